Source: an optimization exercise on an open RTL-to-GDS flow (aim: small area). Production flows keep margins and buffers that such runs may drop. At most, simulation tests tie the RTL to the original design; equivalence was not proved. The runs stand in the order in which they began. Some may have run side by side, so a run need not build on the results above it, and the first need not be the original design. Not every run is shown, and edits may drop behaviour that the tests do not exercise. For runs 4, 8, 9, 26, 28, 29, 34 and 35, only the layout was checked, not whether the RTL still works. No driver is modelled on the clock port, so clocking that relies on it looks cheaper here than on a real chip. Power figures rest on the tool's default switching activity, not on a simulated workload.

## flow/run.sh

```bash
#!/bin/bash
# synth_recipe.tcl (not shown) runs the flow's synth.tcl, then flattens the netlist and writes it again
# the make line also repeats each setting of config.mk as NAME=value (left out here)
make -C /OpenROAD-flow-scripts/flow DESIGN_CONFIG=/design/flow/config.mk WORK_HOME=/design/flow/orfs CLKGATE_MAP_FILE= SYNTH_SCRIPT=/design/flow/synth_recipe.tcl finish
```

## flow/config.mk

```make
export PLATFORM = sky130hd
export DESIGN_NAME = atm_code
export DESIGN_NICKNAME = atm_code
export VERILOG_FILES = /design/flow/design.v
export SDC_FILE = /design/flow/constraint.sdc
export NUM_CORES = 4
export LEC_CHECK = 0
export CAP_MARGIN = 20
export CORE_MARGIN = 2
export CORE_UTILIZATION = 40
export SLEW_MARGIN = 20
```

## flow/constraint.sdc

```tcl
create_clock -name core_clock -period 5.0 [get_ports {clk}]
set_input_delay 1.0000 -clock core_clock [delete_from_list [all_inputs] [get_ports {clk}]]
set_output_delay 1.0000 -clock core_clock [all_outputs]
set_load 0.01 [all_outputs]
```

## flow/design.v

```verilog
`timescale 1ns / 1ps
 module atm_code(input clk, input rst, input BTN3, BTN2, BTN1,input [3:0] SW,  
                     output reg [7:0] LED, output reg [6:0] digit4, digit3, digit2, digit1); 
	 reg [3:0] password;
    reg [15:0] balance;	
	 reg [3:0] current_state; 
	 reg [3:0] next_state;	
	 reg [31:0] counter; 
	 parameter [3:0] IDLE= 4'b0000;
	 parameter [3:0] PASS_ENT_3= 4'b0001;
	 parameter [3:0] PASS_ENT_2= 4'b0010;
	 parameter [3:0] PASS_ENT_1= 4'b0011;
	 parameter [3:0] LOCK = 4'b0100;
    parameter [3:0] ATM_MENU= 4'b0101;
	 parameter [3:0] MONEY= 4'b0110;
	 parameter [3:0] WARNING= 4'b0111;
	 parameter [3:0] PASS_CHG_3= 4'b1000;
	 parameter [3:0] PASS_CHG_2= 4'b1001;
	 parameter [3:0] PASS_CHG_1= 4'b1010;
	 parameter [3:0] PASS_NEW= 4'b1011;
	 always@ (posedge clk or posedge rst)
	 begin
		if(rst==1)
		begin
			current_state<=IDLE;
		end
		else
			current_state<=next_state; 
	 end
	always @ (*)
	begin
				case(current_state)
					IDLE:
					begin
						if(BTN3==1) next_state=PASS_ENT_3;
						else next_state=IDLE;
					end
					PASS_ENT_3:
					begin
						if (BTN3==1) 
						begin
							if(password==SW) next_state=ATM_MENU;	
							else next_state=PASS_ENT_2;
						end
						else if (BTN1==1) next_state=IDLE;
						else next_state=PASS_ENT_3;
					end
					PASS_ENT_2:
					begin
						if (BTN1==1) next_state=IDLE; 
						else if (BTN1==0 && BTN3==1)
						begin
							if (SW==password) next_state=ATM_MENU;
							else next_state=PASS_ENT_1;
						end
						else next_state=PASS_ENT_2;
					end
					PASS_ENT_1:
					begin
						if(BTN1==1) next_state=IDLE;  
						else if (BTN3==1)
						begin
							if (password==SW) next_state=ATM_MENU;
							else next_state=LOCK;	
						end
						else next_state=PASS_ENT_1;
					end
					LOCK:
					begin
						if(counter==32'd100) next_state=IDLE;
						else next_state=LOCK;
					end
					ATM_MENU:
					begin
						if(BTN1==1) next_state=IDLE;
						else if (BTN3==1) next_state=MONEY;
						else if (BTN2==1) next_state=PASS_CHG_3;
						else next_state=ATM_MENU;
					end
					MONEY:
					begin
						if (BTN1==1) next_state=ATM_MENU;
						else if(BTN2==1)
						begin	
							if (balance>SW) next_state=MONEY;		
							else next_state=WARNING;				
						end
						else if (BTN3==1) next_state=MONEY;
						else next_state=MONEY;
					end
					WARNING:
					begin
						if(counter==32'd50) next_state=MONEY;
						else next_state=WARNING;
					end
					PASS_CHG_3:
					begin
						if (BTN1==1) next_state=ATM_MENU;
						else if (BTN3==1)
						begin
							if (password==SW) next_state=PASS_NEW;
							else next_state=PASS_CHG_2;						
						end
						else next_state=PASS_CHG_3;
					end
					PASS_CHG_2:
					begin
						if(BTN1==1) next_state=ATM_MENU;
						else if(BTN3==1)
						begin
							if(password==SW) next_state=PASS_NEW;
							else next_state=PASS_CHG_1;
						end
						else next_state=PASS_CHG_2;
					end
					PASS_CHG_1:
					begin
						if (BTN1==1) next_state=ATM_MENU;
						else if (BTN3==1)
						begin
							if (password==SW) next_state=PASS_NEW;
							else next_state=LOCK;
						end	
						else next_state=PASS_CHG_1;						
					end
					PASS_NEW:
					begin
						if (BTN3==1) next_state=ATM_MENU;
						else next_state=PASS_NEW;
					end
					default: next_state=IDLE;
				endcase
	end
	always @ (posedge clk or posedge rst)
	begin
				if (rst) counter<=0;
				else
				begin
					case (current_state)
						LOCK:
						begin
							if(counter==32'd100) counter<=32'd0;
							else counter<=counter+1;
						end
						WARNING:
						begin
							if(counter==32'd50) counter<=32'd0;
							else counter<=counter+1;
						end
					endcase
				end
	end 	
	always @ (posedge clk or posedge rst)
	begin
			if(rst==1) 
			begin 
				balance<=16'b0000000000000000;  
				password<=4'b0000; 
				LED<=8'b10101010;
			end
			else
			begin
				case(current_state)
					IDLE: 
					begin
						LED <= 8'b00000001; 
						digit4<=7'b0110001;  
						digit3<=7'b0001000;  
						digit2<=7'b1111010;  
						digit1<=7'b1000010;  
					end
					PASS_ENT_3:
					begin
						LED <= 8'b10000000; 
						digit4<=7'b0011000;  
						digit3<=7'b0110000;  
						digit2<=7'b1111110;  
						digit1<=7'b0000110;  
					end
					PASS_ENT_2: 
					begin
						LED <= 8'b11000000;
						digit4<=7'b0011000;  
						digit3<=7'b0110000;  
						digit2<=7'b1111110;  
						digit1<=7'b0010010;  
					end
					PASS_ENT_1: 
					begin
						LED <= 8'b11100000;
						digit4<=7'b0011000;  
						digit3<=7'b0110000;  
						digit2<=7'b1111110;  
						digit1<=7'b1001111;  
					end
					LOCK:
					begin
						LED <= 8'b11111111; 
						digit4<=7'b0111000;  
						digit3<=7'b0001000;  
						digit2<=7'b1111001;  
						digit1<=7'b1110001;  
					end
					ATM_MENU: 
					begin
						LED <= 8'b00010000; 
						digit4<=7'b0000001;  
						digit3<=7'b0011000;  
						digit2<=7'b0110000;  
						digit1<=7'b1101010;  
					end
					MONEY: 
					begin
						if (BTN3==1) balance<=balance+SW; 
						else if (BTN2==1) 
						begin
							if(balance> SW) balance<=balance-SW;  
							else if (balance==SW) balance<=balance-SW;
							else balance<=balance;
						end
						LED <= 8'b00001000; 
						if (balance[15:12]==4'b0000) digit4<=7'b0000001;  
						else if (balance[15:12]==4'b0001) digit4<=7'b1001111;  
						else if (balance[15:12]==4'b0010) digit4<=7'b0010010;  
						else if (balance[15:12]==4'b0011) digit4<=7'b0000110;  
						else if (balance[15:12]==4'b0100) digit4<=7'b1001100;  
						else if (balance[15:12]==4'b0101) digit4<=7'b0100100;  
						else if (balance[15:12]==4'b0110) digit4<=7'b0100000;  
						else if (balance[15:12]==4'b0111) digit4<=7'b0001101;  
						else if (balance[15:12]==4'b1000) digit4<=7'b0000000;  
						else if (balance[15:12]==4'b1001) digit4<=7'b0000100;  
						else if (balance[15:12]==4'b1010) digit4<=7'b0001000;  
						else if (balance[15:12]==4'b1011) digit4<=7'b1100000;  
						else if (balance[15:12]==4'b1100) digit4<=7'b0110001;  
						else if (balance[15:12]==4'b1101) digit4<=7'b1000010;  
						else if (balance[15:12]==4'b1110) digit4<=7'b0110000;  
						else if (balance[15:12]==4'b1111) digit4<=7'b0111000;  
						if (balance[11:8]==4'b0000) digit3<=7'b0000001;  
						else if (balance[11:8]==4'b0001) digit3<=7'b1001111;  
						else if (balance[11:8]==4'b0010) digit3<=7'b0010010;  
						else if (balance[11:8]==4'b0011) digit3<=7'b0000110;  
						else if (balance[11:8]==4'b0100) digit3<=7'b1001100;  
						else if (balance[11:8]==4'b0101) digit3<=7'b0100100;  
						else if (balance[11:8]==4'b0110) digit3<=7'b0100000;  
						else if (balance[11:8]==4'b0111) digit3<=7'b0001101;  
						else if (balance[11:8]==4'b1000) digit3<=7'b0000000;  
						else if (balance[11:8]==4'b1001) digit3<=7'b0000100;  
						else if (balance[11:8]==4'b1010) digit3<=7'b0001000;  
						else if (balance[11:8]==4'b1011) digit3<=7'b1100000;  
						else if (balance[11:8]==4'b1100) digit3<=7'b0110001;  
						else if (balance[11:8]==4'b1101) digit3<=7'b1000010;  
						else if (balance[11:8]==4'b1110) digit3<=7'b0110000;  
						else if (balance[11:8]==4'b1111) digit3<=7'b0111000;  
						if (balance[7:4]==4'b0000) digit2<=7'b0000001;  
						else if (balance[7:4]==4'b0001) digit2<=7'b1001111;  
						else if (balance[7:4]==4'b0010) digit2<=7'b0010010;  
						else if (balance[7:4]==4'b0011) digit2<=7'b0000110;  
						else if (balance[7:4]==4'b0100) digit2<=7'b1001100;  
						else if (balance[7:4]==4'b0101) digit2<=7'b0100100;  
						else if (balance[7:4]==4'b0110) digit2<=7'b0100000;  
						else if (balance[7:4]==4'b0111) digit2<=7'b0001101;  
						else if (balance[7:4]==4'b1000) digit2<=7'b0000000;  
						else if (balance[7:4]==4'b1001) digit2<=7'b0000100;  
						else if (balance[7:4]==4'b1010) digit2<=7'b0001000;  
						else if (balance[7:4]==4'b1011) digit2<=7'b1100000;  
						else if (balance[7:4]==4'b1100) digit2<=7'b0110001;  
						else if (balance[7:4]==4'b1101) digit2<=7'b1000010;  
						else if (balance[7:4]==4'b1110) digit2<=7'b0110000;  
						else if (balance[7:4]==4'b1111) digit2<=7'b0111000;  
						if (balance[3:0]==4'b0000) digit1<=7'b0000001;  
						else if (balance[3:0]==4'b0001) digit1<=7'b1001111;  
						else if (balance[3:0]==4'b0010) digit1<=7'b0010010;  
						else if (balance[3:0]==4'b0011) digit1<=7'b0000110;  
						else if (balance[3:0]==4'b0100) digit1<=7'b1001100;  
						else if (balance[3:0]==4'b0101) digit1<=7'b0100100;  
						else if (balance[3:0]==4'b0110) digit1<=7'b0100000;  
						else if (balance[3:0]==4'b0111) digit1<=7'b0001101;  
						else if (balance[3:0]==4'b1000) digit1<=7'b0000000;  
						else if (balance[3:0]==4'b1001) digit1<=7'b0000100;  
						else if (balance[3:0]==4'b1010) digit1<=7'b0001000;  
						else if (balance[3:0]==4'b1011) digit1<=7'b1100000;  
						else if (balance[3:0]==4'b1100) digit1<=7'b0110001;  
						else if (balance[3:0]==4'b1101) digit1<=7'b1000010;  
						else if (balance[3:0]==4'b1110) digit1<=7'b0110000;  
						else if (balance[3:0]==4'b1111) digit1<=7'b0111000;  
					end
					WARNING:
					begin
						LED <= 8'b11111111; 
						digit4<=7'b1111110;  
						digit3<=7'b1101010;  
						digit2<=7'b0001000;  
						digit1<=7'b1111110;  
					end
					PASS_CHG_3:
					begin
						LED <= 8'b00000100;
						digit4<=7'b0011000;  
						digit3<=7'b0110001;  
						digit2<=7'b1111110;  
						digit1<=7'b0000110;  
					end
					PASS_CHG_2:
					begin
						LED <= 8'b00000110; 
						digit4<=7'b0011000;  
						digit3<=7'b0110001;  
						digit2<=7'b1111110;  
						digit1<=7'b0010010;  
					end
					PASS_CHG_1: 
					begin
						LED <= 8'b00000111; 
						digit4<=7'b0011000;  
						digit3<=7'b0110001;  
						digit2<=7'b1111110;  
						digit1<=7'b1001111;  
					end
					PASS_NEW: 
					begin
					if(BTN3==1)password<=SW;
					LED <= 8'b00000010; 
					digit4<=7'b0011000;  
					digit3<=7'b0001000;  
					digit2<=7'b0100100;  
					digit1<=7'b0100100;  
					end				
				endcase
			end
	end
endmodule
```

==> impl_metrics.ini, run 1 <==
[global_route]
antenna_found_initial = 0
grt_pass1_vias = 4875
grt_max_degree = 44
grt.overflow.total = 0
grtUsageTotal_pct = 19.4
grt_pass1_wl_um = 25300

[hold_path]
hold_depth = 1
hold_path.startpoint = counter[25]
hold_end = counter[25]
hold_class = flip-flop to flip-flop

[drt]
drtPass1Iterations = 5
num_vias = 5156
wire_per_inst_um = 16.8
ant_nets = 0
wl_um = 15000
viasPerCell = 5.77
drtIter0Drc = 410
drcViolationCount = 0

[pwr]
vdd_drop_max_mv = 0.186
leakage_uw = 0.00265
power_density_mw_per_mm2 = 507

[synth]
netlist_top_cells_area = dfrtp_1 25%, edfxtp_1 14%, nand2_1 5.2%
post-synth-top-area-cell = dfrtp_1
syn_area_mm2 = 0.00594
synth-edff-count = 28
synth_common_cells = 82 x nand2_1, 77 x nor2_1, 60 x dfrtp_1
ys_ff_latch = 92
synthCells = 695
synthArstFlopShare_pct = 69.6
ys.flop_type = dfrtp_1
ys_warn_count = 1
synth_nets = 717
synth_most_common_cell = nand2_1
syn_avg_cell_area_um2 = 8.54
synth_top_cell_area_share_pct = 25.3
synth_cell_type_count = 65
yosysSeqAreaShare_pct = 41.2

[cts]
cts.clk_slew.worst_paths_ns = 0.06
cts.sinks = 92
cts_buffers = 9
postCtsSetupRepairBufs = 0
cts_tree = yes
cts-root-buf = clkbuf_16
clock_path_buffers = 2
cts_resized = 0
clk-insertion-delay-late_ns = 0.35
htree_levels = 3
cts.hold.buffers_added = 0

[worst_setup_path]
reg2reg_depth = 7
crit_required_ns = 5.27
end_kind = flip-flop
crit_chain = clkdlybuf4s50_1 > nand3_1 > a2111oi_0 > a2bb2oi_1 > nor3_2 > xor2_1
reg2reg_from = current_state[2]
crit_buf_inv = 1
slowest_delay_ns = 1.08
start_kind = input pin
worst-r2r-setup-slack_ns = 2.15
critPathSlowestCell = clkdlybuf4s50_1
path_class = input pin to flip-flop
path_depth = 6
arrival_ns = 3.46
cp_max_fo = 24
critPathTopFamily = buffers and inverters
r2r_end = counter[4]

[placement]
gp_congestion = 0.862
io_buffers = 44
place_ws_ns = 1.48
place_area_mm2 = 0.00641
dpl.hpwl_um = 10800

[final_layout]
area_delta_synth_final_pct = 13.3
multi_input_area_mm2 = 0.00317
final_nets = 726
drive_above_1_share_pct = 7.19
fillers = 1442
diodes = 0
fin_util_pct = 46.3
seqCellArea_mm2 = 0.00245
stdcell_area_mm2 = 0.00673

[die]
core-area_mm2 = 0.0145
start_util_pct = 40.8
ios = 45
rows = 44
fp.dieW_um = 126
die_area_mm2 = 0.0158
die_h_um = 126

[timing]
setup_tns_ns = 0
period_share_pct = 63.8
setup_ws_ns = 1.81
worst_pin_slew_ns = 0.955
timing.final.crit_period_ns = 3.19
fmax_ghz = 0.314
setup-violations-final = 0
hold_viol_final = 0
skew_ns = 0.00660
final_max_slew_viol_count = 0
slew_headroom_pct = 36.2
rsz0062_at_grt = no

[run]
cap_violations = 0

[status]
status = complete, no violations
## layer usage
layer	up-vias	track usage [%]	wire (µm)
li1	2476	-	-
met1	2503	29.3	7410
met2	155	29.0	6620
met3	22	3.31	763
met4	0	5.24	246
met5	-	0	0
## flip-flops by register name, indices dropped and copies added (netlist names)
register and cells:
password 4, counter 32, digit1 7, current_state 4, digit4 7, digit3 7, digit2 7, balance 16
LED 8
## cells in the final DEF (no fill, tap or decap), drive strengths merged, types with 3 or more instances in the layout
cell,n
clkdlybuf4s50,44
a21oi,50
xor2,20
o22ai,6
o21a,3
mux2,4
nor3,23
xnor2,30
nor2,82
a2111oi,3
ha,11
o21bai,4
nand3,27
o21ai,58
clkbuf,9
inv,25
nand4,12
a22oi,5
a211oi,7
a21o,3
or2,3
buf,5
nor2b,8
edfxtp,28
and3,9
a221oi,5
dfrtp,60
nand2,82
clkinv,3
dfstp,4
nand2b,12
nand3b,4
o211ai,7
a31oi,9
nor4,11
## per-stage QoR
| stage | instances | hold slack, ns | power (µW) |
|---|---|---|---|
| after floorplan | 695 | 0.443 | 2210 |
| after global placement | 877 | 0.484 | 2640 |
| after detailed placement | 877 | 0.487 | 2680 |
| after CTS | 893 | 0.488 | 3410 |
| after global routing | 893 | 0.521 | 3650 |
| final | 893 | 0.492 | 3410 |
## power by group
group / leakage (µW) / total (µW) / switching [µW] / internal [µW]
sequential: 0.00111 / 1230 / 248 / 986
clock: 0.000151 / 727 / 291 / 435
combinational: 0.00139 / 1450 / 864 / 588
## cell type report
cell class / instances / share of cell area [%]
Tap cell: 184 / 3.42
Clock inverter: 7 / 1.32
Multi-Input combinational cell: 528 / 47.1
Timing Repair Buffer: 49 / 7.10
Clock buffer: 9 / 3.35
Inverter: 24 / 1.34
Sequential cell: 92 / 36.4
## how the worst max path moves through the flow
stage / from / endpoint / slack, ns
floorplan: SW[0] / balance[5] / 2.30
global placement: SW[0] / balance[5] / 1.55
detailed placement: SW[3] / balance[8] / 1.48
CTS: SW[3] / balance[5] / 1.84
global route: BTN3 / balance[15] / 1.51
finish: BTN3 / balance[15] / 1.81
## cells by family after synthesis
logic type	after synthesis	share of synthesized area [%]
and+or+nand+nor	280	23.4
AOI/OAI and AO/OA	179	18.5
DFF	92	41.2
buffers and inverters	75	5.40
xor gates and xnor gates	50	7.38
adders and majority gates	13	2.99
muxes	6	1.10
==> run 2, diff against run 1 <==
==> flow/design.v (replaced) <==
module atm_code(input clk, input rst, input BTN3, BTN2, BTN1, input [3:0] SW,
                output reg [7:0] LED, output reg [6:0] digit4, digit3, digit2, digit1);
  localparam [3:0] IDLE = 4'd0;
  localparam [3:0] PE3 = 4'd1;
  localparam [3:0] PE2 = 4'd2;
  localparam [3:0] PE1 = 4'd3;
  localparam [3:0] LOCK = 4'd4;
  localparam [3:0] MENU = 4'd5;
  localparam [3:0] MONEY = 4'd6;
  localparam [3:0] WARN = 4'd7;
  localparam [3:0] PC3 = 4'd8;
  localparam [3:0] PC2 = 4'd9;
  localparam [3:0] PC1 = 4'd10;
  localparam [3:0] NEW = 4'd11;
  localparam [3:0] RSTC = 4'd12;
  reg [3:0] st, disp;
  reg [3:0] pin;
  reg [15:0] bal_d;   
  reg [4:0] pend;     
  reg [6:0] cnt;      
  reg [3:0] st_n;
  reg [4:0] pend_n;
  wire [15:0] addb = {{12{pend[4]}}, pend[3:0]};
  wire [16:0] c;
  assign c[0] = pend[4];
  genvar i;
  generate for (i = 0; i < 16; i = i + 1) begin : rca
    assign c[i+1] = (bal_d[i] & addb[i]) | (c[i] & (bal_d[i] ^ addb[i]));
  end endgenerate
  wire [15:0] bal = bal_d ^ addb ^ c[15:0];
  wire hi_nz = |bal[15:4];
  wire [4:0] g1, g0;
  assign g1[0] = 1'b1; assign g0[0] = 1'b0;
  generate for (i = 0; i < 4; i = i + 1) begin : cmp
    assign g1[i+1] = (bal[i] & ~SW[i]) | (g1[i] & (bal[i] | ~SW[i]));
    assign g0[i+1] = (bal[i] & ~SW[i]) | (g0[i] & (bal[i] | ~SW[i]));
  end endgenerate
  wire gt = hi_nz | g0[4];
  wire ge = hi_nz | g1[4];
  wire ok = (pin == SW);
  wire t100 = (cnt == 7'd22);
  wire t50 = (cnt == 7'd86);
  wire run = (st == LOCK) ? !t100 : (st == WARN) ? !t50 : 1'b0;
  wire [6:0] cnt_step = {cnt[5:0], ~(cnt[6] ^ cnt[5])};
  always @(*) begin
    pend_n = 5'd0;
    if (st == MONEY) begin
      if (BTN3) pend_n = {1'b0, SW};
      else if (BTN2 && ge) pend_n = {1'b1, ~SW};
    end
  end
  always @(*) begin
    st_n = st;
    case (st)
      IDLE: if (BTN3) st_n = PE3;
      PE3: if (BTN3) st_n = ok ? MENU : PE2; else if (BTN1) st_n = IDLE;
      PE2: if (BTN1) st_n = IDLE; else if (BTN3) st_n = ok ? MENU : PE1;
      PE1: if (BTN1) st_n = IDLE; else if (BTN3) st_n = ok ? MENU : LOCK;
      LOCK: if (t100) st_n = IDLE;
      MENU: if (BTN1) st_n = IDLE; else if (BTN3) st_n = MONEY; else if (BTN2) st_n = PC3;
      MONEY: if (BTN1) st_n = MENU; else if (BTN2 && !gt) st_n = WARN;
      WARN: if (t50) st_n = MONEY;
      PC3: if (BTN1) st_n = MENU; else if (BTN3) st_n = ok ? NEW : PC2;
      PC2: if (BTN1) st_n = MENU; else if (BTN3) st_n = ok ? NEW : PC1;
      PC1: if (BTN1) st_n = MENU; else if (BTN3) st_n = ok ? NEW : LOCK;
      NEW: if (BTN3) st_n = MENU;
      default: st_n = 4'bxxxx;
    endcase
  end
  always @(posedge clk or posedge rst) begin
    if (rst) begin
      st <= IDLE; disp <= RSTC; pin <= 4'd0; bal_d <= 16'd0; pend <= 5'd0;
    end else begin
      st <= st_n; disp <= st; bal_d <= bal; pend <= pend_n;
      if (st == NEW && BTN3) pin <= SW;
    end
  end
  always @(posedge clk) cnt <= run ? cnt_step : 7'd0;
  function [6:0] hex7(input [3:0] v);
    case (v)
      4'd0: hex7 = 7'b0000001;
      4'd1: hex7 = 7'b1001111;
      4'd2: hex7 = 7'b0010010;
      4'd3: hex7 = 7'b0000110;
      4'd4: hex7 = 7'b1001100;
      4'd5: hex7 = 7'b0100100;
      4'd6: hex7 = 7'b0100000;
      4'd7: hex7 = 7'b0001101;
      4'd8: hex7 = 7'b0000000;
      4'd9: hex7 = 7'b0000100;
      4'd10: hex7 = 7'b0001000;
      4'd11: hex7 = 7'b1100000;
      4'd12: hex7 = 7'b0110001;
      4'd13: hex7 = 7'b1000010;
      4'd14: hex7 = 7'b0110000;
      4'd15: hex7 = 7'b0111000;
    endcase
  endfunction
  always @(*) begin
    case (disp)
      IDLE: begin LED = 8'b00000001; digit4 = 7'b0110001; digit3 = 7'b0001000; digit2 = 7'b1111010; digit1 = 7'b1000010; end
      PE3: begin LED = 8'b10000000; digit4 = 7'b0011000; digit3 = 7'b0110000; digit2 = 7'b1111110; digit1 = 7'b0000110; end
      PE2: begin LED = 8'b11000000; digit4 = 7'b0011000; digit3 = 7'b0110000; digit2 = 7'b1111110; digit1 = 7'b0010010; end
      PE1: begin LED = 8'b11100000; digit4 = 7'b0011000; digit3 = 7'b0110000; digit2 = 7'b1111110; digit1 = 7'b1001111; end
      LOCK: begin LED = 8'b11111111; digit4 = 7'b0111000; digit3 = 7'b0001000; digit2 = 7'b1111001; digit1 = 7'b1110001; end
      MENU: begin LED = 8'b00010000; digit4 = 7'b0000001; digit3 = 7'b0011000; digit2 = 7'b0110000; digit1 = 7'b1101010; end
      MONEY: begin LED = 8'b00001000; digit4 = hex7(bal_d[15:12]); digit3 = hex7(bal_d[11:8]); digit2 = hex7(bal_d[7:4]); digit1 = hex7(bal_d[3:0]); end
      WARN: begin LED = 8'b11111111; digit4 = 7'b1111110; digit3 = 7'b1101010; digit2 = 7'b0001000; digit1 = 7'b1111110; end
      PC3: begin LED = 8'b00000100; digit4 = 7'b0011000; digit3 = 7'b0110001; digit2 = 7'b1111110; digit1 = 7'b0000110; end
      PC2: begin LED = 8'b00000110; digit4 = 7'b0011000; digit3 = 7'b0110001; digit2 = 7'b1111110; digit1 = 7'b0010010; end
      PC1: begin LED = 8'b00000111; digit4 = 7'b0011000; digit3 = 7'b0110001; digit2 = 7'b1111110; digit1 = 7'b1001111; end
      NEW: begin LED = 8'b00000010; digit4 = 7'b0011000; digit3 = 7'b0001000; digit2 = 7'b0100100; digit1 = 7'b0100100; end
      RSTC: begin LED = 8'b10101010; digit4 = 7'bx; digit3 = 7'bx; digit2 = 7'bx; digit1 = 7'bx; end
      default: begin LED = 8'bx; digit4 = 7'bx; digit3 = 7'bx; digit2 = 7'bx; digit1 = 7'bx; end
    endcase
  end
endmodule
==> run 2 against run 1 <==
  * Now fails the layout checks on negative setup slack
  * Combinational power grew 23%
  * Utilization grew 2.5 points
  * Count of clock-buffer cells in the layout shrank 3
  * Routed wire length shrank 45%
  * Fmax shrank 51%
  * Worst hold slack lost 0.048 ns
  * Sequential share of layout area shrank 14 points
  * Setup slack lost 3.3 ns
  * Synthesized cell count shrank 38%
  * Clock power shrank 64%
  * Register-to-register slack lost 3.7 ns
  * Critical path type is now flip-flop to flip-flop
  * Largest cell class unchanged
==> impl_metrics.ini, run 2 <==
[timing]
worst_pin_slew_ns = 0.786
rsz0062_at_grt = yes
setup-violations-final = 13
hold_viol_final = 0
fmax_ghz = 0.153
slew_headroom_pct = 47.6
holdWs_ns = 0.444
skew_ns = 0.00788
setup_ws_ns = -1.53
final_max_slew_viol_count = 0
period_share_pct = 131
timing.final.crit_period_ns = 6.53

[final_layout]
top_regs = bal_d x16, cnt x7, pend x5
area_delta_synth_final_pct = 20.1
mostFrequentLayoutCell = clkdlybuf4s50_1
top_register = bal_d
final_nets = 523
drive_above_1_share_pct = 16.5
largest_register_ffs = 16
final_cell_mix = 44 x clkdlybuf4s50_1, 33 x nor2_1, 32 x a21oi_1
instances_no_fill = 583
diodes = 0

[pwr]
netSwitchingFraction_pct = 45.5
leakage_uw = 0.00182
switchingPower_uw = 1240
power_density_mw_per_mm2 = 615
combinationalPowerShare_pct = 65.2
vdd_drop_max_mv = 0.264
seq_power_share_pct = 25.3
p_int_uw = 1490
clockPowerShare_pct = 9.5

[synth]
synth_adder_area_share_pct = 17.9
synth_cell_type_count = 73
ys_warn_count = 1
synth_common_cells = 33 x nor2_1, 32 x a21oi_1, 31 x dfrtp_1, 31 x nand2_1, 30 x inv_1
netlist_top_cells_area = dfrtp_1 21%, ha_1 9.5%, fa_1 8.1%
ys.flop_type = dfrtp_1
synth_top_family_by_area = compound AO/OA/AOI/OAI gates
synth_top_cell_area_share_pct = 21.0
synthArstFlopShare_pct = 82.5
syn_area_mm2 = 0.00370
synth_nets = 484
ys_ff_latch = 40
post-synth-top-area-cell = dfrtp_1
synth_most_common_cell = nor2_1
synth-xor-area-share_pct = 2.13
synthCells = 432
synth_compound_area_share_pct = 22.6
syn_avg_cell_area_um2 = 8.56
synth_simple_gate_area_share_pct = 17.6
synth-edff-count = 0
synthMuxAreaShare_pct = 5.82
yosysSeqAreaShare_pct = 26.2

[worst_setup_path]
path_class = flip-flop to flip-flop
reg2reg_from = pend[4]
start_kind = flip-flop
worstSetupStartpoint = pend[4]
cp_max_fo = 3
arrival_ns = 6.70
end_kind = flip-flop
crit_required_ns = 5.17

[cts]
cts_tree = yes
cts_buffers = 5
cts-root-buf = clkbuf_8
clock_path_buffers = 2
clk-insertion-delay-late_ns = 0.29
htree_levels = 2
cts.sinks = 40
cts.clk_slew.worst_paths_ns = 0.08
cts.hold.buffers_added = 0

[placement]
place_ws_ns = -1.56
gp_congestion = 0.836
dpl.hpwl_um = 6400
io_buffers = 44
placedCellCount = 574

[global_route]
grt_pass1_vias = 2923
grt.overflow.total = 0
grtUsageTotal_pct = 17.3
antenna_found_initial = 0
grt_max_degree = 34
grt_pass1_wl_um = 14400

[die]
start_util_pct = 40.6
die_area_mm2 = 0.0100
core-area_mm2 = 0.00911
rows = 35
fp.dieW_um = 100
ios = 45
die_h_um = 100

[status]
status = complete, but fails checks
violations = negative setup slack

[drt]
drtIter0Drc = 143
wl_um = 8310
num_vias = 3173
drtPass1Iterations = 4
wire_per_inst_um = 14.3
ant_nets = 0
drcViolationCount = 0
viasPerCell = 5.44

[hold_path]
hold_path.startpoint = cnt[1]
hold_class = flip-flop to flip-flop

[run]
cap_violations = 0
run 2: cell count changes in the layout (fill, tap and decap cells not counted), moves of 16 or more:
cell      before  now
nand3_1       26   10
a21oi_1       50   32
nand2_1       82   31
dfrtp_1       60   30
xor2_1        20    1
xnor2_1       30    6
edfxtp_1      28    0
nor2_1        77   33
o21ai_0       58   25
ha_1          11   28
run 2: repair_timing:
item / CTS / global route
pin swaps: 6 / 4
setup endpoints to repair: 13 / 13
setup buffers: 1 / 0
resized for setup: 9 / 2
run 2: critical path, stage by stage (launching register included):
cell and delay [ns]:
dfrtp_4 0.48, inv_2 0.06, fa_2 0.18, fa_2 0.19
inv_2 0.04, fa_2 0.32, inv_2 0.06, fa_2 0.18
inv_2 0.04, fa_2 0.34, fa_2 0.35, fa_2 0.34
fa_2 0.35, fa_2 0.34, fa_2 0.34, fa_2 0.34
fa_2 0.35, fa_2 0.34, fa_2 0.34, fa_2 0.43
nor3_2 0.12, o2111ai_1 0.14, nor2_2 0.13, a31o_1 0.21
nand2_2 0.10, mux2_4 0.30
run 2: final timing paths:
path	to	slack (ns)	cells past startpoint
worst min register to register	cnt[2]	0.44	1
max in group asynchronous	pend[4]	3.56	3
worst max-delay path	st[0]	-1.53	25
worst min-delay path	cnt[2]	0.44	1
worst max register to register	st[0]	-1.53	25
min in group asynchronous	bal_d[10]	1.10	3
run 2: area by class of cell:
type | instances | area [µm²]
Clock inverter | 2 | 35.0
Timing Repair Buffer | 62 | 583
Sequential cell | 40 | 972
Tap cell | 111 | 139
Fill cell | 876 | 4670
Multi-Input combinational cell | 325 | 2500
Inverter | 37 | 139
Clock buffer | 6 | 72.6
run 2: kinds of logic after synthesis:
family	after synthesis
multiplexers	16
buffers and inverters	67
AO/OA/AOI/OAI	129
AND/OR/NAND/NOR	127
flip-flops	40
adder cells (fa/ha/maj)	44
XOR/XNOR	9
run 2: metal layers:
layer  part of all wire [%]  track usage (%)  vias up
met4                   0.71             3.90        0
li1                       -                -     1607
met5                      0                0        -
met2                     47             27.8       77
met3                    3.7             1.81        6
met1                     49             25.2     1483
run 2: power by group through the flow:
stage,registers [µW],logic [µW],clock network (µW)
finish,691,1780,260
global route,727,1990,281
CTS,693,1780,265
detailed placement,698,1760,0
global placement,688,1740,0
floorplan,543,1290,0
run 2: stage by stage:
step | cell area [µm²] | TNS, ns | utilization, % | total power [µW]
after global routing | 4440 | -16.93 | 48.8 | 3000
final | 4440 | -14.07 | 48.8 | 2730
after floorplan | 3730 | -13.46 | - | 1840
after global placement | 4290 | -13.65 | 47.1 | 2430
after CTS | 4430 | -14.08 | 48.7 | 2740
after detailed placement | 4290 | -14.42 | 47.1 | 2460
==> run 3, diff against run 2 <==
==> flow/flow/run.sh (new file) <==
#!/bin/bash
set -e
bash standard.sh > standard.log 2>&1
==> flow/standard.sh (new file) <==
#!/bin/bash
# synth_recipe.tcl (not shown) runs the flow's synth.tcl, then flattens the netlist and writes it again
# the make line also repeats each setting of config.mk as NAME=value (left out here)
make -C /OpenROAD-flow-scripts/flow DESIGN_CONFIG=/design/flow/config.mk WORK_HOME=/design/flow/orfs CLKGATE_MAP_FILE= SYNTH_SCRIPT=/design/flow/synth_recipe.tcl "${@:-finish}"
removed: flow/run.sh
==> run 3 against run 2 <==
  * The layout still fails its checks (negative setup slack)
  * Via count stayed put
  * Fmax stayed put
  * Die area stayed put
  * First-iteration DRC count stayed put
  * Setup slack stayed put
  * Critical endpoint unchanged
  * Largest power group unchanged
==> impl_metrics.ini, run 3 <==
[synth]
synth_nets = 484
syn_avg_cell_area_um2 = 8.56
post-synth-top-area-cell = dfrtp_1
synth_common_cells = 33 x nor2_1, 32 x a21oi_1, 31 x dfrtp_1, 31 x nand2_1, 30 x inv_1
synth_top_cell_area_share_pct = 21.0
ys_ff_latch = 40
syn_area_mm2 = 0.00370
ys_warn_count = 1
yosysSeqAreaShare_pct = 26.2
netlist_top_cells_area = dfrtp_1 21%, ha_1 9.5%, fa_1 8.1%
synthArstFlopShare_pct = 82.5
synth_cell_type_count = 73
synth-edff-count = 0
synth_most_common_cell = nor2_1
synthCells = 432
ys.flop_type = dfrtp_1

[timing]
final_max_slew_viol_count = 0
skew_ns = 0.00788
period_share_pct = 131
setup-violations-final = 13
fmax_ghz = 0.153
slew_headroom_pct = 47.6
worst_pin_slew_ns = 0.786
hold_viol_final = 0
setup_ws_ns = -1.53
timing.final.crit_period_ns = 6.53
rsz0062_at_grt = yes

[cts]
clock_path_buffers = 2
cts.sinks = 40
htree_levels = 2
cts_tree = yes
cts_buffers = 5
clk-insertion-delay-late_ns = 0.29
cts.clk_slew.worst_paths_ns = 0.08
cts-root-buf = clkbuf_8

[drt]
wl_um = 8310
num_vias = 3173
drcViolationCount = 0
drtIter0Drc = 143
viasPerCell = 5.44
ant_nets = 0
wire_per_inst_um = 14.3
drtPass1Iterations = 4

[status]
violations = negative setup slack
status = complete, but fails checks

[worst_setup_path]
start_kind = flip-flop
cp_max_fo = 3
end_kind = flip-flop
crit_top_cell = fa_2
critPathTopFamily = adder cells
arrival_ns = 6.70
slowest_delay_ns = 0.48
critPathSlowestCell = dfrtp_4
crit_buf_inv = 4
path_class = flip-flop to flip-flop
crit_required_ns = 5.17

[global_route]
grt_max_degree = 34
grt_pass1_vias = 2923
antenna_found_initial = 0
met1_usage_pct = 25.2
met2_usage_pct = 27.8
grt_use_met3_pct = 1.81
busiest_layer = met2
grtUsageTotal_pct = 17.3
grt_pass1_wl_um = 14400
grt.overflow.total = 0

[die]
core-area_mm2 = 0.00911
die_area_mm2 = 0.0100
ios = 45
fp.dieW_um = 100
start_util_pct = 40.6
die_h_um = 100
rows = 35

[final_layout]
diodes = 0
largest_register_ffs = 16
top_regs = bal_d x16, cnt x7, pend x5
area_delta_synth_final_pct = 20.1
fin_util_pct = 48.8
final_cell_mix = 44 x clkdlybuf4s50_1, 33 x nor2_1, 32 x a21oi_1
mostFrequentLayoutCell = clkdlybuf4s50_1
drive_above_1_share_pct = 16.5
instances_no_fill = 583
top_register = bal_d
final_nets = 523

[pwr]
power_density_mw_per_mm2 = 615
vdd_drop_max_mv = 0.264
leakage_uw = 0.00182

[placement]
dpl.hpwl_um = 6400
gp_congestion = 0.836
place_ws_ns = -1.56
placedCellCount = 574
io_buffers = 44

[run]
cap_violations = 0

[hold_path]
hold_class = flip-flop to flip-flop
-- run 3: cell counts after synthesis --
Identical to the previous run, type by type.
-- run 3: path summary, 6_finish.rpt --
check | endpoint | slack (ns) | depth (start not counted) | start
worst max-delay path | st[0] | -1.53 | 25 | pend[4]
worst max register to register | st[0] | -1.53 | 25 | pend[4]
min in group asynchronous | bal_d[10] | 1.10 | 3 | rst
worst min register to register | cnt[2] | 0.44 | 1 | cnt[1]
worst min-delay path | cnt[2] | 0.44 | 1 | cnt[1]
max in group asynchronous | pend[4] | 3.56 | 3 | rst
-- run 3: layout make-up --
cell class                 instances  area, µm²
clock buffer                       6       72.6
inverter                          37        139
clock inverter                     2       35.0
sequential                        40        972
timing repair buffer              62        583
fill                             876       4670
multi-input combinational        325       2500
tap                              111        139
-- run 3: where the power goes --
| group | leakage (µW) | switching (µW) | internal (µW) |
|---|---|---|---|
| sequential | 0.000486 | 261 | 431 |
| combinational | 0.00128 | 872 | 910 |
| clock | 0.0000552 | 112 | 148 |
| total | 0.00182 | 1240 | 1490 |
-- run 3: timing repair --
item                       in CTS  in global routing
hold buffers                    0                  0
pin swaps                       6                  4
buffers inserted                1                  0
setup endpoints to repair      13                 13
resized for setup               9                  2
-- run 3: metal layers --
layer / wire length, µm / vias up / share of wire [%]
li1: - / 1607 / -
met4: 59 / 0 / 0.71
met5: 0 / - / 0
met2: 3910 / 77 / 47
met1: 4040 / 1483 / 49
met3: 306 / 6 / 3.7
-- run 3: worst reg2reg max path: stages, from the launching register on --
cell	delay, ns
dfrtp_4	0.48
inv_2	0.06
fa_2	0.18
fa_2	0.19
inv_2	0.04
fa_2	0.32
inv_2	0.06
fa_2	0.18
inv_2	0.04
fa_2	0.34
fa_2	0.35
fa_2	0.35
fa_2	0.35
fa_2	0.34
fa_2	0.35
fa_2	0.34
fa_2	0.35
fa_2	0.34
fa_2	0.35
fa_2	0.43
nor3_2	0.12
o2111ai_1	0.14
nor2_2	0.13
a31o_1	0.21
nand2_2	0.10
mux2_4	0.30
-- run 3: cell families after synthesis --
group,synth area share [%]
XOR/XNOR,2.13
buffers and inverters,7.78
AND/OR/NAND/NOR,17.6
multiplexers,5.82
adder cells (fa/ha/maj),17.9
flip-flops,26.2
AO/OA/AOI/OAI,22.6
-- run 3: through the flow --
stage	hold WS [ns]	total power, µW	setup TNS [ns]	instance area, µm²
finish	0.444	2730	-14.07	4440
global route	0.454	3000	-16.93	4440
CTS	0.451	2740	-14.08	4430
detailed placement	0.444	2460	-14.42	4290
global placement	0.426	2430	-13.65	4290
floorplan	0.374	1840	-13.46	3730
==> run 4, diff against run 3 <==
--- a/flow/design.v
+++ b/flow/design.v
@@ -20,14 +20,21 @@
   reg [6:0] cnt;      
   reg [3:0] st_n;
   reg [4:0] pend_n;
-  wire [15:0] addb = {{12{pend[4]}}, pend[3:0]};
-  wire [16:0] c;
-  assign c[0] = pend[4];
+  wire s = pend[4];
+  wire [4:0] c;
+  assign c[0] = s;
   genvar i;
-  generate for (i = 0; i < 16; i = i + 1) begin : rca
-    assign c[i+1] = (bal_d[i] & addb[i]) | (c[i] & (bal_d[i] ^ addb[i]));
+  generate for (i = 0; i < 4; i = i + 1) begin : rca
+    assign c[i+1] = (bal_d[i] & pend[i]) | (c[i] & (bal_d[i] ^ pend[i]));
   end endgenerate
-  wire [15:0] bal = bal_d ^ addb ^ c[15:0];
+  wire [15:0] bal;
+  assign bal[3:0] = bal_d[3:0] ^ pend[3:0] ^ c[3:0];
+  wire [16:4] k;
+  assign k[4] = c[4] ^ s;
+  generate for (i = 4; i < 16; i = i + 1) begin : incdec
+    assign k[i+1] = k[i] & (bal_d[i] ^ s);
+  end endgenerate
+  assign bal[15:4] = bal_d[15:4] ^ k[15:4];
   wire hi_nz = |bal[15:4];
   wire [4:0] g1, g0;
   assign g1[0] = 1'b1; assign g0[0] = 1'b0;
==> flow/run.sh (new file) <==
#!/bin/bash
# synth_recipe.tcl (not shown) runs the flow's synth.tcl, then flattens the netlist and writes it again
# the make line also repeats each setting of config.mk as NAME=value (left out here)
make -C /OpenROAD-flow-scripts/flow DESIGN_CONFIG=/design/flow/config.mk WORK_HOME=/design/flow/orfs CLKGATE_MAP_FILE= SYNTH_SCRIPT=/design/flow/synth_recipe.tcl finish
removed: flow/flow/run.sh
removed: flow/standard.sh
==> run 4 against run 3 <==
  * Now clean on timing, DRC and antenna
  * Sequential share of layout area down 0.091 points
  * Clock skew rose by 0.0064 ns
  * Via count is 9.2% higher
  * Register-to-register slack gained 2.2 ns
  * Worst hold slack worse by 0.014 ns
  * Critical path depth decreased by 12
  * Die area up 4.4%
  * Largest power group unchanged
  * Power decreased by 44%
  * Utilization down 1.1 points
  * Sequential cell count stayed put
==> impl_metrics.ini, run 4 <==
[pwr]
seq_power_share_pct = 32.3
p_int_uw = 877
leakage_uw = 0.00184
clockPowerShare_pct = 14.3
switchingPower_uw = 662
combinationalPowerShare_pct = 53.4
netSwitchingFraction_pct = 43.0
power_density_mw_per_mm2 = 347
vdd_drop_max_mv = 0.248

[synth]
synth_top_family_by_area = simple AND/OR/NAND/NOR gates
synth_compound_area_share_pct = 19.9
ys_warn_count = 1
synthArstFlopShare_pct = 82.5
netlist_top_cells_area = dfrtp_1 20%, ha_1 9.7%, a21oi_1 5.9%
syn_avg_cell_area_um2 = 7.88
synth_simple_gate_area_share_pct = 21.8
synth_top_cell_area_share_pct = 20.0
synth_most_common_cell = nor2_1
ys.flop_type = dfrtp_1
synth-xor-area-share_pct = 5.21
synth_nets = 534
post-synth-top-area-cell = dfrtp_1
synthMuxAreaShare_pct = 8.96
synth-edff-count = 0
ys_ff_latch = 40
synthCells = 491
yosysSeqAreaShare_pct = 25.0
synth_cell_type_count = 61
synth_common_cells = 57 x nor2_1, 46 x a21oi_1, 38 x nand2_1, 38 x o21ai_0, 34 x inv_1
syn_area_mm2 = 0.00387
synth_adder_area_share_pct = 12.0

[timing]
skew_ns = 0.0142
fmax_ghz = 0.231
worst_pin_slew_ns = 0.943
period_share_pct = 86.7
rsz0062_at_grt = no
hold_viol_final = 0
setup-violations-final = 0
slew_headroom_pct = 36.5
final_max_slew_viol_count = 0
timing.final.crit_period_ns = 4.34
setup_tns_ns = 0
setup_ws_ns = 0.664

[cts]
cts.sinks = 40
clk-insertion-delay-late_ns = 0.29
cts_resized = 0
cts.hold.buffers_added = 0
cts.clk_slew.worst_paths_ns = 0.08
clock_path_buffers = 2
cts_tree = yes
cts-root-buf = clkbuf_8
postCtsSetupRepairBufs = 0
cts_buffers = 5
htree_levels = 2

[worst_setup_path]
arrival_ns = 4.50
cp_max_fo = 11
crit_chain = inv_1 > fa_1 > fa_1 > inv_1 > fa_1 > fa_1 > and4b_1 > mux2i_1 > o21ai_0 > a222oi_1 > nand4_1 > a21boi_2 > mux2_1
crit_buf_inv = 2
critPathSlowestCell = mux2i_1
slowest_delay_ns = 0.59
critPathTopFamily = adder cells
crit_top_cell = fa_1
start_kind = flip-flop
path_class = flip-flop to flip-flop
end_kind = flip-flop
crit_required_ns = 5.17

[final_layout]
top_regs = bal_d x16, cnt x7, pend x5
diodes = 0
largest_register_ffs = 16
fillers = 945
final_nets = 554
area_delta_synth_final_pct = 14.8
drive_above_1_share_pct = 6.45
mostFrequentLayoutCell = nor2_1
stdcell_area_mm2 = 0.00444
final_cell_mix = 57 x nor2_1, 46 x a21oi_1, 44 x clkdlybuf4s50_1
top_register = bal_d

[global_route]
grt_pass1_wl_um = 15600
grt_max_degree = 34
grtUsageTotal_pct = 18.4
grt_pass1_vias = 3235
antenna_found_initial = 0
grt.overflow.total = 0

[drt]
drtIter0Drc = 175
drcViolationCount = 0
wl_met3_um = 233
met1_length_um = 4520
wl_met2_um = 4460
wire_per_inst_um = 14.6
num_vias = 3464
wl_um = 9340
drtPass1Iterations = 4
ant_nets = 0
viasPerCell = 5.40
highest_layer = met4

[placement]
dpl.hpwl_um = 7080
io_buffers = 44
place_area_mm2 = 0.00435
gp_congestion = 0.841
place_ws_ns = 0.650

[die]
fp.dieW_um = 102
rows = 35
die_area_mm2 = 0.0105
core-area_mm2 = 0.00933
ios = 45
die_h_um = 102
start_util_pct = 41.5

[run]
cap_violations = 0

[hold_path]
hold_class = flip-flop to flip-flop

[status]
status = complete, no violations
==> run 4: changes by cell type in the layout (fill, tap and decap cells not counted), sizes merged, moves of 6 or more <==
cell	before	now
xor2	1	9
nor2b	4	11
nor2	35	57
nand2	32	38
xnor2	8	14
mux2i	5	11
fa	15	4
buf	18	3
a21oi	32	46
==> run 4: area by class of cell <==
type / instances / area, µm² / share of cell area, %
clock buffers: 6 / 82.6 / 1.86
clock inverters: 2 / 10.0 / 0.225
inverters: 34 / 128 / 2.87
multi-input cells: 383 / 2630 / 59.2
flip-flops and latches: 40 / 968 / 21.8
well taps: 129 / 161 / 3.63
repair buffers: 47 / 463 / 10.4
==> run 4: cells by family after synthesis <==
logic type               Yosys count
XOR/XNOR                          23
adder cells (fa/ha/maj)           35
multiplexers                      28
AND/OR/NAND/NOR                  167
flip-flops                        40
buffers and inverters             68
AO/OA/AOI/OAI                    130
==> run 4: per-stage QoR <==
| stage | utilization [%] | power, µW | instances | hold WS (ns) |
|---|---|---|---|---|
| after floorplan | - | 1000 | 491 | 0.352 |
| after global placement | 46.6 | 1310 | 633 | 0.428 |
| after detailed placement | 46.6 | 1320 | 633 | 0.418 |
| after CTS | 47.6 | 1550 | 641 | 0.429 |
| after global routing | 47.6 | 1660 | 641 | 0.439 |
| final | 47.6 | 1540 | 641 | 0.431 |
==> run 4: power by group through the flow <==
stage,clock network (µW),logic [µW],registers [µW]
after global placement,0,813,498
after CTS,229,826,494
final,221,822,497
after detailed placement,0,820,501
after floorplan,0,609,395
after global routing,240,913,512
==> run 4: metal layers <==
metal / GRT usage (%) / up-vias
met1: 25.2 / 1643
met3: 2.19 / 11
met4: 4.41 / 0
met2: 30.9 / 58
li1: - / 1752
met5: 0 / -
==> run 4: final timing paths <==
kind / depth (start not counted) / end / start / slack [ns]
worst min register to register: 0 / disp[3] / st[3] / 0.43
min in group asynchronous: 3 / bal_d[0] / rst / 1.11
worst max-delay path: 13 / st[1] / bal_d[0] / 0.66
worst max register to register: 13 / st[1] / bal_d[0] / 0.66
worst min-delay path: 0 / disp[3] / st[3] / 0.43
max in group asynchronous: 3 / disp[3] / rst / 3.55
==> run 5, diff against run 4 <==
--- a/flow/design.v
+++ b/flow/design.v
@@ -35,7 +35,8 @@
     assign k[i+1] = k[i] & (bal_d[i] ^ s);
   end endgenerate
   assign bal[15:4] = bal_d[15:4] ^ k[15:4];
-  wire hi_nz = |bal[15:4];
+  wire inc = c[4] & ~s, dec = s & ~c[4];
+  wire hi_nz = ~((bal_d[15:4] == 12'd0 & ~inc & ~dec) | (bal_d[15:4] == 12'hfff & inc) | (bal_d[15:4] == 12'd1 & dec));
   wire [4:0] g1, g0;
   assign g1[0] = 1'b1; assign g0[0] = 1'b0;
   generate for (i = 0; i < 4; i = i + 1) begin : cmp
==> run 5 against run 4 <==
  * Count of clock-buffer cells in the layout decreased by 1
  * Utilization decreased by 0.71 points
  * First-iteration DRC count decreased by 16%
  * Final area decreased by 3.8%
  * Still clean on timing, DRC and antenna
  * Highest routed layer unchanged
  * Power increased by 38%
  * Die area decreased by 4.6%
==> impl_metrics.ini, run 5 <==
[synth]
syn_area_mm2 = 0.00368
synthArstFlopShare_pct = 82.5
synth_nets = 498
syn_avg_cell_area_um2 = 8.10
ys_ff_latch = 40
post-synth-top-area-cell = dfrtp_1
ys.flop_type = dfrtp_1
yosysSeqAreaShare_pct = 26.3
netlist_top_cells_area = dfrtp_1 21%, ha_1 10%, a21oi_1 5.2%
synth-edff-count = 0
synth_top_cell_area_share_pct = 21.1
ys_warn_count = 1
synth_cell_type_count = 59
synthCells = 455
synth_common_cells = 38 x a21oi_1, 36 x o21ai_0, 34 x nor2_1
synth_most_common_cell = a21oi_1

[drt]
viasPerCell = 5.48
ant_nets = 0
drtIter0Drc = 147
drtPass1Iterations = 4
num_vias = 3245
wire_per_inst_um = 15.4
drcViolationCount = 0
wl_um = 9100

[cts]
cts.sinks = 40
cts.hold.buffers_added = 0
postCtsSetupRepairBufs = 0
clock_path_buffers = 2
clk-insertion-delay-late_ns = 0.29
cts-root-buf = clkbuf_8
cts_tree = yes
cts_buffers = 5
htree_levels = 2
cts.clk_slew.worst_paths_ns = 0.08
cts_resized = 0

[worst_setup_path]
arrival_ns = 2.82
cp_max_fo = 20
worst-r2r-setup-slack_ns = 1.30
reg2reg_depth = 15
r2r_end = st[0]
start_kind = flip-flop
endpoint = digit3[6]
end_kind = output pin
path_class = flip-flop to output pin
worstSetupStartpoint = disp[2]
reg2reg_from = pend[4]
crit_required_ns = 4.00

[timing]
holdWs_ns = 0.452
period_share_pct = 76.4
rsz0062_at_grt = no
skew_ns = 0.0129
worst_pin_slew_ns = 0.824
hold_viol_final = 0
fmax_ghz = 0.262
setup_ws_ns = 1.18
final_max_slew_viol_count = 0
slew_headroom_pct = 45.1
timing.final.crit_period_ns = 3.82
setup_tns_ns = 0
setup-violations-final = 0

[final_layout]
drive_above_1_share_pct = 6.65
largest_register_ffs = 16
final_nets = 523
area_delta_synth_final_pct = 16.0
final_cell_mix = 44 x clkdlybuf4s50_1, 38 x a21oi_1, 36 x o21ai_0
mostFrequentLayoutCell = clkdlybuf4s50_1
diodes = 0
top_regs = bal_d x16, cnt x7, pend x5
top_register = bal_d
instances_no_fill = 592

[die]
start_util_pct = 40.5
die_h_um = 100
rows = 35
die_area_mm2 = 0.0100
core-area_mm2 = 0.00911
ios = 45
fp.dieW_um = 100

[pwr]
seq_power_share_pct = 27.1
clockPowerShare_pct = 12.4
p_int_uw = 1190
switchingPower_uw = 927
power_density_mw_per_mm2 = 496
combinationalPowerShare_pct = 60.5
netSwitchingFraction_pct = 43.7
vdd_drop_max_mv = 0.227
leakage_uw = 0.00176

[status]
status = complete, no violations

[global_route]
grt_pass1_vias = 3078
grt_max_degree = 29
grt.overflow.total = 0
grt_pass1_wl_um = 15500
antenna_found_initial = 0
grtUsageTotal_pct = 19.0

[run]
cap_violations = 0

[hold_path]
hold_class = flip-flop to flip-flop

[placement]
io_buffers = 44
dpl.hpwl_um = 6990
placedCellCount = 584
place_ws_ns = 1.32
gp_congestion = 0.862
==> run 5: cell count changes in the layout (fill, tap and decap cells not counted), sizes merged, moves of 5 or more <==
cell   delta
nand2     -6
mux2      -5
nand3     +7
nor2     -21
a21oi     -8
==> run 5: cells by family after synthesis <==
kind of cell    synth area share (%)
fa+ha+maj                       12.9
mux                             6.38
flops                           26.3
xor+xnor                        5.23
compound gates                  22.2
buf+inv                         6.55
simple gates                    20.4
==> run 5: metrics by stage <==
stage	utilization [%]	cell area [µm²]	power, µW
after floorplan	-	3680	1330
after global placement	45.7	4160	1850
after detailed placement	45.7	4160	1860
after CTS	46.9	4270	2130
after global routing	46.9	4270	2310
final	46.9	4270	2120
==> run 5: per-layer routing <==
metal / part of all wire (%) / global-route usage [%]
met5: 0 / 0
met4: 2.0 / 5.27
met3: 3.4 / 2.23
met2: 46 / 29.6
met1: 49 / 28.0
==> run 5: worst min path at each step <==
stage,from,endpoint,depth (start not counted)
floorplan,st[0],disp[0],0
global placement,cnt[1],cnt[2],1
detailed placement,cnt[1],cnt[2],1
CTS,cnt[1],cnt[2],1
global route,cnt[1],cnt[2],1
finish,cnt[1],cnt[2],1
==> run 5: cell type report <==
class	instances	area [µm²]
Clock buffer	5	68.8
Clock inverter	3	42.5
Fill cell	913	4840
Inverter	33	124
Multi-Input combinational cell	354	2470
Sequential cell	40	968
Tap cell	111	139
Timing Repair Buffer	46	455
==> run 5: worst max-delay path, stage by stage, from the launching register on <==
cell and delay (ns):
dfstp_2 0.74, inv_1 0.20, nor2_1 0.45, nand2_1 0.26, o31ai_1 0.30, clkdlybuf4s50_1 0.58
==> run 5: power groups by stage <==
| stage | logic, µW | clock network, µW | registers [µW] |
|---|---|---|---|
| 2_1_floorplan | 893 | 0 | 438 |
| 3_3_place_gp | 1280 | 0 | 574 |
| 3_5_place_dp | 1280 | 0 | 577 |
| 4_1_cts | 1290 | 268 | 571 |
| 5_1_grt | 1420 | 284 | 602 |
| 6_report | 1280 | 263 | 574 |
==> run 6, diff against run 5 <==
==> flow/flow/run.sh (new file) <==
#!/bin/bash
# Own layout flow: the standard synthesis, then the combinational logic between the
# standard synthesis's registers is re-mapped by ABC for area (registers, their names and
# cell types are kept as they are), then the standard layout from floorplan on, with
# the port buffers made of the smallest buffer cell.
set -euo pipefail
W=$(pwd)
R=$W/orfs/results/$FLOW_PLATFORM/atm_code/base
bash standard.sh synth > std_synth.log 2>&1
cp $R/1_2_yosys.v $W/synth_std.v
yosys -c flow/resyn.tcl > resyn.log 2>&1
openroad -no_init -exit flow/mkodb.tcl > mkodb.log 2>&1
bash standard.sh BUFFER_PORTS_ARGS="-buffer_cell sky130_fd_sc_hd__buf_1" finish > std_finish.log 2>&1
==> flow/flow/area.abc (new file) <==
strash
&get -n
&deepsyn -T 20
&put
dch -f
amap
topo
==> flow/flow/mkodb.tcl (new file) <==
# 1_synth.odb from the re-mapped netlist, as ORFS's synth_odb.tcl makes it from 1_2_yosys.v
set p $::env(FLOW_HOME)/platforms/sky130hd
set R orfs/results/$::env(FLOW_PLATFORM)/atm_code/base
read_lef $p/lef/sky130_fd_sc_hd.tlef
read_lef $p/lef/sky130_fd_sc_hd_merged.lef
read_liberty $p/lib/sky130_fd_sc_hd__tt_025C_1v80.lib
read_verilog resyn.v
link_design $::env(FLOW_TOP)
read_sdc $R/1_2_yosys.sdc
write_db $R/1_synth.odb
write_sdc -no_timestamp $R/1_synth.sdc
==> flow/flow/resyn.tcl (new file) <==
# Re-map the combinational logic of the standard synthesis netlist; registers stay.
set lib $::env(FLOW_HOME)/platforms/sky130hd/lib/sky130_fd_sc_hd__tt_025C_1v80.lib
set du {-dont_use *probe* -dont_use *lpflow* -dont_use *clkbuf* -dont_use *clkinv* -dont_use *dlygate* -dont_use *clkdly*}
yosys read_liberty -ignore_miss_func -ignore_miss_dir $lib
yosys read_verilog synth_std.v
yosys hierarchy -top $::env(FLOW_TOP)
yosys blackbox sky130_fd_sc_hd__df* sky130_fd_sc_hd__edf* sky130_fd_sc_hd__sdf* sky130_fd_sc_hd__dl*
yosys flatten
yosys opt -full
yosys read_liberty -lib -overwrite -ignore_miss_func -ignore_miss_dir $lib
yosys abc -liberty $lib {*}$du -script flow/area.abc
yosys setundef -zero
yosys splitnets
yosys opt_clean -purge
yosys hilomap -singleton -hicell sky130_fd_sc_hd__conb_1 HI -locell sky130_fd_sc_hd__conb_1 LO
yosys insbuf -buf sky130_fd_sc_hd__buf_4 A X
yosys check -assert -mapped
yosys stat -liberty $lib
yosys write_verilog -noattr -nohex -nodec resyn.v
==> flow/standard.sh (new file) <==
#!/bin/bash
# synth_recipe.tcl (not shown) runs the flow's synth.tcl, then flattens the netlist and writes it again
# the make line also repeats each setting of config.mk as NAME=value (left out here)
make -C /OpenROAD-flow-scripts/flow DESIGN_CONFIG=/design/flow/config.mk WORK_HOME=/design/flow/orfs CLKGATE_MAP_FILE= SYNTH_SCRIPT=/design/flow/synth_recipe.tcl "${@:-finish}"
removed: flow/run.sh
==> run 6 against run 5 <==
  * Still clean
  * Register-to-register slack worse by 0.64 ns
  * Synthesized cell count is 3.7% lower
  * Power is 9.4% higher
  * First-iteration DRC count is 27% higher
  * Critical path type is now flip-flop to flip-flop
  * Critical endpoint is now st[1]
  * Largest cell class unchanged
==> impl_metrics.ini, run 6 <==
[timing]
slew_headroom_pct = 49.2
setup_tns_ns = 0
setup-violations-final = 0
skew_ns = 0.00725
fmax_ghz = 0.231
worst_pin_slew_ns = 0.755
rsz0062_at_grt = no
hold_viol_final = 0
period_share_pct = 86.7
final_max_slew_viol_count = 0
timing.final.crit_period_ns = 4.34
setup_ws_ns = 0.664

[placement]
io_buffers = 44
placedCellCount = 548
place_ws_ns = 0.746
dpl.hpwl_um = 5890
gp_congestion = 0.914
place_area_mm2 = 0.00303

[synth]
ys_warn_count = 1
syn_area_mm2 = 0.00299
synth_nets = 447
syn_avg_cell_area_um2 = 6.82
synthCells = 438

[pwr]
vdd_drop_max_mv = 0.190
leakage_uw = 0.00135
power_density_mw_per_mm2 = 737
p_total_uw = 2320

[worst_setup_path]
crit_chain = nand2_1 > nand2_1 > o21ai_0 > a21oi_1 > nand2_1 > o21ai_0 > nand2_1 > o21ai_0 > and3_1 > o22ai_1 > inv_1 > o221ai_1 > inv_1 > o21ai_0 > or3_1 > nor2_1 > o21ai_0 > nor3_1 > o311ai_0 > nand3_1 > nand3_1 > a2111oi_0 > a21oi_1
slowest_delay_ns = 0.47
path_class = flip-flop to flip-flop
crit_top_cell = o21ai_0
cp_max_fo = 8
arrival_ns = 4.50
end_kind = flip-flop
start_kind = flip-flop
critPathSlowestCell = dfrtp_1
crit_required_ns = 5.16

[final_layout]
mostFrequentLayoutCell = nor2_1
fillers = 782
final_cell_mix = 90 x nor2_1, 60 x inv_1, 44 x o21ai_0, 44 x buf_1, 36 x nand2_1
drive_above_1_share_pct = 3.06
largest_register_ffs = 16
stdcell_area_mm2 = 0.00315
instances_no_fill = 556
final_nets = 465
top_register = bal_d
diodes = 0
top_regs = bal_d x16, cnt x7, pend x5
area_delta_synth_final_pct = 5.32

[global_route]
met2_usage_pct = 29.8
grt_pass1_vias = 2728
grt_use_met3_pct = 3.01
antenna_found_initial = 0
busiest_layer = met2
grt.overflow.total = 0
met1_usage_pct = 24.8
grtUsageTotal_pct = 18.2
grt_max_degree = 34
grt_pass1_wl_um = 12400

[die]
core-area_mm2 = 0.00725
fp.dieW_um = 90.4
die_area_mm2 = 0.00817
rows = 31
die_h_um = 90.4
ios = 45
start_util_pct = 41.2

[cts]
clock_path_buffers = 2
postCtsSetupRepairBufs = 0
cts_tree = yes
htree_levels = 2
clk-insertion-delay-late_ns = 0.29
cts_buffers = 5
cts_resized = 0
cts.clk_slew.worst_paths_ns = 0.08
cts.sinks = 40
cts-root-buf = clkbuf_8
cts.hold.buffers_added = 0

[run]
cap_violations = 0

[drt]
num_vias = 3015
wl_um = 7530
wire_per_inst_um = 13.5
drtPass1Iterations = 6
drtIter0Drc = 187
viasPerCell = 5.42
drcViolationCount = 0
ant_nets = 0

[status]
status = complete, no violations

[hold_path]
hold_class = flip-flop to flip-flop
run 6: layer usage:
metal  up-vias  wire length [µm]
li1       1508                 -
met1      1353              3420
met2       136              3420
met3        18               521
met4         0               170
met5         -                 0
run 6: layout make-up:
cell class / count / area (µm²) / area share, %
Clock buffer: 5 / 68.8 / 2.19
Multi-Input combinational cell: 302 / 1530 / 48.6
Clock inverter: 3 / 42.5 / 1.35
Tap cell: 99 / 124 / 3.94
Sequential cell: 40 / 968 / 30.8
Timing Repair Buffer: 47 / 188 / 5.97
Inverter: 60 / 225 / 7.16
run 6: worst paths after layout:
kind	start	endpoint	slack, ns	cells past startpoint
min in group asynchronous	rst	bal_d[12]	0.75	3
max in group asynchronous	rst	disp[2]	3.90	3
worst min register to register	cnt[4]	cnt[5]	0.44	2
worst min-delay path	cnt[4]	cnt[5]	0.44	2
worst max-delay path	bal_d[0]	st[1]	0.66	23
worst max register to register	bal_d[0]	st[1]	0.66	23
run 6: report_power, final:
| group | switching, µW | internal (µW) | total (µW) |
|---|---|---|---|
| clock | 113 | 148 | 261 |
| sequential | 184 | 448 | 632 |
| combinational | 942 | 485 | 1430 |
run 6: per-stage QoR:
step           util (%)  hold slack [ns]
5_1_grt            43.4            0.476
3_3_place_gp       41.7            0.435
3_5_place_dp       41.7            0.435
4_1_cts            43.3            0.446
2_1_floorplan         -            0.408
6_report           43.4            0.441
run 6: critical path, delay by kind of cell (launching register included):
kind	cells	cell delay, ns
AO/OA/AOI/OAI	11	1.87
buffers and inverters	2	0.23
flip-flops	1	0.47
AND/OR/NAND/NOR	10	1.63
==> run 7, diff against run 6 <==
--- a/flow/flow/run.sh
+++ b/flow/flow/run.sh
@@ -10,4 +10,4 @@
 cp $R/1_2_yosys.v $W/synth_std.v
 yosys -c flow/resyn.tcl > resyn.log 2>&1
 openroad -no_init -exit flow/mkodb.tcl > mkodb.log 2>&1
-bash standard.sh BUFFER_PORTS_ARGS="-buffer_cell sky130_fd_sc_hd__buf_1" finish > std_finish.log 2>&1
+bash standard.sh BUFFER_PORTS_ARGS="-buffer_cell sky130_fd_sc_hd__buf_1" CTS_ARGS="-buf_list sky130_fd_sc_hd__clkbuf_4 -root_buf sky130_fd_sc_hd__clkbuf_4 -sink_clustering_enable -sink_clustering_size 40 -sink_clustering_max_diameter 200 -dont_use_dummy_load -repair_clock_nets" finish > std_finish.log 2>&1
==> run 7 against run 6 <==
  * Critical endpoint unchanged
  * Critical path depth did not move
  * Critical path type unchanged
  * Cell count fell by 0.54%
  * Still clean on timing, DRC and antenna
  * Clock skew rose by 0.0024 ns
  * Sequential power barely moved
  * Non-clock buffer count did not move
  * Highest routed layer unchanged
  * Final area fell by 2.3%
==> impl_metrics.ini, run 7 <==
[worst_setup_path]
reg2reg_depth = 23
r2r_end = st[1]
start_kind = flip-flop
reg2reg_from = bal_d[0]
end_kind = flip-flop
slowest_delay_ns = 0.48
crit_chain = nand2_1 > nand2_1 > o21ai_0 > a21oi_1 > nand2_1 > o21ai_0 > nand2_1 > o21ai_0 > and3_1 > o22ai_1 > inv_1 > o221ai_1 > inv_1 > o21ai_0 > or3_1 > nor2_1 > o21ai_0 > nor3_1 > o311ai_0 > nand3_1 > nand3_1 > a2111oi_0 > a21oi_1
critPathSlowestCell = dfrtp_1
arrival_ns = 4.56
path_class = flip-flop to flip-flop
crit_top_cell = o21ai_0
worst-r2r-setup-slack_ns = 0.65
critPathTopFamily = compound AO/OA/AOI/OAI gates
crit_required_ns = 5.21
crit_buf_inv = 2
cp_max_fo = 8

[drt]
wire_per_inst_um = 13.6
drtPass1Iterations = 5
num_vias = 2985
ant_nets = 0
drcViolationCount = 0
viasPerCell = 5.40
drtIter0Drc = 174
wl_um = 7500

[global_route]
met1_usage_pct = 24.6
grt_max_degree = 34
grt_pass1_vias = 2737
grt_use_met3_pct = 3.01
met2_usage_pct = 30.5
antenna_found_initial = 0
grt_pass1_wl_um = 12400
busiest_layer = met2
grt.overflow.total = 0
grtUsageTotal_pct = 18.4

[final_layout]
area_delta_synth_final_pct = 2.85
diodes = 0
mostFrequentLayoutCell = nor2_1
drive_above_1_share_pct = 2.42
fillers = 791
seqCellArea_um2 = 968
largest_register_ffs = 16
instances_no_fill = 553
final_nets = 465
multi_input_area_mm2 = 0.00153
top_regs = bal_d x16, cnt x7, pend x5
final_cell_mix = 90 x nor2_1, 60 x inv_1, 44 x o21ai_0, 44 x buf_1, 36 x nand2_1
top_register = bal_d

[synth]
syn_avg_cell_area_um2 = 6.82
synth_nets = 447
synthCells = 438
syn_area_mm2 = 0.00299
ys_warn_count = 1

[cts]
postCtsSetupRepairBufs = 0
htree_levels = 2
cts_buffers = 5
cts.hold.buffers_added = 0
clock_path_buffers = 2
cts.clk_slew.worst_paths_ns = 0.11
cts-root-buf = clkbuf_4
cts.sinks = 40
clk-insertion-delay-late_ns = 0.33
cts_resized = 0
cts_tree = yes

[hold_path]
hold_path.startpoint = cnt[4]
hold_end = cnt[5]
hold_class = flip-flop to flip-flop
hold_depth = 2

[die]
core-area_mm2 = 0.00725
die_area_mm2 = 0.00817
start_util_pct = 41.2
ios = 45
fp.dieW_um = 90.4
die_h_um = 90.4
rows = 31

[timing]
slew_headroom_pct = 48.0
skew_ns = 0.00970
worst_pin_slew_ns = 0.772
hold_viol_final = 0
setup_tns_ns = 0
holdWs_ns = 0.447
final_max_slew_viol_count = 0
setup-violations-final = 0
fmax_ghz = 0.230
timing.final.crit_period_ns = 4.35
rsz0062_at_grt = no
period_share_pct = 87.0

[placement]
dpl.hpwl_um = 5890
io_buffers = 44
gp_congestion = 0.914
placedCellCount = 548

[run]
cap_violations = 0

[pwr]
power_density_mw_per_mm2 = 715
leakage_uw = 0.00132
vdd_drop_max_mv = 0.159
p_total_uw = 2200

[status]
status = complete, no violations
## run 7: through the flow
stage / area [µm²] / worst slack, ns / util (%)
global placement: 3030 / 1.00 / 41.7
global route: 3070 / 0.112 / 42.3
floorplan: 2990 / 1.28 / -
finish: 3070 / 0.649 / 42.3
detailed placement: 3030 / 0.746 / 41.7
CTS: 3070 / 0.672 / 42.3
## run 7: layout make-up
class                   count  share of cell area, %
clock buffers               5                   1.22
well taps                  99                   4.03
inverters                  60                   7.33
repair buffers             47                   6.11
flip-flops and latches     40                   31.5
multi-input cells         302                   49.8
## run 7: layer usage
layer / up-vias / part of all wire (%)
met1: 1338 / 45
met5: - / 0
met2: 121 / 46
li1: 1509 / -
met4: 0 / 2.3
met3: 17 / 6.3
## run 7: power by group
group,switching (µW),internal [µW]
clock network,94.1,47.1
registers,185,447
logic,939,485
total,1220,979
## run 7: worst max-delay path by stage
stage	start	endpoint	slack, ns	cells past startpoint
finish	bal_d[0]	st[1]	0.65	23
global route	bal_d[0]	st[1]	0.11	23
CTS	bal_d[0]	st[1]	0.67	23
detailed placement	bal_d[0]	st[1]	0.75	23
global placement	bal_d[0]	st[1]	1.00	23
floorplan	bal_d[0]	pend[0]	1.28	21
## run 7: tightest hold or removal path, delay by kind of cell (launching register included)
family / cells / cell delay (ns)
buffers and inverters: 1 / 0.06
flip-flops: 1 / 0.31
AND/OR/NAND/NOR: 1 / 0.04
==> run 8, diff against run 7 <==
--- a/flow/design.v
+++ b/flow/design.v
@@ -16,8 +16,9 @@
   reg [3:0] st, disp;
   reg [3:0] pin;
   reg [15:0] bal_d;   
-  reg [4:0] pend;     
-  reg [6:0] cnt;      
+  reg [6:0] x;
+  wire isMd = (disp == MONEY);   
+  wire [4:0] pend = isMd ? x[4:0] : 5'd0;
   reg [3:0] st_n;
   reg [4:0] pend_n;
   wire s = pend[4];
@@ -46,10 +47,10 @@
   wire gt = hi_nz | g0[4];
   wire ge = hi_nz | g1[4];
   wire ok = (pin == SW);
-  wire t100 = (cnt == 7'd22);
-  wire t50 = (cnt == 7'd86);
-  wire run = (st == LOCK) ? !t100 : (st == WARN) ? !t50 : 1'b0;
-  wire [6:0] cnt_step = {cnt[5:0], ~(cnt[6] ^ cnt[5])};
+  wire t100 = (x == 7'd22);
+  wire t50 = ~isMd & (x == 7'd43);
+  wire run = (st == LOCK) ? !t100 : (st == WARN) ? (!t50 & !isMd) : 1'b0;
+  wire [6:0] x_step = {x[5:0], ~(x[6] ^ x[5])};
   always @(*) begin
     pend_n = 5'd0;
     if (st == MONEY) begin
@@ -77,13 +78,13 @@
   end
   always @(posedge clk or posedge rst) begin
     if (rst) begin
-      st <= IDLE; disp <= RSTC; pin <= 4'd0; bal_d <= 16'd0; pend <= 5'd0;
+      st <= IDLE; disp <= RSTC; pin <= 4'd0; bal_d <= 16'd0;
     end else begin
-      st <= st_n; disp <= st; bal_d <= bal; pend <= pend_n;
+      st <= st_n; disp <= st; bal_d <= bal;
       if (st == NEW && BTN3) pin <= SW;
     end
   end
-  always @(posedge clk) cnt <= run ? cnt_step : 7'd0;
+  always @(posedge clk) x <= {2'b00, pend_n} | (run ? x_step : 7'd0);
   function [6:0] hex7(input [3:0] v);
     case (v)
       4'd0: hex7 = 7'b0000001;
==> flow/flow/run.sh (replaced) <==
#!/bin/bash
# Own layout flow: the standard synthesis, then the combinational logic between the
# standard synthesis's registers is re-mapped by ABC for area (registers, their names and
# cell types are kept as they are), then the standard layout from floorplan on, with
# the port buffers made of the smallest buffer cell and a clock tree of few, small buffers.
set -euo pipefail
W=$(pwd)
R=$W/orfs/results/$FLOW_PLATFORM/atm_code/base
bash standard.sh synth > std_synth.log 2>&1
cp $R/1_2_yosys.v $W/synth_std.v
yosys -c flow/resyn.tcl > resyn.log 2>&1
openroad -no_init -exit flow/mkodb.tcl > mkodb.log 2>&1
bash standard.sh BUFFER_PORTS_ARGS="-buffer_cell sky130_fd_sc_hd__buf_1" \
  CTS_ARGS="$(cat flow/cts_args.txt)" finish > std_finish.log 2>&1
==> flow/flow/cts_args.txt (new file) <==
-buf_list sky130_fd_sc_hd__clkbuf_16 -root_buf sky130_fd_sc_hd__clkbuf_16 -sink_clustering_enable -sink_clustering_size 50 -sink_clustering_max_diameter 500 -dont_use_dummy_load
==> run 8 against run 7 <==
  * Synthesized area is 0.54% lower
  * Routed wire length up 11%
  * Clock skew increased by 0.0058 ns
  * Setup slack better by 0.30 ns
  * Global-route usage is 2.4 points higher
  * Fmax up 7.3%
==> impl_metrics.ini, run 8 <==
[status]
status = complete, no violations

[drt]
drcViolationCount = 0
num_vias = 3187
wl_um = 8340
viasPerCell = 5.64
drtPass1Iterations = 6
drtIter0Drc = 352
wire_per_inst_um = 14.8
ant_nets = 0

[placement]
gp_congestion = 1.00
io_buffers = 44
dpl.hpwl_um = 6560
place_ws_ns = 0.951

[timing]
skew_ns = 0.0155
slew_headroom_pct = 51.9
timing.final.crit_period_ns = 4.05
rsz0062_at_grt = no
period_share_pct = 81.1
worst_pin_slew_ns = 0.716
setup_tns_ns = 0
fmax_ghz = 0.247
hold_viol_final = 0
setup_ws_ns = 0.946
setup-violations-final = 0
final_max_slew_viol_count = 0

[global_route]
grt.overflow.total = 0
grt_pass1_wl_um = 14000
antenna_found_initial = 0
grt_pass1_vias = 2884
grt_max_degree = 29
grtUsageTotal_pct = 20.8

[worst_setup_path]
arrival_ns = 4.20
endpoint = x[2]
end_kind = flip-flop
worst-r2r-setup-slack_ns = 0.95
cp_max_fo = 9
worstSetupStartpoint = disp[1]
crit_required_ns = 5.15
start_kind = flip-flop
path_class = flip-flop to flip-flop
reg2reg_depth = 15
r2r_end = x[2]
reg2reg_from = disp[1]

[cts]
clk-insertion-delay-late_ns = 0.28
cts_buffers = 5
htree_levels = 2
cts.sinks = 35
postCtsSetupRepairBufs = 0
cts.clk_slew.worst_paths_ns = 0.05
cts.hold.buffers_added = 0
cts_resized = 0
cts-root-buf = clkbuf_16
cts_tree = yes
clock_path_buffers = 2

[hold_path]
hold_depth = 0
hold_class = flip-flop to flip-flop

[final_layout]
area_delta_synth_final_pct = 5.10
largest_register_ffs = 16
mostFrequentLayoutCell = nor2_1
diodes = 0
fillers = 789
drive_above_1_share_pct = 1.72
final_cell_mix = 105 x nor2_1, 70 x inv_1, 44 x buf_1
top_register = bal_d
top_regs = bal_d x16, x x7
final_nets = 477

[pwr]
leakage_uw = 0.00129
power_density_mw_per_mm2 = 642
vdd_drop_max_mv = 0.235
p_total_uw = 2000

[die]
start_util_pct = 41.2
fp.dieW_um = 90.2
core-area_mm2 = 0.00721
rows = 31
ios = 45
die_area_mm2 = 0.00813
die_h_um = 90.2

[synth]
synthCells = 452
synth_nets = 461
syn_avg_cell_area_um2 = 6.57
syn_area_mm2 = 0.00297
ys_warn_count = 1

[run]
cap_violations = 0
-- run 8: routing by layer --
metal	vias up	GRT usage [%]	routed length [µm]
li1	1555	-	-
met1	1453	29.3	3910
met2	165	32.8	3690
met3	14	3.02	602
met4	0	6.67	140
met5	-	0	0
-- run 8: layout make-up --
cell class                 instances  area (µm²)  share of cell area, %
clock buffer                       5         125                   4.01
multi-input combinational        311        1590                   51.1
inverter                          70         263                   8.42
timing repair buffer              45         173                   5.53
tap                               99         124                   3.97
sequential                        35         843                   27.0
-- run 8: power breakdown --
part / total [µW] / internal, µW / switching (µW)
Combinational: 1220 / 413 / 806
Clock: 275 / 175 / 99.9
Sequential: 509 / 373 / 135
Total: 2000 / 961 / 1040
-- run 8: worst min path at each step --
stage / start / to
final: st[3] / disp[3]
after global routing: st[2] / disp[2]
after CTS: st[3] / disp[3]
after detailed placement: st[3] / disp[3]
after global placement: st[3] / disp[3]
after floorplan: st[1] / disp[1]
-- run 8: metrics by stage --
stage / std cells / hold WS (ns) / area [µm²] / util (%)
after detailed placement: 560 / 0.491 / 3000 / 41.5
final: 565 / 0.500 / 3120 / 43.3
after floorplan: 452 / 0.402 / 2970 / -
after global placement: 560 / 0.494 / 3000 / 41.5
after CTS: 565 / 0.499 / 3120 / 43.3
after global routing: 565 / 0.520 / 3120 / 43.3
-- run 8: worst max-delay path: stages (launching register included) --
cell       delay (ns)
dfrtp_1          0.51
inv_1            0.21
nor2_1           0.34
inv_1            0.14
nor2_1           0.45
o221ai_1         0.26
inv_1            0.12
o221ai_1         0.17
inv_1            0.11
o21ai_0          0.18
nor2_1           0.22
a21boi_0         0.12
a2111oi_0        0.48
inv_1            0.09
o2111ai_1        0.37
o221ai_1         0.15
==> run 9, diff against run 8 <==
==> flow/flow/cts_args.txt (replaced) <==
-buf_list sky130_fd_sc_hd__clkbuf_8 -root_buf sky130_fd_sc_hd__clkbuf_8 -dont_use_dummy_load
==> run 9 against run 8 <==
  * Global-route usage decreased by 0.33 points
  * Power decreased by 5.0%
  * Register-to-register slack about the same
  * Sequential power about the same
  * Critical path depth increased by 5
  * Fmax increased by 0.14%
  * Synthesized cell count unchanged
  * Clock skew increased by 0.0088 ns
  * Setup slack improved by 0.0056 ns
  * Via count decreased by 0.22%
  * Routed wire length decreased by 0.98%
  * Critical path type unchanged
  * Largest power group unchanged
==> impl_metrics.ini, run 9 <==
[status]
status = complete, no violations

[global_route]
grt_pass1_vias = 2871
grt_max_degree = 29
antenna_found_initial = 0
grt_pass1_wl_um = 13800
grt.overflow.total = 0
grtUsageTotal_pct = 20.4

[die]
ios = 45
core-area_mm2 = 0.00721
rows = 31
fp.dieW_um = 90.2
start_util_pct = 41.2
die_h_um = 90.2
die_area_mm2 = 0.00813

[final_layout]
largest_register_ffs = 16
diodes = 0
top_regs = bal_d x16, x x7
area_delta_synth_final_pct = 3.20
drive_above_1_share_pct = 1.72
mostFrequentLayoutCell = nor2_1
top_register = bal_d
final_nets = 477
final_cell_mix = 105 x nor2_1, 70 x inv_1, 44 x buf_1

[timing]
fmax_ghz = 0.247
setup_tns_ns = 0
setup_ws_ns = 0.951
period_share_pct = 81.0
worst_pin_slew_ns = 0.694
rsz0062_at_grt = no
final_max_slew_viol_count = 0
slew_headroom_pct = 53.3
setup-violations-final = 0
skew_ns = 0.0243
timing.final.crit_period_ns = 4.05
hold_viol_final = 0

[drt]
ant_nets = 0
drtIter0Drc = 308
drcViolationCount = 0
wire_per_inst_um = 14.6
wl_um = 8260
num_vias = 3180
drtPass1Iterations = 6
viasPerCell = 5.63

[synth]
synthCells = 452
ys_warn_count = 1
synth_nets = 461
syn_avg_cell_area_um2 = 6.57
syn_area_mm2 = 0.00297

[pwr]
leakage_uw = 0.00126
netSwitchingFraction_pct = 54.0
power_density_mw_per_mm2 = 620
p_int_uw = 875
vdd_drop_max_mv = 0.214
seq_power_share_pct = 26.7
combinationalPowerShare_pct = 63.9
clockPowerShare_pct = 9.4
switchingPower_uw = 1030

[worst_setup_path]
cp_max_fo = 8
path_class = flip-flop to flip-flop
arrival_ns = 4.21
start_kind = flip-flop
end_kind = flip-flop
crit_required_ns = 5.16

[cts]
cts_resized = 0
cts.sinks = 35
cts_tree = yes
clock_path_buffers = 2
cts-root-buf = clkbuf_8
cts.clk_slew.worst_paths_ns = 0.07
cts.hold.buffers_added = 0
cts_buffers = 5
htree_levels = 2
postCtsSetupRepairBufs = 0
clk-insertion-delay-late_ns = 0.29

[placement]
io_buffers = 44
dpl.hpwl_um = 6560
gp_congestion = 1.00
place_ws_ns = 0.951

[run]
cap_violations = 0

[hold_path]
hold_class = flip-flop to flip-flop
## run 9: power groups by stage
stage               combinational, µW  clock, µW  sequential, µW
floorplan                        1130          0             461
finish                           1220        179             508
CTS                              1200        184             504
global route                     1360        196             528
global placement                 1190          0             509
detailed placement               1190          0             510
## run 9: layout make-up
class	count	area, µm²
clock buffer	5	68.8
fill	788	4150
inverter	70	263
multi-input combinational	311	1590
sequential	35	843
tap	99	124
timing repair buffer	45	173
## run 9: worst paths after layout
path,startpoint,endpoint,slack (ns),cells past startpoint
max,x[4],x[2],0.95,20
min,st[2],disp[2],0.50,0
max reg2reg,x[4],x[2],0.95,20
min reg2reg,st[2],disp[2],0.50,0
max in group asynchronous,rst,disp[3],3.91,3
min in group asynchronous,rst,bal_d[14],0.75,3
## run 9: per-layer routing
metal	global-route usage, %	wire length [µm]
met2	32.1	3600
met3	3.27	666
met4	5.64	125
met1	29.2	3870
met5	0	0
## run 9: worst max-delay path, cell delays in order, from the launching register on
cell       delay (ns)
dfxtp_1          0.47
inv_1            0.18
o22ai_1          0.22
nor2_1           0.07
o21ai_0          0.19
nor2_1           0.08
a21oi_1          0.20
nor2b_1          0.20
o22ai_1          0.10
inv_1            0.09
o221ai_1         0.14
inv_1            0.12
o221ai_1         0.16
inv_1            0.10
o21ai_0          0.18
nor2_1           0.22
a21boi_0         0.13
a2111oi_0        0.45
inv_1            0.08
o2111ai_1        0.37
o221ai_1         0.15
## run 9: through the flow
| stage | instances | hold WS, ns | util (%) | area (µm²) | total power (µW) |
|---|---|---|---|---|---|
| 2_1_floorplan | 452 | 0.402 | - | 2970 | 1590 |
| 3_3_place_gp | 560 | 0.494 | 41.5 | 3000 | 1700 |
| 3_5_place_dp | 560 | 0.491 | 41.5 | 3000 | 1700 |
| 4_1_cts | 565 | 0.492 | 42.5 | 3070 | 1890 |
| 5_1_grt | 565 | 0.514 | 42.5 | 3070 | 2080 |
| 6_report | 565 | 0.495 | 42.5 | 3070 | 1900 |
==> run 10, diff against run 9 <==
--- a/flow/design.v
+++ b/flow/design.v
@@ -4,15 +4,15 @@
   localparam [3:0] PE3 = 4'd1;
   localparam [3:0] PE2 = 4'd2;
   localparam [3:0] PE1 = 4'd3;
-  localparam [3:0] LOCK = 4'd4;
+  localparam [3:0] LOCK = 4'd11;
   localparam [3:0] MENU = 4'd5;
-  localparam [3:0] MONEY = 4'd6;
-  localparam [3:0] WARN = 4'd7;
+  localparam [3:0] MONEY = 4'd15;
+  localparam [3:0] WARN = 4'd12;
   localparam [3:0] PC3 = 4'd8;
   localparam [3:0] PC2 = 4'd9;
   localparam [3:0] PC1 = 4'd10;
-  localparam [3:0] NEW = 4'd11;
-  localparam [3:0] RSTC = 4'd12;
+  localparam [3:0] NEW = 4'd4;
+  localparam [3:0] RSTC = 4'd7;
   reg [3:0] st, disp;
   reg [3:0] pin;
   reg [15:0] bal_d;   
==> flow/flow/cts_args.txt (replaced) <==
-buf_list sky130_fd_sc_hd__clkbuf_4 -root_buf sky130_fd_sc_hd__clkbuf_4 -sink_clustering_enable -dont_use_dummy_load
==> run 10 against run 9 <==
  * Still clean
  * Highest routed layer unchanged
  * Synthesized cell count decreased by 2.2%
  * Critical path type unchanged
  * Final area decreased by 0.61%
  * Synthesized area decreased by 1.9%
  * Setup slack got worse by 0.50 ns
  * Clock power decreased by 23%
  * Largest cell class unchanged
  * Utilization increased by 0.20 points
==> impl_metrics.ini, run 10 <==
[timing]
timing.final.crit_period_ns = 4.55
period_share_pct = 91.0
rsz0062_at_grt = no
fmax_ghz = 0.220
setup-violations-final = 0
hold_viol_final = 0
skew_ns = 0.0318
slew_headroom_pct = 46.5
final_max_slew_viol_count = 0
holdWs_ns = 0.451
worst_pin_slew_ns = 0.795

[global_route]
grtUsageTotal_pct = 19.6
grt.overflow.total = 0
grt_max_degree = 29
antenna_found_initial = 0
grt_pass1_vias = 2625
grt_pass1_wl_um = 12200

[worst_setup_path]
crit_chain = inv_1 > o22ai_1 > nor2_1 > o21ai_0 > nor2b_1 > o22ai_1 > nor2b_1 > o22ai_1 > a31oi_1 > nor4_2 > o22ai_1 > nor2_1 > inv_1 > nor2_1 > nand2_1 > a221oi_2 > a41oi_1 > a2111oi_2 > o211ai_1 > a41oi_1 > nand2_1 > o21ai_0 > a32oi_1
start_kind = flip-flop
crit_buf_inv = 2
end_kind = flip-flop
path_class = flip-flop to flip-flop
crit_top_cell = o22ai_1
critPathTopFamily = compound AO/OA/AOI/OAI gates
critPathSlowestCell = dfxtp_2
arrival_ns = 4.80
cp_max_fo = 7
crit_required_ns = 5.25
slowest_delay_ns = 0.42

[drt]
wire_per_inst_um = 14.0
ant_nets = 0
drtPass1Iterations = 5
wl_um = 7870
drtIter0Drc = 156
viasPerCell = 5.45
drcViolationCount = 0
num_vias = 3057

[cts]
cts.sinks = 35
clock_path_buffers = 2
htree_levels = 2
cts.hold.buffers_added = 0
cts_tree = yes
clk-insertion-delay-late_ns = 0.35
cts-root-buf = clkbuf_4
cts.clk_slew.worst_paths_ns = 0.12
cts_buffers = 5
postCtsSetupRepairBufs = 0

[final_layout]
top_register = bal_d
fin_util_pct = 42.7
diodes = 0
final_cell_mix = 89 x nor2_1, 66 x inv_1, 44 x buf_1
instances_no_fill = 561
largest_register_ffs = 16
area_delta_synth_final_pct = 4.60
mostFrequentLayoutCell = nor2_1
drive_above_1_share_pct = 4.55
top_regs = bal_d x16, x x7
final_nets = 473
stdcell_area_mm2 = 0.00305

[synth]
syn_area_mm2 = 0.00291
ys_warn_count = 1
synth_nets = 451
syn_avg_cell_area_um2 = 6.59
synthCells = 442

[run]
cap_violations = 0

[pwr]
netSwitchingFraction_pct = 50.5
clockPowerShare_pct = 10.1
vdd_drop_max_mv = 0.173
seq_power_share_pct = 31.2
p_int_uw = 675
leakage_uw = 0.00118
switchingPower_uw = 689
power_density_mw_per_mm2 = 448
combinationalPowerShare_pct = 58.7

[die]
rows = 31
ios = 45
start_util_pct = 40.8
core-area_mm2 = 0.00714
fp.dieW_um = 89.3
die_h_um = 89.3
die_area_mm2 = 0.00798

[status]
status = complete, no violations

[hold_path]
hold_class = flip-flop to flip-flop

[placement]
dpl.hpwl_um = 6160
place_area_mm2 = 0.00298
placedCellCount = 556
gp_congestion = 0.956
io_buffers = 44
[run 10: final timing paths]
| check | from | to | slack, ns | depth (start not counted) |
|---|---|---|---|---|
| max in group asynchronous | rst | bal_d[6] | 4.00 | 3 |
| min in group asynchronous | rst | st[2] | 0.67 | 3 |
| min reg2reg | st[1] | disp[1] | 0.45 | 0 |
| max reg2reg | x[4] | st[1] | 0.45 | 23 |
| max | x[4] | st[1] | 0.45 | 23 |
| min | st[1] | disp[1] | 0.45 | 0 |
[run 10: routing by layer]
metal	global-route usage (%)	wire, µm
met3	2.86	505
met2	30.2	3490
met4	7.87	199
met5	0	0
met1	27.7	3670
[run 10: per-stage QoR]
stage	total power, µW	TNS [ns]	setup slack, ns
after floorplan	1200	0	0.499
after global placement	1220	0	0.250
after detailed placement	1220	-0.0107	-0.0107
after CTS	1360	0	0.0653
after global routing	1500	0	0.0374
final	1360	0	0.449
[run 10: layout make-up]
type	count	area, µm²
Fill cell	791	4090
Inverter	67	251
Timing Repair Buffer	51	218
Clock buffer	5	37.5
Tap cell	99	124
Multi-Input combinational cell	304	1570
Sequential cell	35	846
[run 10: what timing repair did]
action,in CTS,in global routing
pin swaps,0,1
resized for setup,1,6
setup endpoints to repair,1,7
[run 10: worst register-to-register path: cells and delay by family (launching register included)]
kind / cells / cell delay [ns]
AOI/OAI and AO/OA: 13 / 2.58
and+or+nand+nor: 8 / 1.24
DFF: 1 / 0.42
buffers and inverters: 2 / 0.23
[run 10: power groups by stage]
| stage | Sequential, µW | Clock [µW] | Combinational [µW] |
|---|---|---|---|
| after detailed placement | 430 | 0 | 793 |
| final | 425 | 138 | 801 |
| after global routing | 437 | 152 | 908 |
| after floorplan | 400 | 0 | 796 |
| after CTS | 424 | 143 | 798 |
| after global placement | 430 | 0 | 794 |
==> run 11, diff against run 10 <==
--- a/flow/flow/run.sh
+++ b/flow/flow/run.sh
@@ -10,5 +10,5 @@
 cp $R/1_2_yosys.v $W/synth_std.v
 yosys -c flow/resyn.tcl > resyn.log 2>&1
 openroad -no_init -exit flow/mkodb.tcl > mkodb.log 2>&1
-bash standard.sh BUFFER_PORTS_ARGS="-buffer_cell sky130_fd_sc_hd__buf_1" \
+bash standard.sh $(cat flow/make_args.txt) BUFFER_PORTS_ARGS="-buffer_cell sky130_fd_sc_hd__buf_1" \
   CTS_ARGS="$(cat flow/cts_args.txt)" finish > std_finish.log 2>&1
==> flow/flow/cts_args.txt (replaced) <==
-buf_list sky130_fd_sc_hd__clkbuf_4 -root_buf sky130_fd_sc_hd__clkbuf_8 -sink_clustering_enable -sink_clustering_size 10 -dont_use_dummy_load
==> flow/flow/make_args.txt (new file) <==
GPL_TIMING_DRIVEN=0
==> run 11 against run 10 <==
  * Critical path depth grew 1
  * Synthesized area unchanged
  * Routed wire length rose by 1.3%
  * First-iteration DRC count increased by 56%
  * Count of clock-buffer cells in the layout stayed put
  * Non-clock buffer count up 35
  * Via count up 5.4%
  * Final area rose by 11%
  * Fmax fell by 0.18%
  * Critical endpoint unchanged
==> impl_metrics.ini, run 11 <==
[die]
ios = 45
fp.dieW_um = 89.3
die_h_um = 89.3
core-area_mm2 = 0.00714
die_area_mm2 = 0.00798
rows = 31
start_util_pct = 40.8

[global_route]
met2_usage_pct = 32.1
grtUsageTotal_pct = 20.2
met1_usage_pct = 27.9
grt_pass1_wl_um = 12600
busiest_layer = met2
grt_max_degree = 29
antenna_found_initial = 0
grt_pass1_vias = 2697
grt.overflow.total = 0
grt_use_met3_pct = 3.32

[run]
cap_violations = 0

[timing]
fmax_ghz = 0.219
hold_viol_final = 0
final_max_slew_viol_count = 0
slew_headroom_pct = 41.3
worst_pin_slew_ns = 0.873
setup-violations-final = 0
period_share_pct = 91.2
timing.final.crit_period_ns = 4.56
skew_ns = 0.0249

[cts]
cts.hold.buffers_added = 0
clock_path_buffers = 2
cts_tree = yes
cts.sinks = 35
htree_levels = 2
cts.clk_slew.worst_paths_ns = 0.08
clk-insertion-delay-late_ns = 0.29
cts-root-buf = clkbuf_8
cts_buffers = 5

[worst_setup_path]
r2r_end = st[1]
cp_max_fo = 7
reg2reg_from = bal_d[0]
endpoint = st[1]
arrival_ns = 4.73
worstSetupStartpoint = bal_d[0]
path_class = flip-flop to flip-flop
start_kind = flip-flop
worst-r2r-setup-slack_ns = 0.44
crit_required_ns = 5.17
end_kind = flip-flop
reg2reg_depth = 24

[synth]
synth_nets = 451
syn_avg_cell_area_um2 = 6.59
ys_warn_count = 1
syn_area_mm2 = 0.00291
synthCells = 442

[final_layout]
mostFrequentLayoutCell = nor2_1
area_delta_synth_final_pct = 16.1
diodes = 0
fin_util_pct = 47.4
top_regs = bal_d x16, x x7
instances_no_fill = 596
final_cell_mix = 86 x nor2_1, 63 x inv_1, 44 x buf_1
drive_above_1_share_pct = 12.9
top_register = bal_d
largest_register_ffs = 16
final_nets = 508

[hold_path]
hold_class = flip-flop to flip-flop

[drt]
num_vias = 3222
ant_nets = 0
wire_per_inst_um = 13.4
drtIter0Drc = 243
drtPass1Iterations = 5
viasPerCell = 5.41
wl_um = 7970
drcViolationCount = 0

[placement]
io_buffers = 44
dpl.hpwl_um = 6220
gp_congestion = 0.919
placedCellCount = 585

[status]
status = complete, no violations

[pwr]
leakage_uw = 0.00138
vdd_drop_max_mv = 0.161
power_density_mw_per_mm2 = 489
==> run 11: stage by stage <==
step,power [µW],TNS [ns],setup slack (ns),hold slack (ns),cell area [µm²]
after floorplan,1200,0,0.499,0.408,2910
after global placement,1460,-4.06,-0.836,0.430,3200
after detailed placement,1460,-3.98,-0.821,0.434,3200
after CTS,1650,0,0.0441,0.447,3300
after global routing,1800,-0.0142,-0.0142,0.475,3380
final,1650,0,0.441,0.450,3380
==> run 11: final cells by class <==
type | count | area, µm²
Clock buffer | 5 | 68.8
Buffer | 36 | 270
Tap cell | 99 | 124
Multi-Input combinational cell | 304 | 1600
Fill cell | 759 | 3760
Sequential cell | 35 | 848
Timing Repair Buffer | 50 | 210
Inverter | 67 | 259
==> run 11: timing repair <==
item / CTS / global route
endpoints found under the setup margin: 7 / 7
resized for setup: 7 / 11
setup buffers: 1 / 5
pin swaps: 0 / 3
==> run 11: worst min-delay path by stage <==
stage	slack, ns	depth (start not counted)	endpoint	startpoint
finish	0.45	0	disp[1]	st[1]
global route	0.48	0	disp[1]	st[1]
CTS	0.45	0	disp[1]	st[1]
detailed placement	0.43	0	disp[1]	st[1]
global placement	0.43	0	disp[1]	st[1]
floorplan	0.41	0	disp[1]	st[1]
==> run 11: worst max-delay path, stage by stage, from the launching register on <==
cell and delay [ns]:
dfrtp_1 0.45, inv_2 0.14, o22ai_1 0.11, nor2_1 0.14, o21ai_1 0.12, nor2b_2 0.19
o22ai_2 0.14, nor2b_1 0.20, o22ai_1 0.11, nor3_1 0.23, a31oi_1 0.13, nor4_2 0.29
o22ai_1 0.15, nor2_1 0.15, inv_1 0.08, nor2_2 0.15, nand2_2 0.11, a221oi_4 0.22
a41oi_1 0.11, a2111oi_2 0.43, o211ai_1 0.14, a41oi_1 0.22, nand2_1 0.13, o21ai_0 0.18
a32oi_1 0.12
==> run 11: where the power goes <==
part           switching [µW]  internal [µW]  leakage, µW
clock                    92.9           89.5    0.0000359
sequential               79.4            345     0.000421
combinational             566            482     0.000923
total                     738            917      0.00138
==> run 11: layer usage <==
metal  vias up  part of all wire, %  wire length [µm]
li1       1619                    -                 -
met1      1467                   47              3750
met2       128                   45              3630
met3         8                  6.2               498
met4         0                  1.2                96
met5         -                    0                 0
==> run 12, diff against run 11 <==
==> flow/flow/cts_args.txt (replaced) <==
-buf_list sky130_fd_sc_hd__clkbuf_4 -root_buf sky130_fd_sc_hd__clkbuf_4 -sink_clustering_enable -sink_clustering_max_diameter 40 -dont_use_dummy_load
==> run 12 against run 11 <==
  * Via count fell by 0.81%
  * Critical path depth did not move
  * Worst hold slack improved by 0.012 ns
  * Global-route usage barely moved
  * Clock power fell by 26%
  * Still clean
  * Power fell by 2.9%
  * Cell count did not move
  * Clock skew rose by 0.014 ns
  * Combinational power barely moved
  * Sequential power barely moved
  * Routed wire length fell by 0.20%
  * Synthesized area did not move
==> impl_metrics.ini, run 12 <==
[status]
status = complete, no violations

[global_route]
grtUsageTotal_pct = 20.1
antenna_found_initial = 0
grt_pass1_wl_um = 12600
grt_pass1_vias = 2702
grt_max_degree = 29
grt.overflow.total = 0

[worst_setup_path]
start_kind = flip-flop
path_class = flip-flop to flip-flop
crit_required_ns = 5.24
reg2reg_from = bal_d[0]
end_kind = flip-flop
cp_max_fo = 7
worstSetupStartpoint = bal_d[0]
arrival_ns = 4.78

[cts]
htree_levels = 2
cts.hold.buffers_added = 0
clock_path_buffers = 2
cts.clk_slew.worst_paths_ns = 0.12
clk-insertion-delay-late_ns = 0.35
cts_buffers = 5
cts-root-buf = clkbuf_4
cts_tree = yes
cts.sinks = 35

[final_layout]
area_delta_synth_final_pct = 15.0
final_nets = 508
top_regs = bal_d x16, x x7
fillers = 763
fin_util_pct = 46.9
drive_above_1_share_pct = 12.9
largest_register_ffs = 16
final_cell_mix = 86 x nor2_1, 63 x inv_1, 44 x buf_1
stdcell_area_mm2 = 0.00335
diodes = 0
mostFrequentLayoutCell = nor2_1
top_register = bal_d

[die]
die_h_um = 89.3
core-area_mm2 = 0.00714
ios = 45
rows = 31
fp.dieW_um = 89.3
start_util_pct = 40.8
die_area_mm2 = 0.00798

[drt]
wire_per_inst_um = 13.4
num_vias = 3196
viasPerCell = 5.36
ant_nets = 0
drcViolationCount = 0
drtIter0Drc = 208
wl_um = 7960
drtPass1Iterations = 5

[placement]
io_buffers = 44
gp_congestion = 0.919
dpl.hpwl_um = 6220
place_area_mm2 = 0.00320

[run]
cap_violations = 0

[hold_path]
hold_class = flip-flop to flip-flop
hold_path.startpoint = st[1]

[pwr]
leakage_uw = 0.00137
power_density_mw_per_mm2 = 480
p_total_uw = 1610
vdd_drop_max_mv = 0.193

[timing]
setup-violations-final = 0
worst_pin_slew_ns = 0.867
fmax_ghz = 0.220
rsz0062_at_grt = no
holdWs_ns = 0.463
slew_headroom_pct = 41.7
final_max_slew_viol_count = 0
hold_viol_final = 0
timing.final.crit_period_ns = 4.54
period_share_pct = 90.9
skew_ns = 0.0391

[synth]
synth_nets = 451
syn_area_mm2 = 0.00291
synthCells = 442
ys_warn_count = 1
syn_avg_cell_area_um2 = 6.59
## run 12: cell types whose count changed in the layout (fill, tap and decap cells not counted)
cell / delta
clkbuf_4: +5
clkbuf_8: -5
## run 12: what timing repair did
| item | in CTS | in global routing |
|---|---|---|
| resized for setup | 7 | 11 |
| pin swaps | 0 | 3 |
| endpoints found under the setup margin | 7 | 7 |
| buffers inserted | 1 | 5 |
## run 12: cell type report
type	count	area (µm²)	share of cell area, %
plain buffers	36	270	8.07
flip-flops and latches	35	848	25.3
multi-input cells	304	1600	47.8
clock buffers	5	37.5	1.12
well taps	99	124	3.70
inverters	67	259	7.73
repair buffers	50	210	6.28
## run 12: final timing paths
kind / to / slack [ns] / cells past startpoint
worst max-delay path: st[1] / 0.46 / 24
worst min-delay path: disp[1] / 0.46 / 0
worst max register to register: st[1] / 0.46 / 24
worst min register to register: disp[1] / 0.46 / 0
max in group asynchronous: bal_d[8] / 3.85 / 2
min in group asynchronous: bal_d[15] / 0.69 / 2
## run 12: power by group
group / total (µW) / internal [µW] / switching, µW
logic: 1050 / 482 / 566
registers: 425 / 345 / 80.3
clock network: 134 / 47.0 / 86.6
total: 1610 / 874 / 733
## run 12: worst max-delay path, cell delays in order, from the launching register on
cell	delay, ns
dfrtp_1	0.46
inv_2	0.14
o22ai_1	0.11
nor2_1	0.14
o21ai_1	0.12
nor2b_2	0.19
o22ai_2	0.14
nor2b_1	0.20
o22ai_1	0.10
nor3_1	0.23
a31oi_1	0.13
nor4_2	0.29
o22ai_1	0.15
nor2_1	0.15
inv_1	0.08
nor2_2	0.15
nand2_2	0.11
a221oi_4	0.22
a41oi_1	0.11
a2111oi_2	0.43
o211ai_1	0.14
a41oi_1	0.22
nand2_1	0.13
o21ai_0	0.18
a32oi_1	0.12
## run 12: metrics by stage
stage / worst slack (ns) / cells / setup TNS (ns)
after detailed placement: -0.821 / 585 / -3.98
after global placement: -0.836 / 585 / -4.06
after global routing: 0.000930 / 596 / 0
after floorplan: 0.499 / 442 / 0
final: 0.457 / 596 / 0
after CTS: 0.0491 / 591 / 0
## run 12: per-layer routing
layer	track usage [%]	part of all wire (%)	up-vias
met3	3.32	5.9	6
met2	32.1	46	126
met5	0	0	-
met1	27.8	47	1445
li1	-	-	1619
met4	6.65	1.1	0
==> run 13, diff against run 12 <==
==> flow/flow/cts_args.txt (replaced) <==
-buf_list sky130_fd_sc_hd__clkbuf_4 -root_buf sky130_fd_sc_hd__clkbuf_4 -sink_clustering_enable -sink_clustering_size 10 -dont_use_dummy_load
--- a/flow/flow/resyn.tcl
+++ b/flow/flow/resyn.tcl
@@ -6,11 +6,13 @@
 yosys hierarchy -top $::env(FLOW_TOP)
 yosys blackbox sky130_fd_sc_hd__df* sky130_fd_sc_hd__edf* sky130_fd_sc_hd__sdf* sky130_fd_sc_hd__dl*
 yosys flatten
+yosys rename -hide w:*.*
 yosys opt -full
 yosys read_liberty -lib -overwrite -ignore_miss_func -ignore_miss_dir $lib
 yosys abc -liberty $lib {*}$du -script flow/area.abc
 yosys setundef -zero
 yosys splitnets
+yosys rename -hide w:*.*
 yosys opt_clean -purge
 yosys hilomap -singleton -hicell sky130_fd_sc_hd__conb_1 HI -locell sky130_fd_sc_hd__conb_1 LO
 yosys insbuf -buf sky130_fd_sc_hd__buf_4 A X
==> run 13 against run 12 <==
  * Still clean
  * Non-clock buffer count shrank 33
  * Synthesized cell count shrank 8.1%
  * Sequential cell count is the same
  * Worst hold slack gained 0.0055 ns
  * Via count shrank 2.3%
  * Cell count shrank 9.2%
  * Sequential power shrank 1%
  * Fmax shrank 1.3%
  * Utilization grew 1.7 points
  * Critical path type unchanged
  * Critical endpoint unchanged
==> impl_metrics.ini, run 13 <==
[status]
status = complete, no violations

[cts]
cts.clk_slew.worst_paths_ns = 0.10
cts.sinks = 35
cts-root-buf = clkbuf_4
cts_tree = yes
clk-insertion-delay-late_ns = 0.34
cts.hold.buffers_added = 0
cts_buffers = 5
clock_path_buffers = 2
htree_levels = 2

[final_layout]
top_regs = bal_d x16, x x7
mostFrequentLayoutCell = nor2_1
final_nets = 475
largest_register_ffs = 16
final_cell_mix = 88 x nor2_1, 63 x inv_1, 44 x buf_1
stdcell_area_mm2 = 0.00311
fin_util_pct = 48.6
top_register = bal_d
diodes = 0
drive_above_1_share_pct = 7.33
area_delta_synth_final_pct = 17.5

[hold_path]
hold_class = flip-flop to flip-flop

[timing]
setup_tns_ns = 0
worst_pin_slew_ns = 0.831
hold_viol_final = 0
setup-violations-final = 0
period_share_pct = 92.0
slew_headroom_pct = 44.1
setup_ws_ns = 0.398
fmax_ghz = 0.217
final_max_slew_viol_count = 0
timing.final.crit_period_ns = 4.60
skew_ns = 0.0174

[drt]
drcViolationCount = 0
viasPerCell = 5.77
wire_per_inst_um = 14.6
drtPass1Iterations = 5
ant_nets = 0
drtIter0Drc = 235
num_vias = 3121
wl_um = 7890

[placement]
place_ws_ns = -1.20
place_area_mm2 = 0.00290
dpl.hpwl_um = 6060
gp_congestion = 0.886
io_buffers = 44

[global_route]
grt.overflow.total = 0
antenna_found_initial = 0
grtUsageTotal_pct = 21.3
grt_max_degree = 29
grt_pass1_wl_um = 12600
grt_pass1_vias = 2640

[synth]
synth_nets = 415
syn_avg_cell_area_um2 = 6.51
synthCells = 406
ys_warn_count = 1
syn_area_mm2 = 0.00264

[pwr]
vdd_drop_max_mv = 0.319
leakage_uw = 0.00121
p_total_uw = 1380
power_density_mw_per_mm2 = 443

[die]
fp.dieW_um = 85.3
rows = 29
die_h_um = 85.3
start_util_pct = 41.4
die_area_mm2 = 0.00727
ios = 45
core-area_mm2 = 0.00639

[run]
cap_violations = 0

[worst_setup_path]
end_kind = flip-flop
crit_required_ns = 5.23
path_class = flip-flop to flip-flop
worst-r2r-setup-slack_ns = 0.40
arrival_ns = 4.83
start_kind = flip-flop
cp_max_fo = 10
run 13: metal layers:
metal  global-route usage (%)  vias to the layer above  share of wire [%]
met4                     5.92                        0                1.4
met2                     34.1                      146                 45
met3                     3.50                       15                8.0
met1                     29.9                     1410                 45
li1                         -                     1550                  -
met5                        0                        -                  0
run 13: path summary, 6_finish.rpt:
kind / from / to / depth (start not counted)
setup / recovery: disp[0] / st[1] / 21
hold / removal: st[2] / disp[2] / 0
setup reg to reg: disp[0] / st[1] / 21
hold reg to reg: st[2] / disp[2] / 0
max in group asynchronous: rst / bal_d[6] / 2
min in group asynchronous: rst / pin[3] / 2
run 13: critical path, stage by stage (launching register included):
cell	delay [ns]
dfstp_2	0.59
nand2_1	0.14
nor2_1	0.28
inv_1	0.26
nor2_4	0.23
clkinvlp_4	0.14
nor3_2	0.17
a31oi_2	0.10
nor4_4	0.31
o22ai_2	0.13
nor2_1	0.14
inv_1	0.07
nor2_1	0.16
nand2_1	0.16
a221oi_4	0.24
a41oi_1	0.11
a2111oi_2	0.46
o211ai_1	0.15
a41oi_1	0.22
nand2_1	0.13
o21ai_0	0.17
a32oi_1	0.11
run 13: report_power, final:
group          internal, µW  switching [µW]  total (µW)
logic                   284             537         822
clock network          47.0            87.5         135
registers               345            75.1         420
total                   676             700        1380
run 13: per-stage QoR:
step,instances,hold slack (ns)
after floorplan,406,0.408
after global placement,527,0.437
after detailed placement,527,0.435
after CTS,533,0.467
after global routing,541,0.489
final,541,0.468
run 13: layout make-up:
cell class                      count  area [µm²]
Clock buffer                        5        37.5
Timing Repair Buffer               53         233
Tap cell                           77        96.3
Multi-Input combinational cell    304        1630
Fill cell                         661        3280
Inverter                           67         259
Sequential cell                    35         848
run 13: timing repair:
item | 4_1_cts | 5_1_grt
setup buffers | 1 | 8
gates resized for setup | 10 | 12
setup endpoints to repair | 7 | 7
pin swaps | 1 | 3
==> run 14, diff against run 13 <==
==> flow/flow/make_args.txt (replaced) <==
GPL_TIMING_DRIVEN=1
==> run 14 against run 13 <==
  * Routed wire length up 0.75%
  * Fmax up 1.7%
  * Die area unchanged
  * Clock power about the same
  * Via count unchanged
  * Clock skew up 0.00050 ns
  * First-iteration DRC count down 11%
  * Critical path type unchanged
==> impl_metrics.ini, run 14 <==
[cts]
cts.clk_slew.worst_paths_ns = 0.10
clk-insertion-delay-late_ns = 0.34
cts.hold.buffers_added = 0
cts_tree = yes
htree_levels = 2
cts-root-buf = clkbuf_4
clock_path_buffers = 2
cts.sinks = 35
cts_buffers = 5

[timing]
final_max_slew_viol_count = 0
setup_ws_ns = 0.474
skew_ns = 0.0179
slew_headroom_pct = 45.3
setup-violations-final = 0
holdWs_ns = 0.451
hold_viol_final = 0
setup_tns_ns = 0
period_share_pct = 90.5
fmax_ghz = 0.221
timing.final.crit_period_ns = 4.53
worst_pin_slew_ns = 0.812

[global_route]
grt_max_degree = 29
grt_pass1_wl_um = 13200
antenna_found_initial = 0
grt_pass1_vias = 2849
grt.overflow.total = 0
grtUsageTotal_pct = 22.1

[worst_setup_path]
start_kind = flip-flop
slowest_delay_ns = 0.42
crit_buf_inv = 2
path_class = flip-flop to flip-flop
arrival_ns = 4.73
end_kind = flip-flop
crit_required_ns = 5.21
critPathSlowestCell = a2111oi_2
crit_chain = inv_1 > o22ai_1 > nor2_1 > o21ai_1 > nor2b_2 > o22ai_2 > nor2b_1 > o22ai_1 > a31oi_1 > nor4_2 > o22ai_1 > nor2_1 > inv_1 > nor2_1 > nand2_1 > a221oi_2 > a41oi_1 > a2111oi_2 > o211ai_1 > a41oi_1 > nand2_1 > o21ai_0 > a32oi_1
cp_max_fo = 4
critPathTopFamily = compound AO/OA/AOI/OAI gates

[die]
die_h_um = 85.3
rows = 29
ios = 45
fp.dieW_um = 85.3
start_util_pct = 41.4
die_area_mm2 = 0.00727
core-area_mm2 = 0.00639

[final_layout]
top_regs = bal_d x16, x x7
multi_input_area_mm2 = 0.00158
stdcell_area_mm2 = 0.00304
seqCellArea_um2 = 846
largest_register_ffs = 16
final_cell_mix = 89 x nor2_1, 66 x inv_1, 44 x buf_1
area_delta_synth_final_pct = 14.9
top_register = bal_d
fillers = 683
diodes = 0
instances_no_fill = 540
final_nets = 474
drive_above_1_share_pct = 5.18
mostFrequentLayoutCell = nor2_1

[placement]
placedCellCount = 534
place_area_mm2 = 0.00296
gp_congestion = 1.00
place_ws_ns = 0.0372
dpl.hpwl_um = 6240
io_buffers = 44

[synth]
synthCells = 406
ys_warn_count = 1
syn_avg_cell_area_um2 = 6.51
syn_area_mm2 = 0.00264
synth_nets = 415

[drt]
wire_per_inst_um = 14.7
viasPerCell = 5.78
wl_um = 7950
num_vias = 3121
drcViolationCount = 0
drtIter0Drc = 210
ant_nets = 0
drtPass1Iterations = 5

[pwr]
power_density_mw_per_mm2 = 453
netSwitchingFraction_pct = 50.6
clockPowerShare_pct = 9.8
switchingPower_uw = 696
leakage_uw = 0.00120
vdd_drop_max_mv = 0.365
combinationalPowerShare_pct = 59.5
p_int_uw = 678
seq_power_share_pct = 30.7

[status]
status = complete, no violations

[run]
cap_violations = 0

[hold_path]
hold_class = flip-flop to flip-flop
-- run 14: worst paths after layout --
path                       startpoint  endpoint  slack, ns  cells past startpoint
setup / recovery                 x[0]     st[1]       0.47                     23
hold / removal                  st[1]   disp[1]       0.45                      0
setup reg to reg                 x[0]     st[1]       0.47                     23
hold reg to reg                 st[1]   disp[1]       0.45                      0
max in group asynchronous         rst   disp[2]       3.98                      3
min in group asynchronous         rst  bal_d[4]       0.69                      3
-- run 14: final cells by class --
type	count	share of cell area, %
flip-flops and latches	35	27.9
repair buffers	52	7.42
well taps	77	3.17
clock buffers	5	1.24
inverters	67	8.29
multi-input cells	304	52.0
-- run 14: worst register-to-register path: stages (launching register included) --
cell and delay, ns:
dfxtp_1 0.41, inv_1 0.10, o22ai_1 0.20, nor2_1 0.08, o21ai_1 0.24, nor2b_2 0.24, o22ai_2 0.09, nor2b_1 0.16
o22ai_1 0.18, a31oi_1 0.19, nor4_2 0.32, o22ai_1 0.15, nor2_1 0.15, inv_1 0.07, nor2_1 0.16, nand2_1 0.13
a221oi_2 0.24, a41oi_1 0.10, a2111oi_2 0.42, o211ai_1 0.14, a41oi_1 0.22, nand2_1 0.12, o21ai_0 0.17, a32oi_1 0.11
-- run 14: per-layer routing --
| metal | GRT usage [%] | part of all wire (%) | vias up |
|---|---|---|---|
| met2 | 36.4 | 47 | 116 |
| met5 | 0 | 0 | - |
| met1 | 30.4 | 47 | 1443 |
| met3 | 3.02 | 5.6 | 8 |
| li1 | - | - | 1554 |
| met4 | 6.49 | 1.1 | 0 |
-- run 14: repair_timing --
action,CTS,global route
pin swaps,0,1
endpoints found under the setup margin,1,7
resized for setup,1,9
buffers inserted,0,1
-- run 14: power by group through the flow --
stage,sequential [µW],clock (µW),combinational (µW)
final,422,135,818
after global routing,431,152,913
after CTS,418,141,801
after detailed placement,424,0,797
after global placement,424,0,796
after floorplan,400,0,555
-- run 14: stage by stage --
stage	util, %	power (µW)
2_1_floorplan	-	954
3_3_place_gp	46.3	1220
3_5_place_dp	46.3	1220
4_1_cts	46.9	1360
5_1_grt	47.5	1500
6_report	47.5	1370
==> run 15, diff against run 14 <==
==> flow/flow/run.sh (replaced) <==
#!/bin/bash
# Own layout flow: the standard synthesis, then the combinational logic between the
# standard synthesis's registers is re-mapped by ABC for area (registers, their names and
# cell types are kept as they are; three ABC runs with different seeds, the smallest is
# kept), then the standard layout from floorplan on, with the port buffers made of the
# smallest buffer cell and a clock tree of few, small buffers.
set -euo pipefail
W=$(pwd)
R=$W/orfs/results/$FLOW_PLATFORM/atm_code/base
bash standard.sh synth > std_synth.log 2>&1
cp $R/1_2_yosys.v $W/synth_std.v
for S in 1 2 3; do
  printf 'strash\n&get -n\n&deepsyn -T 30 -S %s\n&put\ndch -f\namap\ntopo\n' $S > area_$S.abc
  ABC_SCRIPT=$W/area_$S.abc RESYN_OUT=resyn_$S.v yosys -c flow/resyn.tcl > resyn_$S.log 2>&1 &
done
wait
best=$(for S in 1 2 3; do echo "$(grep 'Chip area' resyn_$S.log | tail -1 | awk '{print $NF}') $S"; done | sort -g | head -1 | awk '{print $2}')
echo "kept seed $best" > resyn_choice.txt
cp resyn_$best.v resyn.v
openroad -no_init -exit flow/mkodb.tcl > mkodb.log 2>&1
bash standard.sh $(cat flow/make_args.txt) BUFFER_PORTS_ARGS="-buffer_cell sky130_fd_sc_hd__buf_1" \
  CTS_ARGS="$(cat flow/cts_args.txt)" finish > std_finish.log 2>&1
==> flow/flow/cts_args.txt (replaced) <==
-buf_list sky130_fd_sc_hd__clkbuf_4 -root_buf sky130_fd_sc_hd__clkbuf_8 -sink_clustering_enable -dont_use_dummy_load
==> flow/flow/make_args.txt (replaced) <==
GPL_TIMING_DRIVEN=1 CORE_UTILIZATION=55 PLACE_DENSITY=0.75
--- a/flow/flow/resyn.tcl
+++ b/flow/flow/resyn.tcl
@@ -9,7 +9,7 @@
 yosys rename -hide w:*.*
 yosys opt -full
 yosys read_liberty -lib -overwrite -ignore_miss_func -ignore_miss_dir $lib
-yosys abc -liberty $lib {*}$du -script flow/area.abc
+yosys abc -liberty $lib {*}$du -script $::env(ABC_SCRIPT)
 yosys setundef -zero
 yosys splitnets
 yosys rename -hide w:*.*
@@ -18,4 +18,4 @@
 yosys insbuf -buf sky130_fd_sc_hd__buf_4 A X
 yosys check -assert -mapped
 yosys stat -liberty $lib
-yosys write_verilog -noattr -nohex -nodec resyn.v
+yosys write_verilog -noattr -nohex -nodec $::env(RESYN_OUT)
removed: flow/flow/area.abc
==> run 15 against run 14 <==
  * Cell count fell by 4.8%
  * Sequential power down about 10%
  * Clock skew grew 0.0021 ns
  * Synthesized area is 1.2% lower
  * Utilization grew 20 points
  * Largest power group unchanged
  * Highest routed layer unchanged
==> impl_metrics.ini, run 15 <==
[final_layout]
final_nets = 471
largest_register_ffs = 16
seqCellArea_um2 = 845
mostFrequentLayoutCell = nor2_1
top_regs = bal_d x16, x x7
fin_util_pct = 67.2
drive_above_1_share_pct = 10.2
instances_no_fill = 514
final_cell_mix = 82 x nor2_1, 63 x inv_1, 44 x buf_1
fillers = 416
top_register = bal_d
area_delta_synth_final_pct = 19.9
multi_input_area_mm2 = 0.00161
diodes = 0
stdcell_area_mm2 = 0.00313

[worst_setup_path]
arrival_ns = 4.95
start_kind = flip-flop
slowest_delay_ns = 0.55
reg2reg_from = disp[1]
end_kind = flip-flop
crit_required_ns = 5.16
r2r_end = st[1]
cp_max_fo = 4
critPathSlowestCell = dfstp_2
reg2reg_depth = 35
path_class = flip-flop to flip-flop
worst-r2r-setup-slack_ns = 0.21

[timing]
period_share_pct = 95.7
final_max_slew_viol_count = 0
worst_pin_slew_ns = 0.607
setup_tns_ns = 0
timing.final.crit_period_ns = 4.79
setup-violations-final = 0
hold_viol_final = 0
slew_headroom_pct = 59.2
holdWs_ns = 0.458
skew_ns = 0.0200
fmax_ghz = 0.209

[hold_path]
hold_end = disp[1]
hold_class = flip-flop to flip-flop
hold_depth = 0
hold_path.startpoint = st[1]

[pwr]
vdd_drop_max_mv = 0.259
leakage_uw = 0.00133
power_density_mw_per_mm2 = 381

[cts]
cts_tree = yes
cts-root-buf = clkbuf_8
htree_levels = 2
cts.clk_slew.worst_paths_ns = 0.06
clock_path_buffers = 2
cts_buffers = 5
cts.sinks = 35
clk-insertion-delay-late_ns = 0.30

[global_route]
grt_pass1_wl_um = 12400
grtUsageTotal_pct = 29.7
antenna_found_initial = 0
grt.overflow.total = 0
grt_pass1_vias = 2765
grt_max_degree = 29

[die]
ios = 45
rows = 25
die_area_mm2 = 0.00531
fp.dieW_um = 72.9
core-area_mm2 = 0.00466
die_h_um = 72.9
start_util_pct = 56.0

[placement]
gp_congestion = 0.995
io_buffers = 44
place_area_mm2 = 0.00291
placedCellCount = 500
dpl.hpwl_um = 5770

[drt]
viasPerCell = 6.13
wire_per_inst_um = 14.9
wl_um = 7660
drtIter0Drc = 351
drcViolationCount = 0
drtPass1Iterations = 5
num_vias = 3150
ant_nets = 0

[synth]
syn_area_mm2 = 0.00261
synthCells = 393
ys_warn_count = 1
synth_nets = 402
syn_avg_cell_area_um2 = 6.64

[run]
cap_violations = 0

[status]
status = complete, no violations
## run 15: changes by cell type in the layout (fill, tap and decap cells not counted), sizes merged, moves of 4 or more
| cell | change |
|---|---|
| nand2 | -11 |
| buf | +10 |
| nor3 | -8 |
| o22ai | +6 |
| o221ai | +5 |
| o31ai | -5 |
| nor4 | -4 |
| o21ai | -4 |
## run 15: power by group
| part | internal (µW) | leakage, µW | total (µW) | switching, µW |
|---|---|---|---|---|
| Clock | 89.9 | 0.0000359 | 190 | 100 |
| Sequential | 332 | 0.000422 | 380 | 47.9 |
| Combinational | 227 | 0.000873 | 623 | 396 |
## run 15: cell type report
class                   count  share of cell area, %
multi-input cells         293                   51.3
flip-flops and latches     35                   27.0
repair buffers             62                   9.59
inverters                  65                   7.79
clock buffers               5                   2.20
well taps                  54                   2.16
## run 15: routing by layer
metal	part of all wire (%)	GRT usage, %	routed length [µm]
met5	0	0	0
met4	2.5	13.2	188
met3	7.0	5.11	536
met2	49	49.9	3760
met1	41	37.2	3170
## run 15: worst max-delay path: cells and delay by family, from the launching register on
| kind | cells | cell delay [ns] |
|---|---|---|
| buf+inv | 8 | 0.77 |
| flops | 1 | 0.55 |
| simple gates | 13 | 1.73 |
| compound gates | 14 | 1.62 |
## run 15: worst max path at each step
stage,from,to,slack (ns),cells past startpoint
after floorplan,disp[0],st[1],0.05,34
after global placement,disp[0],st[1],0.08,34
after detailed placement,disp[0],st[1],-0.18,34
after CTS,disp[0],st[1],0.03,34
after global routing,x[4],st[1],-0.15,34
final,disp[1],st[1],0.21,35
## run 15: metrics by stage
step	setup WS [ns]	total power, µW
detailed placement	-0.179	978
global route	-0.146	1280
floorplan	0.0505	775
CTS	0.0324	1170
finish	0.213	1190
global placement	0.0811	970
## run 15: what timing repair did
action | in CTS | in global routing
endpoints found under the hold margin | 0 | 0
endpoints found under the setup margin | 7 | 8
setup buffers | 3 | 6
pin swaps | 2 | 9
gates cloned | 0 | 0
resized for setup | 4 | 22
hold buffers | 0 | 0
==> run 16, diff against run 15 <==
==> flow/flow/make_args.txt (replaced) <==
GPL_TIMING_DRIVEN=1
==> run 16 against run 15 <==
  * Combinational power hardly changed
  * Largest power group unchanged
  * Still clean
  * Utilization is 12 points lower
  * Fmax is 0.98% lower
  * Clock power hardly changed
  * Register-to-register slack worse by 0.05 ns
  * Count of clock-buffer cells in the layout stayed put
  * Cell count is 11% higher
==> impl_metrics.ini, run 16 <==
[global_route]
grt.overflow.total = 0
grt_pass1_wl_um = 14300
grt_max_degree = 29
antenna_found_initial = 0
grt_pass1_vias = 3115
grtUsageTotal_pct = 24.6

[hold_path]
hold_class = flip-flop to flip-flop

[timing]
slew_headroom_pct = 58.7
setup_tns_ns = 0
setup-violations-final = 0
worst_pin_slew_ns = 0.615
skew_ns = 0.0227
holdWs_ns = 0.462
fmax_ghz = 0.207
period_share_pct = 96.7
hold_viol_final = 0
final_max_slew_viol_count = 0
timing.final.crit_period_ns = 4.83

[pwr]
combinationalPowerShare_pct = 52.0
clockPowerShare_pct = 16.1
vdd_drop_max_mv = 0.256
p_int_uw = 641
seq_power_share_pct = 32.0
netSwitchingFraction_pct = 46.4
power_density_mw_per_mm2 = 342
leakage_uw = 0.00152
switchingPower_uw = 556

[cts]
clock_path_buffers = 2
cts.sinks = 35
cts.hold.buffers_added = 0
cts-root-buf = clkbuf_8
cts_buffers = 5
cts_tree = yes
clk-insertion-delay-late_ns = 0.30
cts.clk_slew.worst_paths_ns = 0.07
htree_levels = 2

[placement]
io_buffers = 44
placedCellCount = 524
gp_congestion = 0.890
dpl.hpwl_um = 6180

[drt]
viasPerCell = 5.68
ant_nets = 0
drtPass1Iterations = 5
drcViolationCount = 0
num_vias = 3237
wire_per_inst_um = 15.8
wl_um = 8980
drtIter0Drc = 250

[final_layout]
instances_no_fill = 570
top_register = bal_d
final_cell_mix = 78 x nor2_1, 62 x inv_1, 51 x buf_4
area_delta_synth_final_pct = 34.0
top_regs = bal_d x16, x x7
diodes = 0
seqCellArea_um2 = 850
mostFrequentLayoutCell = nor2_1
multi_input_area_mm2 = 0.00169
final_nets = 504
drive_above_1_share_pct = 19.7
fillers = 621
largest_register_ffs = 16

[die]
start_util_pct = 41.3
die_area_mm2 = 0.00719
die_h_um = 84.8
core-area_mm2 = 0.00631
ios = 45
rows = 29
fp.dieW_um = 84.8

[synth]
synthCells = 393
syn_area_mm2 = 0.00261
synth_nets = 402
syn_avg_cell_area_um2 = 6.64
ys_warn_count = 1

[worst_setup_path]
end_kind = flip-flop
slowest_delay_ns = 0.55
path_class = flip-flop to flip-flop
crit_top_cell = buf_4
crit_required_ns = 5.21
critPathSlowestCell = dfstp_2
cp_max_fo = 4
start_kind = flip-flop
arrival_ns = 5.05

[status]
status = complete, no violations

[run]
cap_violations = 0
run 16: path summary, 6_finish.rpt:
path / startpoint / to / slack (ns) / cells after the start
worst min-delay path: st[2] / disp[2] / 0.46 / 0
max in group asynchronous: rst / disp[1] / 3.91 / 3
worst max-delay path: disp[1] / bal_d[11] / 0.17 / 39
worst min register to register: st[2] / disp[2] / 0.46 / 0
min in group asynchronous: rst / bal_d[2] / 0.75 / 3
worst max register to register: disp[1] / bal_d[11] / 0.17 / 39
run 16: timing repair:
item	CTS	global route
endpoints found under the hold margin	0	0
gates resized for setup	4	50
setup buffers	33	8
endpoints found under the setup margin	7	11
pin swaps	4	15
run 16: power groups by stage:
stage / registers (µW) / clock network (µW) / logic (µW)
CTS: 380 / 195 / 605
global placement: 384 / 0 / 605
global route: 391 / 206 / 685
floorplan: 373 / 0 / 402
finish: 383 / 192 / 622
detailed placement: 386 / 0 / 602
run 16: layout make-up:
type                            instances  share of cell area, %
Timing Repair Buffer                   95                   15.7
Clock buffer                            5                   1.97
Sequential cell                        35                   24.3
Multi-Input combinational cell        293                   48.4
Inverter                               65                   6.97
Tap cell                               77                   2.75
run 16: through the flow:
step	util, %	cell area, µm²	worst slack (ns)	total power, µW
detailed placement	46.7	2950	-0.139	988
global route	55.4	3500	-0.118	1280
CTS	51.9	3280	0.0155	1180
finish	55.4	3500	0.166	1200
global placement	46.7	2950	0.0338	989
floorplan	-	2610	0.0505	775
run 16: layer usage:
layer / part of all wire [%] / vias to the layer above / GRT usage [%] / routed length [µm]
met1: 42 / 1489 / 30.4 / 3770
met3: 5.6 / 27 / 4.52 / 502
met4: 2.9 / 0 / 8.66 / 260
met5: 0 / - / 0 / 0
li1: - / 1597 / - / -
met2: 50 / 124 / 42.7 / 4450
run 16: critical path, delay by kind of cell, from the launching register on:
family | cells | cell delay, ns
flip-flops | 1 | 0.55
AND/OR/NAND/NOR | 10 | 1.07
AO/OA/AOI/OAI | 10 | 1.08
buffers and inverters | 19 | 2.09
==> run 17, diff against run 16 <==
--- a/flow/design.v
+++ b/flow/design.v
@@ -1,18 +1,19 @@
 module atm_code(input clk, input rst, input BTN3, BTN2, BTN1, input [3:0] SW,
                 output reg [7:0] LED, output reg [6:0] digit4, digit3, digit2, digit1);
   localparam [3:0] IDLE = 4'd0;
-  localparam [3:0] PE3 = 4'd1;
-  localparam [3:0] PE2 = 4'd2;
-  localparam [3:0] PE1 = 4'd3;
-  localparam [3:0] LOCK = 4'd11;
-  localparam [3:0] MENU = 4'd5;
-  localparam [3:0] MONEY = 4'd15;
-  localparam [3:0] WARN = 4'd12;
-  localparam [3:0] PC3 = 4'd8;
-  localparam [3:0] PC2 = 4'd9;
-  localparam [3:0] PC1 = 4'd10;
-  localparam [3:0] NEW = 4'd4;
-  localparam [3:0] RSTC = 4'd7;
+  localparam [3:0] PE3 = 4'd7;
+  localparam [3:0] PE2 = 4'd6;
+  localparam [3:0] PE1 = 4'd5;
+  localparam [3:0] LOCK = 4'd4;
+  localparam [3:0] MENU = 4'd1;
+  localparam [3:0] MONEY = 4'd2;
+  localparam [3:0] WARN = 4'd3;
+  localparam [3:0] PC3 = 4'd11;
+  localparam [3:0] PC2 = 4'd10;
+  localparam [3:0] PC1 = 4'd9;
+  localparam [3:0] NEW = 4'd12;
+  localparam [3:0] RSTC = 4'd13;
+  localparam [3:0] LOCKB = 4'd8;
   reg [3:0] st, disp;
   reg [3:0] pin;
   reg [15:0] bal_d;   
@@ -49,7 +50,8 @@
   wire ok = (pin == SW);
   wire t100 = (x == 7'd22);
   wire t50 = ~isMd & (x == 7'd43);
-  wire run = (st == LOCK) ? !t100 : (st == WARN) ? (!t50 & !isMd) : 1'b0;
+  wire inLOCK = (st == LOCK) | (st == LOCKB);   
+  wire run = inLOCK ? !t100 : (st == WARN) ? (!t50 & !isMd) : 1'b0;
   wire [6:0] x_step = {x[5:0], ~(x[6] ^ x[5])};
   always @(*) begin
     pend_n = 5'd0;
@@ -65,13 +67,13 @@
       PE3: if (BTN3) st_n = ok ? MENU : PE2; else if (BTN1) st_n = IDLE;
       PE2: if (BTN1) st_n = IDLE; else if (BTN3) st_n = ok ? MENU : PE1;
       PE1: if (BTN1) st_n = IDLE; else if (BTN3) st_n = ok ? MENU : LOCK;
-      LOCK: if (t100) st_n = IDLE;
+      LOCK, LOCKB: if (t100) st_n = IDLE;
       MENU: if (BTN1) st_n = IDLE; else if (BTN3) st_n = MONEY; else if (BTN2) st_n = PC3;
       MONEY: if (BTN1) st_n = MENU; else if (BTN2 && !gt) st_n = WARN;
       WARN: if (t50) st_n = MONEY;
       PC3: if (BTN1) st_n = MENU; else if (BTN3) st_n = ok ? NEW : PC2;
       PC2: if (BTN1) st_n = MENU; else if (BTN3) st_n = ok ? NEW : PC1;
-      PC1: if (BTN1) st_n = MENU; else if (BTN3) st_n = ok ? NEW : LOCK;
+      PC1: if (BTN1) st_n = MENU; else if (BTN3) st_n = ok ? NEW : LOCKB;
       NEW: if (BTN3) st_n = MENU;
       default: st_n = 4'bxxxx;
     endcase
@@ -120,6 +122,7 @@
       PC1: begin LED = 8'b00000111; digit4 = 7'b0011000; digit3 = 7'b0110001; digit2 = 7'b1111110; digit1 = 7'b1001111; end
       NEW: begin LED = 8'b00000010; digit4 = 7'b0011000; digit3 = 7'b0001000; digit2 = 7'b0100100; digit1 = 7'b0100100; end
       RSTC: begin LED = 8'b10101010; digit4 = 7'bx; digit3 = 7'bx; digit2 = 7'bx; digit1 = 7'bx; end
+      LOCKB: begin LED = 8'b11111111; digit4 = 7'b0111000; digit3 = 7'b0001000; digit2 = 7'b1111001; digit1 = 7'b1110001; end
       default: begin LED = 8'bx; digit4 = 7'bx; digit3 = 7'bx; digit2 = 7'bx; digit1 = 7'bx; end
     endcase
   end
==> flow/flow/run.sh (replaced) <==
#!/bin/bash
# Own layout flow: the standard synthesis, then the combinational logic between the
# standard synthesis's registers is re-mapped by ABC for area (registers, their names and
# cell types are kept as they are). ABC runs with four seeds; of the netlists whose
# pre-layout worst slack is at least 0.6 ns, the smallest is kept (if none, the one with
# the best slack). Then the standard layout from floorplan on, with the port buffers
# made of the smallest buffer cell and a clock tree of few, small buffers.
set -euo pipefail
W=$(pwd)
R=$W/orfs/results/$FLOW_PLATFORM/atm_code/base
bash standard.sh synth > std_synth.log 2>&1
cp $R/1_2_yosys.v $W/synth_std.v
for S in 1 2 3 4; do
  printf 'strash\n&get -n\n&deepsyn -T 30 -S %s\n&put\ndch -f\namap\ntopo\n' $S > area_$S.abc
  ( ABC_SCRIPT=$W/area_$S.abc RESYN_OUT=resyn_$S.v yosys -c flow/resyn.tcl > resyn_$S.log 2>&1
    NL=resyn_$S.v openroad -no_init -exit flow/sta.tcl > sta_$S.log 2>&1 ) &
done
wait
for S in 1 2 3 4; do
  echo "$S $(grep 'Chip area' resyn_$S.log | tail -1 | awk '{print $NF}') $(grep WNS_NS sta_$S.log | awk '{print $2}')"
done > candidates.txt
best=$(awk '$3 >= 0.6' candidates.txt | sort -k2 -g | head -1 | awk '{print $1}')
if [[ -z "$best" ]]; then best=$(sort -k3 -gr candidates.txt | head -1 | awk '{print $1}'); fi
echo "kept seed $best" > resyn_choice.txt
cp resyn_$best.v resyn.v
openroad -no_init -exit flow/mkodb.tcl > mkodb.log 2>&1
bash standard.sh $(cat flow/make_args.txt) BUFFER_PORTS_ARGS="-buffer_cell sky130_fd_sc_hd__buf_1" \
  CTS_ARGS="$(cat flow/cts_args.txt)" finish > std_finish.log 2>&1
==> flow/flow/cts_args.txt (replaced) <==
-buf_list sky130_fd_sc_hd__clkbuf_4 -sink_clustering_enable -dont_use_dummy_load
==> flow/flow/sta.tcl (new file) <==
# Pre-layout timing of a candidate netlist (no wires): prints its worst setup slack in ns.
set p $::env(FLOW_HOME)/platforms/sky130hd
read_lef $p/lef/sky130_fd_sc_hd.tlef
read_lef $p/lef/sky130_fd_sc_hd_merged.lef
read_liberty $p/lib/sky130_fd_sc_hd__tt_025C_1v80.lib
read_verilog $::env(NL)
link_design $::env(FLOW_TOP)
read_sdc $::env(FLOW_SDC)
puts "WNS_NS [expr {[sta::worst_slack_cmd max] * 1e9}]"
==> run 17 against run 16 <==
  * Final area down 17%
  * Clock skew grew 0.018 ns
  * Sequential share of layout area increased by 4.7 points
  * Clock power shrank 32%
  * Count of clock-buffer cells in the layout unchanged
  * Critical path type unchanged
==> impl_metrics.ini, run 17 <==
[cts]
cts.hold.buffers_added = 0
cts-root-buf = clkbuf_4
postCtsSetupRepairBufs = 0
cts_resized = 0
cts_tree = yes
cts.sinks = 35
htree_levels = 2
cts.clk_slew.worst_paths_ns = 0.12
clock_path_buffers = 2
cts_buffers = 5
clk-insertion-delay-late_ns = 0.34

[die]
fp.dieW_um = 84.8
ios = 45
die_area_mm2 = 0.00719
die_h_um = 84.8
start_util_pct = 41.3
core-area_mm2 = 0.00631
rows = 29

[placement]
io_buffers = 44
dpl.hpwl_um = 6470
place_ws_ns = 1.28
gp_congestion = 0.971

[final_layout]
area_delta_synth_final_pct = 11.7
diodes = 0
largest_register_ffs = 16
top_register = bal_d
mostFrequentLayoutCell = nor2_1
top_regs = bal_d x16, x x7
final_nets = 465
drive_above_1_share_pct = 1.98
final_cell_mix = 97 x nor2_1, 65 x inv_1, 46 x o21ai_0
fillers = 688

[synth]
syn_area_mm2 = 0.00261
syn_avg_cell_area_um2 = 6.46
synth_nets = 413
synthCells = 404
ys_warn_count = 1

[drt]
drtIter0Drc = 238
wl_um = 8010
ant_nets = 0
viasPerCell = 5.83
wire_per_inst_um = 15.1
drtPass1Iterations = 6
drcViolationCount = 0
num_vias = 3097

[global_route]
grt_pass1_wl_um = 13300
antenna_found_initial = 0
grt_pass1_vias = 2776
grt_max_degree = 29
grtUsageTotal_pct = 22.8
grt.overflow.total = 0

[worst_setup_path]
critPathSlowestCell = dfrtp_1
critPathTopFamily = compound AO/OA/AOI/OAI gates
cp_max_fo = 7
end_kind = flip-flop
start_kind = flip-flop
crit_top_cell = o21ai_0
crit_buf_inv = 5
arrival_ns = 4.01
slowest_delay_ns = 0.46
crit_required_ns = 5.22
crit_chain = inv_1 > o22ai_1 > nor2_1 > o21ai_0 > nand2_1 > o21ai_0 > nor2_1 > o21ai_0 > nand2_1 > inv_1 > o21ai_0 > inv_1 > o221ai_1 > inv_1 > o21ai_0 > nor2_1 > o21ai_0 > inv_1 > o21ai_0 > o2111ai_1 > o221ai_1
path_class = flip-flop to flip-flop

[timing]
rsz0062_at_grt = no
worst_pin_slew_ns = 0.582
hold_viol_final = 0
skew_ns = 0.0412
fmax_ghz = 0.264
setup-violations-final = 0
setup_ws_ns = 1.21
period_share_pct = 75.8
timing.final.crit_period_ns = 3.79
final_max_slew_viol_count = 0
slew_headroom_pct = 61.1
setup_tns_ns = 0

[pwr]
vdd_drop_max_mv = 0.286
power_density_mw_per_mm2 = 719
leakage_uw = 0.00122

[status]
status = complete, no violations

[run]
cap_violations = 0

[hold_path]
hold_class = flip-flop to flip-flop
## run 17: cell count changes in the layout (fill, tap and decap cells not counted), sizes merged, moves of 3 or more
cell	delta
and3	-3
o21ai	+9
a21boi	-3
nor2b	-4
nand3	-3
nor3	+6
nand2	+11
buf	-50
nor2	+9
o32ai	+3
a21oi	-3
## run 17: worst reg2reg max path, delay by kind of cell, from the launching register on
| family | cells | cell delay (ns) |
|---|---|---|
| AOI/OAI and AO/OA | 11 | 2.08 |
| buffers and inverters | 5 | 0.58 |
| and+or+nand+nor | 5 | 0.54 |
| DFF | 1 | 0.46 |
## run 17: final timing paths
kind                            cells past startpoint      from  slack, ns      end
worst max register to register                     21  bal_d[0]       1.21     x[3]
max in group asynchronous                           3       rst       3.96  disp[0]
worst min register to register                      0     st[3]       0.41  disp[3]
worst min-delay path                                0     st[3]       0.41  disp[3]
min in group asynchronous                           3       rst       0.68   pin[3]
worst max-delay path                               21  bal_d[0]       1.21     x[3]
## run 17: layout make-up
| class | instances | area [µm²] | area share [%] |
|---|---|---|---|
| Inverter | 65 | 244 | 8.37 |
| Multi-Input combinational cell | 304 | 1520 | 52.2 |
| Clock buffer | 5 | 37.5 | 1.29 |
| Timing Repair Buffer | 45 | 173 | 5.92 |
| Tap cell | 77 | 96.3 | 3.30 |
| Sequential cell | 35 | 845 | 29.0 |
## run 17: through the flow
stage | cell area (µm²) | hold slack (ns) | total power (µW) | util, % | std cells
after CTS | 2920 | 0.415 | 2090 | 46.2 | 531
after global placement | 2880 | 0.394 | 1950 | 45.6 | 526
after global routing | 2920 | 0.429 | 2290 | 46.2 | 531
after detailed placement | 2880 | 0.398 | 1950 | 45.6 | 526
after floorplan | 2610 | 0.375 | 1490 | - | 404
final | 2920 | 0.412 | 2100 | 46.2 | 531
## run 17: where the power goes
group | switching, µW | total (µW) | internal [µW]
clock | 84.4 | 131 | 47.0
combinational | 973 | 1430 | 458
sequential | 142 | 533 | 391
total | 1200 | 2100 | 896
## run 17: layer usage
metal  up-vias  track usage, %  routed length, µm
met2       129            38.3               3780
li1       1528               -                  -
met5         -               0                  0
met4         0            9.09                267
met3        20            3.24                502
met1      1420            29.7               3460
==> run 18, diff against run 17 <==
==> flow/flow/run.sh (replaced) <==
#!/bin/bash
# Own layout flow: the standard synthesis, then the combinational logic between the
# standard synthesis's registers is re-mapped by ABC for area (registers, their names and
# cell types are kept as they are). ABC runs with six seeds and two mappers; of the
# netlists whose pre-layout worst slack is at least 1.2 ns, the smallest is kept (if none,
# the one with the best slack). Then the standard layout from floorplan on, with the port buffers
# made of the smallest buffer cell and a clock tree of few, small buffers.
set -euo pipefail
W=$(pwd)
R=$W/orfs/results/$FLOW_PLATFORM/atm_code/base
bash standard.sh synth > std_synth.log 2>&1
cp $R/1_2_yosys.v $W/synth_std.v
# candidates: ABC seeds 1-6, each mapped with amap and with &nf; 4 at a time
cands=""
for S in 1 2 3 4 5 6; do
  printf 'strash\n&get -n\n&deepsyn -J 50 -T 120 -S %s\n&put\ndch -f\namap\ntopo\n' $S > area_a$S.abc
  printf 'strash\n&get -n\n&deepsyn -J 50 -T 120 -S %s\n&dch -f\n&nf -R 1000\n&put\ntopo\n' $S > area_n$S.abc
  cands="$cands a$S n$S"
done
run_cand() {
  ABC_SCRIPT=$W/area_$1.abc RESYN_OUT=resyn_$1.v yosys -c flow/resyn.tcl > resyn_$1.log 2>&1
  NL=resyn_$1.v openroad -no_init -exit flow/sta.tcl > sta_$1.log 2>&1
}
n=0
for C in $cands; do
  run_cand $C &
  n=$((n + 1))
  if (( n % ${NUM_CORES:-4} == 0 )); then wait; fi
done
wait
for C in $cands; do
  echo "$C $(grep 'Chip area' resyn_$C.log | tail -1 | awk '{print $NF}') $(grep WNS_NS sta_$C.log | awk '{print $2}')"
done > candidates.txt
best=$(awk 'NF == 3 && $3 >= 1.2' candidates.txt | sort -k2 -g | head -1 | awk '{print $1}')
if [[ -z "$best" ]]; then best=$(awk 'NF == 3' candidates.txt | sort -k3 -gr | head -1 | awk '{print $1}'); fi
echo "kept $best" > resyn_choice.txt
cp resyn_$best.v resyn.v
openroad -no_init -exit flow/mkodb.tcl > mkodb.log 2>&1
bash standard.sh $(cat flow/make_args.txt) BUFFER_PORTS_ARGS="-buffer_cell sky130_fd_sc_hd__buf_1" \
  CTS_ARGS="$(cat flow/cts_args.txt)" finish > std_finish.log 2>&1
==> flow/flow/cts_args.txt (replaced) <==
-buf_list sky130_fd_sc_hd__clkbuf_4 -sink_clustering_enable -sink_clustering_max_diameter 20 -dont_use_dummy_load
==> run 18 against run 17 <==
  * Global-route usage decreased by 0.24 points
  * Utilization increased by 0.12 points
  * Via count decreased by 0.23%
==> impl_metrics.ini, run 18 <==
[cts]
cts_resized = 0
cts-root-buf = clkbuf_4
cts.clk_slew.worst_paths_ns = 0.12
cts.sinks = 35
htree_levels = 2
cts_tree = yes
cts.hold.buffers_added = 0
clock_path_buffers = 2
cts_buffers = 5
clk-insertion-delay-late_ns = 0.34
postCtsSetupRepairBufs = 0

[pwr]
leakage_uw = 0.00127
clockPowerShare_pct = 6.5
combinationalPowerShare_pct = 67.6
p_int_uw = 917
switchingPower_uw = 1210
netSwitchingFraction_pct = 56.9
p_total_uw = 2130
power_density_mw_per_mm2 = 720
seq_power_share_pct = 25.9
vdd_drop_max_mv = 0.332

[timing]
period_share_pct = 84.7
holdWs_ns = 0.443
hold_viol_final = 0
rsz0062_at_grt = no
final_max_slew_viol_count = 0
setup_tns_ns = 0
timing.final.crit_period_ns = 4.23
fmax_ghz = 0.236
skew_ns = 0.0303
setup-violations-final = 0
slew_headroom_pct = 57.2
worst_pin_slew_ns = 0.626

[worst_setup_path]
r2r_end = x[4]
slowest_delay_ns = 0.43
endpoint = x[4]
reg2reg_from = x[4]
worst-r2r-setup-slack_ns = 0.77
critPathSlowestCell = dfxtp_1
worstSetupStartpoint = x[4]
crit_required_ns = 5.22
end_kind = flip-flop
crit_chain = inv_1 > o22ai_1 > nor2b_1 > o22ai_1 > nor2_1 > o21ai_0 > nor2_1 > o21ai_0 > nor2_1 > o221ai_1 > nor2_1 > inv_1 > nor2_1 > o221ai_1 > inv_1 > o21ai_0 > inv_1 > o221ai_1 > or2_0 > nor2_1 > o21ai_0 > o2111ai_1 > o21ai_0
reg2reg_depth = 23
cp_max_fo = 6
crit_top_cell = nor2_1
arrival_ns = 4.46
path_class = flip-flop to flip-flop
start_kind = flip-flop

[drt]
drtIter0Drc = 305
drtPass1Iterations = 5
wl_um = 8160
num_vias = 3090
viasPerCell = 5.75
ant_nets = 0
wire_per_inst_um = 15.2
drcViolationCount = 0

[final_layout]
drive_above_1_share_pct = 1.96
top_regs = bal_d x16, x x7
instances_no_fill = 537
area_delta_synth_final_pct = 11.6
mostFrequentLayoutCell = nor2_1
final_nets = 471
diodes = 0
largest_register_ffs = 16
final_cell_mix = 93 x nor2_1, 75 x inv_1, 47 x o21ai_0
top_register = bal_d
fillers = 692

[die]
start_util_pct = 41.5
die_area_mm2 = 0.00730
core-area_mm2 = 0.00639
fp.dieW_um = 85.4
ios = 45
rows = 29
die_h_um = 85.4

[global_route]
grtUsageTotal_pct = 22.6
grt_pass1_wl_um = 13100
antenna_found_initial = 0
grt_max_degree = 29
grt.overflow.total = 0
grt_pass1_vias = 2748

[hold_path]
hold_depth = 0
hold_class = flip-flop to flip-flop

[run]
cap_violations = 0

[placement]
gp_congestion = 0.953
io_buffers = 44
placedCellCount = 532
dpl.hpwl_um = 6470

[status]
status = complete, no violations

[synth]
ys_warn_count = 1
syn_area_mm2 = 0.00265
synth_nets = 419
syn_avg_cell_area_um2 = 6.47
synthCells = 410
-- run 18: cell types whose count changed in the layout (fill, tap and decap cells not counted), sizes merged, moves of 5 or more --
cell,change
nand2,-8
a31oi,+5
a211oi,+5
a21oi,-12
nor3,+6
inv,+10
o22a,+6
-- run 18: worst min path at each step --
stage	slack (ns)	to	startpoint
finish	0.44	disp[0]	st[0]
detailed placement	0.44	disp[0]	st[0]
global route	0.49	disp[0]	st[0]
floorplan	0.41	disp[0]	st[0]
global placement	0.44	disp[3]	st[3]
CTS	0.45	disp[0]	st[0]
-- run 18: per-stage QoR --
step                      instance area (µm²)  worst slack, ns  util [%]
final                                    2960            0.766      46.3
after CTS                                2960            0.806      46.3
after global routing                     2960            0.238      46.3
after floorplan                          2650             1.38         -
after global placement                   2920            0.937      45.7
after detailed placement                 2920            0.847      45.7
-- run 18: power groups by stage --
| stage | combinational [µW] | sequential [µW] | clock [µW] |
|---|---|---|---|
| after floorplan | 995 | 511 | 0 |
| after global placement | 1420 | 552 | 0 |
| after detailed placement | 1420 | 552 | 0 |
| after CTS | 1420 | 546 | 143 |
| after global routing | 1590 | 575 | 155 |
| final | 1440 | 552 | 138 |
-- run 18: cell type report --
| cell class | count | area [µm²] | area share, % |
|---|---|---|---|
| multi-input cells | 300 | 1530 | 51.6 |
| flip-flops and latches | 35 | 845 | 28.6 |
| inverters | 75 | 282 | 9.52 |
| repair buffers | 45 | 173 | 5.84 |
| well taps | 77 | 96.3 | 3.26 |
| clock buffers | 5 | 37.5 | 1.27 |
-- run 18: routing by layer --
| layer | GRT usage [%] | wire [µm] | share of wire, % |
|---|---|---|---|
| met4 | 6.93 | 169 | 2.1 |
| met5 | 0 | 0 | 0 |
| met1 | 28.7 | 3440 | 42 |
| met3 | 4.38 | 603 | 7.4 |
| met2 | 38.8 | 3940 | 48 |
-- run 18: critical path, delay by kind of cell, from the launching register on --
family	cells	cell delay, ns
flip-flops	1	0.43
AO/OA/AOI/OAI	11	1.86
AND/OR/NAND/NOR	8	1.35
buffers and inverters	4	0.48
==> run 19, diff against run 18 <==
==> flow/flow/cts_args.txt (replaced) <==
-buf_list {sky130_fd_sc_hd__clkbuf_4 sky130_fd_sc_hd__clkbuf_8} -sink_clustering_enable -dont_use_dummy_load
==> run 19 against run 18 <==
  * Non-clock buffer count unchanged
  * Largest power group unchanged
  * Critical path type unchanged
  * Still clean on timing, DRC and antenna
  * Final area increased by 1.1%
  * Sequential cell count unchanged
  * Sequential power about the same
  * First-iteration DRC count increased by 2.3%
  * Critical endpoint unchanged
==> impl_metrics.ini, run 19 <==
[status]
status = complete, no violations

[pwr]
switchingPower_uw = 1220
netSwitchingFraction_pct = 55.9
clockPowerShare_pct = 8.7
seq_power_share_pct = 25.4
leakage_uw = 0.00129
power_density_mw_per_mm2 = 729
p_int_uw = 961
vdd_drop_max_mv = 0.342
p_total_uw = 2180
combinationalPowerShare_pct = 66.0

[worst_setup_path]
arrival_ns = 4.41
crit_buf_inv = 4
path_class = flip-flop to flip-flop
cp_max_fo = 6
crit_required_ns = 5.16
critPathSlowestCell = dfxtp_1
slowest_delay_ns = 0.41
start_kind = flip-flop
end_kind = flip-flop
crit_top_cell = nor2_1
crit_chain = inv_1 > o22ai_1 > nor2b_1 > o22ai_1 > nor2_1 > o21ai_0 > nor2_1 > o21ai_0 > nor2_1 > o221ai_1 > nor2_1 > inv_1 > nor2_1 > o221ai_1 > inv_1 > o21ai_0 > inv_1 > o221ai_1 > or2_0 > nor2_1 > o21ai_0 > o2111ai_1 > o21ai_0
critPathTopFamily = compound AO/OA/AOI/OAI gates

[timing]
holdWs_ns = 0.455
slew_headroom_pct = 57.1
setup_ws_ns = 0.756
timing.final.crit_period_ns = 4.24
worst_pin_slew_ns = 0.627
final_max_slew_viol_count = 0
rsz0062_at_grt = no
hold_viol_final = 0
period_share_pct = 84.9
fmax_ghz = 0.236
skew_ns = 0.0174
setup-violations-final = 0
setup_tns_ns = 0

[cts]
cts_resized = 0
clock_path_buffers = 2
htree_levels = 2
cts-root-buf = clkbuf_8
cts_tree = yes
cts.hold.buffers_added = 0
cts_buffers = 5
clk-insertion-delay-late_ns = 0.29
postCtsSetupRepairBufs = 0
cts.clk_slew.worst_paths_ns = 0.08
cts.sinks = 35

[die]
fp.dieW_um = 85.4
rows = 29
core-area_mm2 = 0.00639
die_area_mm2 = 0.00730
die_h_um = 85.4
ios = 45
start_util_pct = 41.5

[global_route]
grt_max_degree = 29
grt_pass1_wl_um = 13100
antenna_found_initial = 0
grt.overflow.total = 0
grt_pass1_vias = 2750
grtUsageTotal_pct = 22.5

[drt]
drcViolationCount = 0
ant_nets = 0
drtPass1Iterations = 5
num_vias = 3084
wire_per_inst_um = 15.3
viasPerCell = 5.74
wl_um = 8200
drtIter0Drc = 312

[placement]
io_buffers = 44
place_ws_ns = 0.847
gp_congestion = 0.953
place_area_mm2 = 0.00292
dpl.hpwl_um = 6470

[hold_path]
hold_class = flip-flop to flip-flop

[final_layout]
mostFrequentLayoutCell = nor2_1
largest_register_ffs = 16
top_register = bal_d
drive_above_1_share_pct = 1.96
diodes = 0
final_nets = 471
final_cell_mix = 93 x nor2_1, 75 x inv_1, 47 x o21ai_0
stdcell_area_mm2 = 0.00299
top_regs = bal_d x16, x x7
area_delta_synth_final_pct = 12.7

[synth]
ys_warn_count = 1
syn_avg_cell_area_um2 = 6.47
synth_nets = 419
syn_area_mm2 = 0.00265
synthCells = 410

[run]
cap_violations = 0
==> run 19: cell types whose count changed in the layout (fill, tap and decap cells not counted) <==
cell	delta
clkbuf_4	-5
clkbuf_8	+5
==> run 19: area by class of cell <==
class / count / area [µm²]
Timing Repair Buffer: 45 / 173
Fill cell: 689 / 3400
Multi-Input combinational cell: 300 / 1530
Clock buffer: 5 / 68.8
Sequential cell: 35 / 845
Inverter: 75 / 282
Tap cell: 77 / 96.3
==> run 19: per-stage QoR <==
| step | util (%) | cells |
|---|---|---|
| after floorplan | - | 410 |
| after global placement | 45.7 | 532 |
| after detailed placement | 45.7 | 532 |
| after CTS | 46.8 | 537 |
| after global routing | 46.8 | 537 |
| final | 46.8 | 537 |
==> run 19: final timing paths <==
kind / start / endpoint / slack, ns / cells past startpoint
worst min-delay path: st[3] / disp[3] / 0.45 / 0
worst max register to register: x[4] / x[4] / 0.76 / 23
min in group asynchronous: rst / pin[0] / 0.75 / 3
worst min register to register: st[3] / disp[3] / 0.45 / 0
worst max-delay path: x[4] / x[4] / 0.76 / 23
max in group asynchronous: rst / disp[2] / 3.91 / 3
==> run 19: power groups by stage <==
stage	clock [µW]	sequential [µW]	combinational (µW)
2_1_floorplan	0	511	995
3_3_place_gp	0	552	1420
5_1_grt	202	576	1590
6_report	189	553	1440
4_1_cts	189	547	1420
3_5_place_dp	0	552	1420
==> run 19: layer usage <==
| metal | part of all wire, % | GRT usage (%) | vias up |
|---|---|---|---|
| met5 | 0 | 0 | - |
| met4 | 2.2 | 7.36 | 0 |
| met3 | 6.7 | 3.89 | 21 |
| met2 | 49 | 38.7 | 136 |
| met1 | 42 | 28.5 | 1407 |
| li1 | - | - | 1520 |
==> run 19: worst reg2reg max path: stages (launching register included) <==
cell and delay (ns):
dfxtp_1 0.41, inv_1 0.15, o22ai_1 0.25, nor2b_1 0.21, o22ai_1 0.10, nor2_1 0.13
o21ai_0 0.11, nor2_1 0.13, o21ai_0 0.10, nor2_1 0.14, o221ai_1 0.17, nor2_1 0.20
inv_1 0.08, nor2_1 0.18, o221ai_1 0.17, inv_1 0.11, o21ai_0 0.17, inv_1 0.14
o221ai_1 0.15, or2_0 0.25, nor2_1 0.13, o21ai_0 0.14, o2111ai_1 0.36, o21ai_0 0.14
==> run 20, diff against run 19 <==
--- a/flow/design.v
+++ b/flow/design.v
@@ -1,7 +1,7 @@
 module atm_code(input clk, input rst, input BTN3, BTN2, BTN1, input [3:0] SW,
                 output reg [7:0] LED, output reg [6:0] digit4, digit3, digit2, digit1);
-  localparam [3:0] IDLE = 4'd0;
-  localparam [3:0] PE3 = 4'd7;
+  localparam [3:0] IDLE = 4'd8;
+  localparam [3:0] PE3 = 4'd9;
   localparam [3:0] PE2 = 4'd6;
   localparam [3:0] PE1 = 4'd5;
   localparam [3:0] LOCK = 4'd4;
@@ -10,10 +10,10 @@
   localparam [3:0] WARN = 4'd3;
   localparam [3:0] PC3 = 4'd11;
   localparam [3:0] PC2 = 4'd10;
-  localparam [3:0] PC1 = 4'd9;
-  localparam [3:0] NEW = 4'd12;
+  localparam [3:0] PC1 = 4'd7;
+  localparam [3:0] NEW = 4'd0;
   localparam [3:0] RSTC = 4'd13;
-  localparam [3:0] LOCKB = 4'd8;
+  localparam [3:0] LOCKB = 4'd12;
   reg [3:0] st, disp;
   reg [3:0] pin;
   reg [15:0] bal_d;   
--- a/flow/flow/run.sh
+++ b/flow/flow/run.sh
@@ -4,7 +4,8 @@
 # cell types are kept as they are). ABC runs with six seeds and two mappers; of the
 # netlists whose pre-layout worst slack is at least 1.2 ns, the smallest is kept (if none,
 # the one with the best slack). Then the standard layout from floorplan on, with the port buffers
-# made of the smallest buffer cell and a clock tree of few, small buffers.
+# made of the smallest buffer cell and a clock tree of few, small
+# buffers (a clock buffer whose sinks see a slow clock slew after CTS is upsized).
 set -euo pipefail
 W=$(pwd)
 R=$W/orfs/results/$FLOW_PLATFORM/atm_code/base
@@ -36,5 +37,5 @@
 echo "kept $best" > resyn_choice.txt
 cp resyn_$best.v resyn.v
 openroad -no_init -exit flow/mkodb.tcl > mkodb.log 2>&1
-bash standard.sh $(cat flow/make_args.txt) BUFFER_PORTS_ARGS="-buffer_cell sky130_fd_sc_hd__buf_1" \
+bash standard.sh $(cat flow/make_args.txt) POST_CTS_TCL=$W/flow/fix_clk.tcl BUFFER_PORTS_ARGS="-buffer_cell sky130_fd_sc_hd__buf_1" \
   CTS_ARGS="$(cat flow/cts_args.txt)" finish > std_finish.log 2>&1
==> flow/flow/cts_args.txt (replaced) <==
-buf_list sky130_fd_sc_hd__clkbuf_4 -sink_clustering_enable -dont_use_dummy_load
==> flow/flow/fix_clk.tcl (new file) <==
estimate_parasitics -placement
set lim 85e-12
set changed 0
foreach inst [get_cells -filter "ref_name =~ sky130_fd_sc_hd__clkbuf_*"] {
  set out [get_pins -of_objects $inst -filter "direction == output"]
  set net [get_nets -of_objects $out]
  set worst 0
  foreach p [get_pins -of_objects $net -filter "direction == input"] {
    set s [sta::pin_slew $p max]
    if {$s > $worst} { set worst $s }
  }
  set ref [get_property $inst ref_name]
  puts "clock buffer [get_name $inst] $ref worst sink slew [format %.1f [expr {$worst * 1e12}]] ps"
  if {$worst > $lim && $ref eq "sky130_fd_sc_hd__clkbuf_4"} {
    replace_cell $inst sky130_fd_sc_hd__clkbuf_8
    incr changed
  }
}
puts "resized $changed clock buffers"
if {$changed > 0} {
  detailed_placement
  estimate_parasitics -placement
}
foreach inst [get_cells -filter "ref_name =~ sky130_fd_sc_hd__clkbuf_*"] {
  set out [get_pins -of_objects $inst -filter "direction == output"]
  set net [get_nets -of_objects $out]
  set worst 0
  foreach p [get_pins -of_objects $net -filter "direction == input"] {
    set s [sta::pin_slew $p max]
    if {$s > $worst} { set worst $s }
  }
  puts "after: [get_name $inst] [get_property $inst ref_name] [format %.1f [expr {$worst * 1e12}]] ps"
}
==> run 20 against run 19 <==
  * The run now fails in clock tree synthesis (4_1_cts)
  * Synthesized cell count fell by 15%
  * Synthesized area fell by 0.94%
==> impl_metrics.ini, run 20 <==
[status]
status = did not finish
failed_stage = clock tree synthesis (4_1_cts)
error = Error: cts.tcl, 90 invalid command name "sta::pin_slew"

[synth]
syn_avg_cell_area_um2 = 7.50
synth_nets = 359
synthCells = 350
syn_area_mm2 = 0.00263
ys_warn_count = 1

[placement]
gp_congestion = 0.874
io_buffers = 44
dpl.hpwl_um = 5560
placedCellCount = 471

[die]
die_h_um = 85.0
ios = 45
rows = 29
fp.dieW_um = 85.0
start_util_pct = 41.4
## run 20: metrics by stage
| stage | power, µW | hold slack (ns) | setup WS (ns) | instance area (µm²) |
|---|---|---|---|---|
| after floorplan | 1250 | 0.402 | 1.37 | 2630 |
| after global placement | 1600 | 0.432 | 0.990 | 2890 |
| after detailed placement | 1600 | 0.428 | 0.875 | 2890 |
## run 20: worst min-delay path by stage
stage	end	slack, ns	cells past startpoint
after floorplan	disp[3]	0.40	0
after global placement	disp[3]	0.43	0
after detailed placement	disp[3]	0.43	0
## run 20: power groups by stage
| stage | Clock (µW) | Combinational (µW) | Sequential [µW] |
|---|---|---|---|
| 3_3_place_gp | 0 | 1040 | 560 |
| 3_5_place_dp | 0 | 1040 | 560 |
| 2_1_floorplan | 0 | 743 | 507 |
==> run 21, diff against run 20 <==
==> flow/flow/fix_clk.tcl (replaced) <==
estimate_parasitics -placement
set lim 0.105
set changed 0
foreach inst [get_cells -filter "ref_name =~ sky130_fd_sc_hd__clkbuf_*"] {
  set out [get_pins -of_objects $inst -filter "direction == output"]
  set net [get_nets -of_objects $out]
  set worst 0
  foreach p [get_pins -of_objects $net -filter "direction == input"] {
    set s [get_property $p slew_max]
    if {$s > $worst} { set worst $s }
  }
  set ref [get_property $inst ref_name]
  puts "clock buffer [get_name $inst] $ref worst sink slew [format %.1f [expr {$worst * 1e3}]] ps"
  if {$worst > $lim && $ref eq "sky130_fd_sc_hd__clkbuf_4"} {
    replace_cell $inst sky130_fd_sc_hd__clkbuf_8
    incr changed
  }
}
puts "resized $changed clock buffers"
if {$changed > 0} {
  detailed_placement
  estimate_parasitics -placement
}
foreach inst [get_cells -filter "ref_name =~ sky130_fd_sc_hd__clkbuf_*"] {
  set out [get_pins -of_objects $inst -filter "direction == output"]
  set net [get_nets -of_objects $out]
  set worst 0
  foreach p [get_pins -of_objects $net -filter "direction == input"] {
    set s [get_property $p slew_max]
    if {$s > $worst} { set worst $s }
  }
  puts "after: [get_name $inst] [get_property $inst ref_name] [format %.1f [expr {$worst * 1e3}]] ps"
}
==> run 21 against run 20 <==
  * Now clean on timing, DRC and antenna
  * Synthesized area stayed put
  * Synthesized cell count stayed put
==> impl_metrics.ini, run 21 <==
[worst_setup_path]
start_kind = flip-flop
arrival_ns = 4.41
end_kind = flip-flop
slowest_delay_ns = 0.47
critPathSlowestCell = dfrtp_1
cp_max_fo = 8
path_class = flip-flop to flip-flop
crit_chain = maj3_1 > maj3_1 > maj3_1 > nand2_1 > nand2b_1 > o21ai_0 > and3_1 > a22o_1 > and2_0 > nand2_1 > nor2_1 > nand2_1 > nor2_1 > a31oi_1 > nor3_1 > o21ai_0 > o21ai_0 > nor2_1 > a21oi_1
crit_required_ns = 5.24

[drt]
drtIter0Drc = 259
wl_um = 7450
num_vias = 2747
viasPerCell = 5.77
ant_nets = 0
drcViolationCount = 0
drtPass1Iterations = 5
wire_per_inst_um = 15.6

[final_layout]
final_cell_mix = 55 x nor2_1, 44 x buf_1, 42 x nand2_1
fin_util_pct = 46.3
largest_register_ffs = 16
final_nets = 410
diodes = 0
area_delta_synth_final_pct = 11.9
mostFrequentLayoutCell = nor2_1
top_regs = bal_d x16, x x7
top_register = bal_d
drive_above_1_share_pct = 2.51

[synth]
syn_avg_cell_area_um2 = 7.50
synthCells = 350
ys_warn_count = 1
syn_area_mm2 = 0.00263
synth_nets = 359

[global_route]
grt_pass1_vias = 2424
grt_max_degree = 29
antenna_found_initial = 0
grt_pass1_wl_um = 12400
grtUsageTotal_pct = 21.2
grt.overflow.total = 0

[pwr]
power_density_mw_per_mm2 = 601
leakage_uw = 0.00116
vdd_drop_max_mv = 0.365

[cts]
cts.sinks = 35
cts.clk_slew.worst_paths_ns = 0.08
clk-insertion-delay-late_ns = 0.34
cts_tree = yes

[status]
status = complete, no violations

[die]
die_h_um = 85.0
fp.dieW_um = 85.0
core-area_mm2 = 0.00635
rows = 29
die_area_mm2 = 0.00723
ios = 45
start_util_pct = 41.4

[placement]
dpl.hpwl_um = 5560
gp_congestion = 0.874
io_buffers = 44

[timing]
period_share_pct = 83.4
timing.final.crit_period_ns = 4.17
worst_pin_slew_ns = 0.971
setup_tns_ns = 0
final_max_slew_viol_count = 0
skew_ns = 0.0322
hold_viol_final = 0
rsz0062_at_grt = no
fmax_ghz = 0.240
slew_headroom_pct = 35.0
setup-violations-final = 0

[hold_path]
hold_class = flip-flop to flip-flop

[run]
cap_violations = 0
==> run 21: worst max-delay path: cells and delay by family (launching register included) <==
| kind | cells | cell delay [ns] |
|---|---|---|
| DFF | 1 | 0.47 |
| adders and majority gates | 3 | 1.20 |
| and+or+nand+nor | 10 | 1.61 |
| AOI/OAI and AO/OA | 6 | 0.78 |
==> run 21: final timing paths <==
path | end | start | slack, ns | cells after the start
min in group asynchronous | bal_d[10] | rst | 0.71 | 2
worst min-delay path | disp[3] | st[3] | 0.44 | 0
max in group asynchronous | bal_d[3] | rst | 3.85 | 2
worst max register to register | st[0] | bal_d[0] | 0.83 | 19
worst max-delay path | st[0] | bal_d[0] | 0.83 | 19
worst min register to register | disp[3] | st[3] | 0.44 | 0
==> run 21: metrics by stage <==
step | std cells | hold WS, ns | power [µW] | setup slack (ns) | cell area, µm²
after global placement | 471 | 0.432 | 1600 | 0.990 | 2890
after floorplan | 350 | 0.402 | 1250 | 1.37 | 2630
after global routing | 476 | 0.453 | 1930 | 0.439 | 2940
after detailed placement | 471 | 0.428 | 1600 | 0.875 | 2890
final | 476 | 0.439 | 1760 | 0.831 | 2940
==> run 21: report_power, final <==
group | switching (µW) | total, µW | internal (µW)
Sequential | 180 | 557 | 377
Combinational | 656 | 1050 | 397
Clock | 90.6 | 155 | 64.0
Total | 927 | 1760 | 838
==> run 21: metal layers <==
metal  up-vias  GRT usage, %  share of wire, %
met3        16          3.89               6.0
met4         0          6.93               2.3
met2       108          33.5                47
li1       1362             -                 -
met5         -             0                 0
met1      1261          29.4                45
==> run 21: layout make-up <==
| type | count | area, µm² |
|---|---|---|
| fillers | 661 | 3410 |
| repair buffers | 44 | 165 |
| well taps | 77 | 96.3 |
| multi-input cells | 303 | 1740 |
| clock buffers | 5 | 50.0 |
| flip-flops and latches | 35 | 846 |
| inverters | 12 | 45.0 |
==> run 22, diff against run 21 <==
==> flow/flow/make_args.txt (replaced) <==
GPL_TIMING_DRIVEN=1 CORE_UTILIZATION=55
==> run 22 against run 21 <==
  * Still clean
  * Sequential power hardly changed
  * First-iteration DRC count is 23% higher
  * Global-route usage is 7.9 points higher
  * Sequential cell count stayed put
  * Register-to-register slack worse by 0.03 ns
  * Count of clock-buffer cells in the layout stayed put
  * Worst hold slack better by 0.0040 ns
  * Via count is 0.51% higher
  * Final area is 1.2% lower
  * Synthesized area stayed put
  * Largest cell class unchanged
==> impl_metrics.ini, run 22 <==
[status]
status = complete, no violations

[run]
cap_violations = 0

[worst_setup_path]
cp_max_fo = 8
start_kind = flip-flop
end_kind = flip-flop
reg2reg_depth = 19
arrival_ns = 4.44
r2r_end = st[0]
crit_required_ns = 5.24
reg2reg_from = bal_d[0]
worst-r2r-setup-slack_ns = 0.80
path_class = flip-flop to flip-flop

[drt]
ant_nets = 0
drtIter0Drc = 319
drtPass1Iterations = 5
wire_per_inst_um = 16.1
wl_um = 7310
drcViolationCount = 0
num_vias = 2761
viasPerCell = 6.09

[pwr]
leakage_uw = 0.00115
power_density_mw_per_mm2 = 605
vdd_drop_max_mv = 0.334

[hold_path]
hold_depth = 0
hold_class = flip-flop to flip-flop
hold_end = disp[3]
hold_path.startpoint = st[3]

[cts]
cts.clk_slew.worst_paths_ns = 0.09
cts.sinks = 35
cts_tree = yes
clk-insertion-delay-late_ns = 0.33

[timing]
timing.final.crit_period_ns = 4.20
setup_tns_ns = 0
hold_viol_final = 0
rsz0062_at_grt = no
fmax_ghz = 0.238
worst_pin_slew_ns = 0.979
slew_headroom_pct = 33.9
holdWs_ns = 0.443
final_max_slew_viol_count = 0
skew_ns = 0.0233
setup-violations-final = 0
period_share_pct = 84.0

[placement]
gp_congestion = 0.877
io_buffers = 44
dpl.hpwl_um = 5340

[global_route]
grt_max_degree = 29
grtUsageTotal_pct = 29.2
antenna_found_initial = 0
grt.overflow.total = 0
grt_pass1_wl_um = 12100
grt_pass1_vias = 2451

[synth]
ys_warn_count = 1
syn_area_mm2 = 0.00263
syn_avg_cell_area_um2 = 7.50
synth_nets = 359
synthCells = 350

[die]
core-area_mm2 = 0.00466
fp.dieW_um = 73.1
die_h_um = 73.1
die_area_mm2 = 0.00534
rows = 25
start_util_pct = 56.3
ios = 45

[final_layout]
largest_register_ffs = 16
final_nets = 410
fillers = 459
top_regs = bal_d x16, x x7
mostFrequentLayoutCell = nor2_1
final_cell_mix = 55 x nor2_1, 44 x buf_1, 42 x nand2_1
drive_above_1_share_pct = 2.51
area_delta_synth_final_pct = 10.5
diodes = 0
top_register = bal_d
## run 22: report_power, final
part	internal, µW	leakage (µW)	switching (µW)	total, µW
clock network	55.5	0.0000256	89.0	145
registers	376	0.000414	184	560
logic	397	0.000714	655	1050
## run 22: metal layers
metal  global-route usage, %  up-vias  routed length, µm  share of wire [%]
li1                        -     1364                  -                  -
met1                    41.7     1294               3340                 46
met2                    46.2       97               3490                 48
met3                    4.01        6                408                5.6
met4                    7.82        0                 67               0.92
met5                       0        -                  0                  0
## run 22: stage by stage
step	worst slack, ns	std cells	utilization, %	power, µW	area (µm²)
final	0.798	453	62.3	1760	2900
after global routing	0.273	453	62.3	1910	2900
after detailed placement	0.897	448	61.3	1600	2860
after global placement	1.07	448	61.3	1590	2860
after floorplan	1.37	350	-	1250	2630
## run 22: how the worst max path moves through the flow
stage	to	slack [ns]	cells after the start	startpoint
2_1_floorplan	st[0]	1.37	19	bal_d[0]
3_3_place_gp	st[0]	1.07	19	bal_d[0]
3_5_place_dp	x[1]	0.90	18	bal_d[0]
5_1_grt	st[0]	0.27	19	bal_d[0]
6_report	st[0]	0.80	19	bal_d[0]
## run 22: worst max-delay path: stages (launching register included)
cell      delay [ns]
dfrtp_1         0.47
maj3_1          0.41
maj3_1          0.41
maj3_1          0.40
nand2_1         0.10
nand2b_1        0.06
o21ai_0         0.09
and3_1          0.23
a22o_1          0.16
and2_0          0.18
nand2_1         0.10
nor2_1          0.18
nand2_1         0.11
nor2_1          0.29
a31oi_1         0.07
nor3_1          0.33
o21ai_0         0.15
o21ai_0         0.18
nor2_1          0.06
a21oi_1         0.13
## run 22: final cells by class
type / count / area (µm²) / share of cell area, %
tap: 54 / 67.6 / 2.33
inverter: 12 / 45.0 / 1.55
clock buffer: 5 / 43.8 / 1.51
timing repair buffer: 44 / 165 / 5.69
multi-input combinational: 303 / 1740 / 59.8
sequential: 35 / 846 / 29.1
==> run 23, diff against run 22 <==
==> flow/flow/run.sh (replaced) <==
#!/bin/bash
# Own layout flow: the standard synthesis, then the combinational logic between the
# standard synthesis's registers is re-mapped by ABC for area (registers, their names and
# cell types are kept as they are). ABC runs with several seeds and two mappers, in two
# rounds (the second starts from the first round's pick); of the netlists whose pre-layout
# worst slack is at least 1.2 ns, the smallest is kept (if none, the one with the best slack). Then the standard layout from floorplan on, with the port buffers
# made of the smallest buffer cell and a clock tree of few, small
# buffers (a clock buffer whose sinks see a slow clock slew after CTS is upsized).
set -euo pipefail
W=$(pwd)
R=$W/orfs/results/$FLOW_PLATFORM/atm_code/base
bash standard.sh synth > std_synth.log 2>&1
cp $R/1_2_yosys.v $W/synth_std.v
# candidates, round 1: ABC seeds 1-6 on the standard synthesis netlist, each mapped with amap
# and with &nf; round 2: seeds 7-12 on the best netlist of round 1. Four at a time.
run_cand() {  # run_cand NAME INPUT.v
  ABC_SCRIPT=$W/area_$1.abc SYNTH_IN=$2 RESYN_OUT=resyn_$1.v yosys -c flow/resyn.tcl > resyn_$1.log 2>&1
  NL=resyn_$1.v openroad -no_init -exit flow/sta.tcl > sta_$1.log 2>&1
}
run_all() {  # run_all INPUT.v NAMES...
  local in=$1 n=0; shift
  for C in "$@"; do
    run_cand $C $in &
    n=$((n + 1))
    if (( n % ${NUM_CORES:-4} == 0 )); then wait; fi
  done
  wait
}
pick() {  # pick NAMES... : the smallest netlist with pre-layout slack >= 1.2 ns, else the best slack
  for C in "$@"; do
    echo "$C $(grep 'Chip area' resyn_$C.log | tail -1 | awk '{print $NF}') $(grep WNS_NS sta_$C.log | awk '{print $2}')"
  done >> candidates.txt
  local b
  b=$(for C in "$@"; do grep "^$C " candidates.txt; done | awk 'NF == 3 && $3 >= 1.2' | sort -k2 -g | head -1 | awk '{print $1}')
  if [[ -z "$b" ]]; then b=$(for C in "$@"; do grep "^$C " candidates.txt; done | awk 'NF == 3' | sort -k3 -gr | head -1 | awk '{print $1}'); fi
  echo $b
}
: > candidates.txt
r1=""
for S in 1 2 3 4 5 6; do
  printf 'strash\n&get -n\n&deepsyn -J 50 -T 120 -S %s\n&put\ndch -f\namap\ntopo\n' $S > area_a$S.abc
  printf 'strash\n&get -n\n&deepsyn -J 50 -T 120 -S %s\n&dch -f\n&nf -R 1000\n&put\ntopo\n' $S > area_n$S.abc
  r1="$r1 a$S n$S"
done
run_all synth_std.v $r1
b1=$(pick $r1)
r2=""
for S in 7 8 9 10 11 12; do
  printf 'strash\n&get -n\n&deepsyn -J 50 -T 120 -S %s\n&put\ndch -f\namap\ntopo\n' $S > area_b$S.abc
  r2="$r2 b$S"
done
run_all resyn_$b1.v $r2
best=$(pick $b1 $r2)
echo "round 1 kept $b1; kept $best" > resyn_choice.txt
cp resyn_$best.v resyn.v
openroad -no_init -exit flow/mkodb.tcl > mkodb.log 2>&1
bash standard.sh $(cat flow/make_args.txt) POST_CTS_TCL=$W/flow/fix_clk.tcl BUFFER_PORTS_ARGS="-buffer_cell sky130_fd_sc_hd__buf_1" \
  CTS_ARGS="$(cat flow/cts_args.txt)" finish > std_finish.log 2>&1
==> flow/flow/make_args.txt (replaced) <==
GPL_TIMING_DRIVEN=1
--- a/flow/flow/resyn.tcl
+++ b/flow/flow/resyn.tcl
@@ -2,7 +2,7 @@
 set lib $::env(FLOW_HOME)/platforms/sky130hd/lib/sky130_fd_sc_hd__tt_025C_1v80.lib
 set du {-dont_use *probe* -dont_use *lpflow* -dont_use *clkbuf* -dont_use *clkinv* -dont_use *dlygate* -dont_use *clkdly*}
 yosys read_liberty -ignore_miss_func -ignore_miss_dir $lib
-yosys read_verilog synth_std.v
+yosys read_verilog $::env(SYNTH_IN)
 yosys hierarchy -top $::env(FLOW_TOP)
 yosys blackbox sky130_fd_sc_hd__df* sky130_fd_sc_hd__edf* sky130_fd_sc_hd__sdf* sky130_fd_sc_hd__dl*
 yosys flatten
==> run 23 against run 22 <==
  * Largest power group unchanged
  * Routed wire length is 12% higher
  * Die area is 33% higher
  * First-iteration DRC count is 24% lower
  * Count of clock-buffer cells in the layout stayed put
  * Sequential power is 8.2% lower
  * Via count is 9.4% higher
  * Setup slack worse by 0.20 ns
==> impl_metrics.ini, run 23 <==
[status]
status = complete, no violations

[drt]
wire_per_inst_um = 15.9
viasPerCell = 5.88
num_vias = 3021
ant_nets = 0
drtIter0Drc = 243
drcViolationCount = 0
wl_um = 8190
drtPass1Iterations = 5

[timing]
setup-violations-final = 0
period_share_pct = 88.1
hold_viol_final = 0
setup_ws_ns = 0.597
slew_headroom_pct = 55.1
final_max_slew_viol_count = 0
skew_ns = 0.0292
timing.final.crit_period_ns = 4.40
setup_tns_ns = 0
worst_pin_slew_ns = 0.667
fmax_ghz = 0.227
rsz0062_at_grt = no

[worst_setup_path]
crit_buf_inv = 3
path_depth = 21
worstSetupStartpoint = x[4]
crit_top_cell = o22ai_1
end_kind = flip-flop
crit_chain = inv_1 > o22ai_1 > nor2b_1 > o22ai_1 > nor2b_1 > o22ai_1 > nor2b_1 > o22ai_1 > nor4_2 > o22ai_1 > nor2_1 > inv_1 > nor2_1 > o221ai_1 > inv_1 > o21ai_0 > nor2_1 > o221ai_1 > o2111ai_1 > or3_1 > o221ai_1
slowest_delay_ns = 0.47
cp_max_fo = 8
critPathSlowestCell = dfxtp_1
r2r_end = x[2]
start_kind = flip-flop
worst-r2r-setup-slack_ns = 0.60
arrival_ns = 4.60
crit_required_ns = 5.20
reg2reg_from = x[4]
path_class = flip-flop to flip-flop
critPathTopFamily = compound AO/OA/AOI/OAI gates
reg2reg_depth = 21

[final_layout]
mostFrequentLayoutCell = nor2_1
final_nets = 448
fillers = 699
area_delta_synth_final_pct = 13.5
diodes = 0
seqCellArea_um2 = 846
drive_above_1_share_pct = 3.20
top_register = bal_d
top_regs = bal_d x16, x x7
final_cell_mix = 83 x nor2_1, 66 x inv_1, 44 x buf_1
fin_util_pct = 46.6
multi_input_area_mm2 = 0.00149
largest_register_ffs = 16

[global_route]
grtUsageTotal_pct = 23.0
grt.overflow.total = 0
grt_max_degree = 29
antenna_found_initial = 0
grt_pass1_vias = 2689
grt_pass1_wl_um = 13200

[pwr]
combinationalPowerShare_pct = 63.4
vdd_drop_max_mv = 0.363
clockPowerShare_pct = 8.8
seq_power_share_pct = 27.8
power_density_mw_per_mm2 = 631
p_int_uw = 840
leakage_uw = 0.00115
netSwitchingFraction_pct = 54.5
switchingPower_uw = 1010

[die]
rows = 29
die_area_mm2 = 0.00710
fp.dieW_um = 84.3
ios = 45
core-area_mm2 = 0.00628
start_util_pct = 41.1
die_h_um = 84.3

[synth]
syn_avg_cell_area_um2 = 6.71
ys_warn_count = 1
synth_nets = 393
syn_area_mm2 = 0.00258
synthCells = 384

[placement]
gp_congestion = 0.960
io_buffers = 44
dpl.hpwl_um = 6290
place_ws_ns = 0.559

[cts]
cts.clk_slew.worst_paths_ns = 0.10
cts.sinks = 35
clk-insertion-delay-late_ns = 0.36
cts_tree = yes

[hold_path]
hold_end = disp[3]
hold_depth = 0
hold_path.startpoint = st[3]
hold_class = flip-flop to flip-flop

[run]
cap_violations = 0
-- run 23: layer usage --
layer / vias to the layer above / track usage (%) / wire length, µm / share of wire, %
met5: - / 0 / 0 / 0
met4: 0 / 7.77 / 167 / 2.0
met3: 17 / 3.24 / 503 / 6.1
met2: 132 / 38.4 / 3820 / 47
met1: 1391 / 30.7 / 3700 / 45
li1: 1481 / - / - / -
-- run 23: through the flow --
stage	cells	power [µW]	instance area [µm²]	hold WS, ns
2_1_floorplan	384	1280	2580	0.386
3_3_place_gp	509	1660	2870	0.414
5_1_grt	514	1990	2930	0.424
6_report	514	1850	2930	0.407
3_5_place_dp	509	1660	2870	0.409
-- run 23: area by class of cell --
type | count | area share, %
timing repair buffer | 48 | 6.67
sequential | 35 | 28.9
multi-input combinational | 283 | 50.9
tap | 77 | 3.29
clock buffer | 5 | 1.71
inverter | 66 | 8.47
-- run 23: worst max path at each step --
stage	end
6_report	x[2]
5_1_grt	x[2]
3_5_place_dp	x[2]
3_3_place_gp	x[0]
2_1_floorplan	x[0]
-- run 23: worst reg2reg max path: cells and delay by family (launching register included) --
kind,cells,cell delay (ns)
AO/OA/AOI/OAI,10,1.75
buffers and inverters,3,0.31
flip-flops,1,0.47
AND/OR/NAND/NOR,8,1.74
-- run 23: power groups by stage --
stage | Sequential [µW] | Combinational, µW | Clock (µW)
2_1_floorplan | 474 | 801 | 0
3_3_place_gp | 515 | 1150 | 0
3_5_place_dp | 515 | 1150 | 0
5_1_grt | 529 | 1290 | 175
6_report | 514 | 1170 | 162
==> run 24, diff against run 23 <==
==> flow/flow/make_args.txt (replaced) <==
GPL_TIMING_DRIVEN=0
==> run 24 against run 23 <==
  * Sequential power is 2% higher
  * Still clean
  * Critical endpoint is now x[3]
  * Sequential share of layout area is 0.098 points higher
  * Highest routed layer unchanged
  * Via count is 0.79% lower
==> impl_metrics.ini, run 24 <==
[placement]
dpl.hpwl_um = 6070
io_buffers = 44
place_ws_ns = -0.176
gp_congestion = 0.927
place_area_mm2 = 0.00284
placedCellCount = 505

[worst_setup_path]
crit_required_ns = 5.17
crit_chain = inv_1 > o22ai_1 > nor2b_1 > o22ai_1 > nor2b_1 > o22ai_1 > nor2b_1 > o22ai_2 > nor4_2 > o22ai_1 > nor2_1 > inv_1 > nor2_1 > o221ai_1 > inv_1 > o21ai_0 > nor2_2 > o221ai_1 > o2111ai_1 > or3_1 > o221ai_1
cp_max_fo = 10
start_kind = flip-flop
path_class = flip-flop to flip-flop
crit_top_cell = o22ai_1
end_kind = flip-flop
slowest_delay_ns = 0.46
critPathSlowestCell = dfrtp_2
arrival_ns = 4.64

[final_layout]
largest_register_ffs = 16
seqCellArea_um2 = 848
stdcell_area_mm2 = 0.00292
mostFrequentLayoutCell = nor2_1
fillers = 679
diodes = 0
final_cell_mix = 80 x nor2_1, 64 x inv_1, 44 x buf_1
final_nets = 445
instances_no_fill = 511
fin_util_pct = 46.6
area_delta_synth_final_pct = 13.4
drive_above_1_share_pct = 4.38
top_register = bal_d
top_regs = bal_d x16, x x7
multi_input_area_mm2 = 0.00151

[cts]
cts.clk_slew.worst_paths_ns = 0.10
cts_tree = yes
cts.sinks = 35
clk-insertion-delay-late_ns = 0.33

[die]
die_area_mm2 = 0.00710
start_util_pct = 41.1
core-area_mm2 = 0.00628
fp.dieW_um = 84.3
ios = 45
rows = 29
die_h_um = 84.3

[drt]
drtIter0Drc = 238
num_vias = 2997
wire_per_inst_um = 15.5
ant_nets = 0
viasPerCell = 5.86
drcViolationCount = 0
wl_um = 7930
drtPass1Iterations = 5

[global_route]
grt_max_degree = 29
grt.overflow.total = 0
grt_pass1_wl_um = 13000
antenna_found_initial = 0
grt_pass1_vias = 2755
grtUsageTotal_pct = 22.2

[timing]
rsz0062_at_grt = no
hold_viol_final = 0
worst_pin_slew_ns = 0.711
final_max_slew_viol_count = 0
slew_headroom_pct = 52.2
period_share_pct = 89.2
skew_ns = 0.0277
timing.final.crit_period_ns = 4.46
setup_ws_ns = 0.540
fmax_ghz = 0.224
setup-violations-final = 0

[synth]
synthCells = 384
syn_avg_cell_area_um2 = 6.71
ys_warn_count = 1
synth_nets = 393
syn_area_mm2 = 0.00258

[pwr]
power_density_mw_per_mm2 = 626
p_total_uw = 1830
vdd_drop_max_mv = 0.310
leakage_uw = 0.00115

[run]
cap_violations = 0

[hold_path]
hold_class = flip-flop to flip-flop

[status]
status = complete, no violations
-- run 24: cell types whose count changed in the layout (fill, tap and decap cells not counted), sizes merged --
cell / change
buf: -3
-- run 24: where the power goes --
| part | internal (µW) | switching [µW] |
|---|---|---|
| sequential | 381 | 140 |
| clock | 64.1 | 91.6 |
| combinational | 390 | 763 |
-- run 24: layout make-up --
| type | count | area share (%) |
|---|---|---|
| clock buffers | 5 | 1.71 |
| well taps | 77 | 3.29 |
| multi-input cells | 283 | 51.6 |
| flip-flops and latches | 35 | 29.0 |
| inverters | 66 | 8.47 |
| repair buffers | 45 | 5.91 |
-- run 24: path summary, 6_finish.rpt --
check	from	slack, ns	cells past startpoint	to
max	bal_d[0]	0.54	21	x[3]
min	st[3]	0.42	0	disp[3]
max reg2reg	bal_d[0]	0.54	21	x[3]
min reg2reg	st[3]	0.42	0	disp[3]
max in group asynchronous	rst	3.82	2	bal_d[0]
min in group asynchronous	rst	0.71	2	st[0]
-- run 24: critical path: cells and delay by family, from the launching register on --
kind	cells	cell delay (ns)
compound gates	10	1.84
buf+inv	3	0.30
flops	1	0.46
simple gates	8	1.73
-- run 24: per-stage QoR --
stage | TNS [ns] | hold WS (ns)
2_1_floorplan | 0 | 0.386
3_3_place_gp | -0.773 | 0.404
3_5_place_dp | -0.869 | 0.402
5_1_grt | 0 | 0.426
6_report | 0 | 0.423
-- run 24: layer usage --
metal / GRT usage (%) / routed length [µm] / vias to the layer above
met5: 0 / 0 / -
met3: 3.83 / 452 / 14
li1: - / - / 1479
met1: 30.0 / 3630 / 1397
met4: 7.77 / 173 / 0
met2: 36.1 / 3670 / 107
==> run 25, diff against run 24 <==
--- a/flow/design.v
+++ b/flow/design.v
@@ -1,7 +1,7 @@
 module atm_code(input clk, input rst, input BTN3, BTN2, BTN1, input [3:0] SW,
                 output reg [7:0] LED, output reg [6:0] digit4, digit3, digit2, digit1);
-  localparam [3:0] IDLE = 4'd8;
-  localparam [3:0] PE3 = 4'd9;
+  localparam [3:0] IDLE = 4'd0;
+  localparam [3:0] PE3 = 4'd7;
   localparam [3:0] PE2 = 4'd6;
   localparam [3:0] PE1 = 4'd5;
   localparam [3:0] LOCK = 4'd4;
@@ -10,10 +10,10 @@
   localparam [3:0] WARN = 4'd3;
   localparam [3:0] PC3 = 4'd11;
   localparam [3:0] PC2 = 4'd10;
-  localparam [3:0] PC1 = 4'd7;
-  localparam [3:0] NEW = 4'd0;
+  localparam [3:0] PC1 = 4'd9;
+  localparam [3:0] NEW = 4'd12;
   localparam [3:0] RSTC = 4'd13;
-  localparam [3:0] LOCKB = 4'd12;
+  localparam [3:0] LOCKB = 4'd8;
   reg [3:0] st, disp;
   reg [3:0] pin;
   reg [15:0] bal_d;   
==> flow/flow/make_args.txt (replaced) <==
GPL_TIMING_DRIVEN=1
==> run 25 against run 24 <==
  * Synthesized area increased by 0.63%
  * Clock power about the same
  * Clock skew decreased by 0.0058 ns
  * Register-to-register slack improved by 0.13 ns
  * Count of clock-buffer cells in the layout unchanged
  * Synthesized cell count increased by 2.3%
  * Die area increased by 0.61%
  * First-iteration DRC count increased by 25%
  * Still clean on timing, DRC and antenna
  * Sequential power increased by 7.9%
  * Non-clock buffer count increased by 2
  * Power increased by 18%
  * Worst hold slack improved by 0.024 ns
  * Critical endpoint is now st[0]
  * Largest power group unchanged
==> impl_metrics.ini, run 25 <==
[synth]
syn_area_mm2 = 0.00259
syn_avg_cell_area_um2 = 6.60
ys_warn_count = 1
synth_nets = 402
synthCells = 393

[global_route]
grt_pass1_wl_um = 13100
antenna_found_initial = 0
grt_max_degree = 29
grt.overflow.total = 0
grtUsageTotal_pct = 22.6
grt_pass1_vias = 2673

[worst_setup_path]
crit_required_ns = 5.22
arrival_ns = 4.55
path_class = flip-flop to flip-flop
end_kind = flip-flop
cp_max_fo = 6
worst-r2r-setup-slack_ns = 0.67
start_kind = flip-flop

[timing]
slew_headroom_pct = 44.2
hold_viol_final = 0
holdWs_ns = 0.447
setup_ws_ns = 0.669
setup_tns_ns = 0
period_share_pct = 86.6
skew_ns = 0.0219
final_max_slew_viol_count = 0
worst_pin_slew_ns = 0.831
fmax_ghz = 0.231
timing.final.crit_period_ns = 4.33
setup-violations-final = 0
rsz0062_at_grt = no

[run]
cap_violations = 0

[die]
fp.dieW_um = 84.5
die_area_mm2 = 0.00714
core-area_mm2 = 0.00631
die_h_um = 84.5
ios = 45
rows = 29
start_util_pct = 41.1

[final_layout]
top_register = bal_d
drive_above_1_share_pct = 2.70
mostFrequentLayoutCell = nor2_1
area_delta_synth_final_pct = 13.1
diodes = 0
final_nets = 456
largest_register_ffs = 16
final_cell_mix = 83 x nor2_1, 58 x inv_1, 47 x o21ai_0
top_regs = bal_d x16, x x7

[cts]
clk-insertion-delay-late_ns = 0.34
cts.sinks = 35
cts_tree = yes
cts.clk_slew.worst_paths_ns = 0.07

[drt]
drtIter0Drc = 298
wire_per_inst_um = 14.7
drcViolationCount = 0
wl_um = 7690
num_vias = 2995
ant_nets = 0
viasPerCell = 5.74
drtPass1Iterations = 5

[placement]
place_ws_ns = 0.663
dpl.hpwl_um = 6180
gp_congestion = 0.979
io_buffers = 44

[pwr]
power_density_mw_per_mm2 = 735
leakage_uw = 0.00121
p_total_uw = 2160
vdd_drop_max_mv = 0.329

[hold_path]
hold_class = flip-flop to flip-flop

[status]
status = complete, no violations
==> run 25: critical path, cell delays in order, from the launching register on <==
cell and delay [ns]:
dfxtp_1 0.36, inv_1 0.15, nor2_1 0.09, o22ai_1 0.15, nor2_1 0.08, o21ai_1 0.23, nor2b_1 0.24, o22ai_2 0.10
nor2b_1 0.16, o22ai_1 0.15, nor2b_1 0.19, o221ai_1 0.18, nor2_1 0.17, inv_1 0.07, nor2_1 0.15, o221ai_1 0.17
inv_1 0.13, o21ai_0 0.16, inv_1 0.14, o221ai_1 0.15, or2_0 0.25, nor2_1 0.13, o21ai_0 0.16, nor3_1 0.18
nor3_1 0.07, o32ai_1 0.23
==> run 25: power breakdown <==
part | total (µW) | internal [µW] | leakage [µW] | switching [µW]
sequential | 563 | 404 | 0.000399 | 159
combinational | 1440 | 477 | 0.000782 | 962
clock | 154 | 63.9 | 0.0000282 | 90.2
==> run 25: cell type report <==
| type | instances | area, µm² |
|---|---|---|
| fill | 678 | 3380 |
| clock buffer | 5 | 50.0 |
| sequential | 35 | 845 |
| tap | 77 | 96.3 |
| inverter | 58 | 218 |
| timing repair buffer | 47 | 188 |
| multi-input combinational | 300 | 1540 |
==> run 25: final timing paths <==
check | cells after the start | endpoint | from
max | 25 | st[0] | x[4]
min | 0 | disp[3] | st[3]
max reg2reg | 25 | st[0] | x[4]
min reg2reg | 0 | disp[3] | st[3]
max in group asynchronous | 3 | disp[2] | rst
min in group asynchronous | 3 | bal_d[10] | rst
==> run 25: per-layer routing <==
layer / GRT usage, % / vias to the layer above / routed length, µm
met5: 0 / - / 0
met4: 8.95 / 0 / 195
met3: 4.92 / 19 / 533
met2: 31.8 / 111 / 3200
met1: 33.7 / 1363 / 3770
li1: - / 1502 / -
==> run 25: stage by stage <==
step / utilization, % / cells / instance area (µm²)
final: 46.5 / 522 / 2930
after global routing: 46.5 / 522 / 2930
after global placement: 45.5 / 516 / 2870
after detailed placement: 45.5 / 516 / 2870
after floorplan: - / 393 / 2590
==> run 26, diff against run 25 <==
--- a/flow/design.v
+++ b/flow/design.v
@@ -1,19 +1,19 @@
 module atm_code(input clk, input rst, input BTN3, BTN2, BTN1, input [3:0] SW,
                 output reg [7:0] LED, output reg [6:0] digit4, digit3, digit2, digit1);
-  localparam [3:0] IDLE = 4'd0;
-  localparam [3:0] PE3 = 4'd7;
-  localparam [3:0] PE2 = 4'd6;
-  localparam [3:0] PE1 = 4'd5;
-  localparam [3:0] LOCK = 4'd4;
-  localparam [3:0] MENU = 4'd1;
-  localparam [3:0] MONEY = 4'd2;
-  localparam [3:0] WARN = 4'd3;
-  localparam [3:0] PC3 = 4'd11;
-  localparam [3:0] PC2 = 4'd10;
-  localparam [3:0] PC1 = 4'd9;
-  localparam [3:0] NEW = 4'd12;
-  localparam [3:0] RSTC = 4'd13;
-  localparam [3:0] LOCKB = 4'd8;
+  localparam [3:0] IDLE = 4'd13;
+  localparam [3:0] PE3 = 4'd3;
+  localparam [3:0] PE2 = 4'd1;
+  localparam [3:0] PE1 = 4'd2;
+  localparam [3:0] LOCK = 4'd0;
+  localparam [3:0] MENU = 4'd15;
+  localparam [3:0] MONEY = 4'd14;
+  localparam [3:0] WARN = 4'd12;
+  localparam [3:0] PC3 = 4'd7;
+  localparam [3:0] PC2 = 4'd5;
+  localparam [3:0] PC1 = 4'd6;
+  localparam [3:0] NEW = 4'd10;
+  localparam [3:0] RSTC = 4'd8;
+  localparam [3:0] LOCKB = 4'd4;
   reg [3:0] st, disp;
   reg [3:0] pin;
   reg [15:0] bal_d;   
==> run 26 against run 25 <==
  * Still clean on timing, DRC and antenna
  * Critical path depth is 5 lower
  * Cell count fell by 1.5%
  * Utilization decreased by 0.36 points
  * Fmax down 1.6%
  * Setup slack got worse by 0.069 ns
==> impl_metrics.ini, run 26 <==
[status]
status = complete, no violations

[die]
die_h_um = 84.4
start_util_pct = 41.0
die_area_mm2 = 0.00713
fp.dieW_um = 84.4
rows = 29
ios = 45
core-area_mm2 = 0.00631

[global_route]
grtUsageTotal_pct = 22.6
grt_use_met3_pct = 3.44
grt_max_degree = 29
met1_usage_pct = 27.7
grt_pass1_wl_um = 13000
grt.overflow.total = 0
met2_usage_pct = 40.5
busiest_layer = met2
grt_pass1_vias = 2801
antenna_found_initial = 0

[cts]
clk-insertion-delay-late_ns = 0.34
cts.sinks = 35
cts_tree = yes
cts.clk_slew.worst_paths_ns = 0.09

[worst_setup_path]
r2r_end = st[1]
end_kind = flip-flop
reg2reg_depth = 20
crit_required_ns = 5.22
start_kind = flip-flop
reg2reg_from = disp[3]
arrival_ns = 4.62
cp_max_fo = 8
worst-r2r-setup-slack_ns = 0.60
path_class = flip-flop to flip-flop

[drt]
drtIter0Drc = 261
ant_nets = 0
wl_um = 8010
drtPass1Iterations = 6
num_vias = 2982
wire_per_inst_um = 15.6
drcViolationCount = 0
viasPerCell = 5.80

[final_layout]
diodes = 0
instances_no_fill = 514
final_nets = 448
mostFrequentLayoutCell = nor2_1
top_register = bal_d
final_cell_mix = 82 x nor2_1, 63 x inv_1, 44 x buf_1
area_delta_synth_final_pct = 12.6
top_regs = bal_d x16, x x7
drive_above_1_share_pct = 2.29
largest_register_ffs = 16

[pwr]
seq_power_share_pct = 30.0
switchingPower_uw = 829
p_total_uw = 1580
clockPowerShare_pct = 10.7
combinationalPowerShare_pct = 59.3
vdd_drop_max_mv = 0.263
leakage_uw = 0.00118
netSwitchingFraction_pct = 52.5
p_int_uw = 751
power_density_mw_per_mm2 = 543

[synth]
ys_warn_count = 1
synthCells = 387
syn_area_mm2 = 0.00259
synth_nets = 396
syn_avg_cell_area_um2 = 6.68

[timing]
rsz0062_at_grt = no
fmax_ghz = 0.227
hold_viol_final = 0
setup_tns_ns = 0
final_max_slew_viol_count = 0
worst_pin_slew_ns = 0.682
setup-violations-final = 0
slew_headroom_pct = 54.3
timing.final.crit_period_ns = 4.40
skew_ns = 0.0217
period_share_pct = 88.0

[run]
cap_violations = 0

[placement]
gp_congestion = 0.958
io_buffers = 44
dpl.hpwl_um = 6210
placedCellCount = 509

[hold_path]
hold_class = flip-flop to flip-flop
hold_end = disp[3]
hold_path.startpoint = st[3]
hold_depth = 0
==> run 26: how the worst max path moves through the flow <==
stage | slack [ns] | cells after the start | start | end
final | 0.60 | 20 | disp[3] | st[1]
after floorplan | 1.32 | 23 | x[4] | st[1]
after global routing | 0.08 | 23 | x[4] | st[1]
after global placement | 0.88 | 23 | x[4] | st[1]
after detailed placement | 0.68 | 23 | x[4] | st[1]
==> run 26: final cells by class <==
cell class                      count  area [µm²]
Tap cell                           77        96.3
Clock buffer                        5        56.3
Inverter                           63         236
Fill cell                         671        3400
Sequential cell                    35         846
Multi-Input combinational cell    289        1500
Timing Repair Buffer               45         173
==> run 26: worst max-delay path: stages (launching register included) <==
cell	delay, ns
dfstp_2	0.61
inv_1	0.12
nor2_1	0.19
inv_1	0.12
nor2_1	0.17
inv_1	0.13
nor2_1	0.38
o221ai_1	0.24
inv_1	0.11
o221ai_1	0.16
inv_1	0.11
o21ai_0	0.11
inv_1	0.09
nand2_1	0.08
a21oi_1	0.26
o21ai_0	0.18
inv_1	0.14
a41oi_1	0.06
a2111o_1	0.34
or4_1	0.49
o21a_1	0.18
==> run 26: power groups by stage <==
stage | combinational [µW] | sequential (µW) | clock [µW]
floorplan | 643 | 443 | 0
global placement | 922 | 474 | 0
detailed placement | 922 | 477 | 0
global route | 1040 | 488 | 187
finish | 937 | 473 | 170
==> run 26: per-layer routing <==
layer / vias up / part of all wire (%)
met5: - / 0
li1: 1478 / -
met4: 0 / 1.9
met2: 114 / 49
met1: 1375 / 43
met3: 15 / 5.6
==> run 26: per-stage QoR <==
stage                     utilization, %  worst slack (ns)  hold slack [ns]  area [µm²]
after floorplan                        -              1.32            0.391        2590
after global placement              45.2             0.876            0.417        2860
after detailed placement            45.2             0.677            0.415        2860
after global routing                46.1            0.0813            0.426        2910
final                               46.1             0.599            0.407        2910
==> run 27, diff against run 26 <==
--- a/flow/design.v
+++ b/flow/design.v
@@ -1,19 +1,19 @@
 module atm_code(input clk, input rst, input BTN3, BTN2, BTN1, input [3:0] SW,
                 output reg [7:0] LED, output reg [6:0] digit4, digit3, digit2, digit1);
-  localparam [3:0] IDLE = 4'd13;
-  localparam [3:0] PE3 = 4'd3;
-  localparam [3:0] PE2 = 4'd1;
-  localparam [3:0] PE1 = 4'd2;
-  localparam [3:0] LOCK = 4'd0;
-  localparam [3:0] MENU = 4'd15;
-  localparam [3:0] MONEY = 4'd14;
-  localparam [3:0] WARN = 4'd12;
-  localparam [3:0] PC3 = 4'd7;
-  localparam [3:0] PC2 = 4'd5;
-  localparam [3:0] PC1 = 4'd6;
-  localparam [3:0] NEW = 4'd10;
-  localparam [3:0] RSTC = 4'd8;
-  localparam [3:0] LOCKB = 4'd4;
+  localparam [3:0] IDLE = 4'd5;
+  localparam [3:0] PE3 = 4'd13;
+  localparam [3:0] PE2 = 4'd15;
+  localparam [3:0] PE1 = 4'd14;
+  localparam [3:0] LOCK = 4'd12;
+  localparam [3:0] MENU = 4'd7;
+  localparam [3:0] MONEY = 4'd4;
+  localparam [3:0] WARN = 4'd6;
+  localparam [3:0] PC3 = 4'd9;
+  localparam [3:0] PC2 = 4'd11;
+  localparam [3:0] PC1 = 4'd10;
+  localparam [3:0] NEW = 4'd2;
+  localparam [3:0] RSTC = 4'd0;
+  localparam [3:0] LOCKB = 4'd8;
   reg [3:0] st, disp;
   reg [3:0] pin;
   reg [15:0] bal_d;   
==> run 27 against run 26 <==
  * Cell count increased by 0.97%
  * Worst hold slack improved by 0.025 ns
  * Via count increased by 0.74%
  * Synthesized cell count increased by 1.3%
  * Sequential share of layout area about the same
  * Critical path depth decreased by 4
  * Count of clock-buffer cells in the layout unchanged
  * Fmax increased by 3.2%
  * Routed wire length increased by 3.0%
  * Register-to-register slack improved by 0.14 ns
  * Clock power decreased by 6%
  * Sequential cell count unchanged
  * Critical path type unchanged
==> impl_metrics.ini, run 27 <==
[hold_path]
hold_class = flip-flop to flip-flop
hold_depth = 0
hold_end = disp[2]
hold_path.startpoint = st[2]

[die]
ios = 45
rows = 29
die_area_mm2 = 0.00711
die_h_um = 84.4
fp.dieW_um = 84.4
core-area_mm2 = 0.00631
start_util_pct = 40.9

[global_route]
antenna_found_initial = 0
grt.overflow.total = 0
grtUsageTotal_pct = 23.3
grt_pass1_wl_um = 13500
grt_pass1_vias = 2803
grt_max_degree = 29

[worst_setup_path]
reg2reg_depth = 16
crit_chain = nor2_1 > nand2_1 > nor2_1 > inv_1 > a21oi_1 > o21ai_0 > nor2_1 > o21ai_0 > nor2_1 > o221ai_1 > inv_1 > o21ai_0 > nor2_1 > o21ai_0 > o2111ai_1 > o21ai_0
critPathTopFamily = simple AND/OR/NAND/NOR gates
reg2reg_from = disp[1]
cp_max_fo = 11
crit_required_ns = 5.19
arrival_ns = 4.46
r2r_end = x[4]
path_depth = 16
worst-r2r-setup-slack_ns = 0.73
crit_buf_inv = 2
critPathSlowestCell = dfrtp_1
start_kind = flip-flop
path_class = flip-flop to flip-flop
slowest_delay_ns = 0.51
end_kind = flip-flop

[final_layout]
instances_no_fill = 519
seqCellArea_um2 = 843
fillers = 706
diodes = 0
area_delta_synth_final_pct = 12.6
largest_register_ffs = 16
drive_above_1_share_pct = 2.04
mostFrequentLayoutCell = nor2_1
top_regs = bal_d x16, x x7
final_nets = 453
final_cell_mix = 99 x nor2_1, 56 x inv_1, 45 x o21ai_0
multi_input_area_mm2 = 0.00154
fin_util_pct = 46.1
top_register = bal_d

[timing]
setup_tns_ns = 0
slew_headroom_pct = 56.8
holdWs_ns = 0.432
fmax_ghz = 0.234
period_share_pct = 85.3
rsz0062_at_grt = no
timing.final.crit_period_ns = 4.27
setup-violations-final = 0
skew_ns = 0.0193
worst_pin_slew_ns = 0.646
hold_viol_final = 0
final_max_slew_viol_count = 0

[synth]
synth_nets = 401
syn_avg_cell_area_um2 = 6.59
ys_warn_count = 1
synthCells = 392
syn_area_mm2 = 0.00258

[pwr]
power_density_mw_per_mm2 = 756
leakage_uw = 0.00117
vdd_drop_max_mv = 0.276

[run]
cap_violations = 0

[drt]
drtIter0Drc = 294
ant_nets = 0
drtPass1Iterations = 5
num_vias = 3004
viasPerCell = 5.79
wire_per_inst_um = 15.9
wl_um = 8250
drcViolationCount = 0

[cts]
cts_tree = yes
clk-insertion-delay-late_ns = 0.33
cts.clk_slew.worst_paths_ns = 0.09
cts.sinks = 35

[placement]
gp_congestion = 0.959
dpl.hpwl_um = 6380
placedCellCount = 514
io_buffers = 44

[status]
status = complete, no violations
[run 27: metrics by stage]
stage / power, µW / instance area (µm²) / setup WS [ns]
5_1_grt: 2420 / 2910 / 0.146
3_3_place_gp: 2010 / 2850 / 1.00
3_5_place_dp: 2020 / 2850 / 0.841
6_report: 2200 / 2910 / 0.735
2_1_floorplan: 1550 / 2580 / 1.54
[run 27: worst max path at each step]
stage | slack, ns | to | start
2_1_floorplan | 1.54 | st[1] | x[4]
3_3_place_gp | 1.00 | x[4] | disp[1]
3_5_place_dp | 0.84 | x[4] | disp[1]
5_1_grt | 0.15 | x[3] | disp[1]
6_report | 0.73 | x[4] | disp[1]
[run 27: layer usage]
metal / global-route usage (%) / up-vias / share of wire (%)
met1: 31.4 / 1386 / 45
met5: 0 / - / 0
met4: 6.78 / 0 / 1.9
met2: 38.0 / 116 / 46
met3: 4.92 / 15 / 6.7
li1: - / 1487 / -
[run 27: report_power, final]
part / leakage, µW / total [µW] / internal [µW] / switching (µW)
combinational: 0.000731 / 1460 / 494 / 970
sequential: 0.000409 / 574 / 398 / 177
clock: 0.0000282 / 159 / 64.1 / 94.7
total: 0.00117 / 2200 / 956 / 1240
[run 27: final cells by class]
class	instances	share of cell area [%]
repair buffers	45	5.94
inverters	56	7.23
well taps	77	3.31
clock buffers	5	1.72
flip-flops and latches	35	29.0
multi-input cells	301	52.8
==> run 28, diff against run 27 <==
--- a/flow/design.v
+++ b/flow/design.v
@@ -1,19 +1,19 @@
 module atm_code(input clk, input rst, input BTN3, BTN2, BTN1, input [3:0] SW,
                 output reg [7:0] LED, output reg [6:0] digit4, digit3, digit2, digit1);
-  localparam [3:0] IDLE = 4'd5;
-  localparam [3:0] PE3 = 4'd13;
-  localparam [3:0] PE2 = 4'd15;
-  localparam [3:0] PE1 = 4'd14;
-  localparam [3:0] LOCK = 4'd12;
-  localparam [3:0] MENU = 4'd7;
-  localparam [3:0] MONEY = 4'd4;
-  localparam [3:0] WARN = 4'd6;
-  localparam [3:0] PC3 = 4'd9;
-  localparam [3:0] PC2 = 4'd11;
-  localparam [3:0] PC1 = 4'd10;
-  localparam [3:0] NEW = 4'd2;
-  localparam [3:0] RSTC = 4'd0;
-  localparam [3:0] LOCKB = 4'd8;
+  localparam [3:0] IDLE = 4'd11;
+  localparam [3:0] PE3 = 4'd1;
+  localparam [3:0] PE2 = 4'd0;
+  localparam [3:0] PE1 = 4'd2;
+  localparam [3:0] LOCK = 4'd3;
+  localparam [3:0] MENU = 4'd10;
+  localparam [3:0] MONEY = 4'd8;
+  localparam [3:0] WARN = 4'd9;
+  localparam [3:0] PC3 = 4'd5;
+  localparam [3:0] PC2 = 4'd4;
+  localparam [3:0] PC1 = 4'd6;
+  localparam [3:0] NEW = 4'd14;
+  localparam [3:0] RSTC = 4'd15;
+  localparam [3:0] LOCKB = 4'd7;
   reg [3:0] st, disp;
   reg [3:0] pin;
   reg [15:0] bal_d;   
==> run 28 against run 27 <==
  * Still clean on timing, DRC and antenna
  * Count of clock-buffer cells in the layout unchanged
  * Global-route usage shrank 0.42 points
  * Utilization is 0.059 points higher
  * Setup slack better by 0.49 ns
  * Synthesized area rose by 0.39%
  * Critical path type is now flip-flop to output pin
==> impl_metrics.ini, run 28 <==
[global_route]
grt_pass1_vias = 2695
grtUsageTotal_pct = 22.9
grt.overflow.total = 0
grt_max_degree = 29
antenna_found_initial = 0
grt_pass1_wl_um = 13200

[final_layout]
top_regs = bal_d x16, x x7
mostFrequentLayoutCell = nor2_1
final_nets = 447
instances_no_fill = 513
largest_register_ffs = 16
top_register = bal_d
drive_above_1_share_pct = 2.98
stdcell_area_mm2 = 0.00291
diodes = 0
final_cell_mix = 93 x nor2_1, 63 x inv_1, 44 x buf_1
area_delta_synth_final_pct = 12.3

[worst_setup_path]
critPathSlowestCell = dfstp_2
worst-r2r-setup-slack_ns = 1.28
arrival_ns = 2.77
endpoint = digit1[4]
crit_chain = inv_1 > nor2_1 > inv_1 > nor2_1 > inv_1 > o22ai_1 > nor2_1 > o32ai_1 > buf_1
crit_required_ns = 4.00
path_depth = 9
critPathTopFamily = buffers and inverters
worstSetupStartpoint = disp[3]
reg2reg_depth = 19
path_class = flip-flop to output pin
cp_max_fo = 13
r2r_end = x[2]
crit_buf_inv = 4
start_kind = flip-flop
reg2reg_from = bal_d[0]
slowest_delay_ns = 0.57
end_kind = output pin

[drt]
drtPass1Iterations = 5
wl_um = 8090
drcViolationCount = 0
wire_per_inst_um = 15.8
viasPerCell = 5.84
drtIter0Drc = 227
ant_nets = 0
num_vias = 2998

[timing]
worst_pin_slew_ns = 0.735
rsz0062_at_grt = no
hold_viol_final = 0
fmax_ghz = 0.265
final_max_slew_viol_count = 0
setup-violations-final = 0
period_share_pct = 75.4
skew_ns = 0.0279
setup_tns_ns = 0
timing.final.crit_period_ns = 3.77
slew_headroom_pct = 49.8

[die]
fp.dieW_um = 84.5
die_h_um = 84.5
ios = 45
core-area_mm2 = 0.00631
die_area_mm2 = 0.00714
start_util_pct = 41.1
rows = 29

[pwr]
netSwitchingFraction_pct = 56.1
switchingPower_uw = 1210
p_int_uw = 949
vdd_drop_max_mv = 0.392
clockPowerShare_pct = 7.3
seq_power_share_pct = 26.9
power_density_mw_per_mm2 = 743
combinationalPowerShare_pct = 65.8
leakage_uw = 0.00119

[placement]
dpl.hpwl_um = 6440
placedCellCount = 508
gp_congestion = 0.887
io_buffers = 44
place_area_mm2 = 0.00286

[cts]
clk-insertion-delay-late_ns = 0.33
cts.clk_slew.worst_paths_ns = 0.08
cts.sinks = 35
cts_tree = yes

[synth]
synth_nets = 395
syn_area_mm2 = 0.00259
synthCells = 386
syn_avg_cell_area_um2 = 6.72
ys_warn_count = 1

[hold_path]
hold_class = flip-flop to flip-flop
hold_depth = 0

[run]
cap_violations = 0

[status]
status = complete, no violations
==> run 28: cell count changes in the layout (fill, tap and decap cells not counted), sizes merged, moves of 4 or more <==
cell	previous run	this run
inv	56	63
o21ai	45	23
a31oi	5	11
a22oi	1	6
dfrtp	26	21
nor3	24	20
o22a	6	1
nand2	22	29
dfstp	2	7
nor2	99	93
a21oi	27	21
nor2b	5	1
==> run 28: per-stage QoR <==
| stage | total power [µW] | hold WS (ns) | util [%] | setup WS (ns) |
|---|---|---|---|---|
| 6_report | 2160 | 0.397 | 46.1 | 1.23 |
| 5_1_grt | 2360 | 0.403 | 46.1 | 0.848 |
| 3_5_place_dp | 1990 | 0.392 | 45.3 | 1.35 |
| 2_1_floorplan | 1530 | 0.379 | - | 1.77 |
| 3_3_place_gp | 1990 | 0.395 | 45.3 | 1.46 |
==> run 28: power by group through the flow <==
| stage | registers [µW] | logic [µW] | clock network, µW |
|---|---|---|---|
| 6_report | 581 | 1420 | 158 |
| 5_1_grt | 601 | 1580 | 176 |
| 3_5_place_dp | 579 | 1410 | 0 |
| 3_3_place_gp | 580 | 1410 | 0 |
| 2_1_floorplan | 523 | 1000 | 0 |
==> run 28: worst min path at each step <==
stage | start | slack, ns | end
3_5_place_dp | st[0] | 0.39 | disp[0]
2_1_floorplan | st[0] | 0.38 | disp[0]
6_report | st[0] | 0.40 | disp[0]
5_1_grt | st[0] | 0.40 | disp[0]
3_3_place_gp | st[0] | 0.40 | disp[0]
==> run 28: worst reg2reg max path, stage by stage, from the launching register on <==
cell       delay [ns]
dfrtp_1          0.41
inv_1            0.15
o22ai_1          0.24
a21oi_1          0.07
a21oi_1          0.17
inv_1            0.07
o21ai_0          0.06
o21ai_0          0.15
nor2_1           0.13
a21oi_1          0.06
or3_1            0.38
o22ai_1          0.20
inv_1            0.11
a21oi_1          0.18
inv_1            0.08
nor2_1           0.18
a21oi_1          0.09
a2111o_1         0.32
o2111ai_1        0.38
o221ai_1         0.16
==> run 28: layout make-up <==
type                       count  area (µm²)
fill                         713        3400
multi-input combinational    288        1510
sequential                    35         850
inverter                      63         236
timing repair buffer          45         173
tap                           77        96.3
clock buffer                   5        50.0
==> run 28: routing by layer <==
| metal | routed length, µm | vias up | part of all wire (%) | global-route usage [%] |
|---|---|---|---|---|
| met1 | 3670 | 1358 | 45 | 31.8 |
| met2 | 3580 | 135 | 44 | 35.1 |
| met3 | 604 | 21 | 7.5 | 4.72 |
| met5 | 0 | - | 0 | 0 |
| li1 | - | 1484 | - | - |
| met4 | 231 | 0 | 2.9 | 8.80 |
==> run 29, diff against run 28 <==
--- a/flow/design.v
+++ b/flow/design.v
@@ -1,20 +1,68 @@
 module atm_code(input clk, input rst, input BTN3, BTN2, BTN1, input [3:0] SW,
                 output reg [7:0] LED, output reg [6:0] digit4, digit3, digit2, digit1);
-  localparam [3:0] IDLE = 4'd11;
-  localparam [3:0] PE3 = 4'd1;
-  localparam [3:0] PE2 = 4'd0;
-  localparam [3:0] PE1 = 4'd2;
-  localparam [3:0] LOCK = 4'd3;
-  localparam [3:0] MENU = 4'd10;
-  localparam [3:0] MONEY = 4'd8;
+  localparam [3:0] IDLE = 4'd1;
+  localparam [3:0] PE3 = 4'd2;
+  localparam [3:0] PE2 = 4'd3;
+  localparam [3:0] PE1 = 4'd6;
+  localparam [3:0] LOCK = 4'd7;
+  localparam [3:0] MENU = 4'd0;
+  localparam [3:0] MONEY = 4'd11;
   localparam [3:0] WARN = 4'd9;
-  localparam [3:0] PC3 = 4'd5;
-  localparam [3:0] PC2 = 4'd4;
-  localparam [3:0] PC1 = 4'd6;
-  localparam [3:0] NEW = 4'd14;
-  localparam [3:0] RSTC = 4'd15;
-  localparam [3:0] LOCKB = 4'd7;
-  reg [3:0] st, disp;
+  localparam [3:0] PC3 = 4'd10;
+  localparam [3:0] PC2 = 4'd15;
+  localparam [3:0] PC1 = 4'd14;
+  localparam [3:0] NEW = 4'd5;
+  localparam [3:0] RSTC = 4'd4;
+  localparam [3:0] LOCKB = 4'd8;
+  reg [3:0] disp;       
+  reg [1:0] stl;        
+  reg [1:0] sth;        
+  wire [3:0] st = {sth, stl};
+  always @(*) begin
+    case ({disp, stl})
+      {IDLE, 2'd1}: sth = 2'd0;   
+      {IDLE, 2'd2}: sth = 2'd0;   
+      {PE3, 2'd2}: sth = 2'd0;   
+      {PE3, 2'd3}: sth = 2'd0;   
+      {PE3, 2'd0}: sth = 2'd0;   
+      {PE3, 2'd1}: sth = 2'd0;   
+      {PE2, 2'd3}: sth = 2'd0;   
+      {PE2, 2'd2}: sth = 2'd1;   
+      {PE2, 2'd0}: sth = 2'd0;   
+      {PE2, 2'd1}: sth = 2'd0;   
+      {PE1, 2'd2}: sth = 2'd1;   
+      {PE1, 2'd3}: sth = 2'd1;   
+      {PE1, 2'd0}: sth = 2'd0;   
+      {PE1, 2'd1}: sth = 2'd0;   
+      {LOCK, 2'd3}: sth = 2'd1;   
+      {LOCK, 2'd1}: sth = 2'd0;   
+      {MENU, 2'd0}: sth = 2'd0;   
+      {MENU, 2'd1}: sth = 2'd0;   
+      {MENU, 2'd3}: sth = 2'd2;   
+      {MENU, 2'd2}: sth = 2'd2;   
+      {MONEY, 2'd3}: sth = 2'd2;   
+      {MONEY, 2'd0}: sth = 2'd0;   
+      {MONEY, 2'd1}: sth = 2'd2;   
+      {WARN, 2'd1}: sth = 2'd2;   
+      {WARN, 2'd3}: sth = 2'd2;   
+      {PC3, 2'd2}: sth = 2'd2;   
+      {PC3, 2'd3}: sth = 2'd3;   
+      {PC3, 2'd1}: sth = 2'd1;   
+      {PC3, 2'd0}: sth = 2'd0;   
+      {PC2, 2'd3}: sth = 2'd3;   
+      {PC2, 2'd2}: sth = 2'd3;   
+      {PC2, 2'd1}: sth = 2'd1;   
+      {PC2, 2'd0}: sth = 2'd0;   
+      {PC1, 2'd2}: sth = 2'd3;   
+      {PC1, 2'd3}: sth = 2'd1;   
+      {PC1, 2'd1}: sth = 2'd1;   
+      {PC1, 2'd0}: sth = 2'd0;   
+      {NEW, 2'd1}: sth = 2'd1;   
+      {NEW, 2'd0}: sth = 2'd0;   
+      {RSTC, 2'd1}: sth = 2'd0;   
+      default: sth = 2'bxx;
+    endcase
+  end
   reg [3:0] pin;
   reg [15:0] bal_d;   
   reg [6:0] x;
@@ -73,16 +121,16 @@
       WARN: if (t50) st_n = MONEY;
       PC3: if (BTN1) st_n = MENU; else if (BTN3) st_n = ok ? NEW : PC2;
       PC2: if (BTN1) st_n = MENU; else if (BTN3) st_n = ok ? NEW : PC1;
-      PC1: if (BTN1) st_n = MENU; else if (BTN3) st_n = ok ? NEW : LOCKB;
+      PC1: if (BTN1) st_n = MENU; else if (BTN3) st_n = ok ? NEW : LOCK;
       NEW: if (BTN3) st_n = MENU;
       default: st_n = 4'bxxxx;
     endcase
   end
   always @(posedge clk or posedge rst) begin
     if (rst) begin
-      st <= IDLE; disp <= RSTC; pin <= 4'd0; bal_d <= 16'd0;
+      stl <= IDLE[1:0]; disp <= RSTC; pin <= 4'd0; bal_d <= 16'd0;
     end else begin
-      st <= st_n; disp <= st; bal_d <= bal;
+      stl <= st_n[1:0]; disp <= st; bal_d <= bal;
       if (st == NEW && BTN3) pin <= SW;
     end
   end
==> run 29 against run 28 <==
  * Via count grew 3.9%
  * Worst hold slack gained 0.044 ns
  * Die area shrank 0.73%
  * Non-clock buffer count grew 3
  * Global-route usage grew 2.4 points
  * Register-to-register slack lost 0.53 ns
  * Clock skew shrank 0.0092 ns
  * Combinational power is essentially flat
  * Final area shrank 0.13%
==> impl_metrics.ini, run 29 <==
[status]
status = complete, no violations

[synth]
syn_avg_cell_area_um2 = 6.56
synthCells = 392
synth_nets = 401
syn_area_mm2 = 0.00257
ys_warn_count = 1

[run]
cap_violations = 0

[drt]
drcViolationCount = 0
ant_nets = 0
wire_per_inst_um = 17.1
drtIter0Drc = 238
wl_um = 8910
viasPerCell = 5.97
num_vias = 3114
drtPass1Iterations = 5

[worst_setup_path]
crit_buf_inv = 6
critPathSlowestCell = dfrtp_1
crit_chain = inv_1 > nor2_1 > nand2_1 > inv_1 > o21ai_0 > nor3_1 > inv_1 > nor3_1 > nand2_1 > o22ai_1 > inv_1 > nor2_1 > a41oi_1 > a2111oi_0 > buf_4 > o21a_1 > nor4_1 > a222oi_1 > inv_1
cp_max_fo = 9
end_kind = flip-flop
slowest_delay_ns = 0.52
worst-r2r-setup-slack_ns = 0.75
crit_required_ns = 5.21
critPathTopFamily = simple AND/OR/NAND/NOR gates
start_kind = flip-flop
path_class = flip-flop to flip-flop
arrival_ns = 4.46
crit_top_cell = inv_1

[pwr]
vdd_drop_max_mv = 0.326
leakage_uw = 0.00119
power_density_mw_per_mm2 = 699

[timing]
timing.final.crit_period_ns = 4.25
holdWs_ns = 0.440
slew_headroom_pct = 37.4
fmax_ghz = 0.235
setup-violations-final = 0
rsz0062_at_grt = no
worst_pin_slew_ns = 0.916
setup_ws_ns = 0.752
skew_ns = 0.0187
period_share_pct = 85.0
hold_viol_final = 0
setup_tns_ns = 0
final_max_slew_viol_count = 0

[final_layout]
top_regs = bal_d x16, x x7
fin_util_pct = 46.3
fillers = 664
final_nets = 456
area_delta_synth_final_pct = 13.0
seqCellArea_um2 = 793
mostFrequentLayoutCell = nor2_1
multi_input_area_mm2 = 0.00153
drive_above_1_share_pct = 2.47
largest_register_ffs = 16
diodes = 0
top_register = bal_d
final_cell_mix = 81 x nor2_1, 66 x inv_1, 44 x buf_1

[die]
start_util_pct = 41.0
fp.dieW_um = 84.2
die_area_mm2 = 0.00709
core-area_mm2 = 0.00628
die_h_um = 84.2
rows = 29
ios = 45

[cts]
cts_tree = yes
cts.sinks = 33
cts.clk_slew.worst_paths_ns = 0.09
clk-insertion-delay-late_ns = 0.34

[placement]
place_ws_ns = 0.828
dpl.hpwl_um = 7020
gp_congestion = 0.943
io_buffers = 44

[global_route]
grt_pass1_wl_um = 14300
grt_max_degree = 27
grt.overflow.total = 0
grtUsageTotal_pct = 25.3
grt_pass1_vias = 2876
antenna_found_initial = 0

[hold_path]
hold_class = flip-flop to flip-flop
run 29: changes by cell type in the layout (fill, tap and decap cells not counted), sizes merged, moves of 3 or more:
cell	delta
dfrtp	+3
dfstp	-5
a211oi	-6
o21ai	+11
inv	+3
buf	+3
a222oi	+5
nand2	+14
nor2	-12
a31o	+3
o22ai	-11
run 29: report_power, final:
part	switching (µW)	internal, µW	leakage (µW)
registers	126	363	0.000387
logic	942	453	0.000777
clock network	93.2	55.6	0.0000256
run 29: through the flow:
step	std cells	cell area, µm²	total power (µW)
2_1_floorplan	392	2570	1380
3_5_place_dp	517	2860	1860
6_report	522	2910	2030
5_1_grt	522	2910	2200
3_3_place_gp	517	2860	1880
run 29: per-layer routing:
metal | up-vias | wire, µm | part of all wire (%) | GRT usage, %
met5 | - | 0 | 0 | 0
met4 | 0 | 356 | 4.0 | 11.9
met3 | 28 | 629 | 7.1 | 3.93
met2 | 155 | 4320 | 48 | 42.7
met1 | 1420 | 3600 | 40 | 31.7
li1 | 1511 | - | - | -
run 29: cell type report:
class	instances	area share [%]
multi-input cells	293	52.7
flip-flops and latches	33	27.3
inverters	66	8.52
repair buffers	48	6.71
well taps	77	3.31
clock buffers	5	1.51
run 29: path summary, 6_finish.rpt:
path,from,end,cells after the start
worst max-delay path,disp[1],x[3],19
worst min-delay path,stl[0],disp[0],0
worst max register to register,disp[1],x[3],19
worst min register to register,stl[0],disp[0],0
max in group asynchronous,rst,disp[2],3
min in group asynchronous,rst,bal_d[6],3
==> run 30, diff against run 29 <==
--- a/flow/design.v
+++ b/flow/design.v
@@ -3,12 +3,12 @@
   localparam [3:0] IDLE = 4'd1;
   localparam [3:0] PE3 = 4'd2;
   localparam [3:0] PE2 = 4'd3;
-  localparam [3:0] PE1 = 4'd6;
+  localparam [3:0] PE1 = 4'd10;
   localparam [3:0] LOCK = 4'd7;
   localparam [3:0] MENU = 4'd0;
   localparam [3:0] MONEY = 4'd11;
   localparam [3:0] WARN = 4'd9;
-  localparam [3:0] PC3 = 4'd10;
+  localparam [3:0] PC3 = 4'd6;
   localparam [3:0] PC2 = 4'd15;
   localparam [3:0] PC1 = 4'd14;
   localparam [3:0] NEW = 4'd5;
@@ -27,10 +27,10 @@
       {PE3, 2'd0}: sth = 2'd0;   
       {PE3, 2'd1}: sth = 2'd0;   
       {PE2, 2'd3}: sth = 2'd0;   
-      {PE2, 2'd2}: sth = 2'd1;   
+      {PE2, 2'd2}: sth = 2'd2;   
       {PE2, 2'd0}: sth = 2'd0;   
       {PE2, 2'd1}: sth = 2'd0;   
-      {PE1, 2'd2}: sth = 2'd1;   
+      {PE1, 2'd2}: sth = 2'd2;   
       {PE1, 2'd3}: sth = 2'd1;   
       {PE1, 2'd0}: sth = 2'd0;   
       {PE1, 2'd1}: sth = 2'd0;   
@@ -39,13 +39,13 @@
       {MENU, 2'd0}: sth = 2'd0;   
       {MENU, 2'd1}: sth = 2'd0;   
       {MENU, 2'd3}: sth = 2'd2;   
-      {MENU, 2'd2}: sth = 2'd2;   
+      {MENU, 2'd2}: sth = 2'd1;   
       {MONEY, 2'd3}: sth = 2'd2;   
       {MONEY, 2'd0}: sth = 2'd0;   
       {MONEY, 2'd1}: sth = 2'd2;   
       {WARN, 2'd1}: sth = 2'd2;   
       {WARN, 2'd3}: sth = 2'd2;   
-      {PC3, 2'd2}: sth = 2'd2;   
+      {PC3, 2'd2}: sth = 2'd1;   
       {PC3, 2'd3}: sth = 2'd3;   
       {PC3, 2'd1}: sth = 2'd1;   
       {PC3, 2'd0}: sth = 2'd0;   
==> run 30 against run 29 <==
  * Sequential cell count stayed put
  * Setup slack got worse by 0.20 ns
  * Non-clock buffer count is 2 lower
  * Sequential power is 13% lower
  * Count of clock-buffer cells in the layout unchanged
  * Via count shrank 0.26%
  * Routed wire length down 2.7%
  * Sequential share of layout area fell by 0.12 points
==> impl_metrics.ini, run 30 <==
[status]
status = complete, no violations

[pwr]
leakage_uw = 0.00125
power_density_mw_per_mm2 = 595
vdd_drop_max_mv = 0.334

[global_route]
grt_pass1_vias = 2757
grt_pass1_wl_um = 14200
grt.overflow.total = 0
grt_max_degree = 17
grtUsageTotal_pct = 25.1
antenna_found_initial = 0

[timing]
hold_viol_final = 0
slew_headroom_pct = 46.0
final_max_slew_viol_count = 0
rsz0062_at_grt = no
setup_ws_ns = 0.552
setup-violations-final = 0
fmax_ghz = 0.225
timing.final.crit_period_ns = 4.45
setup_tns_ns = 0
skew_ns = 0.0233
period_share_pct = 89.0
worst_pin_slew_ns = 0.803

[final_layout]
drive_above_1_share_pct = 2.43
fin_util_pct = 46.5
diodes = 0
fillers = 670
top_register = bal_d
top_regs = bal_d x16, x x7
final_cell_mix = 97 x nor2_1, 61 x inv_1, 48 x o21ai_0
mostFrequentLayoutCell = nor2_1
final_nets = 464
area_delta_synth_final_pct = 13.9
largest_register_ffs = 16
instances_no_fill = 530
stdcell_area_mm2 = 0.00292

[worst_setup_path]
critPathSlowestCell = dfrtp_1
crit_buf_inv = 7
path_class = flip-flop to flip-flop
crit_chain = inv_1 > nor2_1 > inv_1 > nor2_1 > nand2_1 > inv_2 > o221ai_1 > inv_1 > o221ai_1 > inv_1 > o21ai_0 > inv_1 > o221ai_1 > or3_1 > nor2_2 > inv_1 > nor2_1 > o211ai_1 > o21ai_1 > a31oi_1 > nor4_1 > a21oi_1
end_kind = flip-flop
critPathTopFamily = simple AND/OR/NAND/NOR gates
slowest_delay_ns = 0.49
crit_top_cell = inv_1
arrival_ns = 4.70
start_kind = flip-flop
crit_required_ns = 5.25
cp_max_fo = 11

[die]
fp.dieW_um = 84.1
die_area_mm2 = 0.00707
die_h_um = 84.1
start_util_pct = 40.9
rows = 29
core-area_mm2 = 0.00628
ios = 45

[cts]
cts.sinks = 33
cts.clk_slew.worst_paths_ns = 0.07
cts_tree = yes
clk-insertion-delay-late_ns = 0.34

[placement]
io_buffers = 44
dpl.hpwl_um = 6850
gp_congestion = 0.949
place_ws_ns = 0.469
place_area_mm2 = 0.00286
placedCellCount = 525

[run]
cap_violations = 0

[hold_path]
hold_class = flip-flop to flip-flop

[drt]
drcViolationCount = 0
drtPass1Iterations = 5
ant_nets = 0
wl_um = 8670
viasPerCell = 5.86
wire_per_inst_um = 16.4
num_vias = 3106
drtIter0Drc = 295

[synth]
synthCells = 402
synth_nets = 411
syn_area_mm2 = 0.00256
ys_warn_count = 1
syn_avg_cell_area_um2 = 6.38
run 30: worst reg2reg max path: stages (launching register included):
cell and delay (ns):
dfrtp_1 0.49, inv_1 0.24, nor2_1 0.22, inv_1 0.12, nor2_1 0.14, nand2_1 0.25
inv_2 0.24, o221ai_1 0.17, inv_1 0.10, o221ai_1 0.17, inv_1 0.14, o21ai_0 0.14
inv_1 0.12, o221ai_1 0.17, or3_1 0.40, nor2_2 0.19, inv_1 0.07, nor2_1 0.19
o211ai_1 0.19, o21ai_1 0.20, a31oi_1 0.16, nor4_1 0.20, a21oi_1 0.07
run 30: path summary, 6_finish.rpt:
check	start	endpoint	slack, ns	cells after the start
max reg2reg	disp[1]	stl[0]	0.55	22
max in group asynchronous	rst	stl[0]	3.69	3
min	stl[0]	disp[0]	0.45	0
min reg2reg	stl[0]	disp[0]	0.45	0
min in group asynchronous	rst	bal_d[9]	0.70	2
max	disp[1]	stl[0]	0.55	22
run 30: area by class of cell:
| class | instances | area (µm²) | area share, % |
|---|---|---|---|
| repair buffers | 46 | 200 | 6.86 |
| well taps | 77 | 96.3 | 3.30 |
| inverters | 62 | 233 | 7.97 |
| flip-flops and latches | 33 | 793 | 27.2 |
| multi-input cells | 307 | 1540 | 52.8 |
| clock buffers | 5 | 56.3 | 1.93 |
run 30: where the power goes:
group / switching [µW] / internal, µW / total, µW
Sequential: 86.1 / 338 / 424
Combinational: 783 / 362 / 1150
Clock: 95.5 / 72.4 / 168
run 30: per-layer routing:
metal  share of wire (%)  global-route usage [%]  vias up
li1                    -                       -     1515
met1                  47                    37.9     1426
met2                  44                    38.2      151
met3                 7.6                    2.97       14
met4                 1.6                    5.87        0
met5                   0                       0        -
run 30: per-stage QoR:
step / power, µW / hold slack, ns
2_1_floorplan: 1150 / 0.414
3_3_place_gp: 1550 / 0.437
3_5_place_dp: 1540 / 0.434
5_1_grt: 1880 / 0.461
6_report: 1740 / 0.446
==> run 31, diff against run 30 <==
==> flow/flow/mkodb.tcl (replaced) <==
# 1_synth.odb from the re-mapped netlist, as ORFS's synth_odb.tcl makes it from 1_2_yosys.v.
# A combinational cell of the smallest drive strength that drives many pins (the inverted
# reset, typically) is given the x4 cell of the same function, so that the later repair
# does not have to buffer its net.
set p $::env(FLOW_HOME)/platforms/sky130hd
set R orfs/results/$::env(FLOW_PLATFORM)/atm_code/base
read_lef $p/lef/sky130_fd_sc_hd.tlef
read_lef $p/lef/sky130_fd_sc_hd_merged.lef
read_liberty $p/lib/sky130_fd_sc_hd__tt_025C_1v80.lib
read_verilog resyn.v
link_design $::env(FLOW_TOP)
read_sdc $R/1_2_yosys.sdc
foreach net [get_nets *] {
  set loads [get_pins -quiet -of_objects $net -filter "direction == input"]
  if {[llength $loads] < 16} { continue }
  foreach drv [get_pins -quiet -of_objects $net -filter "direction == output"] {
    set inst [get_cells -of_objects $drv]
    set ref [get_property $inst ref_name]
    if {![regexp {^(sky130_fd_sc_hd__(inv|buf|nand2|nor2|and2|or2))_[012]$} $ref -> base]} { continue }
    if {[llength [get_lib_cells -quiet */${base}_4]] == 0} { continue }
    puts "upsizing [get_name $inst] $ref -> ${base}_4 (drives [llength $loads] pins of [get_name $net])"
    replace_cell $inst ${base}_4
  }
}
write_db $R/1_synth.odb
write_sdc -no_timestamp $R/1_synth.sdc
==> run 31 against run 30 <==
  * Still clean on timing, DRC and antenna
  * Power down 1.5%
  * Synthesized cell count unchanged
  * Cell count down 0.19%
  * Non-clock buffer count down 1
  * Synthesized area about the same
  * Global-route usage down 0.63 points
  * Die area about the same
  * Utilization down 0.60 points
  * Combinational power about the same
==> impl_metrics.ini, run 31 <==
[die]
ios = 45
die_area_mm2 = 0.00708
rows = 29
core-area_mm2 = 0.00628
start_util_pct = 40.9
die_h_um = 84.1
fp.dieW_um = 84.1

[status]
status = complete, no violations

[synth]
syn_area_mm2 = 0.00257
ys_warn_count = 1
syn_avg_cell_area_um2 = 6.39
synth_nets = 411
synthCells = 402

[global_route]
antenna_found_initial = 0
grt_pass1_wl_um = 14000
grt_max_degree = 27
grt_use_met3_pct = 4.35
met2_usage_pct = 35.7
met1_usage_pct = 36.9
grtUsageTotal_pct = 24.5
busiest_layer = met1
grt_pass1_vias = 2710
grt.overflow.total = 0

[final_layout]
fillers = 687
diodes = 0
area_delta_synth_final_pct = 12.3
seqCellArea_um2 = 793
top_register = bal_d
final_nets = 463
top_regs = bal_d x16, x x7
final_cell_mix = 97 x nor2_1, 60 x inv_1, 49 x o21ai_0
mostFrequentLayoutCell = nor2_1
largest_register_ffs = 16
drive_above_1_share_pct = 2.43
multi_input_area_mm2 = 0.00154
stdcell_area_mm2 = 0.00288

[timing]
holdWs_ns = 0.454
rsz0062_at_grt = no
hold_viol_final = 0
final_max_slew_viol_count = 0
setup-violations-final = 0
slew_headroom_pct = 44.1
skew_ns = 0.0117
timing.final.crit_period_ns = 4.41
fmax_ghz = 0.227
worst_pin_slew_ns = 0.832
period_share_pct = 88.2
setup_tns_ns = 0

[drt]
drtIter0Drc = 265
wire_per_inst_um = 16.3
drcViolationCount = 0
viasPerCell = 5.74
ant_nets = 0
num_vias = 3039
drtPass1Iterations = 5
wl_um = 8640

[cts]
cts.sinks = 33
cts.clk_slew.worst_paths_ns = 0.09
cts_tree = yes
clk-insertion-delay-late_ns = 0.34

[pwr]
vdd_drop_max_mv = 0.319
power_density_mw_per_mm2 = 594
leakage_uw = 0.00123

[worst_setup_path]
crit_top_cell = inv_1
reg2reg_depth = 25
reg2reg_from = bal_d[0]
arrival_ns = 4.67
worst-r2r-setup-slack_ns = 0.59
slowest_delay_ns = 0.45
crit_required_ns = 5.26
worstSetupStartpoint = bal_d[0]
path_class = flip-flop to flip-flop
start_kind = flip-flop
critPathSlowestCell = dfrtp_1
cp_max_fo = 7
r2r_end = stl[0]
end_kind = flip-flop

[hold_path]
hold_depth = 0
hold_class = flip-flop to flip-flop
hold_end = disp[0]
hold_path.startpoint = stl[0]

[run]
cap_violations = 0

[placement]
gp_congestion = 0.942
dpl.hpwl_um = 6830
io_buffers = 44
place_area_mm2 = 0.00284
## run 31: power by group
part | switching [µW] | internal (µW)
Combinational | 777 | 360
Clock | 95.3 | 55.6
Sequential | 85.2 | 338
## run 31: layout make-up
type | instances | area share (%)
Inverter | 62 | 8.16
Sequential cell | 33 | 27.5
Clock buffer | 5 | 1.52
Tap cell | 77 | 3.34
Multi-Input combinational cell | 307 | 53.5
Timing Repair Buffer | 45 | 5.99
## run 31: routing by layer
| layer | part of all wire [%] | up-vias |
|---|---|---|
| li1 | - | 1512 |
| met1 | 48 | 1377 |
| met2 | 43 | 134 |
| met3 | 6.7 | 16 |
| met4 | 2.0 | 0 |
| met5 | 0 | - |
## run 31: worst max-delay path: cells and delay by family (launching register included)
family / cells / cell delay [ns]
AO/OA/AOI/OAI: 13 / 1.94
flip-flops: 1 / 0.45
buffers and inverters: 6 / 0.63
AND/OR/NAND/NOR: 6 / 1.34
## run 31: worst max-delay path by stage
stage	end	depth (start not counted)	slack [ns]
6_report	stl[0]	25	0.59
5_1_grt	stl[1]	25	0.02
3_5_place_dp	stl[0]	22	0.49
3_3_place_gp	stl[0]	22	0.75
2_1_floorplan	stl[0]	25	1.30
## run 31: through the flow
stage | util (%) | cells | worst slack, ns | total power (µW)
final | 45.9 | 529 | 0.591 | 1710
after global placement | 45.2 | 524 | 0.754 | 1550
after detailed placement | 45.2 | 524 | 0.487 | 1540
after global routing | 45.9 | 529 | 0.0193 | 1850
after floorplan | - | 402 | 1.30 | 1150
==> run 32, diff against run 31 <==
==> flow/design.v: back to that of run 27 <==
==> run 32 against run 31 <==
  * Fmax increased by 4.0%
  * Clock skew increased by 0.0090 ns
  * Setup slack improved by 0.17 ns
  * Cell count decreased by 2.1%
  * Non-clock buffer count decreased by 1
  * Still clean on timing, DRC and antenna
  * Critical endpoint is now x[4]
  * Sequential cell count increased by 2
  * Synthesized cell count decreased by 2.5%
==> impl_metrics.ini, run 32 <==
[status]
status = complete, no violations

[synth]
syn_avg_cell_area_um2 = 6.59
synthCells = 392
synth_nets = 401
syn_area_mm2 = 0.00258
ys_warn_count = 1

[worst_setup_path]
crit_required_ns = 5.20
arrival_ns = 4.44
cp_max_fo = 11
worstSetupStartpoint = disp[1]
worst-r2r-setup-slack_ns = 0.76
endpoint = x[4]
end_kind = flip-flop
r2r_end = x[4]
reg2reg_depth = 16
reg2reg_from = disp[1]
start_kind = flip-flop
path_class = flip-flop to flip-flop

[global_route]
grt.overflow.total = 0
grt_max_degree = 29
antenna_found_initial = 0
grt_pass1_vias = 2670
grtUsageTotal_pct = 22.4
grt_pass1_wl_um = 12900

[final_layout]
drive_above_1_share_pct = 2.04
stdcell_area_mm2 = 0.00291
final_nets = 452
final_cell_mix = 99 x nor2_1, 55 x inv_1, 45 x o21ai_0
mostFrequentLayoutCell = nor2_1
largest_register_ffs = 16
top_register = bal_d
area_delta_synth_final_pct = 12.5
fin_util_pct = 46.1
diodes = 0
top_regs = bal_d x16, x x7

[drt]
num_vias = 3018
drtIter0Drc = 235
drcViolationCount = 0
drtPass1Iterations = 5
wire_per_inst_um = 15.5
wl_um = 8050
viasPerCell = 5.83
ant_nets = 0

[die]
die_area_mm2 = 0.00712
ios = 45
core-area_mm2 = 0.00631
rows = 29
start_util_pct = 40.9
die_h_um = 84.4
fp.dieW_um = 84.4

[timing]
slew_headroom_pct = 56.1
holdWs_ns = 0.427
worst_pin_slew_ns = 0.657
rsz0062_at_grt = no
final_max_slew_viol_count = 0
timing.final.crit_period_ns = 4.24
skew_ns = 0.0207
fmax_ghz = 0.236
hold_viol_final = 0
period_share_pct = 84.8
setup-violations-final = 0
setup_tns_ns = 0

[pwr]
vdd_drop_max_mv = 0.324
power_density_mw_per_mm2 = 758
leakage_uw = 0.00117

[placement]
io_buffers = 44
place_area_mm2 = 0.00285
gp_congestion = 0.915
dpl.hpwl_um = 6250

[cts]
clk-insertion-delay-late_ns = 0.34
cts.clk_slew.worst_paths_ns = 0.07
cts_tree = yes
cts.sinks = 35

[run]
cap_violations = 0

[hold_path]
hold_class = flip-flop to flip-flop
-- run 32: per-layer routing --
layer  wire, µm  global-route usage [%]  part of all wire (%)
met3        592                    4.62                   7.4
met2       3700                    36.2                    46
met1       3660                    30.8                    45
met4        106                    5.63                   1.3
met5          0                       0                     0
-- run 32: per-stage QoR --
| step | total power (µW) | std cells | setup slack (ns) |
|---|---|---|---|
| floorplan | 1550 | 392 | 1.54 |
| global placement | 2010 | 513 | 1.01 |
| detailed placement | 2010 | 513 | 0.859 |
| global route | 2410 | 518 | 0.143 |
| finish | 2200 | 518 | 0.759 |
-- run 32: how the worst min path moves through the flow --
stage / start / endpoint / slack (ns) / cells after the start
2_1_floorplan: st[2] / disp[2] / 0.40 / 0
3_3_place_gp: st[2] / disp[2] / 0.41 / 0
3_5_place_dp: st[2] / disp[2] / 0.41 / 0
5_1_grt: st[2] / disp[2] / 0.44 / 0
6_report: st[2] / disp[2] / 0.43 / 0
-- run 32: worst max-delay path, cell delays in order (launching register included) --
cell	delay, ns
dfrtp_1	0.49
nor2_1	0.27
nand2_1	0.25
nor2_1	0.40
inv_1	0.32
a21oi_1	0.19
o21ai_0	0.16
nor2_1	0.18
o21ai_0	0.15
nor2_1	0.25
o221ai_1	0.19
inv_1	0.11
o21ai_0	0.16
nor2_1	0.30
o21ai_0	0.20
o2111ai_1	0.36
o21ai_0	0.14
-- run 32: cell type report --
type	count	area, µm²
Clock buffer	5	56.3
Fill cell	678	3400
Inverter	56	213
Multi-Input combinational cell	301	1540
Sequential cell	35	843
Tap cell	77	96.3
Timing Repair Buffer	44	165
-- run 32: power by group --
part	switching (µW)	total, µW	internal [µW]
registers	174	572	398
clock network	98.2	171	72.4
logic	968	1460	494
==> run 33, diff against run 32 <==
==> flow/design.v: back to that of run 30 <==
==> flow/flow/mkodb.tcl (replaced) <==
# 1_synth.odb from the re-mapped netlist, as ORFS's synth_odb.tcl makes it from 1_2_yosys.v.
# A combinational cell of the smallest drive strength that drives many pins (the inverted
# reset, typically) is given a stronger cell of the same function (inv_2, which is no
# larger than inv_1, or the x4 cell), and a flip-flop whose output drives many pins gets
# its x2 cell (the same type, a larger drive strength), so that the later repair does not
# have to buffer their nets.
set p $::env(FLOW_HOME)/platforms/sky130hd
set R orfs/results/$::env(FLOW_PLATFORM)/atm_code/base
read_lef $p/lef/sky130_fd_sc_hd.tlef
read_lef $p/lef/sky130_fd_sc_hd_merged.lef
read_liberty $p/lib/sky130_fd_sc_hd__tt_025C_1v80.lib
read_verilog resyn.v
link_design $::env(FLOW_TOP)
read_sdc $R/1_2_yosys.sdc
foreach net [get_nets *] {
  set loads [get_pins -quiet -of_objects $net -filter "direction == input"]
  if {[llength $loads] < 12} { continue }
  foreach drv [get_pins -quiet -of_objects $net -filter "direction == output"] {
    set inst [get_cells -of_objects $drv]
    set ref [get_property $inst ref_name]
    if {[regexp {^(sky130_fd_sc_hd__(dfrtp|dfxtp))_1$} $ref -> base]} {
      set new ${base}_2
    } elseif {[regexp {^sky130_fd_sc_hd__inv_[01]$} $ref]} {
      set new sky130_fd_sc_hd__inv_2
    } elseif {[regexp {^(sky130_fd_sc_hd__(buf|nand2|nor2|and2|or2))_[012]$} $ref -> base]} {
      set new ${base}_4
    } else {
      continue
    }
    if {[llength [get_lib_cells -quiet */$new]] == 0} { continue }
    puts "upsizing [get_name $inst] $ref -> $new (drives [llength $loads] pins of [get_name $net])"
    replace_cell $inst $new
  }
}
write_db $R/1_synth.odb
write_sdc -no_timestamp $R/1_synth.sdc
==> run 33 against run 32 <==
  * Combinational power down 22%
  * Power down 21%
  * Cell count up 2.1%
  * Utilization up 0.087 points
  * Clock power down 8%
  * Routed wire length up 8.7%
  * Worst hold slack better by 0.020 ns
  * Largest cell class unchanged
  * Count of clock-buffer cells in the layout unchanged
  * Synthesized area down 0.73%
  * Sequential share of layout area down 1.6 points
  * Clock skew up 0.0061 ns
  * Final area down 0.39%
==> impl_metrics.ini, run 33 <==
[final_layout]
mostFrequentLayoutCell = nor2_1
stdcell_area_mm2 = 0.00290
top_register = bal_d
largest_register_ffs = 16
drive_above_1_share_pct = 3.10
area_delta_synth_final_pct = 12.9
instances_no_fill = 529
top_regs = bal_d x16, x x7
fillers = 678
diodes = 0
final_nets = 463
fin_util_pct = 46.2
final_cell_mix = 97 x nor2_1, 59 x inv_1, 49 x o21ai_0

[drt]
drtIter0Drc = 292
drtPass1Iterations = 6
wire_per_inst_um = 16.5
ant_nets = 0
viasPerCell = 5.93
drcViolationCount = 0
num_vias = 3139
wl_um = 8750

[worst_setup_path]
cp_max_fo = 8
reg2reg_depth = 22
end_kind = flip-flop
crit_required_ns = 5.27
start_kind = flip-flop
path_class = flip-flop to flip-flop
arrival_ns = 4.70

[global_route]
met1_usage_pct = 36.9
grt.overflow.total = 0
grt_pass1_vias = 2780
busiest_layer = met1
grtUsageTotal_pct = 24.8
grt_pass1_wl_um = 14000
grt_max_degree = 27
grt_use_met3_pct = 4.35
antenna_found_initial = 0
met2_usage_pct = 35.3

[die]
die_area_mm2 = 0.00707
rows = 29
start_util_pct = 40.9
core-area_mm2 = 0.00628
ios = 45
die_h_um = 84.1
fp.dieW_um = 84.1

[timing]
fmax_ghz = 0.225
period_share_pct = 88.8
rsz0062_at_grt = no
setup_tns_ns = 0
worst_pin_slew_ns = 0.840
final_max_slew_viol_count = 0
timing.final.crit_period_ns = 4.44
slew_headroom_pct = 43.6
skew_ns = 0.0268
setup-violations-final = 0
hold_viol_final = 0

[run]
cap_violations = 0

[pwr]
p_total_uw = 1740
vdd_drop_max_mv = 0.358
leakage_uw = 0.00123
power_density_mw_per_mm2 = 599

[placement]
io_buffers = 44
placedCellCount = 523
place_area_mm2 = 0.00283
dpl.hpwl_um = 6780
gp_congestion = 0.975

[cts]
cts_tree = yes
clk-insertion-delay-late_ns = 0.34
cts.clk_slew.worst_paths_ns = 0.09
cts.sinks = 33

[hold_path]
hold_depth = 0
hold_class = flip-flop to flip-flop

[synth]
syn_area_mm2 = 0.00257
synthCells = 402
synth_nets = 411
ys_warn_count = 1
syn_avg_cell_area_um2 = 6.38

[status]
status = complete, no violations
run 33: final timing paths:
kind	startpoint	end	slack, ns
max	disp[1]	stl[0]	0.56
min	stl[0]	disp[0]	0.45
max reg2reg	disp[1]	stl[0]	0.56
min reg2reg	stl[0]	disp[0]	0.45
max in group asynchronous	rst	disp[3]	3.86
min in group asynchronous	rst	disp[1]	0.71
run 33: final cells by class:
| type | count | area (µm²) | share of cell area, % |
|---|---|---|---|
| multi-input combinational | 307 | 1550 | 53.4 |
| sequential | 33 | 795 | 27.4 |
| inverter | 62 | 236 | 8.16 |
| timing repair buffer | 45 | 173 | 5.96 |
| tap | 77 | 96.3 | 3.32 |
| clock buffer | 5 | 50.0 | 1.73 |
run 33: where the power goes:
group	internal, µW	switching, µW	total [µW]	leakage (µW)
clock network	64.0	93.4	157	0.0000282
logic	363	777	1140	0.000813
registers	338	98.9	437	0.000389
run 33: per-stage QoR:
| step | hold slack [ns] | setup slack (ns) |
|---|---|---|
| after global placement | 0.439 | 0.768 |
| after global routing | 0.458 | 0.0459 |
| after detailed placement | 0.433 | 0.464 |
| final | 0.447 | 0.562 |
| after floorplan | 0.414 | 1.30 |
run 33: metal layers:
metal	vias to the layer above	part of all wire, %	wire, µm
met2	174	43	3730
met5	-	0	0
li1	1516	-	-
met4	0	2.9	251
met3	29	7.6	664
met1	1420	47	4110
run 33: worst max-delay path, cell delays in order (launching register included):
cell	delay, ns
dfrtp_1	0.53
clkinvlp_4	0.17
nor2_1	0.18
inv_1	0.13
nor2_1	0.15
nand2_1	0.24
inv_2	0.24
o221ai_1	0.16
inv_1	0.09
o221ai_1	0.18
inv_1	0.14
o21ai_0	0.15
inv_1	0.12
o221ai_1	0.16
or3_1	0.40
nor2_2	0.19
inv_1	0.07
nor2_1	0.21
o211ai_1	0.20
o21ai_0	0.21
a31oi_1	0.16
nor4_1	0.21
a21oi_1	0.07
==> run 34, diff against run 33 <==
--- a/flow/design.v
+++ b/flow/design.v
@@ -1,65 +1,65 @@
 module atm_code(input clk, input rst, input BTN3, BTN2, BTN1, input [3:0] SW,
                 output reg [7:0] LED, output reg [6:0] digit4, digit3, digit2, digit1);
-  localparam [3:0] IDLE = 4'd1;
-  localparam [3:0] PE3 = 4'd2;
-  localparam [3:0] PE2 = 4'd3;
-  localparam [3:0] PE1 = 4'd10;
-  localparam [3:0] LOCK = 4'd7;
-  localparam [3:0] MENU = 4'd0;
-  localparam [3:0] MONEY = 4'd11;
-  localparam [3:0] WARN = 4'd9;
-  localparam [3:0] PC3 = 4'd6;
-  localparam [3:0] PC2 = 4'd15;
-  localparam [3:0] PC1 = 4'd14;
-  localparam [3:0] NEW = 4'd5;
-  localparam [3:0] RSTC = 4'd4;
-  localparam [3:0] LOCKB = 4'd8;
+  localparam [3:0] IDLE = 4'd10;
+  localparam [3:0] PE3 = 4'd0;
+  localparam [3:0] PE2 = 4'd9;
+  localparam [3:0] PE1 = 4'd8;
+  localparam [3:0] LOCK = 4'd1;
+  localparam [3:0] MENU = 4'd7;
+  localparam [3:0] MONEY = 4'd5;
+  localparam [3:0] WARN = 4'd14;
+  localparam [3:0] PC3 = 4'd4;
+  localparam [3:0] PC2 = 4'd13;
+  localparam [3:0] PC1 = 4'd12;
+  localparam [3:0] NEW = 4'd6;
+  localparam [3:0] RSTC = 4'd3;
+  localparam [3:0] LOCKB = 4'd15;
   reg [3:0] disp;       
   reg [1:0] stl;        
   reg [1:0] sth;        
   wire [3:0] st = {sth, stl};
   always @(*) begin
     case ({disp, stl})
-      {IDLE, 2'd1}: sth = 2'd0;   
-      {IDLE, 2'd2}: sth = 2'd0;   
-      {PE3, 2'd2}: sth = 2'd0;   
-      {PE3, 2'd3}: sth = 2'd0;   
+      {IDLE, 2'd2}: sth = 2'd2;   
+      {IDLE, 2'd0}: sth = 2'd0;   
       {PE3, 2'd0}: sth = 2'd0;   
-      {PE3, 2'd1}: sth = 2'd0;   
-      {PE2, 2'd3}: sth = 2'd0;   
+      {PE3, 2'd1}: sth = 2'd2;   
+      {PE3, 2'd3}: sth = 2'd1;   
+      {PE3, 2'd2}: sth = 2'd2;   
+      {PE2, 2'd1}: sth = 2'd2;   
+      {PE2, 2'd0}: sth = 2'd2;   
+      {PE2, 2'd3}: sth = 2'd1;   
       {PE2, 2'd2}: sth = 2'd2;   
-      {PE2, 2'd0}: sth = 2'd0;   
-      {PE2, 2'd1}: sth = 2'd0;   
+      {PE1, 2'd0}: sth = 2'd2;   
+      {PE1, 2'd1}: sth = 2'd0;   
+      {PE1, 2'd3}: sth = 2'd1;   
       {PE1, 2'd2}: sth = 2'd2;   
-      {PE1, 2'd3}: sth = 2'd1;   
-      {PE1, 2'd0}: sth = 2'd0;   
-      {PE1, 2'd1}: sth = 2'd0;   
-      {LOCK, 2'd3}: sth = 2'd1;   
       {LOCK, 2'd1}: sth = 2'd0;   
-      {MENU, 2'd0}: sth = 2'd0;   
-      {MENU, 2'd1}: sth = 2'd0;   
-      {MENU, 2'd3}: sth = 2'd2;   
-      {MENU, 2'd2}: sth = 2'd1;   
-      {MONEY, 2'd3}: sth = 2'd2;   
-      {MONEY, 2'd0}: sth = 2'd0;   
-      {MONEY, 2'd1}: sth = 2'd2;   
-      {WARN, 2'd1}: sth = 2'd2;   
-      {WARN, 2'd3}: sth = 2'd2;   
+      {LOCK, 2'd2}: sth = 2'd2;   
+      {MENU, 2'd3}: sth = 2'd1;   
+      {MENU, 2'd2}: sth = 2'd2;   
+      {MENU, 2'd1}: sth = 2'd1;   
+      {MENU, 2'd0}: sth = 2'd1;   
+      {MONEY, 2'd1}: sth = 2'd1;   
+      {MONEY, 2'd3}: sth = 2'd1;   
+      {MONEY, 2'd2}: sth = 2'd3;   
+      {WARN, 2'd2}: sth = 2'd3;   
+      {WARN, 2'd1}: sth = 2'd1;   
+      {PC3, 2'd0}: sth = 2'd1;   
+      {PC3, 2'd1}: sth = 2'd3;   
       {PC3, 2'd2}: sth = 2'd1;   
-      {PC3, 2'd3}: sth = 2'd3;   
-      {PC3, 2'd1}: sth = 2'd1;   
-      {PC3, 2'd0}: sth = 2'd0;   
-      {PC2, 2'd3}: sth = 2'd3;   
-      {PC2, 2'd2}: sth = 2'd3;   
-      {PC2, 2'd1}: sth = 2'd1;   
-      {PC2, 2'd0}: sth = 2'd0;   
-      {PC1, 2'd2}: sth = 2'd3;   
+      {PC3, 2'd3}: sth = 2'd1;   
+      {PC2, 2'd1}: sth = 2'd3;   
+      {PC2, 2'd0}: sth = 2'd3;   
+      {PC2, 2'd2}: sth = 2'd1;   
+      {PC2, 2'd3}: sth = 2'd1;   
+      {PC1, 2'd0}: sth = 2'd3;   
+      {PC1, 2'd1}: sth = 2'd0;   
+      {PC1, 2'd2}: sth = 2'd1;   
       {PC1, 2'd3}: sth = 2'd1;   
-      {PC1, 2'd1}: sth = 2'd1;   
-      {PC1, 2'd0}: sth = 2'd0;   
-      {NEW, 2'd1}: sth = 2'd1;   
-      {NEW, 2'd0}: sth = 2'd0;   
-      {RSTC, 2'd1}: sth = 2'd0;   
+      {NEW, 2'd2}: sth = 2'd1;   
+      {NEW, 2'd3}: sth = 2'd1;   
+      {RSTC, 2'd2}: sth = 2'd2;   
       default: sth = 2'bxx;
     endcase
   end
==> flow/flow/mkodb.tcl (replaced) <==
# 1_synth.odb from the re-mapped netlist, as ORFS's synth_odb.tcl makes it from 1_2_yosys.v.
# A combinational cell of the smallest drive strength that drives many pins (the inverted
# reset, typically) is given the x4 cell of the same function, so that the later repair
# does not have to buffer its net.
set p $::env(FLOW_HOME)/platforms/sky130hd
set R orfs/results/$::env(FLOW_PLATFORM)/atm_code/base
read_lef $p/lef/sky130_fd_sc_hd.tlef
read_lef $p/lef/sky130_fd_sc_hd_merged.lef
read_liberty $p/lib/sky130_fd_sc_hd__tt_025C_1v80.lib
read_verilog resyn.v
link_design $::env(FLOW_TOP)
read_sdc $R/1_2_yosys.sdc
foreach net [get_nets *] {
  set loads [get_pins -quiet -of_objects $net -filter "direction == input"]
  if {[llength $loads] < 16} { continue }
  foreach drv [get_pins -quiet -of_objects $net -filter "direction == output"] {
    set inst [get_cells -of_objects $drv]
    set ref [get_property $inst ref_name]
    if {![regexp {^(sky130_fd_sc_hd__(inv|buf|nand2|nor2|and2|or2))_[012]$} $ref -> base]} { continue }
    if {[llength [get_lib_cells -quiet */${base}_4]] == 0} { continue }
    puts "upsizing [get_name $inst] $ref -> ${base}_4 (drives [llength $loads] pins of [get_name $net])"
    replace_cell $inst ${base}_4
  }
}
write_db $R/1_synth.odb
write_sdc -no_timestamp $R/1_synth.sdc
==> run 34 against run 33 <==
  * Still clean on timing, DRC and antenna
  * Register-to-register slack hardly changed
  * Sequential cell count did not move
  * Combinational power up 16%
  * Critical path depth shrank 2
  * Largest cell class unchanged
==> impl_metrics.ini, run 34 <==
[cts]
cts.clk_slew.worst_paths_ns = 0.08
cts_tree = yes
cts.sinks = 33
clk-insertion-delay-late_ns = 0.34

[timing]
final_max_slew_viol_count = 0
setup-violations-final = 0
fmax_ghz = 0.225
slew_headroom_pct = 61.4
skew_ns = 0.0110
worst_pin_slew_ns = 0.578
setup_tns_ns = 0
rsz0062_at_grt = no
period_share_pct = 89.0
holdWs_ns = 0.434
hold_viol_final = 0
timing.final.crit_period_ns = 4.45

[drt]
ant_nets = 0
wl_um = 8680
drcViolationCount = 0
drtPass1Iterations = 5
num_vias = 3083
viasPerCell = 5.81
wire_per_inst_um = 16.3
drtIter0Drc = 217

[final_layout]
final_nets = 465
final_cell_mix = 91 x nor2_1, 66 x inv_1, 47 x o21ai_0
instances_no_fill = 531
diodes = 0
mostFrequentLayoutCell = nor2_1
stdcell_area_mm2 = 0.00293
area_delta_synth_final_pct = 12.7
largest_register_ffs = 16
top_register = bal_d
drive_above_1_share_pct = 3.30
top_regs = bal_d x16, x x7
fillers = 701

[die]
ios = 45
fp.dieW_um = 84.6
die_area_mm2 = 0.00715
rows = 29
die_h_um = 84.6
core-area_mm2 = 0.00631
start_util_pct = 41.1

[global_route]
grt_pass1_vias = 2788
grt_pass1_wl_um = 14000
grt.overflow.total = 0
antenna_found_initial = 0
grtUsageTotal_pct = 24.4
grt_max_degree = 27

[hold_path]
hold_depth = 0
hold_path.startpoint = stl[1]
hold_end = disp[1]
hold_class = flip-flop to flip-flop

[synth]
synthCells = 403
syn_area_mm2 = 0.00260
syn_avg_cell_area_um2 = 6.44
synth_nets = 412
ys_warn_count = 1

[worst_setup_path]
worst-r2r-setup-slack_ns = 0.55
reg2reg_from = disp[0]
critPathTopFamily = compound AO/OA/AOI/OAI gates
cp_max_fo = 6
path_class = flip-flop to flip-flop
crit_buf_inv = 6
crit_top_cell = inv_1
critPathSlowestCell = dfstp_2
reg2reg_depth = 20
crit_chain = inv_1 > nor2_1 > inv_1 > nor2_2 > inv_1 > a21oi_1 > o21ai_0 > nor2_2 > o21ai_0 > inv_1 > o221ai_1 > inv_1 > o221ai_1 > inv_1 > o221ai_1 > a211oi_2 > o211ai_1 > nand3_1 > o211ai_1 > a221o_1
r2r_end = stl[1]
crit_required_ns = 5.26
slowest_delay_ns = 0.58
end_kind = flip-flop
start_kind = flip-flop
arrival_ns = 4.70

[pwr]
vdd_drop_max_mv = 0.288
power_density_mw_per_mm2 = 661
leakage_uw = 0.00122

[run]
cap_violations = 0

[placement]
placedCellCount = 526
io_buffers = 44
place_area_mm2 = 0.00287
gp_congestion = 0.980
dpl.hpwl_um = 6870

[status]
status = complete, no violations
run 34: final cells by class:
cell class | count | area (µm²) | share of cell area [%]
tap | 77 | 96.3 | 3.29
timing repair buffer | 46 | 180 | 6.16
sequential | 33 | 795 | 27.1
inverter | 68 | 258 | 8.81
clock buffer | 5 | 43.8 | 1.50
multi-input combinational | 302 | 1550 | 53.1
run 34: power breakdown:
group / switching, µW / internal [µW]
clock: 91.4 / 55.6
sequential: 116 / 355
combinational: 887 / 428
run 34: through the flow:
step,utilization [%],total power (µW),worst slack (ns)
floorplan,-,1320,1.27
global placement,45.5,1770,0.673
detailed placement,45.5,1760,0.442
global route,46.4,2110,0.0486
finish,46.4,1930,0.552
run 34: routing by layer:
metal / routed length [µm] / part of all wire [%] / global-route usage [%] / vias to the layer above
met5: 0 / 0 / 0 / -
met3: 592 / 6.8 / 3.93 / 9
met1: 3840 / 44 / 32.8 / 1404
met2: 4150 / 48 / 40.9 / 144
met4: 92 / 1.1 / 6.06 / 0
li1: - / - / - / 1526
run 34: worst max-delay path by stage:
stage | to | cells after the start | from | slack (ns)
floorplan | stl[1] | 20 | disp[0] | 1.27
finish | stl[1] | 20 | disp[0] | 0.55
detailed placement | stl[0] | 21 | disp[0] | 0.44
global route | stl[0] | 25 | x[4] | 0.05
global placement | stl[1] | 20 | disp[0] | 0.67
==> run 35, diff against run 34 <==
==> flow/design.v: back to that of run 29 <==
==> run 35 against run 34 <==
  * Power grew 5.9%
  * Highest routed layer unchanged
  * Register-to-register slack better by 0.03 ns
  * Critical endpoint is now x[3]
  * Sequential cell count stayed put
  * First-iteration DRC count grew 76%
  * Critical path depth down 1
  * Synthesized cell count down 2.7%
  * Count of clock-buffer cells in the layout unchanged
  * Routed wire length is 4.1% higher
==> impl_metrics.ini, run 35 <==
[synth]
ys_warn_count = 1
synth_nets = 401
synthCells = 392
syn_area_mm2 = 0.00257
syn_avg_cell_area_um2 = 6.57

[timing]
worst_pin_slew_ns = 1.00
period_share_pct = 88.4
final_max_slew_viol_count = 0
slew_headroom_pct = 31.5
skew_ns = 0.0265
timing.final.crit_period_ns = 4.42
setup_tns_ns = 0
hold_viol_final = 0
holdWs_ns = 0.437
rsz0062_at_grt = no
setup-violations-final = 0
fmax_ghz = 0.226

[hold_path]
hold_class = flip-flop to flip-flop
hold_depth = 0

[worst_setup_path]
crit_buf_inv = 6
path_class = flip-flop to flip-flop
path_depth = 19
crit_chain = inv_1 > nor2_1 > nand2_1 > inv_1 > o21ai_0 > nor3_1 > inv_1 > nor3_1 > nand2_1 > o22ai_1 > inv_1 > nor2_1 > a41oi_1 > a2111oi_0 > buf_4 > o21a_1 > nor4_1 > a222oi_1 > inv_1
crit_top_cell = inv_1
cp_max_fo = 9
slowest_delay_ns = 0.56
critPathTopFamily = simple AND/OR/NAND/NOR gates
reg2reg_depth = 19
critPathSlowestCell = dfrtp_1
end_kind = flip-flop
arrival_ns = 4.63
start_kind = flip-flop
crit_required_ns = 5.20

[die]
start_util_pct = 41.0
core-area_mm2 = 0.00628
ios = 45
die_h_um = 84.2
fp.dieW_um = 84.2
die_area_mm2 = 0.00710
rows = 29

[drt]
wl_um = 9030
wire_per_inst_um = 17.3
drcViolationCount = 0
viasPerCell = 5.92
ant_nets = 0
drtIter0Drc = 381
drtPass1Iterations = 7
num_vias = 3090

[final_layout]
mostFrequentLayoutCell = nor2_1
largest_register_ffs = 16
top_regs = bal_d x16, x x7
diodes = 0
drive_above_1_share_pct = 2.70
area_delta_synth_final_pct = 13.3
fillers = 671
top_register = bal_d
final_cell_mix = 81 x nor2_1, 65 x inv_1, 44 x buf_1
final_nets = 456

[pwr]
power_density_mw_per_mm2 = 702
vdd_drop_max_mv = 0.339
leakage_uw = 0.00119

[cts]
cts_tree = yes
cts.clk_slew.worst_paths_ns = 0.10
clk-insertion-delay-late_ns = 0.34
cts.sinks = 33

[placement]
dpl.hpwl_um = 7100
io_buffers = 44
gp_congestion = 0.959

[global_route]
grtUsageTotal_pct = 25.3
grt_max_degree = 27
antenna_found_initial = 0
grt.overflow.total = 0
grt_pass1_wl_um = 14400
grt_pass1_vias = 2905

[run]
cap_violations = 0

[status]
status = complete, no violations
[run 35: cell count changes in the layout (fill, tap and decap cells not counted), sizes merged, moves of 6 or more]
cell   delta
nor2     -12
nor4      +6
nor3     +10
o22ai     -6
o21ai    -13
a31oi     -6
[run 35: per-layer routing]
layer / vias up / GRT usage, % / share of wire [%]
li1: 1512 / - / -
met1: 1444 / 31.8 / 43
met2: 115 / 44.1 / 50
met3: 19 / 3.54 / 4.2
met4: 0 / 9.53 / 2.8
met5: - / 0 / 0
[run 35: through the flow]
stage	area [µm²]	instances	total power [µW]	utilization (%)	worst slack, ns
after floorplan	2570	392	1390	-	1.39
after detailed placement	2870	517	1860	45.7	0.790
after global placement	2870	517	1870	45.7	1.02
final	2920	522	2050	46.5	0.578
after global routing	2920	522	2210	46.5	0.185
[run 35: worst reg2reg max path: stages, from the launching register on]
cell and delay, ns:
dfrtp_1 0.56, inv_1 0.23, nor2_1 0.24, nand2_1 0.30, inv_1 0.32, o21ai_0 0.18, nor3_1 0.26, inv_1 0.10
nor3_1 0.23, nand2_1 0.14, o22ai_1 0.22, inv_1 0.11, nor2_1 0.20, a41oi_1 0.07, a2111oi_0 0.38, buf_4 0.20
o21a_1 0.11, nor4_1 0.09, a222oi_1 0.27, inv_1 0.07
[run 35: area by class of cell]
cell class	instances	area, µm²	area share, %
flip-flops and latches	33	793	27.2
well taps	77	96.3	3.30
multi-input cells	293	1530	52.5
clock buffers	5	50.0	1.72
inverters	66	250	8.58
repair buffers	48	195	6.69
[run 35: power breakdown]
part | total, µW | switching (µW) | leakage, µW | internal [µW]
registers | 496 | 132 | 0.000387 | 363
clock network | 156 | 91.6 | 0.0000282 | 64.0
logic | 1400 | 938 | 0.000776 | 457
[run 35: path summary, 6_finish.rpt]
check | startpoint | endpoint | slack [ns]
hold reg to reg | stl[0] | disp[0] | 0.44
max in group asynchronous | rst | disp[2] | 4.08
setup reg to reg | disp[1] | x[3] | 0.58
setup / recovery | disp[1] | x[3] | 0.58
min in group asynchronous | rst | stl[1] | 0.62
hold / removal | stl[0] | disp[0] | 0.44
==> run 36, diff against run 35 <==
--- a/flow/design.v
+++ b/flow/design.v
@@ -3,12 +3,12 @@
   localparam [3:0] IDLE = 4'd1;
   localparam [3:0] PE3 = 4'd2;
   localparam [3:0] PE2 = 4'd3;
-  localparam [3:0] PE1 = 4'd6;
+  localparam [3:0] PE1 = 4'd10;
   localparam [3:0] LOCK = 4'd7;
   localparam [3:0] MENU = 4'd0;
   localparam [3:0] MONEY = 4'd11;
   localparam [3:0] WARN = 4'd9;
-  localparam [3:0] PC3 = 4'd10;
+  localparam [3:0] PC3 = 4'd6;
   localparam [3:0] PC2 = 4'd15;
   localparam [3:0] PC1 = 4'd14;
   localparam [3:0] NEW = 4'd5;
@@ -27,10 +27,10 @@
       {PE3, 2'd0}: sth = 2'd0;   
       {PE3, 2'd1}: sth = 2'd0;   
       {PE2, 2'd3}: sth = 2'd0;   
-      {PE2, 2'd2}: sth = 2'd1;   
+      {PE2, 2'd2}: sth = 2'd2;   
       {PE2, 2'd0}: sth = 2'd0;   
       {PE2, 2'd1}: sth = 2'd0;   
-      {PE1, 2'd2}: sth = 2'd1;   
+      {PE1, 2'd2}: sth = 2'd2;   
       {PE1, 2'd3}: sth = 2'd1;   
       {PE1, 2'd0}: sth = 2'd0;   
       {PE1, 2'd1}: sth = 2'd0;   
@@ -39,13 +39,13 @@
       {MENU, 2'd0}: sth = 2'd0;   
       {MENU, 2'd1}: sth = 2'd0;   
       {MENU, 2'd3}: sth = 2'd2;   
-      {MENU, 2'd2}: sth = 2'd2;   
+      {MENU, 2'd2}: sth = 2'd1;   
       {MONEY, 2'd3}: sth = 2'd2;   
       {MONEY, 2'd0}: sth = 2'd0;   
       {MONEY, 2'd1}: sth = 2'd2;   
       {WARN, 2'd1}: sth = 2'd2;   
       {WARN, 2'd3}: sth = 2'd2;   
-      {PC3, 2'd2}: sth = 2'd2;   
+      {PC3, 2'd2}: sth = 2'd1;   
       {PC3, 2'd3}: sth = 2'd3;   
       {PC3, 2'd1}: sth = 2'd1;   
       {PC3, 2'd0}: sth = 2'd0;   
--- a/flow/flow/fix_clk.tcl
+++ b/flow/flow/fix_clk.tcl
@@ -1,5 +1,5 @@
 estimate_parasitics -placement
-set lim 0.105
+set lim 0.112
 set changed 0
 foreach inst [get_cells -filter "ref_name =~ sky130_fd_sc_hd__clkbuf_*"] {
   set out [get_pins -of_objects $inst -filter "direction == output"]
==> run 36 against run 35 <==
  * Final area is 1.2% lower
  * Global-route usage is 0.87 points lower
  * Highest routed layer unchanged
  * Still clean on timing, DRC and antenna
  * Synthesized cell count is 2.6% higher
  * Largest cell class unchanged
  * Sequential cell count stayed put
  * Critical endpoint is now stl[0]
  * First-iteration DRC count is 30% lower
  * Sequential power is 15% lower
==> impl_metrics.ini, run 36 <==
[status]
status = complete, no violations

[pwr]
power_density_mw_per_mm2 = 594
leakage_uw = 0.00123
vdd_drop_max_mv = 0.319

[final_layout]
final_cell_mix = 97 x nor2_1, 60 x inv_1, 49 x o21ai_0
fillers = 687
instances_no_fill = 529
multi_input_area_mm2 = 0.00154
area_delta_synth_final_pct = 12.3
drive_above_1_share_pct = 2.43
mostFrequentLayoutCell = nor2_1
diodes = 0
final_nets = 463
top_register = bal_d
stdcell_area_mm2 = 0.00288
largest_register_ffs = 16
top_regs = bal_d x16, x x7
seqCellArea_um2 = 793

[hold_path]
hold_end = disp[0]
hold_path.startpoint = stl[0]
hold_class = flip-flop to flip-flop
hold_depth = 0

[synth]
syn_avg_cell_area_um2 = 6.39
synthCells = 402
synth_nets = 411
syn_area_mm2 = 0.00257
ys_warn_count = 1

[timing]
hold_viol_final = 0
final_max_slew_viol_count = 0
holdWs_ns = 0.454
timing.final.crit_period_ns = 4.41
period_share_pct = 88.2
fmax_ghz = 0.227
setup_ws_ns = 0.591
skew_ns = 0.0117
slew_headroom_pct = 44.1
setup_tns_ns = 0
setup-violations-final = 0
rsz0062_at_grt = no
worst_pin_slew_ns = 0.832

[placement]
dpl.hpwl_um = 6830
placedCellCount = 524
gp_congestion = 0.942
place_area_mm2 = 0.00284
place_ws_ns = 0.487
io_buffers = 44

[cts]
cts_tree = yes
cts.clk_slew.worst_paths_ns = 0.09
clk-insertion-delay-late_ns = 0.34
cts.sinks = 33

[global_route]
grtUsageTotal_pct = 24.5
antenna_found_initial = 0
grt_pass1_vias = 2710
grt_pass1_wl_um = 14000
grt.overflow.total = 0
grt_max_degree = 27

[worst_setup_path]
critPathSlowestCell = dfrtp_1
start_kind = flip-flop
worst-r2r-setup-slack_ns = 0.59
reg2reg_from = bal_d[0]
slowest_delay_ns = 0.45
arrival_ns = 4.67
crit_required_ns = 5.26
reg2reg_depth = 25
worstSetupStartpoint = bal_d[0]
crit_top_cell = inv_1
cp_max_fo = 7
path_class = flip-flop to flip-flop
end_kind = flip-flop
r2r_end = stl[0]

[die]
die_area_mm2 = 0.00708
start_util_pct = 40.9
fp.dieW_um = 84.1
ios = 45
rows = 29
core-area_mm2 = 0.00628
die_h_um = 84.1

[run]
cap_violations = 0

[drt]
ant_nets = 0
wl_um = 8640
drtPass1Iterations = 5
drtIter0Drc = 265
viasPerCell = 5.74
num_vias = 3039
wire_per_inst_um = 16.3
drcViolationCount = 0
run 36: cell type report:
class	instances	area share, %
clock buffers	5	1.52
flip-flops and latches	33	27.5
multi-input cells	307	53.5
repair buffers	45	5.99
inverters	62	8.16
well taps	77	3.34
run 36: how the worst max path moves through the flow:
| stage | slack [ns] | to |
|---|---|---|
| finish | 0.59 | stl[0] |
| global route | 0.02 | stl[1] |
| detailed placement | 0.49 | stl[0] |
| global placement | 0.75 | stl[0] |
| floorplan | 1.30 | stl[0] |
run 36: worst max-delay path, delay by kind of cell (launching register included):
kind / cells / cell delay [ns]
buffers and inverters: 6 / 0.63
AND/OR/NAND/NOR: 6 / 1.34
flip-flops: 1 / 0.45
AO/OA/AOI/OAI: 13 / 1.94
run 36: metrics by stage:
stage / total power, µW / util (%)
after floorplan: 1150 / -
after global placement: 1550 / 45.2
after detailed placement: 1540 / 45.2
after global routing: 1850 / 45.9
final: 1710 / 45.9
run 36: power by group:
group,switching (µW),internal [µW],total (µW)
clock,95.3,55.6,151
combinational,777,360,1140
sequential,85.2,338,423
total,957,754,1710
run 36: routing by layer:
metal	global-route usage [%]	part of all wire (%)	up-vias
met5	0	0	-
met4	6.74	2.0	0
met3	4.35	6.7	16
met2	35.7	43	134
met1	36.9	48	1377
li1	-	-	1512
==> run 37, diff against run 36 <==
--- a/flow/flow/fix_clk.tcl
+++ b/flow/flow/fix_clk.tcl
@@ -1,5 +1,5 @@
 estimate_parasitics -placement
-set lim 0.112
+set lim 0.105
 set changed 0
 foreach inst [get_cells -filter "ref_name =~ sky130_fd_sc_hd__clkbuf_*"] {
   set out [get_pins -of_objects $inst -filter "direction == output"]
==> flow/flow/make_args.txt (replaced) <==
GPL_TIMING_DRIVEN=0
==> run 37 against run 36 <==
  * Die area unchanged
  * Clock skew up 0.010 ns
  * Non-clock buffer count unchanged
  * Cell count unchanged
  * Largest cell class unchanged
  * Largest power group unchanged
  * Highest routed layer unchanged
==> impl_metrics.ini, run 37 <==
[placement]
io_buffers = 44
dpl.hpwl_um = 6440
gp_congestion = 1.00

[die]
ios = 45
core-area_mm2 = 0.00628
start_util_pct = 40.9
die_area_mm2 = 0.00708
fp.dieW_um = 84.1
rows = 29
die_h_um = 84.1

[worst_setup_path]
slowest_delay_ns = 0.49
r2r_end = x[4]
endpoint = x[4]
worst-r2r-setup-slack_ns = 0.56
start_kind = flip-flop
path_depth = 20
reg2reg_depth = 20
end_kind = flip-flop
crit_top_cell = inv_1
arrival_ns = 4.62
crit_buf_inv = 7
crit_required_ns = 5.18
crit_chain = inv_1 > nor2_1 > inv_1 > nor2_1 > nand2_1 > inv_2 > o221ai_1 > inv_1 > o221ai_1 > inv_1 > o21ai_0 > inv_1 > o221ai_1 > or3_1 > nor2_2 > inv_1 > nor2_2 > o211ai_1 > o2111ai_1 > o21ai_0
critPathSlowestCell = dfrtp_1
path_class = flip-flop to flip-flop
worstSetupStartpoint = disp[1]
cp_max_fo = 11
critPathTopFamily = compound AO/OA/AOI/OAI gates
reg2reg_from = disp[1]

[timing]
worst_pin_slew_ns = 0.766
slew_headroom_pct = 48.5
timing.final.crit_period_ns = 4.44
holdWs_ns = 0.450
skew_ns = 0.0217
setup_tns_ns = 0
period_share_pct = 88.9
fmax_ghz = 0.225
rsz0062_at_grt = no
setup-violations-final = 0
hold_viol_final = 0
final_max_slew_viol_count = 0

[synth]
syn_avg_cell_area_um2 = 6.39
ys_warn_count = 1
synthCells = 402
synth_nets = 411
syn_area_mm2 = 0.00257

[final_layout]
area_delta_synth_final_pct = 12.9
top_regs = bal_d x16, x x7
top_register = bal_d
fillers = 686
mostFrequentLayoutCell = nor2_1
seqCellArea_um2 = 793
drive_above_1_share_pct = 2.88
multi_input_area_mm2 = 0.00155
diodes = 0
fin_util_pct = 46.2
final_cell_mix = 96 x nor2_1, 60 x inv_1, 48 x o21ai_0
final_nets = 463
largest_register_ffs = 16

[drt]
wl_um = 8350
drtIter0Drc = 267
ant_nets = 0
drtPass1Iterations = 5
drcViolationCount = 0
wire_per_inst_um = 15.8
viasPerCell = 5.72
num_vias = 3024

[global_route]
grtUsageTotal_pct = 23.1
antenna_found_initial = 0
grt_max_degree = 27
grt_pass1_vias = 2681
grt_pass1_wl_um = 13300
grt.overflow.total = 0

[cts]
cts.clk_slew.worst_paths_ns = 0.07
cts_tree = yes
cts.sinks = 33
clk-insertion-delay-late_ns = 0.34

[pwr]
leakage_uw = 0.00124
p_total_uw = 1700
vdd_drop_max_mv = 0.360
power_density_mw_per_mm2 = 587

[run]
cap_violations = 0

[hold_path]
hold_class = flip-flop to flip-flop

[status]
status = complete, no violations
==> run 37: cell count changes in the layout (fill, tap and decap cells not counted) <==
| cell | previous run | this run |
|---|---|---|
| clkbuf_4 | 4 | 3 |
| clkbuf_8 | 1 | 2 |
| nor2_1 | 97 | 96 |
| nor2_2 | 1 | 2 |
| nor4_1 | 6 | 5 |
| nor4_2 | 0 | 1 |
| o21ai_0 | 49 | 48 |
| o21ai_1 | 0 | 1 |
==> run 37: routing by layer <==
layer	global-route usage [%]	wire length, µm	vias to the layer above	share of wire (%)
met3	3.56	636	11	7.6
met5	0	0	-	0
met2	36.1	3770	145	45
met4	5.87	99	0	1.2
met1	33.4	3850	1360	46
li1	-	-	1508	-
==> run 37: power by group <==
part           internal, µW  switching (µW)  total (µW)
Combinational           361             752        1110
Clock                  64.0            92.2         156
Sequential              338            95.0         433
Total                   763             939        1700
==> run 37: how the worst min path moves through the flow <==
stage	slack, ns	endpoint	cells after the start	startpoint
floorplan	0.41	disp[0]	0	stl[0]
global placement	0.44	disp[0]	0	stl[0]
detailed placement	0.44	disp[0]	0	stl[0]
global route	0.46	disp[0]	0	stl[0]
finish	0.45	disp[0]	0	stl[0]
==> run 37: layout make-up <==
type | instances | share of cell area, %
sequential | 33 | 27.4
tap | 77 | 3.32
inverter | 62 | 8.12
timing repair buffer | 45 | 5.96
multi-input combinational | 307 | 53.5
clock buffer | 5 | 1.73
==> run 37: per-stage QoR <==
stage                     setup slack, ns  instances  cell area [µm²]
after floorplan                      1.30        402             2570
after global placement              0.363        523             2830
after detailed placement            0.356        523             2830
after global routing               0.0417        529             2900
final                               0.557        529             2900

==> static timing again, ports no longer ideal <==
In the flow no input, the clock included, has a driving cell. The finished layouts below were timed again as built, in two steps.
Step 1 assumes that a clkbuf_16 drives the clock port and a buf_2 every other input.
Step 2, shift: input delay + t, output delay - t, t = (earliest + latest rising clock arrival at the registers) / 2. This alone moves slack from input paths to output paths.
Slacks: no drivers / after step 1 / after step 2; pairs: no drivers / after step 1.
| run | shift t [ns] | slack for setup (ns) | hold WS [ns] | latest minus earliest clock arrival (ns) | cell pins on the clock port's net |
|---|---|---|---|---|---|
| run 1 | 0.383 | 1.812 / 1.826 / 1.444 | 0.492 / 0.492 / 0.492 | 0.007 / 0.007 | 1 |
| run 2 | 0.312 | -1.526 / -1.526 / -1.526 | 0.444 / 0.444 / 0.444 | 0.008 / 0.008 | 1 |
| run 3 | 0.312 | -1.526 / -1.526 / -1.526 | 0.444 / 0.444 / 0.444 | 0.008 / 0.008 | 1 |
| run 4 | 0.315 | 0.664 / 0.664 / 0.664 | 0.431 / 0.431 / 0.431 | 0.014 / 0.015 | 1 |
| run 5 | 0.310 | 1.179 / 1.151 / 1.304 | 0.452 / 0.452 / 0.452 | 0.013 / 0.013 | 1 |
| run 6 | 0.315 | 0.664 / 0.664 / 0.664 | 0.441 / 0.441 / 0.441 | 0.007 / 0.007 | 1 |
| run 7 | 0.357 | 0.649 / 0.649 / 0.649 | 0.447 / 0.447 / 0.447 | 0.010 / 0.010 | 1 |
| run 8 | 0.303 | 0.946 / 0.946 / 0.946 | 0.500 / 0.500 / 0.500 | 0.016 / 0.016 | 1 |
| run 9 | 0.303 | 0.951 / 0.951 / 0.951 | 0.495 / 0.495 / 0.495 | 0.025 / 0.024 | 1 |
| run 10 | 0.362 | 0.449 / 0.449 / 0.449 | 0.451 / 0.451 / 0.451 | 0.032 / 0.032 | 1 |
| run 11 | 0.307 | 0.441 / 0.441 / 0.441 | 0.450 / 0.450 / 0.450 | 0.025 / 0.025 | 1 |
| run 12 | 0.356 | 0.457 / 0.457 / 0.457 | 0.463 / 0.463 / 0.463 | 0.040 / 0.040 | 1 |
| run 13 | 0.356 | 0.398 / 0.398 / 0.398 | 0.468 / 0.468 / 0.468 | 0.017 / 0.018 | 1 |
| run 14 | 0.355 | 0.474 / 0.474 / 0.474 | 0.451 / 0.451 / 0.451 | 0.018 / 0.018 | 1 |
| run 15 | 0.318 | 0.213 / 0.213 / 0.213 | 0.458 / 0.458 / 0.458 | 0.020 / 0.020 | 1 |
| run 16 | 0.322 | 0.166 / 0.166 / 0.166 | 0.462 / 0.462 / 0.462 | 0.022 / 0.023 | 1 |
| run 17 | 0.344 | 1.211 / 1.211 / 1.211 | 0.412 / 0.412 / 0.412 | 0.041 / 0.042 | 1 |
| run 18 | 0.353 | 0.766 / 0.766 / 0.766 | 0.443 / 0.443 / 0.443 | 0.031 / 0.030 | 1 |
| run 19 | 0.311 | 0.756 / 0.756 / 0.756 | 0.455 / 0.455 / 0.455 | 0.018 / 0.018 | 1 |
| run 21 | 0.348 | 0.831 / 0.831 / 0.831 | 0.439 / 0.439 / 0.439 | 0.032 / 0.033 | 1 |
| run 22 | 0.349 | 0.798 / 0.798 / 0.798 | 0.443 / 0.443 / 0.443 | 0.023 / 0.023 | 1 |
| run 23 | 0.367 | 0.597 / 0.597 / 0.597 | 0.407 / 0.407 / 0.407 | 0.029 / 0.029 | 1 |
| run 24 | 0.347 | 0.540 / 0.540 / 0.540 | 0.423 / 0.423 / 0.423 | 0.028 / 0.028 | 1 |
| run 25 | 0.354 | 0.669 / 0.669 / 0.669 | 0.447 / 0.447 / 0.447 | 0.022 / 0.022 | 1 |
| run 26 | 0.355 | 0.599 / 0.599 / 0.599 | 0.407 / 0.407 / 0.407 | 0.022 / 0.021 | 1 |
| run 27 | 0.347 | 0.735 / 0.735 / 0.735 | 0.432 / 0.432 / 0.432 | 0.019 / 0.019 | 1 |
| run 28 | 0.348 | 1.229 / 1.202 / 1.278 | 0.397 / 0.397 / 0.397 | 0.028 / 0.028 | 1 |
| run 29 | 0.361 | 0.752 / 0.752 / 0.752 | 0.440 / 0.440 / 0.440 | 0.019 / 0.018 | 1 |
| run 30 | 0.357 | 0.552 / 0.552 / 0.552 | 0.446 / 0.446 / 0.446 | 0.023 / 0.023 | 1 |
| run 31 | 0.360 | 0.591 / 0.591 / 0.591 | 0.454 / 0.454 / 0.454 | 0.012 / 0.012 | 1 |
| run 32 | 0.362 | 0.759 / 0.759 / 0.759 | 0.427 / 0.427 / 0.427 | 0.021 / 0.020 | 1 |
| run 33 | 0.353 | 0.562 / 0.562 / 0.562 | 0.447 / 0.447 / 0.447 | 0.027 / 0.027 | 1 |
| run 34 | 0.354 | 0.552 / 0.552 / 0.552 | 0.434 / 0.434 / 0.434 | 0.011 / 0.011 | 1 |
| run 35 | 0.356 | 0.578 / 0.578 / 0.578 | 0.437 / 0.437 / 0.437 | 0.027 / 0.026 | 1 |
| run 36 | 0.360 | 0.591 / 0.591 / 0.591 | 0.454 / 0.454 / 0.454 | 0.012 / 0.012 | 1 |
| run 37 | 0.355 | 0.557 / 0.557 / 0.557 | 0.450 / 0.450 / 0.450 | 0.021 / 0.022 | 1 |
For run 1, which loses most, drivers alone change the setup slack by +0.014 ns; drivers and shift together by -0.368 ns.
